From an optimization exercise on the open Yosys and OpenROAD flow, aimed at small area; shortcuts taken in it are not production practice.
In this exercise RTL edits were held to simulation tests only and were not proved equivalent to the original.
Runs are listed by start time; runs that overlapped did not see each other's results, and the first one shown may already differ from the original design.
The series may have gaps, and a smaller design here may also do less where the tests do not look.

===== flow/config.mk =====
export PLATFORM = sky130hd
export DESIGN_NAME = Modu_BPU
export DESIGN_NICKNAME = Modu_BPU
export VERILOG_FILES = /design/flow/design.v
export SDC_FILE = /design/flow/constraint.sdc
export NUM_CORES = 4
export LEC_CHECK = 0
export CAP_MARGIN = 20
export CORE_MARGIN = 2
export CORE_UTILIZATION = 40
export PLACE_DENSITY = 0.6
export SLEW_MARGIN = 20

===== flow/constraint.sdc =====
create_clock -name core_clock -period 10.0 [get_ports {clk}]
set_input_delay 2.0000 -clock core_clock [delete_from_list [all_inputs] [get_ports {clk}]]
set_output_delay 2.0000 -clock core_clock [all_outputs]
set_load 0.01 [all_outputs]

===== flow/design.v =====
`timescale 1ns / 1ps
module Modu_BPU(
	clk,Iter,blockIndex,Parallel_degree,Init_Flag_BPU_M,Init_Flag_BPU_L,initBeta,Alpha_In_BPU,
	data_In_BPU,
	q_up,
	betaValueOut_next,Le_sys,Le_par,D
	);
	input clk;
	input [3:0] Iter;
	input [2:0] blockIndex;
	input [3:0] Parallel_degree;
	input Init_Flag_BPU_M;
	input Init_Flag_BPU_L;
	input [79:0] initBeta;
	input [79:0] Alpha_In_BPU;
	input [21:0] data_In_BPU;
	input [3:0] q_up;
	output [79:0] betaValueOut_next;
	output [7:0] Le_sys;
	output [7:0] Le_par;
	output D;
	function [11:0] qmax;
		input [11:0] a;
		input [11:0] b;
		reg [11:0] d;
		begin
			d = a - b;
			qmax = d[11] ? b : a;
		end
	endfunction
	function [10:0] emax;
		input [10:0] a;
		input [10:0] b;
		reg [11:0] d;
		begin
			d = {a[10], a} - {b[10], b};
			emax = d[11] ? b : a;
		end
	endfunction
	function [9:0] sat10;
		input [11:0] v;
		begin
			if (v[11:9] == 3'b000 || v[11:9] == 3'b111)
				sat10 = v[9:0];
			else
				sat10 = v[11] ? 10'h200 : 10'h1ff;
		end
	endfunction
	function [7:0] scale_sat;
		input [12:0] x;
		reg [13:0] ex, mag, s;
		reg [12:0] o;
		begin
			ex = {x[12], x};
			mag = ex[13] ? (~ex + 14'd1) : ex;
			s = {2'b00, mag[13:2]} + {3'b000, mag[13:3]} - {6'b000000, mag[13:6]};
			o = x[12] ? (~s[12:0] + 13'd1) : s[12:0];
			if (o[12:7] == 6'b000000 || o[12:7] == 6'b111111)
				scale_sat = o[7:0];
			else
				scale_sat = o[12] ? 8'h80 : 8'h7f;
		end
	endfunction
	reg [8:0] sa_r;    
	reg [6:0] par_r;   
	always @(posedge clk) begin
		sa_r  <= {{2{data_In_BPU[6]}}, data_In_BPU[6:0]} + {data_In_BPU[21], data_In_BPU[21:14]};
		par_r <= data_In_BPU[13:7];
	end
	wire [9:0] g0 = {sa_r[8], sa_r} + {{3{par_r[6]}}, par_r};    
	wire [9:0] g1 = {sa_r[8], sa_r} - {{3{par_r[6]}}, par_r};    
	reg [79:0] Breg;
	wire [9:0] B0 = Breg[9:0],   B1 = Breg[19:10], B2 = Breg[29:20], B3 = Breg[39:30];
	wire [9:0] B4 = Breg[49:40], B5 = Breg[59:50], B6 = Breg[69:60], B7 = Breg[79:70];
	function [10:0] cn;
		input [9:0] b;
		input [9:0] n;
		begin
			cn = {b[9], b} - {n[9], n};
		end
	endfunction
	wire [10:0] C0 = cn(B0, B1), C2 = cn(B2, B1), C3 = cn(B3, B1), C4 = cn(B4, B1);
	wire [10:0] C5 = cn(B5, B1), C6 = cn(B6, B1), C7 = cn(B7, B1);
	wire [11:0] g0x = {{2{g0[9]}}, g0};
	wire [11:0] g1x = {{2{g1[9]}}, g1};
	function [9:0] bfly;
		input [10:0] ci;
		input [10:0] cj;
		input [11:0] g;
		reg [11:0] t1, t2;
		reg [12:0] d;
		begin
			t1 = {ci[10], ci} + g;
			t2 = {cj[10], cj} - g;
			d = {t1[11], t1} - {t2[11], t2};
			bfly = sat10(d[12] ? t2 : t1);
		end
	endfunction
	assign betaValueOut_next = {
		bfly(C6, C7,  g0x),    
		bfly(C4, C5,  g1x),    
		bfly(C2, C3, -g1x),    
		bfly(C0, 11'd0, -g0x), 
		bfly(C6, C7, -g0x),    
		bfly(C4, C5, -g1x),    
		bfly(C2, C3,  g1x),    
		bfly(C0, 11'd0, g0x)   
	};
	wire init_any = Init_Flag_BPU_L == 1 || Init_Flag_BPU_M == 1;
	wire init_zero = (Iter==0 && Init_Flag_BPU_L==1'b0 && Init_Flag_BPU_M==1'b1)
		|| (q_up == 1 && blockIndex<Parallel_degree-1 && Iter==0 && Init_Flag_BPU_L==1'b1 && Init_Flag_BPU_M==1'b0);
	always @(posedge clk) begin
		if (init_any)
			Breg <= init_zero ? 80'd0 : initBeta;
		else
			Breg <= betaValueOut_next;
	end
	function [10:0] ab;
		input [9:0] a;
		input [9:0] b;
		begin
			ab = {a[9], a} + {b[9], b};
		end
	endfunction
	wire [9:0] A0 = Alpha_In_BPU[9:0],   A1 = Alpha_In_BPU[19:10], A2 = Alpha_In_BPU[29:20], A3 = Alpha_In_BPU[39:30];
	wire [9:0] A4 = Alpha_In_BPU[49:40], A5 = Alpha_In_BPU[59:50], A6 = Alpha_In_BPU[69:60], A7 = Alpha_In_BPU[79:70];
	wire [10:0] M1 = emax(ab(A0,B0), ab(A4,B1));
	wire [10:0] M2 = emax(ab(A1,B2), ab(A5,B3));
	wire [10:0] M3 = emax(ab(A6,B4), ab(A2,B5));
	wire [10:0] M4 = emax(ab(A7,B6), ab(A3,B7));
	wire [10:0] M5 = emax(ab(A4,B0), ab(A0,B1));
	wire [10:0] M6 = emax(ab(A5,B2), ab(A1,B3));
	wire [10:0] M7 = emax(ab(A2,B4), ab(A6,B5));
	wire [10:0] M8 = emax(ab(A3,B6), ab(A7,B7));
	wire [11:0] px = {{5{par_r[6]}}, par_r};
	wire [11:0] sx = {{3{sa_r[8]}}, sa_r};
	function [11:0] ext;
		input [10:0] m;
		begin
			ext = {m[10], m};
		end
	endfunction
	wire [11:0] Fs1 = qmax(qmax(ext(M1) + px, ext(M2) - px), qmax(ext(M3) - px, ext(M4) + px));
	wire [11:0] Fs2 = qmax(qmax(ext(M5) - px, ext(M6) + px), qmax(ext(M7) + px, ext(M8) - px));
	wire [11:0] Fp1 = qmax(qmax(ext(M1) + sx, ext(M6) - sx), qmax(ext(M7) - sx, ext(M4) + sx));
	wire [11:0] Fp2 = qmax(qmax(ext(M5) - sx, ext(M2) + sx), qmax(ext(M3) + sx, ext(M8) - sx));
	wire [12:0] les_t = {Fs1[11], Fs1} - {Fs2[11], Fs2};
	wire [12:0] lep_t = {Fp1[11], Fp1} - {Fp2[11], Fp2};
	wire [13:0] d_t = {les_t[12], les_t} + {{4{sa_r[8]}}, sa_r, 1'b0};
	reg [12:0] les_r, lep_r;
	reg [3:0] d_pipe;
	always @(posedge clk) begin
		les_r <= les_t;
		lep_r <= lep_t;
		d_pipe <= {d_pipe[2:0], d_t[13]};
	end
	assign D = d_pipe[3];
	reg [47:0] les_pipe, lep_pipe;
	always @(posedge clk) begin
		les_pipe <= {les_pipe[39:0], scale_sat(les_r)};
		lep_pipe <= {lep_pipe[39:0], scale_sat(lep_r)};
	end
	assign Le_sys = les_pipe[47:40];
	assign Le_par = lep_pipe[47:40];
endmodule

===== flow/run.sh =====
#!/bin/bash
# synth_recipe.tcl (not shown) runs the flow's synth.tcl, then flattens the netlist and writes it again
# the make line also repeats each setting of config.mk as NAME=value (left out here)
make -C /OpenROAD-flow-scripts/flow DESIGN_CONFIG=/design/flow/config.mk WORK_HOME=/design/flow/orfs CLKGATE_MAP_FILE= SYNTH_SCRIPT=/design/flow/synth_recipe.tcl finish

==> results of run 1 <==
## layout make-up
class,count,area [um^2],share of cell area (%)
multi-input cells,4495,38700,62.8
diodes,5,12.5,0.0203
inverters,639,2410,3.90
clock inverters,21,219,0.355
clock buffers,32,767,1.24
flip-flops and latches,222,4450,7.21
repair buffers,1615,13300,21.6
well taps,1414,1770,2.87
## layer usage
metal | track usage, % | part of all wire [%]
met4 | 10.7 | 4.9
met5 | 0 | 0.019
met3 | 3.38 | 5.2
met1 | 36.6 | 44
met2 | 50.1 | 46
## cells by family after synthesis
| family | synth area share, % |
|---|---|
| AOI/OAI and AO/OA | 24.5 |
| xor gates and xnor gates | 11.6 |
| adders and majority gates | 30.6 |
| buffers and inverters | 6.42 |
| DFF | 10.2 |
| muxes | 5.58 |
| other | 0.00860 |
| and+or+nand+nor | 11.0 |
## cells in the final DEF, fill, tap and decap left out, drive strengths merged, types with 13 or more instances in the layout
master | Yosys | final
nor2 | 330 | 330
clkdlybuf4s50 | 0 | 269
xnor2 | 385 | 386
or3 | 19 | 19
nand3 | 59 | 59
buf | 39 | 1327
o21ai | 335 | 335
mux2 | 50 | 50
o21a | 75 | 75
a21o | 244 | 244
o21bai | 145 | 145
a211o | 16 | 16
nand2 | 214 | 214
nor4 | 18 | 18
a21oi | 489 | 489
nor2b | 85 | 85
o31ai | 43 | 43
or2 | 16 | 16
a22o | 31 | 31
a211oi | 31 | 31
ha | 943 | 943
nand4 | 23 | 23
fa | 76 | 76
inv | 639 | 648
a31oi | 41 | 41
a2111oi | 13 | 13
xor2 | 180 | 180
nor3 | 72 | 72
nand2b | 107 | 107
mux2i | 187 | 187
dfxtp | 222 | 222
o211ai | 41 | 41
a21boi | 31 | 31
clkbuf | 43 | 33
## cells in the mapped netlist, drive strengths merged, types with 19 or more instances
master / number
o31ai: 43
nand2: 214
xor2: 180
buf: 39
nor3: 72
mux2: 50
a211oi: 31
a21oi: 489
a22o: 31
inv: 639
mux2i: 187
ha: 943
o21ai: 335
nor2b: 85
a21boi: 31
o21bai: 145
dfxtp: 222
fa: 76
nand3: 59
nand4: 23
a31oi: 41
xnor2: 385
nand2b: 107
or3: 19
o21a: 75
a21o: 244
nor2: 330
o211ai: 41
clkbuf: 43
## worst max-delay path: cells and delay by family
family | cells | cell delay (ps)
and+or+nand+nor | 4 | 420
adders and majority gates | 9 | 1940
AOI/OAI and AO/OA | 25 | 4820
muxes | 4 | 1020
xor gates and xnor gates | 5 | 910
buffers and inverters | 18 | 2060
## what timing repair did
action,in CTS,in global routing
cloned,1,0
setup buffers,127,48
pin swaps,168,123
endpoints found under the hold margin,0,0
gates resized for setup,337,180
setup endpoints to repair,45,65
## registers in the layout, indices dropped and copies added, names as in the netlist
name and count:
Breg 80, lep_pipe 48, les_pipe 48, lep_r 13, les_r 13, sa_r 9, par_r 7, d_pipe 4
## path summary, 6_finish.rpt
check	start	cells past startpoint	to	slack [ps]
worst max-delay path	Alpha_In_BPU[70]	65	lep_r[12]	-2580
worst min-delay path	lep_pipe[31]	0	lep_pipe[39]	300
worst max register to register	Breg[60]	63	d_pipe[0]	-1590
worst min register to register	lep_pipe[31]	0	lep_pipe[39]	300
## metrics by stage
stage | util [%] | setup TNS, ps | setup WS, ps | cell area (um^2)
global route | 56.8 | -59720 | -3120 | 61600
global placement | 52.8 | -81430 | -3880 | 57300
floorplan | - | -44070 | -2720 | 44000
detailed placement | 52.8 | -85640 | -4040 | 57300
CTS | 55.7 | -44880 | -2480 | 60400
finish | 56.8 | -47270 | -2580 | 61700
==> results.txt, run 1 <==
status: complete, but fails checks
SO Viols: negative setup slack
antenna violations before repair: 10
die height: 334 um
Slew Limit Fails: 0
max-cap violations: 0
row count: 121
Die ar.: 0.112 mm^2
H-Tree Depth: 1
worst-skew pair later-pin latency: 660 ps
Most Frequent Cell on Critical Path: buf_4
Die W: 334 um
fraction of layout cells with a size suffix above 1: 26.3%
placed insts: 8225
Min-Delay Path Class: reg2reg
CP startpoint kind: input port
Rel. slew slack: 33.7%
Tcrit/Tclk final: 126%
Residual DRC: 0
synth-to-layout area growth: 41.4%
Via density: 5.29
WL/cell: 19.7 um
crit end category: register
Detailed Route WL: 167 mm
post-synthesis sequential area ratio: 10.2%
CP max FO: 4
Nets: 8221
global-route wire length before repair: 249 mm
post-synth cell types: 98
Min Hold Slack: 297 ps
RSZ-0062 raised after global routing: yes
max incr delay on CP: 430 ps
non-filler cells, final: 8443
yosys warns: 1
worst slew pin tran: 985 ps
Final Worst Setup Slack: -2580 ps
top area cells in the synthesized netlist: ha_1, dfxtp_1, xnor2_1
fmax: 0.0795 GHz
Yosys top cell by area: ha_1
drt first-iter violations: 2331
Worst path slowest cell: o32a_1
synthesized area: 0.0436 mm^2
CTS clk-pin slew, worst paths: 90 ps
post-detail-place hpwl: 143 mm
CTS sink cnt: 222
minimum clock period after layout: 12580 ps
vias in the first global route: 43700
Post-synth ARST share: 0%
Root Buffer: clkbuf_16
IO buf count: 296
Initial Util: 40.2%
data required time of the critical path: 10580 ps
# fillers: 10000
Synth top area share: 27.1%
crit path DAT: 13160 ps
Worst Clk Skew: 62.4 ps
routability cong.: 1.01
CTS Hold Buffers Added: 0
endpoints failing hold: 0
largest net degree at the start of global routing: 59
CTS Buf Count: 29
Yosys reg bits: 222
CTS Buffer Depth: 3
Final Setup Violations: 27
Initial DRT Pass Iterations: 6
I/O pin count: 297
syn_area_per_cell: 8.03 um^2
critical path class: in2reg
TritonCTS clock tree: done
cells after synthesis: 5430
vias: 44700
remaining global-route overflow: 0
Total GRT Usage: 28.9%
Final ANT Viol Nets: 0
EDFF count, synth: 0
core area: 0.109 mm^2
top_reg_cell synth: dfxtp_1
Power of run 1 is left out: the tool's default activity adds up to more than one toggle a clock period on the data nets, which glitch-free logic cannot reach.
==> run 2: changes to the inputs <==
--- a/flow/design.v
+++ b/flow/design.v
@@ -20,4 +20,18 @@
 	output [7:0] Le_par;
 	output D;
+	function [13:0] add14;
+		input [13:0] a;
+		input [13:0] b;
+		input ci;
+		integer i;
+		reg c;
+		begin
+			c = ci;
+			for (i = 0; i < 14; i = i + 1) begin
+				add14[i] = a[i] ^ b[i] ^ c;
+				c = (a[i] & b[i]) | (c & (a[i] ^ b[i]));
+			end
+		end
+	endfunction
 	function [11:0] qmax;
 		input [11:0] a;
@@ -25,5 +39,5 @@
 		reg [11:0] d;
 		begin
-			d = a - b;
+			d = add14({2'b00, a}, ~{2'b00, b}, 1'b1);
 			qmax = d[11] ? b : a;
 		end
@@ -34,5 +48,5 @@
 		reg [11:0] d;
 		begin
-			d = {a[10], a} - {b[10], b};
+			d = add14({{3{a[10]}}, a}, ~{{3{b[10]}}, b}, 1'b1);
 			emax = d[11] ? b : a;
 		end
@@ -53,7 +67,7 @@
 		begin
 			ex = {x[12], x};
-			mag = ex[13] ? (~ex + 14'd1) : ex;
-			s = {2'b00, mag[13:2]} + {3'b000, mag[13:3]} - {6'b000000, mag[13:6]};
-			o = x[12] ? (~s[12:0] + 13'd1) : s[12:0];
+			mag = ex[13] ? add14(~ex, 14'd0, 1'b1) : ex;
+			s = add14(add14({2'b00, mag[13:2]}, {3'b000, mag[13:3]}, 1'b0), ~{6'b000000, mag[13:6]}, 1'b1);
+			o = x[12] ? add14({1'b1, ~s[12:0]}, 14'd0, 1'b1) : s[12:0];
 			if (o[12:7] == 6'b000000 || o[12:7] == 6'b111111)
 				scale_sat = o[7:0];
@@ -65,9 +79,11 @@
 	reg [6:0] par_r;   
 	always @(posedge clk) begin
-		sa_r  <= {{2{data_In_BPU[6]}}, data_In_BPU[6:0]} + {data_In_BPU[21], data_In_BPU[21:14]};
+		sa_r  <= add14({{7{data_In_BPU[6]}}, data_In_BPU[6:0]}, {{6{data_In_BPU[21]}}, data_In_BPU[21:14]}, 1'b0);
 		par_r <= data_In_BPU[13:7];
 	end
-	wire [9:0] g0 = {sa_r[8], sa_r} + {{3{par_r[6]}}, par_r};    
-	wire [9:0] g1 = {sa_r[8], sa_r} - {{3{par_r[6]}}, par_r};    
+	wire [13:0] g0f = add14({{5{sa_r[8]}}, sa_r}, {{7{par_r[6]}}, par_r}, 1'b0);
+	wire [13:0] g1f = add14({{5{sa_r[8]}}, sa_r}, ~{{7{par_r[6]}}, par_r}, 1'b1);
+	wire [9:0] g0 = g0f[9:0];    
+	wire [9:0] g1 = g1f[9:0];    
 	reg [79:0] Breg;
 	wire [9:0] B0 = Breg[9:0],   B1 = Breg[19:10], B2 = Breg[29:20], B3 = Breg[39:30];
@@ -77,5 +93,5 @@
 		input [9:0] n;
 		begin
-			cn = {b[9], b} - {n[9], n};
+			cn = add14({{4{b[9]}}, b}, ~{{4{n[9]}}, n}, 1'b1);
 		end
 	endfunction
@@ -84,26 +100,31 @@
 	wire [11:0] g0x = {{2{g0[9]}}, g0};
 	wire [11:0] g1x = {{2{g1[9]}}, g1};
+	wire [13:0] n0f = add14(~{{4{g0[9]}}, g0}, 14'd0, 1'b1);
+	wire [13:0] n1f = add14(~{{4{g1[9]}}, g1}, 14'd0, 1'b1);
+	wire [11:0] n0x = n0f[11:0];
+	wire [11:0] n1x = n1f[11:0];
 	function [9:0] bfly;
 		input [10:0] ci;
 		input [10:0] cj;
 		input [11:0] g;
+		input [11:0] ng;
 		reg [11:0] t1, t2;
-		reg [12:0] d;
-		begin
-			t1 = {ci[10], ci} + g;
-			t2 = {cj[10], cj} - g;
-			d = {t1[11], t1} - {t2[11], t2};
+		reg [13:0] d;
+		begin
+			t1 = add14({{3{ci[10]}}, ci}, {{2{g[11]}}, g}, 1'b0);
+			t2 = add14({{3{cj[10]}}, cj}, {{2{ng[11]}}, ng}, 1'b0);
+			d = add14({{2{t1[11]}}, t1}, ~{{2{t2[11]}}, t2}, 1'b1);
 			bfly = sat10(d[12] ? t2 : t1);
 		end
 	endfunction
 	assign betaValueOut_next = {
-		bfly(C6, C7,  g0x),    
-		bfly(C4, C5,  g1x),    
-		bfly(C2, C3, -g1x),    
-		bfly(C0, 11'd0, -g0x), 
-		bfly(C6, C7, -g0x),    
-		bfly(C4, C5, -g1x),    
-		bfly(C2, C3,  g1x),    
-		bfly(C0, 11'd0, g0x)   
+		bfly(C6, C7, g0x, n0x),    
+		bfly(C4, C5, g1x, n1x),    
+		bfly(C2, C3, n1x, g1x),    
+		bfly(C0, 11'd0, n0x, g0x), 
+		bfly(C6, C7, n0x, g0x),    
+		bfly(C4, C5, n1x, g1x),    
+		bfly(C2, C3, g1x, n1x),    
+		bfly(C0, 11'd0, g0x, n0x)   
 	};
 	wire init_any = Init_Flag_BPU_L == 1 || Init_Flag_BPU_M == 1;
@@ -120,5 +141,5 @@
 		input [9:0] b;
 		begin
-			ab = {a[9], a} + {b[9], b};
+			ab = add14({{4{a[9]}}, a}, {{4{b[9]}}, b}, 1'b0);
 		end
 	endfunction
@@ -135,30 +156,48 @@
 	wire [11:0] px = {{5{par_r[6]}}, par_r};
 	wire [11:0] sx = {{3{sa_r[8]}}, sa_r};
-	function [11:0] ext;
+	function [11:0] addo;
 		input [10:0] m;
-		begin
-			ext = {m[10], m};
-		end
-	endfunction
-	wire [11:0] Fs1 = qmax(qmax(ext(M1) + px, ext(M2) - px), qmax(ext(M3) - px, ext(M4) + px));
-	wire [11:0] Fs2 = qmax(qmax(ext(M5) - px, ext(M6) + px), qmax(ext(M7) + px, ext(M8) - px));
-	wire [11:0] Fp1 = qmax(qmax(ext(M1) + sx, ext(M6) - sx), qmax(ext(M7) - sx, ext(M4) + sx));
-	wire [11:0] Fp2 = qmax(qmax(ext(M5) - sx, ext(M2) + sx), qmax(ext(M3) + sx, ext(M8) - sx));
-	wire [12:0] les_t = {Fs1[11], Fs1} - {Fs2[11], Fs2};
-	wire [12:0] lep_t = {Fp1[11], Fp1} - {Fp2[11], Fp2};
-	wire [13:0] d_t = {les_t[12], les_t} + {{4{sa_r[8]}}, sa_r, 1'b0};
-	reg [12:0] les_r, lep_r;
-	reg [3:0] d_pipe;
-	always @(posedge clk) begin
-		les_r <= les_t;
-		lep_r <= lep_t;
-		d_pipe <= {d_pipe[2:0], d_t[13]};
-	end
-	assign D = d_pipe[3];
+		input [11:0] o;
+		begin
+			addo = add14({{3{m[10]}}, m}, {{2{o[11]}}, o}, 1'b0);
+		end
+	endfunction
+	function [11:0] subo;
+		input [10:0] m;
+		input [11:0] o;
+		begin
+			subo = add14({{3{m[10]}}, m}, ~{{2{o[11]}}, o}, 1'b1);
+		end
+	endfunction
+	reg [11:0] Xs1, Ys1, Xs2, Ys2, Xp1, Yp1, Xp2, Yp2;
+	reg [8:0] sa_d;
+	always @(posedge clk) begin
+		Xs1 <= qmax(addo(M1, px), subo(M2, px));
+		Ys1 <= qmax(subo(M3, px), addo(M4, px));
+		Xs2 <= qmax(subo(M5, px), addo(M6, px));
+		Ys2 <= qmax(addo(M7, px), subo(M8, px));
+		Xp1 <= qmax(addo(M1, sx), subo(M6, sx));
+		Yp1 <= qmax(subo(M7, sx), addo(M4, sx));
+		Xp2 <= qmax(subo(M5, sx), addo(M2, sx));
+		Yp2 <= qmax(addo(M3, sx), subo(M8, sx));
+		sa_d <= sa_r;
+	end
+	wire [11:0] Fs1 = qmax(Xs1, Ys1);
+	wire [11:0] Fs2 = qmax(Xs2, Ys2);
+	wire [11:0] Fp1 = qmax(Xp1, Yp1);
+	wire [11:0] Fp2 = qmax(Xp2, Yp2);
+	wire [13:0] les_f = add14({{2{Fs1[11]}}, Fs1}, ~{{2{Fs2[11]}}, Fs2}, 1'b1);
+	wire [13:0] lep_f = add14({{2{Fp1[11]}}, Fp1}, ~{{2{Fp2[11]}}, Fp2}, 1'b1);
+	wire [12:0] les_t = les_f[12:0];
+	wire [12:0] lep_t = lep_f[12:0];
+	wire [13:0] d_t = add14({les_t[12], les_t}, {{4{sa_d[8]}}, sa_d, 1'b0}, 1'b0);
+	reg [2:0] d_pipe;
 	reg [47:0] les_pipe, lep_pipe;
 	always @(posedge clk) begin
-		les_pipe <= {les_pipe[39:0], scale_sat(les_r)};
-		lep_pipe <= {lep_pipe[39:0], scale_sat(lep_r)};
-	end
+		d_pipe <= {d_pipe[1:0], d_t[13]};
+		les_pipe <= {les_pipe[39:0], scale_sat(les_t)};
+		lep_pipe <= {lep_pipe[39:0], scale_sat(lep_t)};
+	end
+	assign D = d_pipe[2];
 	assign Le_sys = les_pipe[47:40];
 	assign Le_par = lep_pipe[47:40];
==> run 2 against run 1 <==
Effect of this change:
- the layout still fails its checks (negative setup slack)
- core utilization increased by 1.8 points
- fmax increased by 11%
- hold slack improved by 24 ps
- cell count decreased by 30%
- register-to-register slack improved by 500 ps
- global-route usage increased by 0.51 points
- critical path depth decreased by 26
- clock-buffer cell count increased by 17
- sequential share of layout area increased by 4.1 points
- die area decreased by 16%
- routed wire length decreased by 16%
- synthesized area decreased by 16%
- critical path type unchanged
- largest cell class unchanged
- highest routed layer is now met4
==> results.txt, run 2 <==
DRT met1 WL: 55.9 mm (-23%)
vias in the first global route: 32900 (-25%)
metal2 WL: 63.7 mm (-18%)
CTS Buf Count: 40 (+38%)
max incr delay on CP: 510 ps (+80 ps)
largest net degree at the start of global routing: 81 (+37%)
CP max FO: 4 (unchanged)
synth-to-layout area growth: 45.9%
Nets: 5956 (-28%)
top post-synthesis cells by count: inv_1, fa_1, ha_1, dfxtp_1, a21oi_1
Via density: 5.31 (+0.21%)
Final ANT Viol Nets: 0 (unchanged)
Post-synth ARST share: 0% (unchanged)
crit end category: register
Synth top area share: 32.6% (+5.5 points)
minimum clock period after layout: 11370 ps (-1210 ps)
post-synth cell types: 82 (-16%)
IO buf count: 296 (unchanged)
core area: 0.0912 mm^2 (-16%)
WL/cell: 23.5 um (+19%)
CTS sink cnt: 300 (+35%)
drt first-iter violations: 2114 (-9.3%)
remaining global-route overflow: 0 (unchanged)
endpoints failing hold: 0 (unchanged)
Yosys reg bits: 300 (+35%)
top area cells in the synthesized netlist: fa_1, dfxtp_1, ha_1
antenna violations before repair: 7 (-3)
yosys warns: 1 (unchanged)
Slew Limit Fails: 0 (unchanged)
Rel. slew slack: 32.9% (-0.80 points)
Min-Delay Path Class: reg2reg
non-filler cells, final: 5926 (-30%)
fmax: 0.0880 GHz (+11%)
row count: 111 (-8.3%)
placed insts: 5681 (-31%)
Placed Area: 0.0468 mm^2 (-18%)
crit path DAT: 11840 ps (-1320 ps)
die height: 307 um (-8.2%)
Initial DRT Pass Iterations: 7 (+1)
CTS clk-pin slew, worst paths: 60 ps (-30 ps)
Place WS: -2690 ps (+1350 ps)
Yosys top cell by area: fa_1
Regs by FF count: Breg x80, lep_pipe x48, les_pipe x48
worst-skew pair later-pin latency: 610 ps (-50 ps)
status: complete, but fails checks
Finished Cell Area: 0.0534 mm^2 (-13%)
global-route wire length before repair: 203 mm (-18%)
Initial Util: 40.2% (about the same)
Die ar.: 0.0940 mm^2 (-16%)
TritonCTS clock tree: done
EDFF count, synth: 0 (unchanged)
max-cap violations: 0 (unchanged)
Detailed Route WL: 139 mm (-16%)
top_reg_cell synth: dfxtp_1
RSZ-0062 raised after global routing: yes
highest routed layer: met4
cells after synthesis: 3659 (-33%)
Tcrit/Tclk final: 114% (-12 points)
SO Viols: negative setup slack
Worst path slowest cell: fa_1
Top reg by flops: Breg
synthesized area: 0.0366 mm^2 (-16%)
Worst Clk Skew: 33.5 ps (-29.0 ps)
I/O pin count: 297 (unchanged)
fraction of layout cells with a size suffix above 1: 42.0% (+16 points)
Root Buffer: clkbuf_16
met3 routed WL: 10.7 mm (+24%)
commonest non-fill, non-tap cell in the layout: buf_4
CP startpoint kind: input port
Most Frequent Cell on Critical Path: fa_2
critical path class: in2reg
H-Tree Depth: 2 (+1)
vias: 31400 (-30%)
count leader, synth: inv_1
post-synthesis sequential area ratio: 16.4% (+6.2 points)
Total GRT Usage: 29.4% (+0.51 points)
syn_area_per_cell: 10.0 um^2 (+25%)
Largest register FFs: 80 (unchanged)
Final Setup Violations: 139 (+410%)
data required time of the critical path: 10470 ps (-110 ps)
post-detail-place hpwl: 116 mm (-19%)
commonest non-fill, non-tap cells in the layout: buf_4, inv_1, fa_2, ha_1, dfxtp_1
CTS Buffer Depth: 3 (unchanged)
Die W: 307 um (-8.2%)
Final Worst Setup Slack: -1370 ps (+1210 ps)
Residual DRC: 0 (unchanged)
worst slew pin tran: 1000 ps (+20.5 ps)
Min Hold Slack: 321 ps (+24.3 ps)
routability cong.: 1.00 (-0.56%)
[run 2: path summary, 6_finish.rpt]
check,start,to,slack [ps],depth (start not counted)
max,Alpha_In_BPU[30],Ys1[1],-1370,39
min,lep_pipe[20],lep_pipe[28],320,0
max reg2reg,Ys1[1],les_pipe[6],-1090,46
min reg2reg,lep_pipe[20],lep_pipe[28],320,0
[run 2: through the flow]
step	util (%)	TNS (ps)
6_report	58.6	-129030
5_1_grt	58.6	-164280
4_1_cts	56.7	-132670
3_5_place_dp	51.3	-264880
3_3_place_gp	51.3	-247760
2_1_floorplan	-	-137230
[run 2: final cells by class]
cell class	instances	area [um^2]
Inverter	735	2780
Timing Repair Buffer	1123	9930
Tap cell	1186	1480
Multi-Input combinational cell	2508	31800
Antenna cell	2	5.00
Fill cell	7615	37800
Sequential cell	300	6030
Clock buffer	49	1090
Clock inverter	23	288
[run 2: kinds of logic after synthesis]
logic type,synth area share [%]
compound gates,13.1
xor+xnor,0.693
fa+ha+maj,48.0
buf+inv,9.07
flops,16.4
mux,5.99
other cells,0.0205
simple gates,6.76
[run 2: timing repair]
| action | 4_1_cts | 5_1_grt |
|---|---|---|
| setup buffers | 128 | 74 |
| gates cloned | 15 | 3 |
| hold buffers | 0 | 0 |
| pin swaps | 293 | 235 |
| resized for setup | 944 | 396 |
| endpoints found under the setup margin | 184 | 185 |
[run 2: critical path, delay by kind of cell]
family | cells | cell delay (ps)
AOI/OAI and AO/OA | 4 | 760
xor gates and xnor gates | 1 | 240
adders and majority gates | 23 | 7520
buffers and inverters | 9 | 680
muxes | 2 | 640
[run 2: per-layer routing]
metal  GRT usage [%]  up-vias
met4            14.8        0
met2            47.6     1222
met5               0        -
li1                -    14300
met1            37.6    15600
met3            5.51      286
Power of run 2 is left out for the same reason.
==> run 3: changes to the inputs <==
==> flow/design.v (replaced) <==
`timescale 1ns / 1ps
module Modu_BPU(
	clk,Iter,blockIndex,Parallel_degree,Init_Flag_BPU_M,Init_Flag_BPU_L,initBeta,Alpha_In_BPU,
	data_In_BPU,
	q_up,
	betaValueOut_next,Le_sys,Le_par,D
	);
	input clk;
	input [3:0] Iter;
	input [2:0] blockIndex;
	input [3:0] Parallel_degree;
	input Init_Flag_BPU_M;
	input Init_Flag_BPU_L;
	input [79:0] initBeta;
	input [79:0] Alpha_In_BPU;
	input [21:0] data_In_BPU;
	input [3:0] q_up;
	output [79:0] betaValueOut_next;
	output [7:0] Le_sys;
	output [7:0] Le_par;
	output D;
	function [11:0] qmax;
		input [11:0] a;
		input [11:0] b;
		reg [11:0] d;
		begin
			d = a - b;
			qmax = d[11] ? b : a;
		end
	endfunction
	function [10:0] emax;
		input [10:0] a;
		input [10:0] b;
		reg [11:0] d;
		begin
			d = {a[10], a} - {b[10], b};
			emax = d[11] ? b : a;
		end
	endfunction
	function [9:0] sat10;
		input [11:0] v;
		begin
			if (v[11:9] == 3'b000 || v[11:9] == 3'b111)
				sat10 = v[9:0];
			else
				sat10 = v[11] ? 10'h200 : 10'h1ff;
		end
	endfunction
	function [7:0] scale_sat;
		input [12:0] x;
		reg [13:0] ex, mag, s;
		reg [12:0] o;
		begin
			ex = {x[12], x};
			mag = ex[13] ? (~ex + 14'd1) : ex;
			s = {2'b00, mag[13:2]} + {3'b000, mag[13:3]} - {6'b000000, mag[13:6]};
			o = x[12] ? (~s[12:0] + 13'd1) : s[12:0];
			if (o[12:7] == 6'b000000 || o[12:7] == 6'b111111)
				scale_sat = o[7:0];
			else
				scale_sat = o[12] ? 8'h80 : 8'h7f;
		end
	endfunction
	reg [8:0] sa_r;    
	reg [6:0] par_r;   
	always @(posedge clk) begin
		sa_r  <= {{2{data_In_BPU[6]}}, data_In_BPU[6:0]} + {data_In_BPU[21], data_In_BPU[21:14]};
		par_r <= data_In_BPU[13:7];
	end
	wire [9:0] g0 = {sa_r[8], sa_r} + {{3{par_r[6]}}, par_r};    
	wire [9:0] g1 = {sa_r[8], sa_r} - {{3{par_r[6]}}, par_r};    
	reg [79:0] Breg;
	wire [9:0] B0 = Breg[9:0],   B1 = Breg[19:10], B2 = Breg[29:20], B3 = Breg[39:30];
	wire [9:0] B4 = Breg[49:40], B5 = Breg[59:50], B6 = Breg[69:60], B7 = Breg[79:70];
	function [10:0] cn;
		input [9:0] b;
		input [9:0] n;
		begin
			cn = {b[9], b} - {n[9], n};
		end
	endfunction
	wire [10:0] C0 = cn(B0, B1), C2 = cn(B2, B1), C3 = cn(B3, B1), C4 = cn(B4, B1);
	wire [10:0] C5 = cn(B5, B1), C6 = cn(B6, B1), C7 = cn(B7, B1);
	wire [11:0] g0x = {{2{g0[9]}}, g0};
	wire [11:0] g1x = {{2{g1[9]}}, g1};
	function [9:0] bfly;
		input [10:0] ci;
		input [10:0] cj;
		input [11:0] g;
		reg [11:0] t1, t2;
		reg [12:0] d;
		begin
			t1 = {ci[10], ci} + g;
			t2 = {cj[10], cj} - g;
			d = {t1[11], t1} - {t2[11], t2};
			bfly = sat10(d[12] ? t2 : t1);
		end
	endfunction
	assign betaValueOut_next = {
		bfly(C6, C7,  g0x),    
		bfly(C4, C5,  g1x),    
		bfly(C2, C3, -g1x),    
		bfly(C0, 11'd0, -g0x), 
		bfly(C6, C7, -g0x),    
		bfly(C4, C5, -g1x),    
		bfly(C2, C3,  g1x),    
		bfly(C0, 11'd0, g0x)   
	};
	wire init_any = Init_Flag_BPU_L == 1 || Init_Flag_BPU_M == 1;
	wire init_zero = (Iter==0 && Init_Flag_BPU_L==1'b0 && Init_Flag_BPU_M==1'b1)
		|| (q_up == 1 && blockIndex<Parallel_degree-1 && Iter==0 && Init_Flag_BPU_L==1'b1 && Init_Flag_BPU_M==1'b0);
	always @(posedge clk) begin
		if (init_any)
			Breg <= init_zero ? 80'd0 : initBeta;
		else
			Breg <= betaValueOut_next;
	end
	function [10:0] ab;
		input [9:0] a;
		input [9:0] b;
		begin
			ab = {a[9], a} + {b[9], b};
		end
	endfunction
	wire [9:0] A0 = Alpha_In_BPU[9:0],   A1 = Alpha_In_BPU[19:10], A2 = Alpha_In_BPU[29:20], A3 = Alpha_In_BPU[39:30];
	wire [9:0] A4 = Alpha_In_BPU[49:40], A5 = Alpha_In_BPU[59:50], A6 = Alpha_In_BPU[69:60], A7 = Alpha_In_BPU[79:70];
	wire [10:0] M1 = emax(ab(A0,B0), ab(A4,B1));
	wire [10:0] M2 = emax(ab(A1,B2), ab(A5,B3));
	wire [10:0] M3 = emax(ab(A6,B4), ab(A2,B5));
	wire [10:0] M4 = emax(ab(A7,B6), ab(A3,B7));
	wire [10:0] M5 = emax(ab(A4,B0), ab(A0,B1));
	wire [10:0] M6 = emax(ab(A5,B2), ab(A1,B3));
	wire [10:0] M7 = emax(ab(A2,B4), ab(A6,B5));
	wire [10:0] M8 = emax(ab(A3,B6), ab(A7,B7));
	wire [11:0] px = {{5{par_r[6]}}, par_r};
	wire [11:0] sx = {{3{sa_r[8]}}, sa_r};
	function [11:0] ext;
		input [10:0] m;
		begin
			ext = {m[10], m};
		end
	endfunction
	reg [11:0] Xs1, Ys1, Xs2, Ys2, Xp1, Yp1, Xp2, Yp2;
	reg [8:0] sa_d;
	always @(posedge clk) begin
		Xs1 <= qmax(ext(M1) + px, ext(M2) - px);
		Ys1 <= qmax(ext(M3) - px, ext(M4) + px);
		Xs2 <= qmax(ext(M5) - px, ext(M6) + px);
		Ys2 <= qmax(ext(M7) + px, ext(M8) - px);
		Xp1 <= qmax(ext(M1) + sx, ext(M6) - sx);
		Yp1 <= qmax(ext(M7) - sx, ext(M4) + sx);
		Xp2 <= qmax(ext(M5) - sx, ext(M2) + sx);
		Yp2 <= qmax(ext(M3) + sx, ext(M8) - sx);
		sa_d <= sa_r;
	end
	wire [11:0] Fs1 = qmax(Xs1, Ys1);
	wire [11:0] Fs2 = qmax(Xs2, Ys2);
	wire [11:0] Fp1 = qmax(Xp1, Yp1);
	wire [11:0] Fp2 = qmax(Xp2, Yp2);
	wire [12:0] les_t = {Fs1[11], Fs1} - {Fs2[11], Fs2};
	wire [12:0] lep_t = {Fp1[11], Fp1} - {Fp2[11], Fp2};
	wire [13:0] d_t = {les_t[12], les_t} + {{4{sa_d[8]}}, sa_d, 1'b0};
	reg [2:0] d_pipe;
	reg [47:0] les_pipe, lep_pipe;
	always @(posedge clk) begin
		d_pipe <= {d_pipe[1:0], d_t[13]};
		les_pipe <= {les_pipe[39:0], scale_sat(les_t)};
		lep_pipe <= {lep_pipe[39:0], scale_sat(lep_t)};
	end
	assign D = d_pipe[2];
	assign Le_sys = les_pipe[47:40];
	assign Le_par = lep_pipe[47:40];
endmodule
==> run 3 against run 2 <==
Effect of this change:
- routed wire length grew 22%
- highest routed layer is now met5
- now clean on timing, DRC and antenna
- sequential share of layout area shrank 0.21 points
- cell area grew 1.6%
- clock skew shrank 7.3 ps
- register-to-register slack gained 1800 ps
==> results.txt, run 3 <==
status: finished clean
IO buf count: 296 (unchanged)
fraction of the mapped netlist area in adder cells: 28.4% (-20 points)
CP Buf/Inv Count: 6 (-3)
Initial Util: 40.2% (about the same)
EDFF count, synth: 0 (unchanged)
Yosys top cell by area: ha_1
Final ANT Viol Nets: 0 (unchanged)
top_reg_cell synth: dfxtp_1
Largest register FFs: 80 (unchanged)
Tcrit/Tclk final: 98.2% (-15 points)
yosys warns: 1 (unchanged)
row count: 125 (+13%)
largest net degree at the start of global routing: 82 (+1.2%)
post-detail-place hpwl: 146 mm (+26%)
crit path DAT: 7820 ps (-4020 ps)
Synth Area in Simple Gates: 12.7% (+5.9 points)
count leader, synth: ha_1
TritonCTS clock tree: done
commonest non-fill, non-tap cell in the layout: ha_1
CTS clk-pin slew, worst paths: 60 ps (about the same)
Total GRT Usage: 27.4% (-2.0 points)
Min-Delay Path Class: reg2reg
synthesized area: 0.0466 mm^2 (+27%)
Slew Limit Fails: 0 (unchanged)
worst slew pin tran: 1010 ps (+5.14 ps)
Top reg by flops: Breg
endpoints failing hold: 0 (unchanged)
Yosys reg bits: 300 (unchanged)
Place WS: 77.9 ps (+2770 ps)
top area cells in the synthesized netlist: ha_1, dfxtp_1, xnor2_1
CP startpoint kind: register
max incr delay on CP: 620 ps (+110 ps)
vias in the first global route: 41400 (+26%)
vias: 43300 (+38%)
Die W: 345 um (+13%)
CP max FO: 8 (+4)
drt first-iter violations: 3046 (+44%)
critical path class: reg2out
routability cong.: 1.00 (+0.36%)
Worst path slowest cell: clkdlybuf4s50_1
Worst Clk Skew: 26.1 ps (-7.32 ps)
CTS Buffer Depth: 3 (unchanged)
Residual DRC: 0 (unchanged)
crit end category: primary output
WL/cell: 21.8 um (-7.3%)
commonest non-fill, non-tap cells in the layout: ha_1, inv_1, a21oi_1, nor2_1, xnor2_1
worst-skew pair later-pin latency: 630 ps (+20 ps)
Most Frequent Cell on Critical Path: buf_4
synth-to-layout area growth: 16.7%
I/O pin count: 297 (unchanged)
Initial DRT Pass Iterations: 6 (-1)
post-synth cell types: 94 (+15%)
Root Buffer: clkbuf_16
compound-gate portion of the synthesized area: 23.4% (+10 points)
Post-synth ARST share: 0% (unchanged)
post-synthesis mux area share: 6.37% (+0.39 points)
Finished Cell Area: 0.0543 mm^2 (+1.6%)
core area: 0.116 mm^2 (+27%)
cells after synthesis: 5765 (+58%)
top post-synthesis cells by count: ha_1, inv_1, a21oi_1, nor2_1, xnor2_1
Nets: 7436 (+25%)
top cell family by delay on the critical path: compound AO/OA/AOI/OAI gates
Final Worst Setup Slack: 183 ps (+1550 ps)
CTS Buf Count: 41 (+2.5%)
remaining global-route overflow: 0 (unchanged)
die height: 345 um (+13%)
fmax: 0.102 GHz (+16%)
post-synthesis sequential area ratio: 12.9% (-3.5 points)
Via density: 5.57 (+5.0%)
Placed Area: 0.0526 mm^2 (+12%)
syn_area_per_cell: 8.08 um^2 (-19%)
antenna violations before repair: 7 (unchanged)
Synth top area share: 25.3% (-7.3 points)
XOR/XNOR Fraction of Synth Area: 10.2% (+9.5 points)
fraction of layout cells with a size suffix above 1: 7.12% (-35 points)
minimum clock period after layout: 9820 ps (-1550 ps)
global-route wire length before repair: 250 mm (+23%)
Final Setup Violations: 0 (-100%)
largest family of logic cells by synthesized area: adder cells
H-Tree Depth: 2 (unchanged)
data required time of the critical path: 8000 ps (-2470 ps)
Detailed Route WL: 169 mm (+22%)
Rel. slew slack: 32.7% (-0.21 points)
Regs by FF count: Breg x80, lep_pipe x48, les_pipe x48
Die ar.: 0.119 mm^2 (+27%)
max-cap violations: 0 (unchanged)
CTS sink cnt: 300 (unchanged)
[run 3: changes by cell type after synthesis, sizes merged, moves of 81 or more]
cell,change
nor2,+260
xor2,+166
a21o,+157
o21ai,+192
nor2b,+94
o21bai,+110
fa,-524
nand2,+117
inv,-81
mux2i,+84
a21oi,+268
ha,+489
xnor2,+339
[run 3: logic make-up after synthesis]
kind of cell / after synthesis
AO/OA/AOI/OAI: 1656
AND/OR/NAND/NOR: 1233
adder cells (fa/ha/maj): 1013
buffers and inverters: 740
XOR/XNOR: 535
flip-flops: 300
multiplexers: 286
other: 2
[run 3: layer usage]
metal,global-route usage (%),share of wire [%],vias up
li1,-,-,21500
met1,34.4,43,20200
met2,46.0,45,1313
met3,4.08,6.2,337
met4,12.9,5.4,8
met5,0,0.029,-
[run 3: layout make-up]
cell class	count	area, um^2
fill	11300	61600
multi-input combinational	4731	37900
sequential	300	6020
timing repair buffer	494	4520
inverter	655	2470
tap	1524	1910
clock buffer	51	1090
clock inverter	23	383
antenna	1	2.50
[run 3: final timing paths]
path | start | endpoint | slack [ps] | cells after the start
min | les_pipe[11] | les_pipe[19] | 320 | 0
min reg2reg | les_pipe[11] | les_pipe[19] | 320 | 0
max | par_r[2] | betaValueOut_next[47] | 180 | 25
max reg2reg | Xs2[1] | les_pipe[1] | 690 | 38
[run 3: per-stage QoR]
step | setup TNS [ps] | util (%) | hold WS [ps] | std cells
2_1_floorplan | 0 | - | 310 | 5771
3_3_place_gp | 0 | 45.4 | 310 | 7697
3_5_place_dp | 0 | 45.4 | 312 | 7697
4_1_cts | 0 | 46.7 | 324 | 7773
5_1_grt | -300 | 46.9 | 325 | 7778
6_report | 0 | 46.9 | 324 | 7779
[run 3: what timing repair did]
item                       4_1_cts  5_1_grt
hold buffers                     0        0
setup endpoints to repair       14      112
setup buffers                    2        5
pin swaps                        0        1
gates resized for setup          7       41
hold endpoints to repair         0        0
Power of run 3 is left out for the same reason.
==> run 4: changes to the inputs <==
--- a/flow/config.mk
+++ b/flow/config.mk
@@ -6,4 +6,5 @@
 export NUM_CORES = 4
 export LEC_CHECK = 0
+export ABC_AREA = 1
 export CAP_MARGIN = 20
 export CORE_MARGIN = 2
==> run 4 against run 3 <==
Effect of this change:
- global-route usage is 0.24 points higher
- still clean
- cell count is 12% higher
- routed wire length is 0.74% higher
- via count is 5.8% higher
- fmax is 2.9% higher
- critical path depth is 10 higher
- hold slack hardly changed
- die area hardly changed
- first-iteration DRC count is 12% higher
==> results.txt, run 4 <==
H-Tree Depth: 2 (unchanged)
TritonCTS clock tree: done
Initial Util: 40.2% (about the same)
crit path DAT: 7540 ps (-280 ps)
Largest register FFs: 80 (unchanged)
EDFF count, synth: 0 (unchanged)
minimum clock period after layout: 9540 ps (-275 ps)
routability cong.: 0.990 (-1.4%)
Min-Delay Path Class: reg2reg
Initial DRT Pass Iterations: 6 (unchanged)
Worst path slowest cell: dfxtp_1
fraction of layout cells with a size suffix above 1: 5.00% (-2.1 points)
Worst Hold Path Cells: 0 (unchanged)
largest net degree at the start of global routing: 53 (-35%)
CTS Buf Count: 40 (-2.4%)
R2R depth: 38 (unchanged)
Via density: 5.25 (-5.9%)
count leader, synth: nand2_1
worst-skew pair later-pin latency: 640 ps (about the same)
core area: 0.116 mm^2 (-0.13%)
fraction of the mapped netlist area in adder cells: 28.4% (about the same)
placed insts: 8666 (+13%)
GR Util met1: 35.7% (+1.3 points)
yosys warns: 1 (unchanged)
post-detail-place hpwl: 148 mm (+1.8%)
Final ANT Viol Nets: 0 (unchanged)
remaining global-route overflow: 0 (unchanged)
Final Setup Violations: 0 (unchanged)
GR Layer Usage met2: 46.7% (+0.69 points)
CTS Buffer Depth: 3 (unchanged)
cells after synthesis: 6829 (+18%)
vias: 45900 (+5.8%)
XOR/XNOR Fraction of Synth Area: 10.6% (+0.39 points)
Yosys top cell by area: ha_1
Die ar.: 0.119 mm^2 (about the same)
Root Buffer: clkbuf_16
CP max FO: 9 (+1)
max incr delay on CP: 610 ps (about the same)
worst slew pin tran: 1110 ps (+98.8 ps)
final core occ: 46.1% (-0.77 points)
largest family of logic cells by synthesized area: adder cells
synthesized area: 0.0465 mm^2 (about the same)
antenna violations before repair: 5 (-2)
Tcrit/Tclk final: 95.4% (-2.8 points)
endpoints failing hold: 0 (unchanged)
Synth Area in Simple Gates: 21.4% (+8.7 points)
top_reg_cell synth: dfxtp_1
Rel. slew slack: 25.3% (-7.4 points)
commonest non-fill, non-tap cells in the layout: nand2_1, inv_1, ha_1, a21oi_1, o21ai_0
reg2reg setup slack: 1790 ps (+1100 ps)
commonest non-fill, non-tap cell in the layout: nand2_1
Residual DRC: 0 (unchanged)
Total GRT Usage: 27.6% (+0.24 points)
Most Frequent Cell on Critical Path: inv_1
synth-to-layout area growth: 14.7%
IO buf count: 296 (unchanged)
syn_area_per_cell: 6.81 um^2 (-16%)
Post-synth ARST share: 0% (unchanged)
post-synthesis sequential area ratio: 12.9% (about the same)
max-cap violations: 0 (unchanged)
met3 global-route usage: 3.06% (-1.0 points)
status: finished clean
crit end category: primary output
I/O pin count: 297 (unchanged)
Worst Clk Skew: 38.4 ps (+12.3 ps)
drt first-iter violations: 3401 (+12%)
fmax: 0.105 GHz (+2.9%)
CTS clk-pin slew, worst paths: 70 ps (about the same)
post-synthesis mux area share: 0.153% (-6.2 points)
Detailed Route WL: 171 mm (+0.74%)
critical path class: reg2out
global-route wire length before repair: 254 mm (+1.7%)
die height: 345 um (about the same)
Yosys reg bits: 300 (unchanged)
non-filler cells, final: 8745 (+12%)
vias in the first global route: 43000 (+3.8%)
CP startpoint kind: register
Regs by FF count: Breg x80, lep_pipe x48, les_pipe x48
Synth top area share: 25.3% (about the same)
Die W: 345 um (about the same)
data required time of the critical path: 8000 ps (about the same)
Slew Limit Fails: 0 (unchanged)
compound-gate portion of the synthesized area: 17.4% (-6.0 points)
CTS Hold Buffers Added: 0 (unchanged)
Nets: 8403 (+13%)
Top reg by flops: Breg
row count: 125 (unchanged)
CTS sink cnt: 300 (unchanged)
top post-synthesis cells by count: nand2_1, inv_1, ha_1, a21oi_1, o21ai_0
GRT busiest layer: met2
post-synth cell types: 65 (-31%)
top area cells in the synthesized netlist: ha_1, dfxtp_1, nand2_1
WL/cell: 19.5 um (-10%)
==> run 4: layout make-up <==
class	instances	area (um^2)
fillers	11800	62400
multi-input cells	5418	36300
flip-flops and latches	300	6010
repair buffers	414	3880
inverters	1014	3820
well taps	1524	1910
clock buffers	46	1060
clock inverters	26	315
repair inverters	2	15.0
diodes	1	2.50
==> run 4: worst paths after layout <==
kind	start	endpoint
setup reg to reg	Xs2[10]	les_pipe[5]
hold / removal	les_pipe[39]	les_pipe[47]
setup / recovery	sa_r[1]	betaValueOut_next[20]
hold reg to reg	les_pipe[39]	les_pipe[47]
==> run 4: timing repair <==
action,CTS,global route
pin swaps,0,1
resized for setup,1,44
endpoints found under the setup margin,1,122
setup buffers,0,4
gates cloned,0,2
hold endpoints to repair,0,0
==> run 4: metrics by stage <==
step                TNS (ps)  instance area, um^2  hold WS [ps]  setup WS [ps]
finish                     0                53400           324            458
floorplan                  0                46600           310           1500
global placement       -5880                51800           311           -328
CTS                        0                53200           325           74.0
detailed placement     -5800                51800           312           -329
global route           -35.6                53400           330          -12.8
==> run 4: metal layers <==
metal  vias up  part of all wire (%)
met1     20900                    44
met5         -                 0.024
met2      1336                    45
met4         6                   4.6
li1      23400                     -
met3       262                   5.7
==> run 4: cells by family (layout without fill, tap and decap cells) <==
group / count (synthesis) / after routing
AO/OA/AOI/OAI: 1452 / 1452
XOR/XNOR: 556 / 556
adder cells (fa/ha/maj): 1013 / 1013
buffers and inverters: 1117 / 1502
flip-flops: 300 / 300
multiplexers: 7 / 7
other: 2 / 9
AND/OR/NAND/NOR: 2382 / 2382
==> run 4: critical path: cells and delay by family, from the launching register on <==
family / cells / cell delay, ps
AOI/OAI and AO/OA: 8 / 1450
buffers and inverters: 9 / 1640
adders and majority gates: 3 / 890
xor gates and xnor gates: 2 / 770
and+or+nand+nor: 13 / 1550
DFF: 1 / 610
Power of run 4 is left out for the same reason.
==> run 5: changes to the inputs <==
==> flow/design.v (replaced) <==
`timescale 1ns / 1ps
module Modu_BPU(
	clk,Iter,blockIndex,Parallel_degree,Init_Flag_BPU_M,Init_Flag_BPU_L,initBeta,Alpha_In_BPU,
	data_In_BPU,
	q_up,
	betaValueOut_next,Le_sys,Le_par,D
	);
	input clk;
	input [3:0] Iter;
	input [2:0] blockIndex;
	input [3:0] Parallel_degree;
	input Init_Flag_BPU_M;
	input Init_Flag_BPU_L;
	input [79:0] initBeta;
	input [79:0] Alpha_In_BPU;
	input [21:0] data_In_BPU;
	input [3:0] q_up;
	output [79:0] betaValueOut_next;
	output [7:0] Le_sys;
	output [7:0] Le_par;
	output D;
	function [13:0] add14;
		input [13:0] a;
		input [13:0] b;
		input ci;
		integer i;
		reg c;
		begin
			c = ci;
			for (i = 0; i < 14; i = i + 1) begin
				add14[i] = a[i] ^ b[i] ^ c;
				c = (a[i] & b[i]) | (c & (a[i] ^ b[i]));
			end
		end
	endfunction
	function [13:0] sx10;
		input [9:0] v;
		begin
			sx10 = {{4{v[9]}}, v};
		end
	endfunction
	function [13:0] sx11;
		input [10:0] v;
		begin
			sx11 = {{3{v[10]}}, v};
		end
	endfunction
	function [13:0] sx12;
		input [11:0] v;
		begin
			sx12 = {{2{v[11]}}, v};
		end
	endfunction
	function [10:0] emax;
		input [10:0] a;
		input [10:0] b;
		reg [13:0] d;
		begin
			d = add14(sx11(a), ~sx11(b), 1'b1);
			emax = d[11] ? b : a;
		end
	endfunction
	function [11:0] qmax;
		input [11:0] a;
		input [11:0] b;
		reg [13:0] d;
		begin
			d = add14({2'b00, a}, ~{2'b00, b}, 1'b1);
			qmax = d[11] ? b : a;
		end
	endfunction
	function [11:0] qmaxf;
		input [11:0] a;
		input [11:0] b;
		reg [11:0] d;
		begin
			d = a - b;
			qmaxf = d[11] ? b : a;
		end
	endfunction
	function [9:0] sat10;
		input [11:0] v;
		begin
			if (v[11:9] == 3'b000 || v[11:9] == 3'b111)
				sat10 = v[9:0];
			else
				sat10 = v[11] ? 10'h200 : 10'h1ff;
		end
	endfunction
	function [7:0] scale_sat;
		input [12:0] x;
		reg [13:0] mag, t1, t2;
		reg [7:0] t;
		reg big, sat_p, sat_n;
		begin
			mag = x[12] ? add14(~{x[12], x}, 14'd0, 1'b1) : {x[12], x};
			big = |mag[13:9];
			t1 = add14({7'd0, mag[8:2]}, {8'd0, mag[8:3]}, 1'b0);
			t2 = add14(t1, ~{11'd0, mag[8:6]}, 1'b1);
			t = t2[7:0];
			sat_p = big | t[7];
			sat_n = big | (t[7] & (|t[6:0]));
			if (x[12])
				scale_sat = sat_n ? 8'h80 : (~t + 8'd1);
			else
				scale_sat = sat_p ? 8'h7f : t;
		end
	endfunction
	reg [8:0] sa_r;    
	reg [6:0] par_r;   
	wire [13:0] sa_in = add14({{7{data_In_BPU[6]}}, data_In_BPU[6:0]}, {{6{data_In_BPU[21]}}, data_In_BPU[21:14]}, 1'b0);
	always @(posedge clk) begin
		sa_r  <= sa_in[8:0];
		par_r <= data_In_BPU[13:7];
	end
	wire [13:0] g0f = add14({{5{sa_r[8]}}, sa_r}, {{7{par_r[6]}}, par_r}, 1'b0);    
	wire [13:0] g1f = add14({{5{sa_r[8]}}, sa_r}, ~{{7{par_r[6]}}, par_r}, 1'b1);   
	reg [79:0] Breg;
	wire [9:0] B0 = Breg[9:0],   B1 = Breg[19:10], B2 = Breg[29:20], B3 = Breg[39:30];
	wire [9:0] B4 = Breg[49:40], B5 = Breg[59:50], B6 = Breg[69:60], B7 = Breg[79:70];
	function [10:0] cn;
		input [9:0] b;
		input [9:0] n;
		reg [13:0] d;
		begin
			d = add14(sx10(b), ~sx10(n), 1'b1);
			cn = d[10:0];
		end
	endfunction
	wire [10:0] C0 = cn(B0, B1), C2 = cn(B2, B1), C3 = cn(B3, B1), C4 = cn(B4, B1);
	wire [10:0] C5 = cn(B5, B1), C6 = cn(B6, B1), C7 = cn(B7, B1);
	function [9:0] bfly;
		input [10:0] ci;
		input [10:0] cj;
		input [9:0] g;
		input neg;
		reg [13:0] gp, gn, t1, t2, d;
		begin
			gp = neg ? ~sx10(g) : sx10(g);
			gn = neg ? sx10(g) : ~sx10(g);
			t1 = add14(sx11(ci), gp, neg);
			t2 = add14(sx11(cj), gn, ~neg);
			d = add14(sx12(t1[11:0]), ~sx12(t2[11:0]), 1'b1);
			bfly = sat10(d[12] ? t2[11:0] : t1[11:0]);
		end
	endfunction
	assign betaValueOut_next = {
		bfly(C6, C7,    g0f[9:0], 1'b0),   
		bfly(C4, C5,    g1f[9:0], 1'b0),   
		bfly(C2, C3,    g1f[9:0], 1'b1),   
		bfly(C0, 11'd0, g0f[9:0], 1'b1),   
		bfly(C6, C7,    g0f[9:0], 1'b1),   
		bfly(C4, C5,    g1f[9:0], 1'b1),   
		bfly(C2, C3,    g1f[9:0], 1'b0),   
		bfly(C0, 11'd0, g0f[9:0], 1'b0)    
	};
	wire init_any = Init_Flag_BPU_L == 1 || Init_Flag_BPU_M == 1;
	wire init_zero = (Iter==0 && Init_Flag_BPU_L==1'b0 && Init_Flag_BPU_M==1'b1)
		|| (q_up == 1 && blockIndex<Parallel_degree-1 && Iter==0 && Init_Flag_BPU_L==1'b1 && Init_Flag_BPU_M==1'b0);
	always @(posedge clk) begin
		if (init_any)
			Breg <= init_zero ? 80'd0 : initBeta;
		else
			Breg <= betaValueOut_next;
	end
	function [10:0] ab;
		input [9:0] a;
		input [9:0] b;
		reg [13:0] s;
		begin
			s = add14(sx10(a), sx10(b), 1'b0);
			ab = s[10:0];
		end
	endfunction
	wire [9:0] A0 = Alpha_In_BPU[9:0],   A1 = Alpha_In_BPU[19:10], A2 = Alpha_In_BPU[29:20], A3 = Alpha_In_BPU[39:30];
	wire [9:0] A4 = Alpha_In_BPU[49:40], A5 = Alpha_In_BPU[59:50], A6 = Alpha_In_BPU[69:60], A7 = Alpha_In_BPU[79:70];
	reg [10:0] M1, M2, M3, M4, M5, M6, M7, M8;
	reg [8:0] sa_1;
	reg [6:0] par_1;
	always @(posedge clk) begin
		M1 <= emax(ab(A0,B0), ab(A4,B1));
		M2 <= emax(ab(A1,B2), ab(A5,B3));
		M3 <= emax(ab(A6,B4), ab(A2,B5));
		M4 <= emax(ab(A7,B6), ab(A3,B7));
		M5 <= emax(ab(A4,B0), ab(A0,B1));
		M6 <= emax(ab(A5,B2), ab(A1,B3));
		M7 <= emax(ab(A2,B4), ab(A6,B5));
		M8 <= emax(ab(A3,B6), ab(A7,B7));
		sa_1 <= sa_r;
		par_1 <= par_r;
	end
	function [11:0] addo;
		input [10:0] m;
		input [11:0] o;
		reg [13:0] s;
		begin
			s = add14(sx11(m), sx12(o), 1'b0);
			addo = s[11:0];
		end
	endfunction
	function [11:0] subo;
		input [10:0] m;
		input [11:0] o;
		reg [13:0] s;
		begin
			s = add14(sx11(m), ~sx12(o), 1'b1);
			subo = s[11:0];
		end
	endfunction
	wire [11:0] px = {{5{par_1[6]}}, par_1};
	wire [11:0] sx = {{3{sa_1[8]}}, sa_1};
	reg [11:0] Fs1, Fs2, Fp1, Fp2;
	reg [8:0] sa_2;
	always @(posedge clk) begin
		Fs1 <= qmaxf(qmax(addo(M1, px), subo(M2, px)), qmax(subo(M3, px), addo(M4, px)));
		Fs2 <= qmaxf(qmax(subo(M5, px), addo(M6, px)), qmax(addo(M7, px), subo(M8, px)));
		Fp1 <= qmaxf(qmax(addo(M1, sx), subo(M6, sx)), qmax(subo(M7, sx), addo(M4, sx)));
		Fp2 <= qmaxf(qmax(subo(M5, sx), addo(M2, sx)), qmax(addo(M3, sx), subo(M8, sx)));
		sa_2 <= sa_1;
	end
	wire [13:0] les_f = add14(sx12(Fs1), ~sx12(Fs2), 1'b1);
	wire [13:0] lep_f = add14(sx12(Fp1), ~sx12(Fp2), 1'b1);
	wire [13:0] d_t = add14(les_f, {{4{sa_2[8]}}, sa_2, 1'b0}, 1'b0);
	reg [12:0] les_r, lep_r;
	reg [1:0] d_pipe;
	always @(posedge clk) begin
		les_r <= les_f[12:0];
		lep_r <= lep_f[12:0];
		d_pipe <= {d_pipe[0], d_t[13]};
	end
	assign D = d_pipe[1];
	reg [31:0] les_pipe, lep_pipe;
	always @(posedge clk) begin
		les_pipe <= {les_pipe[23:0], scale_sat(les_r)};
		lep_pipe <= {lep_pipe[23:0], scale_sat(lep_r)};
	end
	assign Le_sys = les_pipe[31:24];
	assign Le_par = lep_pipe[31:24];
endmodule
--- a/flow/config.mk
+++ b/flow/config.mk
@@ -6,5 +6,4 @@
 export NUM_CORES = 4
 export LEC_CHECK = 0
-export ABC_AREA = 1
 export CAP_MARGIN = 20
 export CORE_MARGIN = 2
==> run 5 against run 4 <==
Effect of this change:
- sequential share of layout area is 4.4 points higher
- cell area fell by 16%
- sequential cell count rose by 49
- still clean on timing, DRC and antenna
- critical path type unchanged
- routed wire length fell by 29%
- setup slack lost 340 ps
- cell count shrank 37%
- via count decreased by 38%
- clock-buffer cell count up 8
- largest cell class unchanged
==> results.txt, run 5 <==
Hold Crit Start: les_pipe[15]
routability cong.: 0.954 (-3.6%)
Yosys top cell by area: fa_1
crit end category: primary output
post-detail-place hpwl: 105 mm (-29%)
Worst Hold Path Cells: 0 (unchanged)
fraction of layout cells with a size suffix above 1: 12.6% (+7.6 points)
Root Buffer: clkbuf_16
Total GRT Usage: 25.8% (-1.8 points)
CTS clk-pin slew, worst paths: 60 ps (about the same)
status: finished clean
minimum clock period after layout: 9880 ps (+340 ps)
yosys warns: 1 (unchanged)
worst r2r src: par_1[0]
commonest non-fill, non-tap cells in the layout: inv_1, fa_1, ha_1, dfxtp_1, clkdlybuf4s50_1
Slew Limit Fails: 0 (unchanged)
global-route wire length before repair: 182 mm (-29%)
fmax: 0.101 GHz (-3.4%)
syn_area_per_cell: 9.72 um^2 (+43%)
remaining global-route overflow: 0 (unchanged)
reg2reg setup slack: 600 ps (-1190 ps)
CTS Buffer Depth: 3 (unchanged)
Largest register FFs: 80 (unchanged)
top_reg_cell synth: dfxtp_1
vias in the first global route: 29100 (-32%)
Residual DRC: 0 (unchanged)
synthesized area: 0.0371 mm^2 (-20%)
H-Tree Depth: 2 (unchanged)
Yosys reg bits: 349 (+16%)
Reg-to-Reg End: Fs2[6]
Synth top area share: 31.1% (+5.7 points)
post-synth cell types: 83 (+28%)
Tcrit/Tclk final: 98.8% (+3.4 points)
max-cap violations: 0 (unchanged)
worst slew pin tran: 1050 ps (-54.6 ps)
met3 global-route usage: 4.24% (+1.2 points)
Fin Setup TNS: 0 ps (unchanged)
CP max FO: 6 (-3)
Via density: 5.14 (-2.0%)
largest net degree at the start of global routing: 54 (+1.9%)
top post-synthesis cells by count: inv_1, fa_1, ha_1, dfxtp_1, nand2_1
Post-synth ARST share: 0% (unchanged)
Initial DRT Pass Iterations: 9 (+3)
post-synthesis sequential area ratio: 18.8% (+5.9 points)
CTS sink cnt: 349 (+16%)
worst-skew pair later-pin latency: 590 ps (-50 ps)
Final Setup Violations: 0 (unchanged)
row count: 111 (-11%)
top area cells in the synthesized netlist: fa_1, dfxtp_1, ha_1
Worst Clk Skew: 17.5 ps (-20.9 ps)
Regs by FF count: Breg x80, lep_pipe x32, les_pipe x32
CP startpoint kind: register
GR Util met1: 33.6% (-2.1 points)
Initial Util: 40.5% (+0.24 points)
CTS Buf Count: 44 (+10%)
endpoints failing hold: 0 (unchanged)
R2R depth: 39 (+2.6%)
Top reg by flops: Breg
Rel. slew slack: 29.6% (+4.3 points)
Hold EP: les_pipe[23]
count leader, synth: inv_1
drt first-iter violations: 1913 (-44%)
I/O pin count: 297 (unchanged)
antenna violations before repair: 6 (+1)
cells after synthesis: 3819 (-44%)
Detailed Route WL: 122 mm (-29%)
TritonCTS clock tree: done
EDFF count, synth: 0 (unchanged)
Final ANT Viol Nets: 0 (unchanged)
Min-Delay Path Class: reg2reg
GRT busiest layer: met2
core area: 0.0918 mm^2 (-21%)
IO buf count: 296 (unchanged)
crit path DAT: 7880 ps (+340 ps)
critical path class: reg2out
WL/cell: 22.1 um (+13%)
RSZ-0062 raised after global routing: yes
commonest non-fill, non-tap cell in the layout: inv_1
Die ar.: 0.0953 mm^2 (-20%)
Nets: 5417 (-36%)
die height: 309 um (-11%)
GR Layer Usage met2: 41.6% (-5.1 points)
data required time of the critical path: 8000 ps (about the same)
synth-to-layout area growth: 20.2%
vias: 28400 (-38%)
Die W: 309 um (-11%)
==> run 5: cell count changes after synthesis, sizes merged, moves of 135 or more <==
| cell | delta |
|---|---|
| nand2 | -1372 |
| ha | -547 |
| fa | +504 |
| a21oi | -470 |
| xor2 | -393 |
| o21ai | -347 |
| nand3 | -286 |
| mux2i | +180 |
| inv | -172 |
| nor2 | -157 |
| xnor2 | -135 |
==> run 5: through the flow <==
stage | hold slack, ps | util, % | setup WS [ps] | cells | cell area (um^2)
6_report | 324 | 48.6 | 118 | 5524 | 44700
5_1_grt | 329 | 48.6 | -62.4 | 5524 | 44700
4_1_cts | 325 | 48.0 | -13.4 | 5482 | 44100
3_5_place_dp | 312 | 45.9 | -199 | 5374 | 42200
3_3_place_gp | 310 | 45.9 | -152 | 5374 | 42200
2_1_floorplan | 310 | - | 204 | 3819 | 37100
==> run 5: routing by layer <==
| metal | wire length (um) | part of all wire [%] |
|---|---|---|
| met1 | 51300 | 42 |
| met2 | 56000 | 46 |
| met5 | 0 | 0 |
| met3 | 7400 | 6.1 |
| met4 | 7260 | 6.0 |
==> run 5: final cells by class <==
type                    count  area (um^2)
clock inverters            23          244
fillers                  8650        47100
inverters                 841         3160
clock buffers              54         1190
flip-flops and latches    349         7000
well taps                1243         1560
diodes                      3         7.51
multi-input cells        2524        27100
repair buffers            487         4370
==> run 5: cell families after synthesis <==
logic type | Yosys count | share of synthesized area [%]
fa+ha+maj | 976 | 44.5
buf+inv | 947 | 9.80
compound gates | 699 | 12.6
simple gates | 597 | 7.41
flops | 349 | 18.8
mux | 223 | 6.14
xor+xnor | 28 | 0.782
==> run 5: worst max path at each step <==
stage	startpoint	endpoint	slack, ps	depth (start not counted)
final	sa_r[0]	betaValueOut_next[33]	120	27
after global routing	sa_r[0]	betaValueOut_next[23]	-60	27
after CTS	sa_r[0]	betaValueOut_next[30]	-10	26
after detailed placement	sa_r[1]	betaValueOut_next[30]	-200	28
after global placement	sa_r[1]	betaValueOut_next[30]	-150	28
after floorplan	sa_r[0]	betaValueOut_next[30]	200	24
==> run 5: timing repair <==
action	4_1_cts	5_1_grt
setup endpoints to repair	72	71
hold buffers	0	0
pin swaps	38	45
resized for setup	217	178
cloned	3	2
setup buffers	28	37
==> run 5: critical path, cell delays in order, from the launching register on <==
cell	delay [ps]
dfxtp_2	340
ha_1	140
inv_1	50
fa_1	380
fa_2	350
fa_2	350
fa_2	350
fa_2	350
fa_1	530
buf_4	160
buf_4	170
fa_2	370
fa_2	350
fa_2	340
inv_2	70
fa_2	460
inv_1	80
ha_1	250
a21o_1	200
a211o_1	300
or3_1	320
o21ai_2	130
buf_6	140
buf_4	120
buf_4	110
mux2_2	360
a221oi_4	330
buf_2	200
Power of run 5 is left out for the same reason.
==> run 6: changes to the inputs <==
--- a/flow/config.mk
+++ b/flow/config.mk
@@ -6,4 +6,5 @@
 export NUM_CORES = 4
 export LEC_CHECK = 0
+export ABC_AREA = 1
 export CAP_MARGIN = 20
 export CORE_MARGIN = 2
==> run 6 against run 5 <==
Effect of this change:
- clock-buffer cell count did not move
- global-route usage shrank 2.1 points
- register-to-register slack better by 1200 ps
- critical endpoint is now betaValueOut_next[75]
- setup slack improved by 95 ps
- largest cell class unchanged
- still clean
- synthesized area down 1.8%
- die area is 1.8% lower
- critical path type unchanged
- sequential share of layout area is 0.77 points higher
- cell area is 4.8% lower
- cell count up 4.3%
- highest routed layer is now met5
- synthesized cell count up 12%
- core utilization is 1.5 points lower
==> results.txt, run 6 <==
status: finished clean
Initial Util: 40.4% (about the same)
commonest non-fill, non-tap cells in the layout: inv_1, nand2_1, fa_1, ha_1, dfxtp_1
CTS clk-pin slew, worst paths: 70 ps (about the same)
worst slew pin tran: 964 ps (-90.2 ps)
max incr delay on CP: 560 ps (+30 ps)
drt first-iter violations: 1675 (-12%)
cells after synthesis: 4280 (+12%)
Die W: 306 um (-0.91%)
post-synth cell types: 44 (-47%)
synthesized area: 0.0365 mm^2 (-1.8%)
Top reg by flops: Breg
minimum clock period after layout: 9790 ps (-94.7 ps)
Min Hold Slack: 325 ps (+0.0460 ps)
CTS Hold Buffers Added: 0 (unchanged)
EDFF count, synth: 0 (unchanged)
Synth Area in Simple Gates: 15.7% (+8.3 points)
H-Tree Depth: 2 (unchanged)
Yosys top cell by area: fa_1
Total GRT Usage: 23.8% (-2.1 points)
critical path class: reg2out
CP max FO: 14 (+8)
Regs by FF count: Breg x80, lep_pipe x32, les_pipe x32
max-cap violations: 0 (unchanged)
I/O pin count: 297 (unchanged)
vias: 27400 (-3.5%)
worst-skew pair later-pin latency: 620 ps (+30 ps)
RSZ-0062 raised after global routing: yes
Slew Limit Fails: 0 (unchanged)
remaining global-route overflow: 0 (unchanged)
Worst path slowest cell: fa_1
synth-to-layout area growth: 16.6%
global-route wire length before repair: 166 mm (-8.4%)
commonest non-fill, non-tap cell in the layout: inv_1
fmax: 0.102 GHz (+0.97%)
routability cong.: 0.963 (+0.87%)
fraction of layout cells with a size suffix above 1: 6.24% (-6.4 points)
Rel. slew slack: 35.7% (+6.0 points)
Detailed Route WL: 109 mm (-10%)
yosys warns: 1 (unchanged)
post-detail-place hpwl: 96.7 mm (-7.8%)
Most Frequent Cell on Critical Path: fa_1
top_reg_cell synth: dfxtp_1
endpoints failing hold: 0 (unchanged)
Via density: 4.76 (-7.4%)
placed insts: 5668 (+5.5%)
Tcrit/Tclk final: 97.9% (-0.95 points)
post-synthesis sequential area ratio: 19.2% (+0.35 points)
CTS sink cnt: 349 (unchanged)
Final ANT Viol Nets: 0 (unchanged)
top cell family by delay on the critical path: adder cells
core area: 0.0901 mm^2 (-1.8%)
Fin Setup TNS: 0 ps (unchanged)
Root Buffer: clkbuf_16
data required time of the critical path: 8000 ps (about the same)
XOR/XNOR Fraction of Synth Area: 0.553% (-0.23 points)
Worst Clk Skew: 38.3 ps (+20.8 ps)
syn_area_per_cell: 8.52 um^2 (-12%)
Largest register FFs: 80 (unchanged)
Initial DRT Pass Iterations: 5 (-4)
Nets: 5717 (+5.5%)
fraction of the mapped netlist area in adder cells: 45.2% (+0.67 points)
Yosys reg bits: 349 (unchanged)
largest family of logic cells by synthesized area: adder cells
vias in the first global route: 28100 (-3.4%)
CTS Buffer Depth: 3 (unchanged)
largest net degree at the start of global routing: 82 (+52%)
Post-synth ARST share: 0% (unchanged)
cell chain of the critical path: clkinvlp_4 > buf_12 > fa_1 > fa_1 > fa_1 > fa_1 > fa_1 > fa_1 > fa_1 > inv_1 > fa_1 > fa_1 > fa_1 > fa_1 > ha_1 > nor3_2 > nand2_2 > nand2_4 > buf_8 > nor2_1 > a21oi_1 > nand2_1 > nand2_2 > clkdlybuf4s50_1
crit path DAT: 7790 ps (-90 ps)
WL/cell: 19.0 um (-14%)
top post-synthesis cells by count: inv_1, nand2_1, fa_1, ha_1, dfxtp_1
Final Setup Violations: 0 (unchanged)
IO buf count: 296 (unchanged)
Min-Delay Path Class: reg2reg
TritonCTS clock tree: done
non-filler cells, final: 5759 (+4.3%)
top area cells in the synthesized netlist: fa_1, dfxtp_1, ha_1
die height: 306 um (-0.91%)
crit end category: primary output
CTS Buf Count: 43 (-2.3%)
post-synthesis mux area share: 0.110% (-6.0 points)
Residual DRC: 0 (unchanged)
row count: 110 (-0.90%)
Die ar.: 0.0936 mm^2 (-1.8%)
antenna violations before repair: 3 (-3)
compound-gate portion of the synthesized area: 7.07% (-5.5 points)
CP Buf/Inv Count: 5 (-4)
Synth top area share: 31.6% (+0.58 points)
count leader, synth: inv_1
CP startpoint kind: register
run 6: changes by cell type in the layout (fill, tap and decap cells not counted), moves of 37 or more:
cell	change
mux2i_1	-166
fa_2	-74
fa_1	+74
nand2_1	+629
clkdlybuf4s50_1	+40
nand3_1	+171
mux2_2	-37
buf_4	-147
nand2_2	+81
inv_1	+191
a21o_1	-73
run 6: logic make-up after synthesis:
family / Yosys count
flip-flops: 349
AO/OA/AOI/OAI: 451
XOR/XNOR: 23
adder cells (fa/ha/maj): 970
AND/OR/NAND/NOR: 1340
buffers and inverters: 1143
multiplexers: 4
run 6: area by class of cell:
cell class | instances | area [um^2]
Fill cell | 8739 | 47600
Multi-Input combinational cell | 2788 | 25200
Sequential cell | 349 | 6990
Inverter | 1035 | 3900
Timing Repair Buffer | 330 | 3370
Tap cell | 1176 | 1470
Clock buffer | 54 | 1200
Clock inverter | 26 | 383
Antenna cell | 1 | 2.50
run 6: through the flow:
stage	utilization, %	area, um^2	setup WS (ps)
global route	47.1	42500	-43.9
global placement	44.9	40500	400
floorplan	-	36500	1490
CTS	46.8	42200	-3.20
finish	47.2	42500	213
detailed placement	44.9	40500	393
run 6: metal layers:
layer	GRT usage, %	share of wire, %
met5	0	0.019
met4	9.27	4.2
met3	3.23	5.3
met2	41.1	49
met1	30.1	42
run 6: worst paths after layout:
kind                                               to   startpoint  cells past startpoint  slack (ps)
worst max-delay path            betaValueOut_next[75]     Breg[11]                     24         210
worst min-delay path                     lep_pipe[17]  lep_pipe[9]                      0         320
worst max register to register                 Fs2[0]     par_1[0]                     27        1840
worst min register to register           lep_pipe[17]  lep_pipe[9]                      0         320
run 6: worst register-to-register path, delay by kind of cell, from the launching register on:
family / cells / cell delay (ps)
AOI/OAI and AO/OA: 5 / 1400
adders and majority gates: 12 / 4510
buffers and inverters: 2 / 180
DFF: 1 / 530
and+or+nand+nor: 8 / 1380
run 6: timing repair:
item                                    CTS  global route
cloned                                    0             0
resized for setup                        16            83
buffers inserted                          8             2
endpoints found under the setup margin   63            72
endpoints found under the hold margin     0             0
pin swaps                                 0             2
Power of run 6 is left out for the same reason.
==> run 7: changes to the inputs <==
==> flow/flow/run.sh (new file) <==
#!/bin/bash
# The standard layout, with the port buffers taken from the smallest
# buffer cell instead of the one buffer_ports picks by default.
set -e
export BUFFER_PORTS_ARGS="-buffer_cell sky130_fd_sc_hd__buf_1"
bash standard.sh > standard.log 2>&1
==> flow/standard.sh (new file) <==
#!/bin/bash
# synth_recipe.tcl (not shown) runs the flow's synth.tcl, then flattens the netlist and writes it again
# the make line also repeats each setting of config.mk as NAME=value (left out here)
make -C /OpenROAD-flow-scripts/flow DESIGN_CONFIG=/design/flow/config.mk WORK_HOME=/design/flow/orfs CLKGATE_MAP_FILE= SYNTH_SCRIPT=/design/flow/synth_recipe.tcl "${@:-finish}"
--- a/flow/config.mk
+++ b/flow/config.mk
@@ -11,3 +11,4 @@
 export CORE_UTILIZATION = 40
 export PLACE_DENSITY = 0.6
+export SETUP_SLACK_MARGIN = 0.15
 export SLEW_MARGIN = 20
removed: flow/run.sh
==> run 7 against run 6 <==
Effect of this change:
- sequential cell count stayed put
- register-to-register slack improved by 100 ps
- via count is 1.1% higher
- die area unchanged
- highest routed layer unchanged
- global-route usage fell by 0.49 points
- non-clock buffer count grew 7
- core utilization down 2.1 points
- clock-buffer cell count is 1 higher
- clock skew shrank 4.7 ps
- setup slack improved by 99 ps
==> results.txt, run 7 <==
Die ar.: 0.0936 mm^2 (unchanged)
Nets: 5728 (+0.19%)
post-synthesis sequential area ratio: 19.2% (unchanged)
CP startpoint kind: register
Synth top area share: 31.6% (unchanged)
Fin Setup TNS: 0 ps (unchanged)
Post-synth ARST share: 0% (unchanged)
RSZ-0062 raised after global routing: yes
Tcrit/Tclk final: 96.9% (-0.99 points)
routability cong.: 1.01 (+4.7%)
yosys warns: 1 (unchanged)
Rel. slew slack: 32.9% (-2.7 points)
Worst Clk Skew: 33.6 ps (-4.67 ps)
CP max FO: 10 (-4)
max incr delay on CP: 560 ps (about the same)
syn_area_per_cell: 8.52 um^2 (unchanged)
CTS Buffer Depth: 3 (unchanged)
commonest non-fill, non-tap cells in the layout: inv_1, nand2_1, fa_1, ha_1, dfxtp_1
I/O pin count: 297 (unchanged)
Initial Util: 40.4% (unchanged)
critical path class: reg2out
Detailed Route WL: 109 mm (-0.58%)
CTS sink cnt: 349 (unchanged)
crit end category: primary output
endpoints failing hold: 0 (unchanged)
core area: 0.0901 mm^2 (unchanged)
CTS Buf Count: 42 (-2.3%)
post-synth cell types: 44 (unchanged)
antenna violations before repair: 6 (+3)
Final ANT Viol Nets: 0 (unchanged)
die height: 306 um (unchanged)
Root Buffer: clkbuf_16
fmax: 0.103 GHz (+1.0%)
crit path DAT: 7690 ps (-100 ps)
post-detail-place hpwl: 94.9 mm (-1.9%)
commonest non-fill, non-tap cell in the layout: inv_1
synth-to-layout area growth: 11.5%
global-route wire length before repair: 163 mm (-2.1%)
Largest register FFs: 80 (unchanged)
drt first-iter violations: 1643 (-1.9%)
top_reg_cell synth: dfxtp_1
Residual DRC: 0 (unchanged)
worst slew pin tran: 1010 ps (+42.1 ps)
vias: 27700 (+1.1%)
minimum clock period after layout: 9690 ps (-98.5 ps)
synthesized area: 0.0365 mm^2 (unchanged)
Via density: 4.80 (+0.90%)
IO buf count: 296 (unchanged)
row count: 110 (unchanged)
Total GRT Usage: 23.3% (-0.49 points)
reg2reg setup slack: 1940 ps (+100 ps)
count leader, synth: inv_1
largest net degree at the start of global routing: 81 (-1.2%)
CTS clk-pin slew, worst paths: 90 ps (+20 ps)
WL/cell: 18.8 um (-0.73%)
remaining global-route overflow: 0 (unchanged)
H-Tree Depth: 2 (unchanged)
CTS Hold Buffers Added: 0 (unchanged)
fraction of layout cells with a size suffix above 1: 6.21% (-0.034 points)
Yosys reg bits: 349 (unchanged)
Min-Delay Path Class: reg2reg
TritonCTS clock tree: done
cell chain of the critical path: inv_1 > ha_2 > inv_1 > fa_2 > buf_4 > fa_1 > fa_1 > fa_1 > fa_1 > fa_1 > fa_1 > fa_1 > fa_1 > fa_1 > fa_1 > inv_1 > ha_1 > nand2_1 > nand2_2 > nand2_4 > o21ai_0 > nand2_1 > nand2_2 > buf_1
Slew Limit Fails: 0 (unchanged)
Most Frequent Cell on Critical Path: fa_1
top post-synthesis cells by count: inv_1, nand2_1, fa_1, ha_1, dfxtp_1
EDFF count, synth: 0 (unchanged)
top area cells in the synthesized netlist: fa_1, dfxtp_1, ha_1
final core occ: 45.1% (-2.1 points)
Top reg by flops: Breg
Final Setup Violations: 0 (unchanged)
status: finished clean
data required time of the critical path: 8000 ps (about the same)
worst-skew pair later-pin latency: 600 ps (-20 ps)
cells after synthesis: 4280 (unchanged)
Die W: 306 um (unchanged)
Regs by FF count: Breg x80, lep_pipe x32, les_pipe x32
Yosys top cell by area: fa_1
vias in the first global route: 28000 (-0.36%)
max-cap violations: 0 (unchanged)
Worst path slowest cell: fa_1
Initial DRT Pass Iterations: 8 (+3)
## run 7: changes by cell type in the layout (fill, tap and decap cells not counted), moves of 5 or more
cell / change
buf_6: -5
clkbuf_2: +6
dlymetal6s2s_1: -31
fa_2: -9
clkdlybuf4s50_1: -264
buf_4: +13
nand2_8: +6
fa_1: +9
buf_1: +290
clkbuf_1: +5
## run 7: worst max-delay path: cells and delay by family (launching register included)
family	cells	cell delay, ps
AO/OA/AOI/OAI	1	420
adder cells (fa/ha/maj)	13	5130
buffers and inverters	5	540
flip-flops	1	380
AND/OR/NAND/NOR	5	610
## run 7: layout make-up
type | count | area [um^2]
sequential | 349 | 6990
antenna | 1 | 2.50
tap | 1176 | 1470
inverter | 1035 | 3900
timing repair buffer | 337 | 1470
clock buffer | 55 | 1160
multi-input combinational | 2793 | 25300
clock inverter | 22 | 359
fill | 8946 | 49500
## run 7: per-stage QoR
step	std cells	hold slack [ps]	setup WS, ps	cell area, um^2
after floorplan	4280	310	1490	36500
after global placement	5660	311	672	38600
after detailed placement	5660	312	496	38600
after CTS	5746	324	157	40200
after global routing	5767	329	101	40600
final	5768	317	311	40600
## run 7: cell families after synthesis
| logic type | share of synthesized area (%) |
|---|---|
| xor+xnor | 0.553 |
| compound gates | 7.07 |
| fa+ha+maj | 45.2 |
| buf+inv | 12.2 |
| simple gates | 15.7 |
| flops | 19.2 |
| mux | 0.110 |
## run 7: path summary, 6_finish.rpt
path                start               endpoint  cells after the start
max               sa_r[0]  betaValueOut_next[50]                     24
min          lep_pipe[14]           lep_pipe[22]                      0
max reg2reg       sa_1[1]                 Fp2[0]                     31
min reg2reg  lep_pipe[14]           lep_pipe[22]                      0
## run 7: timing repair
| action | CTS | global route |
|---|---|---|
| endpoints found under the setup margin | 54 | 71 |
| pin swaps | 0 | 12 |
| resized for setup | 11 | 56 |
| cloned | 0 | 5 |
| setup buffers | 9 | 16 |
## run 7: layer usage
metal	global-route usage (%)	share of wire, %
met5	0	0.010
met4	9.96	4.7
met3	3.02	5.9
met2	40.0	48
met1	29.4	41
Power of run 7 is left out for the same reason.
==> run 8: changes to the inputs <==
--- a/flow/config.mk
+++ b/flow/config.mk
@@ -9,6 +9,6 @@
 export CAP_MARGIN = 20
 export CORE_MARGIN = 2
-export CORE_UTILIZATION = 40
-export PLACE_DENSITY = 0.6
+export CORE_UTILIZATION = 60
+export PLACE_DENSITY = 0.75
 export SETUP_SLACK_MARGIN = 0.15
 export SLEW_MARGIN = 20
==> run 8 against run 7 <==
Effect of this change:
- sequential share of layout area increased by 0.32 points
- global-route usage increased by 9.9 points
- hold slack improved by 4.2 ps
- critical endpoint is now betaValueOut_next[10]
==> results.txt, run 8 <==
status: finished clean
Nets: 5712 (-0.28%)
worst-skew pair later-pin latency: 590 ps (about the same)
data required time of the critical path: 8000 ps (about the same)
top area cells in the synthesized netlist: fa_1, dfxtp_1, ha_1
Fin Setup TNS: 0 ps (unchanged)
remaining global-route overflow: 0 (unchanged)
fraction of the mapped netlist area in adder cells: 45.2% (unchanged)
Hold EP: les_pipe[17]
vias in the first global route: 28300 (+0.89%)
Min-Delay Path Class: reg2reg
minimum clock period after layout: 9640 ps (-52.0 ps)
yosys warns: 1 (unchanged)
R2R depth: 32 (+3.2%)
Via density: 5.27 (+9.6%)
RSZ-0062 raised after global routing: yes
CTS Buf Count: 40 (-4.8%)
H-Tree Depth: 2 (unchanged)
GRT busiest layer: met2
Total GRT Usage: 33.2% (+9.9 points)
Worst Hold Path Cells: 0 (unchanged)
CTS Buffer Depth: 3 (unchanged)
top_reg_cell synth: dfxtp_1
CP max FO: 20 (+10)
I/O pin count: 297 (unchanged)
CTS clk-pin slew, worst paths: 70 ps (-20 ps)
syn_area_per_cell: 8.52 um^2 (unchanged)
core area: 0.0602 mm^2 (-33%)
Yosys top cell by area: fa_1
Detailed Route WL: 102 mm (-6.1%)
CTS sink cnt: 349 (unchanged)
Final Setup Violations: 0 (unchanged)
row count: 90 (-18%)
Synth top area share: 31.6% (unchanged)
Reg-to-Reg End: Fp1[9]
Final ANT Viol Nets: 0 (unchanged)
GR Util met1: 41.9% (+12 points)
WL/cell: 19.0 um (+1.0%)
drt first-iter violations: 2078 (+26%)
Synth Area in Simple Gates: 15.7% (unchanged)
met3 global-route usage: 5.75% (+2.7 points)
worst slew pin tran: 970 ps (-36.2 ps)
endpoints failing hold: 0 (unchanged)
crit path DAT: 7640 ps (-50 ps)
Hold Crit Start: les_pipe[9]
top post-synthesis cells by count: inv_1, nand2_1, fa_1, ha_1, dfxtp_1
post-synthesis mux area share: 0.110% (unchanged)
post-synthesis sequential area ratio: 19.2% (unchanged)
max-cap violations: 0 (unchanged)
Tcrit/Tclk final: 96.4% (-0.52 points)
global-route wire length before repair: 156 mm (-4.0%)
synth-to-layout area growth: 9.46%
Residual DRC: 0 (unchanged)
Regs by FF count: Breg x80, lep_pipe x32, les_pipe x32
Root Buffer: clkbuf_16
count leader, synth: inv_1
reg2reg setup slack: 1730 ps (-210 ps)
TritonCTS clock tree: done
EDFF count, synth: 0 (unchanged)
die height: 250 um (-18%)
XOR/XNOR Fraction of Synth Area: 0.553% (unchanged)
antenna violations before repair: 1 (-5)
commonest non-fill, non-tap cell in the layout: inv_1
GR Layer Usage met2: 55.0% (+15 points)
Slew Limit Fails: 0 (unchanged)
synthesized area: 0.0365 mm^2 (unchanged)
Yosys reg bits: 349 (unchanged)
Die W: 250 um (-18%)
Largest register FFs: 80 (unchanged)
critical path class: reg2out
Initial DRT Pass Iterations: 6 (-2)
worst r2r src: sa_1[1]
Initial Util: 60.5% (+20 points)
Die ar.: 0.0627 mm^2 (-33%)
fmax: 0.104 GHz (+0.54%)
Setup crit start: sa_r[0]
fraction of layout cells with a size suffix above 1: 5.79% (-0.41 points)
Top reg by flops: Breg
crit end category: primary output
largest family of logic cells by synthesized area: adder cells
CP startpoint kind: register
largest net degree at the start of global routing: 82 (+1.2%)
IO buf count: 296 (unchanged)
cells after synthesis: 4280 (unchanged)
Rel. slew slack: 35.3% (+2.4 points)
routability cong.: 1.03 (+2.3%)
post-detail-place hpwl: 89.3 mm (-5.9%)
Post-synth ARST share: 0% (unchanged)
Worst Clk Skew: 35.0 ps (+1.35 ps)
post-synth cell types: 44 (unchanged)
compound-gate portion of the synthesized area: 7.07% (unchanged)
commonest non-fill, non-tap cells in the layout: inv_1, nand2_1, fa_1, ha_1, dfxtp_1
vias: 28200 (+1.9%)
-- run 8: worst max path at each step --
stage / to / slack (ps) / depth (start not counted)
finish: betaValueOut_next[10] / 360 / 27
global route: betaValueOut_next[10] / 90 / 27
CTS: betaValueOut_next[53] / 150 / 25
detailed placement: betaValueOut_next[30] / 630 / 26
global placement: betaValueOut_next[33] / 720 / 24
floorplan: betaValueOut_next[30] / 1490 / 24
-- run 8: metal layers --
metal / vias to the layer above / share of wire (%)
met5: - / 0
li1: 13400 / -
met3: 253 / 7.1
met1: 13500 / 40
met4: 0 / 6.1
met2: 1066 / 47
-- run 8: cells by family after synthesis --
logic type | after synthesis
buffers and inverters | 1143
AND/OR/NAND/NOR | 1340
AO/OA/AOI/OAI | 451
multiplexers | 4
flip-flops | 349
adder cells (fa/ha/maj) | 970
XOR/XNOR | 23
-- run 8: final cells by class --
class                   instances  area [um^2]
multi-input cells            2791        25200
fillers                      5044        20300
repair buffers                325         1380
clock buffers                  48         1090
flip-flops and latches        349         6990
well taps                     782          978
clock inverters                26          304
diodes                          3         7.51
inverters                    1035         3900
-- run 8: stage by stage --
| stage | cell area, um^2 | cells | util, % | setup WS (ps) | hold WS (ps) |
|---|---|---|---|---|---|
| after floorplan | 36500 | 4280 | - | 1490 | 310 |
| after global placement | 38100 | 5265 | 63.2 | 722 | 310 |
| after detailed placement | 38100 | 5265 | 63.2 | 627 | 312 |
| after CTS | 39600 | 5346 | 65.7 | 146 | 326 |
| after global routing | 39900 | 5356 | 66.2 | 86.4 | 327 |
| final | 39900 | 5359 | 66.2 | 363 | 321 |
-- run 8: critical path, cell delays in order, from the launching register on --
cell	delay, ps
dfxtp_1	360
inv_1	80
ha_4	160
inv_1	70
fa_2	560
buf_4	210
fa_1	430
fa_1	400
fa_1	390
fa_1	400
fa_1	390
fa_1	390
fa_1	380
fa_1	380
fa_1	400
fa_1	370
inv_1	110
ha_1	250
nor3_1	220
nand2_2	150
nand2_8	160
nand2_1	70
nand2_1	120
nand2_1	100
nand2_4	120
nand2_1	90
nand2_2	100
buf_1	160
-- run 8: repair_timing --
action	CTS	global route
resized for setup	5	53
hold buffers	0	0
buffers inserted	7	6
endpoints found under the setup margin	54	72
pin swaps	0	7
cloned	0	4
Power of run 8 is left out for the same reason.
==> run 9: changes to the inputs <==
--- a/flow/config.mk
+++ b/flow/config.mk
@@ -9,6 +9,6 @@
 export CAP_MARGIN = 20
 export CORE_MARGIN = 2
-export CORE_UTILIZATION = 60
-export PLACE_DENSITY = 0.75
-export SETUP_SLACK_MARGIN = 0.15
+export CORE_UTILIZATION = 75
+export PLACE_DENSITY = 0.85
+export SETUP_SLACK_MARGIN = 0.1
 export SLEW_MARGIN = 20
==> run 9 against run 8 <==
Effect of this change:
- via count increased by 7.6%
- global-route usage increased by 11 points
- fmax decreased by 1.9%
- routed wire length increased by 11%
- still clean on timing, DRC and antenna
- synthesized area unchanged
- synthesized cell count unchanged
- core utilization increased by 16 points
- hold slack got worse by 2.4 ps
- cell area decreased by 0.95%
- sequential share of layout area increased by 0.16 points
- first-iteration DRC count increased by 50%
==> results.txt, run 9 <==
crit end category: primary output
Synth top area share: 31.6% (unchanged)
status: finished clean
minimum clock period after layout: 9830 ps (+191 ps)
WL/cell: 21.8 um (+15%)
worst slew pin tran: 964 ps (-5.78 ps)
largest net degree at the start of global routing: 82 (unchanged)
IO buf count: 296 (unchanged)
CTS Buf Count: 38 (-5.0%)
post-synthesis sequential area ratio: 19.2% (unchanged)
cells after synthesis: 4280 (unchanged)
Yosys top cell by area: fa_1
# fillers: 2871 (-43%)
Root Buffer: clkbuf_16
global-route wire length before repair: 166 mm (+6.5%)
syn_area_per_cell: 8.52 um^2 (unchanged)
CP startpoint kind: register
row count: 80 (-11%)
H-Tree Depth: 2 (unchanged)
TritonCTS clock tree: done
fmax: 0.102 GHz (-1.9%)
CTS Buffer Depth: 3 (unchanged)
crit path DAT: 7830 ps (+190 ps)
CP max FO: 10 (-50%)
Worst Clk Skew: 36.8 ps (+1.87 ps)
fraction of layout cells with a size suffix above 1: 5.57% (-0.22 points)
non-filler cells, final: 5193 (-3.1%)
Via density: 5.85 (+11%)
Residual DRC: 0 (unchanged)
Initial Util: 76.2% (+16 points)
commonest non-fill, non-tap cells in the layout: inv_1, nand2_1, fa_1, ha_1, dfxtp_1
data required time of the critical path: 8000 ps (about the same)
Slew Limit Fails: 0 (unchanged)
die height: 224 um (-10%)
Min-Delay Path Class: reg2reg
synth-to-layout area growth: 8.42%
Yosys reg bits: 349 (unchanged)
EDFF count, synth: 0 (unchanged)
Post-synth ARST share: 0% (unchanged)
CTS sink cnt: 349 (unchanged)
Die W: 224 um (-10%)
max-cap violations: 0 (unchanged)
core area: 0.0478 mm^2 (-21%)
Detailed Route WL: 113 mm (+11%)
routability cong.: 1.03 (about the same)
antenna violations before repair: 7 (+6)
CTS clk-pin slew, worst paths: 70 ps (about the same)
synthesized area: 0.0365 mm^2 (unchanged)
Total GRT Usage: 44.6% (+11 points)
Final ANT Viol Nets: 0 (unchanged)
RSZ-0062 raised after global routing: yes
Initial DRT Pass Iterations: 6 (unchanged)
count leader, synth: inv_1
placed insts: 5095 (-3.2%)
Nets: 5714 (+0.035%)
remaining global-route overflow: 0 (unchanged)
post-detail-place hpwl: 91.5 mm (+2.5%)
post-synth cell types: 44 (unchanged)
worst-skew pair later-pin latency: 600 ps (about the same)
commonest non-fill, non-tap cell in the layout: inv_1
Tcrit/Tclk final: 98.3% (+1.9 points)
Largest register FFs: 80 (unchanged)
Regs by FF count: Breg x80, lep_pipe x32, les_pipe x32
vias: 30400 (+7.6%)
Top reg by flops: Breg
Final Setup Violations: 0 (unchanged)
top post-synthesis cells by count: inv_1, nand2_1, fa_1, ha_1, dfxtp_1
endpoints failing hold: 0 (unchanged)
top area cells in the synthesized netlist: fa_1, dfxtp_1, ha_1
I/O pin count: 297 (unchanged)
CTS Hold Buffers Added: 0 (unchanged)
vias in the first global route: 30900 (+9.2%)
yosys warns: 1 (unchanged)
Die ar.: 0.0504 mm^2 (-20%)
Rel. slew slack: 35.6% (+0.31 points)
critical path class: reg2out
Fin Setup TNS: 0 ps (unchanged)
drt first-iter violations: 3114 (+50%)
top_reg_cell synth: dfxtp_1
## run 9: changes by cell type in the layout (fill, tap and decap cells not counted), sizes merged
cell,change
buf,+10
clkbuf,-7
bufinv,-2
clkinvlp,-1
diode,+1
## run 9: worst max-delay path, cell delays in order (launching register included)
cell,delay (ps)
dfxtp_4,470
ha_1,180
inv_1,130
fa_1,490
fa_1,430
fa_1,580
inv_1,110
fa_1,420
fa_1,420
fa_1,400
fa_1,420
fa_1,410
fa_1,400
fa_1,400
fa_1,470
ha_1,240
nor3_4,230
nand2_4,130
nand2_8,140
nand2_1,60
nand2_1,140
nand2_1,120
nand2_4,120
nand2_1,80
nand2_2,80
buf_1,160
## run 9: final timing paths
check | startpoint | to | slack [ps] | cells after the start
min | les_pipe[7] | les_pipe[15] | 320 | 0
min reg2reg | les_pipe[7] | les_pipe[15] | 320 | 0
max reg2reg | sa_1[1] | Fp2[8] | 1800 | 31
max | Breg[10] | betaValueOut_next[73] | 170 | 25
## run 9: cell families (layout without fill, tap and decap cells)
kind of cell,count (synthesis),in the layout,synth area share (%)
AOI/OAI and AO/OA,451,451,7.07
adders and majority gates,970,970,45.2
and+or+nand+nor,1340,1343,15.7
xor gates and xnor gates,23,23,0.553
DFF,349,349,19.2
muxes,4,4,0.110
buffers and inverters,1143,1434,12.2
other,0,4,0
## run 9: through the flow
stage	utilization (%)	worst slack [ps]	instance area, um^2	hold WS [ps]
finish	82.6	172	39500	319
global route	82.6	-62.5	39500	325
CTS	81.8	83.6	39200	322
detailed placement	79.1	568	37900	312
global placement	79.1	779	37900	310
floorplan	-	1490	36500	310
## run 9: metal layers
metal	part of all wire (%)	vias up	wire [um]	track usage, %
met5	0.020	-	23	0
met2	46	1976	51800	73.2
met1	34	14300	37900	50.6
met4	9.9	4	11200	34.1
met3	11	639	12200	10.6
li1	-	13400	-	-
## run 9: timing repair
action / 4_1_cts / 5_1_grt
pin swaps: 0 / 9
gates cloned: 0 / 3
setup buffers: 0 / 21
endpoints found under the setup margin: 55 / 69
gates resized for setup: 9 / 34
## run 9: area by class of cell
class / count / area, um^2 / share of cell area [%]
Clock buffer: 47 / 1030 / 2.60
Sequential cell: 349 / 6990 / 17.7
Inverter: 1035 / 3890 / 9.85
Antenna cell: 4 / 10.0 / 0.0253
Clock inverter: 23 / 244 / 0.617
Timing Repair Buffer: 329 / 1390 / 3.50
Tap cell: 615 / 769 / 1.95
Multi-Input combinational cell: 2791 / 25200 / 63.8
Power of run 9 is left out for the same reason.
==> run 10: changes to the inputs <==
--- a/flow/design.v
+++ b/flow/design.v
@@ -52,11 +52,23 @@
 		end
 	endfunction
+	function carry13;
+		input [12:0] a;
+		input [12:0] b;
+		input integer n;
+		integer i;
+		reg c;
+		begin
+			c = 1'b1;
+			for (i = 0; i < 13; i = i + 1)
+				if (i < n)
+					c = (a[i] & ~b[i]) | (c & (a[i] | ~b[i]));
+			carry13 = c;
+		end
+	endfunction
 	function [10:0] emax;
 		input [10:0] a;
 		input [10:0] b;
-		reg [13:0] d;
-		begin
-			d = add14(sx11(a), ~sx11(b), 1'b1);
-			emax = d[11] ? b : a;
+		begin
+			emax = (a[10] ^ ~b[10] ^ carry13({2'b00, a}, {2'b00, b}, 11)) ? b : a;
 		end
 	endfunction
@@ -64,8 +76,6 @@
 		input [11:0] a;
 		input [11:0] b;
-		reg [13:0] d;
-		begin
-			d = add14({2'b00, a}, ~{2'b00, b}, 1'b1);
-			qmax = d[11] ? b : a;
+		begin
+			qmax = (a[11] ^ ~b[11] ^ carry13({2'b00, a}, {2'b00, b}, 11)) ? b : a;
 		end
 	endfunction
@@ -135,5 +145,5 @@
 		input [9:0] g;
 		input neg;
-		reg [13:0] gp, gn, t1, t2, d;
+		reg [13:0] gp, gn, t1, t2;
 		begin
 			gp = neg ? ~sx10(g) : sx10(g);
@@ -141,6 +151,5 @@
 			t1 = add14(sx11(ci), gp, neg);
 			t2 = add14(sx11(cj), gn, ~neg);
-			d = add14(sx12(t1[11:0]), ~sx12(t2[11:0]), 1'b1);
-			bfly = sat10(d[12] ? t2[11:0] : t1[11:0]);
+			bfly = sat10((t1[11] ^ ~t2[11] ^ carry13({1'b0, t1[11:0]}, {1'b0, t2[11:0]}, 12)) ? t2[11:0] : t1[11:0]);
 		end
 	endfunction
==> run 10 against run 9 <==
Effect of this change:
- still clean on timing, DRC and antenna
- setup slack better by 95 ps
- die area decreased by 2.7%
- global-route usage rose by 0.56 points
- hold slack improved by 1.1 ps
- clock-buffer cell count is 6 higher
- sequential cell count stayed put
- cell area shrank 2.2%
- register-to-register slack lost 760 ps
- critical path depth rose by 2
- synthesized area fell by 2.8%
- clock skew down 8.9 ps
- first-iteration DRC count is 18% higher
==> results.txt, run 10 <==
final core occ: 83.0% (+0.43 points)
yosys warns: 1 (unchanged)
Residual DRC: 0 (unchanged)
Regs by FF count: Breg x80, lep_pipe x32, les_pipe x32
IO buf count: 296 (unchanged)
Worst Clk Skew: 27.9 ps (-8.89 ps)
antenna violations before repair: 1 (-6)
Initial DRT Pass Iterations: 11 (+5)
Die ar.: 0.0490 mm^2 (-2.7%)
CP max FO: 14 (+4)
worst-skew pair later-pin latency: 580 ps (-20 ps)
vias in the first global route: 31100 (+0.79%)
Initial Util: 76.1% (about the same)
CTS clk-pin slew, worst paths: 70 ps (about the same)
global-route wire length before repair: 168 mm (+1.0%)
H-Tree Depth: 2 (unchanged)
syn_area_per_cell: 8.07 um^2 (-5.3%)
Yosys reg bits: 349 (unchanged)
Root Buffer: clkbuf_16
Place WS: 672 ps (+105 ps)
CP startpoint kind: register
Largest register FFs: 80 (unchanged)
Nets: 5671 (-0.75%)
data required time of the critical path: 8000 ps (about the same)
row count: 79 (-1.3%)
die height: 221 um (-1.4%)
register area: 0.00699 mm^2 (unchanged)
Rel. slew slack: 27.9% (-7.8 points)
Total GRT Usage: 45.1% (+0.56 points)
endpoints failing hold: 0 (unchanged)
commonest non-fill, non-tap cell in the layout: nand2_1
Die W: 221 um (-1.4%)
Final ANT Viol Nets: 0 (unchanged)
Yosys top cell by area: fa_1
drt first-iter violations: 3675 (+18%)
top_reg_cell synth: dfxtp_1
status: finished clean
CTS Hold Buffers Added: 0 (unchanged)
fraction of layout cells with a size suffix above 1: 5.09% (-0.49 points)
synth-to-layout area growth: 9.06%
top post-synthesis cells by count: nand2_1, inv_1, fa_1, dfxtp_1, nand3_1
vias: 31100 (+2.3%)
Tcrit/Tclk final: 97.3% (-0.95 points)
Via density: 5.83 (-0.26%)
routability cong.: 1.03 (-0.54%)
Detailed Route WL: 111 mm (-1.9%)
Final Setup Violations: 0 (unchanged)
fmax: 0.103 GHz (+0.98%)
Min Hold Slack: 320 ps (+1.09 ps)
WL/cell: 20.8 um (-4.3%)
cells after synthesis: 4395 (+2.7%)
multi-input logic area: 0.0243 mm^2 (-3.7%)
CTS sink cnt: 349 (unchanged)
worst slew pin tran: 1080 ps (+116 ps)
# fillers: 2862 (-0.31%)
count leader, synth: nand2_1
post-synthesis sequential area ratio: 19.7% (+0.54 points)
commonest non-fill, non-tap cells in the layout: nand2_1, inv_1, fa_1, dfxtp_1, nand3_1
crit end category: primary output
minimum clock period after layout: 9730 ps (-95.3 ps)
CTS Buf Count: 39 (+2.6%)
Final Worst Setup Slack: 267 ps (+95.3 ps)
core area: 0.0466 mm^2 (-2.7%)
EDFF count, synth: 0 (unchanged)
Slew Limit Fails: 0 (unchanged)
post-synth cell types: 51 (+16%)
synthesized area: 0.0354 mm^2 (-2.8%)
Fin Setup TNS: 0 ps (unchanged)
crit path DAT: 7730 ps (-100 ps)
largest net degree at the start of global routing: 78 (-4.9%)
post-detail-place hpwl: 91.1 mm (-0.43%)
Min-Delay Path Class: reg2reg
max-cap violations: 0 (unchanged)
top area cells in the synthesized netlist: fa_1, dfxtp_1, nand2_1
TritonCTS clock tree: done
Top reg by flops: Breg
RSZ-0062 raised after global routing: yes
Synth top area share: 32.5% (+0.90 points)
I/O pin count: 297 (unchanged)
CTS Buffer Depth: 3 (unchanged)
remaining global-route overflow: 0 (unchanged)
Post-synth ARST share: 0% (unchanged)
critical path class: reg2out
run 10: changes by cell type after synthesis, sizes merged, moves of 10 or more:
cell	before	now
o21a	19	7
a21oi	188	70
o21bai	26	16
nand3	212	317
buf	54	41
nor2	140	68
nand2	936	1196
o21ai	173	270
o22ai	7	45
a21boi	11	1
or2	6	21
nor3	28	10
ha	394	207
a22oi	1	23
run 10: cell type report:
type / count / area share (%)
multi-input combinational: 2935 / 62.8
sequential: 349 / 18.1
inverter: 1026 / 9.99
timing repair buffer: 337 / 3.71
clock buffer: 53 / 2.90
tap: 607 / 1.96
clock inverter: 18 / 0.586
antenna: 1 / 0.00647
run 10: stage by stage:
step           cells  instance area, um^2
2_1_floorplan   4395                35400
3_3_place_gp    5219                36900
3_5_place_dp    5219                36900
4_1_cts         5290                38300
5_1_grt         5325                38700
6_report        5326                38700
run 10: kinds of logic (layout without fill, tap and decap cells):
group / after synthesis / after routing / synth area share, %
AND/OR/NAND/NOR: 1635 / 1638 / 19.5
buffers and inverters: 1114 / 1434 / 12.2
adder cells (fa/ha/maj): 783 / 783 / 39.8
AO/OA/AOI/OAI: 488 / 488 / 8.18
flip-flops: 349 / 349 / 19.7
XOR/XNOR: 26 / 26 / 0.642
other: 0 / 1 / 0
run 10: repair_timing:
item                                    in CTS  in global routing
cloned                                       0                  3
setup buffers                                0                 32
gates resized for setup                      3                 33
pin swaps                                    0                  9
endpoints found under the setup margin      12                 72
run 10: worst paths after layout:
path / slack (ps) / cells past startpoint / endpoint / startpoint
setup / recovery: 270 / 27 / betaValueOut_next[11] / sa_r[0]
hold / removal: 320 / 0 / lep_pipe[31] / lep_pipe[23]
setup reg to reg: 1040 / 30 / Fs1[0] / par_1[0]
hold reg to reg: 320 / 0 / lep_pipe[31] / lep_pipe[23]
run 10: layer usage:
layer / vias up / GRT usage (%) / routed length [um]
met5: - / 0 / 11
met4: 2 / 34.3 / 10100
met3: 529 / 8.79 / 11400
met2: 2048 / 72.7 / 51100
met1: 14600 / 53.8 / 38400
li1: 13900 / - / -
run 10: worst max-delay path, stage by stage (launching register included):
cell and delay (ps):
dfxtp_1 370, inv_1 70, ha_1 230, inv_1 100, fa_2 560, fa_1 480
fa_1 420, fa_1 410, fa_1 390, fa_1 400, fa_1 410, fa_1 400
fa_1 400, fa_1 400, fa_1 430, ha_1 210, nor2_1 130, nand2_2 90
nand2_2 90, nand2_1 120, nand2_4 190, nand2_1 70, nand2_1 140, nand2_1 120
nand2_4 140, nand2_1 70, nand2_1 130, buf_1 170
Power of run 10 is left out for the same reason.
==> run 11: changes to the inputs <==
--- a/flow/config.mk
+++ b/flow/config.mk
@@ -9,6 +9,6 @@
 export CAP_MARGIN = 20
 export CORE_MARGIN = 2
-export CORE_UTILIZATION = 75
-export PLACE_DENSITY = 0.85
-export SETUP_SLACK_MARGIN = 0.1
+export CORE_UTILIZATION = 60
+export PLACE_DENSITY = 0.75
+export SETUP_SLACK_MARGIN = 0.15
 export SLEW_MARGIN = 20
==> run 11 against run 10 <==
Effect of this change:
- setup slack better by 120 ps
- largest cell class unchanged
- synthesized area did not move
- cell count increased by 3.1%
- sequential share of layout area down 0.16 points
- clock skew grew 4.7 ps
- routed wire length decreased by 5.8%
- still clean
- via count shrank 6.8%
==> results.txt, run 11 <==
status: finished clean
core area: 0.0587 mm^2 (+26%)
drt first-iter violations: 2074 (-44%)
Top reg by flops: Breg
data required time of the critical path: 8000 ps (about the same)
Final Setup Violations: 0 (unchanged)
Residual DRC: 0 (unchanged)
remaining global-route overflow: 0 (unchanged)
Rel. slew slack: 20.5% (-7.3 points)
Yosys reg bits: 349 (unchanged)
die height: 247 um (+12%)
post-detail-place hpwl: 91.3 mm (+0.19%)
Root Buffer: clkbuf_16
row count: 89 (+13%)
Min Hold Slack: 325 ps (+5.12 ps)
Fin Setup TNS: 0 ps (unchanged)
placed insts: 5396 (+3.4%)
post-synth cell types: 51 (unchanged)
Total GRT Usage: 35.2% (-9.9 points)
CTS clk-pin slew, worst paths: 60 ps (about the same)
CP Buf/Inv Count: 7 (+4)
vias in the first global route: 28200 (-9.2%)
largest net degree at the start of global routing: 78 (unchanged)
global-route wire length before repair: 160 mm (-5.1%)
antenna violations before repair: 4 (+3)
CP startpoint kind: register
max incr delay on CP: 640 ps (+80 ps)
Initial DRT Pass Iterations: 7 (-4)
CTS sink cnt: 349 (unchanged)
top_reg_cell synth: dfxtp_1
Via density: 5.27 (-9.6%)
count leader, synth: nand2_1
Tcrit/Tclk final: 96.1% (-1.2 points)
Slew Limit Fails: 0 (unchanged)
yosys warns: 1 (unchanged)
Min-Delay Path Class: reg2reg
max-cap violations: 0 (unchanged)
Die ar.: 0.0610 mm^2 (+25%)
Post-synth ARST share: 0% (unchanged)
Synth top area share: 32.5% (unchanged)
top area cells in the synthesized netlist: fa_1, dfxtp_1, nand2_1
top cell family by delay on the critical path: adder cells
syn_area_per_cell: 8.07 um^2 (unchanged)
Worst Clk Skew: 32.6 ps (+4.71 ps)
H-Tree Depth: 2 (unchanged)
minimum clock period after layout: 9610 ps (-121 ps)
Worst path slowest cell: fa_2
Regs by FF count: Breg x80, lep_pipe x32, les_pipe x32
TritonCTS clock tree: done
critical path class: reg2out
crit path DAT: 7610 ps (-120 ps)
cells after synthesis: 4395 (unchanged)
worst slew pin tran: 1180 ps (+99.0 ps)
Most Frequent Cell on Critical Path: fa_1
fraction of layout cells with a size suffix above 1: 5.13% (+0.043 points)
synthesized area: 0.0354 mm^2 (unchanged)
Final ANT Viol Nets: 0 (unchanged)
Detailed Route WL: 105 mm (-5.8%)
I/O pin count: 297 (unchanged)
Nets: 5666 (-0.088%)
vias: 28900 (-6.8%)
EDFF count, synth: 0 (unchanged)
CTS Buf Count: 43 (+10%)
# diodes: 0 (-1)
crit end category: primary output
IO buf count: 296 (unchanged)
Yosys top cell by area: fa_1
non-filler cells, final: 5490 (+3.1%)
endpoints failing hold: 0 (unchanged)
post-synthesis sequential area ratio: 19.7% (unchanged)
WL/cell: 19.0 um (-8.6%)
CTS Hold Buffers Added: 0 (unchanged)
Initial Util: 60.4% (-16 points)
CTS Buffer Depth: 3 (unchanged)
fmax: 0.104 GHz (+1.3%)
routability cong.: 1.04 (+1.7%)
top post-synthesis cells by count: nand2_1, inv_1, fa_1, dfxtp_1, nand3_1
Largest register FFs: 80 (unchanged)
worst-skew pair later-pin latency: 600 ps (+20 ps)
Die W: 247 um (+12%)
synth-to-layout area growth: 10.0%
commonest non-fill, non-tap cell in the layout: nand2_1
CP max FO: 15 (+1)
commonest non-fill, non-tap cells in the layout: nand2_1, inv_1, fa_1, dfxtp_1, nand3_1
RSZ-0062 raised after global routing: yes
[run 11: per-stage QoR]
stage | cell area (um^2) | worst slack [ps] | util (%)
finish | 39000 | 388 | 66.4
global route | 39000 | 116 | 66.4
CTS | 38800 | 144 | 66.1
detailed placement | 37200 | 744 | 63.4
global placement | 37200 | 831 | 63.4
floorplan | 35400 | 1610 | -
[run 11: cells by family after synthesis]
| logic type | Yosys count | synth area share (%) |
|---|---|---|
| flops | 349 | 19.7 |
| buf+inv | 1114 | 12.2 |
| compound gates | 488 | 8.18 |
| fa+ha+maj | 783 | 39.8 |
| simple gates | 1635 | 19.5 |
| xor+xnor | 26 | 0.642 |
[run 11: cell type report]
type / count / area (um^2)
Inverter: 1026 / 3850
Clock buffer: 50 / 1150
Multi-Input combinational cell: 2932 / 24200
Fill cell: 4990 / 19700
Tap cell: 773 / 967
Timing Repair Buffer: 331 / 1380
Sequential cell: 349 / 6990
Clock inverter: 29 / 424
[run 11: worst paths after layout]
| kind | slack [ps] | start | cells after the start | end |
|---|---|---|---|---|
| min reg2reg | 330 | lep_pipe[19] | 0 | lep_pipe[27] |
| min | 330 | lep_pipe[19] | 0 | lep_pipe[27] |
| max reg2reg | 1240 | par_1[0] | 28 | Fs1[10] |
| max | 390 | sa_r[0] | 27 | betaValueOut_next[32] |
[run 11: what timing repair did]
item | in CTS | in global routing
gates cloned | 0 | 0
endpoints found under the setup margin | 8 | 72
resized for setup | 2 | 31
pin swaps | 0 | 6
setup buffers | 0 | 15
[run 11: per-layer routing]
metal	track usage [%]	routed length [um]	part of all wire [%]	up-vias
met2	57.8	48700	47	1112
met1	44.3	41200	39	13600
met4	20.4	7060	6.8	6
met5	0	37	0.035	-
met3	5.63	7540	7.2	276
li1	-	-	-	13900
Power of run 11 is left out for the same reason.
==> run 12: changes to the inputs <==
==> flow/design.v (replaced) <==
`timescale 1ns / 1ps
module Modu_fa(a, b, c, s, co);
	input a, b, c;
	output s, co;
	assign s = a ^ b ^ c;
	assign co = (a & b) | (c & (a ^ b));
endmodule
module Modu_ha(a, b, s, co);
	input a, b;
	output s, co;
	assign s = a ^ b;
	assign co = a & b;
endmodule
module Modu_top(a, b, c, s);
	input a, b, c;
	output s;
	assign s = (a & b) | (~c & (a | b));
endmodule
module Modu_add(a, b, s);
	parameter W = 8;
	parameter CI = 0;
	input [W-2:0] a;
	input [W-2:0] b;
	output [W-1:0] s;
	wire [W-1:0] c;
	genvar i;
	generate
		if (CI == 0) begin : g_lo0
			Modu_ha h0(.a(a[0]), .b(b[0]), .s(s[0]), .co(c[1]));
		end else begin : g_lo1
			Modu_fa h0(.a(a[0]), .b(b[0]), .c(1'b1), .s(s[0]), .co(c[1]));
		end
		for (i = 1; i < W-1; i = i + 1) begin : g_bit
			Modu_fa f(.a(a[i]), .b(b[i]), .c(c[i]), .s(s[i]), .co(c[i+1]));
		end
	endgenerate
	Modu_top t(.a(a[W-2]), .b(b[W-2]), .c(c[W-1]), .s(s[W-1]));
endmodule
`timescale 1ns / 1ps
module Modu_BPU(
	clk,Iter,blockIndex,Parallel_degree,Init_Flag_BPU_M,Init_Flag_BPU_L,initBeta,Alpha_In_BPU,
	data_In_BPU,
	q_up,
	betaValueOut_next,Le_sys,Le_par,D
	);
	input clk;
	input [3:0] Iter;
	input [2:0] blockIndex;
	input [3:0] Parallel_degree;
	input Init_Flag_BPU_M;
	input Init_Flag_BPU_L;
	input [79:0] initBeta;
	input [79:0] Alpha_In_BPU;
	input [21:0] data_In_BPU;
	input [3:0] q_up;
	output [79:0] betaValueOut_next;
	output [7:0] Le_sys;
	output [7:0] Le_par;
	output D;
	function [13:0] add14;
		input [13:0] a;
		input [13:0] b;
		input ci;
		integer i;
		reg c;
		begin
			c = ci;
			for (i = 0; i < 14; i = i + 1) begin
				add14[i] = a[i] ^ b[i] ^ c;
				c = (a[i] & b[i]) | (c & (a[i] ^ b[i]));
			end
		end
	endfunction
	function [13:0] sx10;
		input [9:0] v;
		begin
			sx10 = {{4{v[9]}}, v};
		end
	endfunction
	function [13:0] sx11;
		input [10:0] v;
		begin
			sx11 = {{3{v[10]}}, v};
		end
	endfunction
	function [13:0] sx12;
		input [11:0] v;
		begin
			sx12 = {{2{v[11]}}, v};
		end
	endfunction
	function carry13;
		input [12:0] a;
		input [12:0] b;
		input integer n;
		integer i;
		reg c;
		begin
			c = 1'b1;
			for (i = 0; i < 13; i = i + 1)
				if (i < n)
					c = (a[i] & ~b[i]) | (c & (a[i] | ~b[i]));
			carry13 = c;
		end
	endfunction
	function [10:0] emax;
		input [10:0] a;
		input [10:0] b;
		begin
			emax = (a[10] ^ ~b[10] ^ carry13({2'b00, a}, {2'b00, b}, 11)) ? b : a;
		end
	endfunction
	function [11:0] qmax;
		input [11:0] a;
		input [11:0] b;
		begin
			qmax = (a[11] ^ ~b[11] ^ carry13({2'b00, a}, {2'b00, b}, 11)) ? b : a;
		end
	endfunction
	function [11:0] qmaxf;
		input [11:0] a;
		input [11:0] b;
		reg [11:0] d;
		begin
			d = a - b;
			qmaxf = d[11] ? b : a;
		end
	endfunction
	function [9:0] sat10;
		input [11:0] v;
		begin
			if (v[11:9] == 3'b000 || v[11:9] == 3'b111)
				sat10 = v[9:0];
			else
				sat10 = v[11] ? 10'h200 : 10'h1ff;
		end
	endfunction
	function [7:0] scale_sat;
		input [12:0] x;
		reg [13:0] mag, t1, t2;
		reg [7:0] t;
		reg big, sat_p, sat_n;
		begin
			mag = x[12] ? add14(~{x[12], x}, 14'd0, 1'b1) : {x[12], x};
			big = |mag[13:9];
			t1 = add14({7'd0, mag[8:2]}, {8'd0, mag[8:3]}, 1'b0);
			t2 = add14(t1, ~{11'd0, mag[8:6]}, 1'b1);
			t = t2[7:0];
			sat_p = big | t[7];
			sat_n = big | (t[7] & (|t[6:0]));
			if (x[12])
				scale_sat = sat_n ? 8'h80 : (~t + 8'd1);
			else
				scale_sat = sat_p ? 8'h7f : t;
		end
	endfunction
	reg [8:0] sa_r;    
	reg [6:0] par_r;   
	wire [8:0] sa_in;
	Modu_add #(.W(9), .CI(0)) u_sa(.a({data_In_BPU[6], data_In_BPU[6:0]}), .b(data_In_BPU[21:14]), .s(sa_in));
	always @(posedge clk) begin
		sa_r  <= sa_in;
		par_r <= data_In_BPU[13:7];
	end
	wire [9:0] g0, g1;    
	Modu_add #(.W(10), .CI(0)) u_g0(.a(sa_r), .b({{2{par_r[6]}}, par_r}), .s(g0));
	Modu_add #(.W(10), .CI(1)) u_g1(.a(sa_r), .b(~{{2{par_r[6]}}, par_r}), .s(g1));
	wire [13:0] n0f = add14(~sx10(g0), 14'd0, 1'b1);
	wire [9:0] n0 = n0f[9:0];    
	reg [79:0] Breg;
	wire [9:0] B1 = Breg[19:10];
	wire [87:0] Cf;
	assign Cf[21:11] = 11'd0;
	genvar gi;
	generate
		for (gi = 0; gi < 8; gi = gi + 1) begin : g_c
			if (gi != 1) begin : g_sub
				Modu_add #(.W(11), .CI(1)) u_c(.a(Breg[gi*10 +: 10]), .b(~B1), .s(Cf[gi*11 +: 11]));
			end
		end
	endgenerate
	function [9:0] bsel;
		input [11:0] t1;
		input [11:0] t2;
		begin
			bsel = sat10((t1[11] ^ ~t2[11] ^ carry13({1'b0, t1}, {1'b0, t2}, 12)) ? t2 : t1);
		end
	endfunction
	wire [95:0] t1, t2;
	wire [11:0] gx0 = {{2{g0[9]}}, g0};
	wire [11:0] gx1 = {{2{g1[9]}}, g1};
	wire [10:0] gy0 = {g0[9], g0};
	wire [10:0] gy1 = {g1[9], g1};
	Modu_add #(.W(12), .CI(0)) u_t1_0(.a(Cf[10:0]), .b(gy0), .s(t1[11:0]));
	assign t2[11:0] = {{2{n0[9]}}, n0};
	Modu_add #(.W(12), .CI(1)) u_t1_4(.a(Cf[10:0]), .b(~gy0), .s(t1[59:48]));
	assign t2[59:48] = gx0;
	Modu_add #(.W(12), .CI(0)) u_t1_1(.a(Cf[32:22]), .b(gy1), .s(t1[23:12]));
	Modu_add #(.W(12), .CI(1)) u_t2_1(.a(Cf[43:33]), .b(~gy1), .s(t2[23:12]));
	Modu_add #(.W(12), .CI(1)) u_t1_5(.a(Cf[32:22]), .b(~gy1), .s(t1[71:60]));
	Modu_add #(.W(12), .CI(0)) u_t2_5(.a(Cf[43:33]), .b(gy1), .s(t2[71:60]));
	Modu_add #(.W(12), .CI(1)) u_t1_2(.a(Cf[54:44]), .b(~gy1), .s(t1[35:24]));
	Modu_add #(.W(12), .CI(0)) u_t2_2(.a(Cf[65:55]), .b(gy1), .s(t2[35:24]));
	Modu_add #(.W(12), .CI(0)) u_t1_6(.a(Cf[54:44]), .b(gy1), .s(t1[83:72]));
	Modu_add #(.W(12), .CI(1)) u_t2_6(.a(Cf[65:55]), .b(~gy1), .s(t2[83:72]));
	Modu_add #(.W(12), .CI(1)) u_t1_3(.a(Cf[76:66]), .b(~gy0), .s(t1[47:36]));
	Modu_add #(.W(12), .CI(0)) u_t2_3(.a(Cf[87:77]), .b(gy0), .s(t2[47:36]));
	Modu_add #(.W(12), .CI(0)) u_t1_7(.a(Cf[76:66]), .b(gy0), .s(t1[95:84]));
	Modu_add #(.W(12), .CI(1)) u_t2_7(.a(Cf[87:77]), .b(~gy0), .s(t2[95:84]));
	generate
		for (gi = 0; gi < 8; gi = gi + 1) begin : g_bn
			assign betaValueOut_next[gi*10 +: 10] = bsel(t1[gi*12 +: 12], t2[gi*12 +: 12]);
		end
	endgenerate
	wire init_any = Init_Flag_BPU_L == 1 || Init_Flag_BPU_M == 1;
	wire init_zero = (Iter==0 && Init_Flag_BPU_L==1'b0 && Init_Flag_BPU_M==1'b1)
		|| (q_up == 1 && blockIndex<Parallel_degree-1 && Iter==0 && Init_Flag_BPU_L==1'b1 && Init_Flag_BPU_M==1'b0);
	always @(posedge clk) begin
		if (init_any)
			Breg <= init_zero ? 80'd0 : initBeta;
		else
			Breg <= betaValueOut_next;
	end
	wire [175:0] Sf;
	generate
		for (gi = 0; gi < 16; gi = gi + 1) begin : g_s
			localparam [63:0] AI = 64'h7362_1504_3726_5140;
			localparam [63:0] BJ = 64'h7654_3210_7654_3210;
			localparam integer I = (AI >> (gi*4)) & 15;
			localparam integer J = (BJ >> (gi*4)) & 15;
			Modu_add #(.W(11), .CI(0)) u_ab(.a(Alpha_In_BPU[I*10 +: 10]),
				.b(Breg[J*10 +: 10]), .s(Sf[gi*11 +: 11]));
		end
	endgenerate
	reg [10:0] M1, M2, M3, M4, M5, M6, M7, M8;
	reg [8:0] sa_1;
	reg [6:0] par_1;
	always @(posedge clk) begin
		M1 <= emax(Sf[10:0], Sf[21:11]);
		M2 <= emax(Sf[32:22], Sf[43:33]);
		M3 <= emax(Sf[54:44], Sf[65:55]);
		M4 <= emax(Sf[76:66], Sf[87:77]);
		M5 <= emax(Sf[98:88], Sf[109:99]);
		M6 <= emax(Sf[120:110], Sf[131:121]);
		M7 <= emax(Sf[142:132], Sf[153:143]);
		M8 <= emax(Sf[164:154], Sf[175:165]);
		sa_1 <= sa_r;
		par_1 <= par_r;
	end
	wire [10:0] py = {{4{par_1[6]}}, par_1};
	wire [10:0] sy = {{2{sa_1[8]}}, sa_1};
	wire [87:0] Mv = {M8, M7, M6, M5, M4, M3, M2, M1};
	wire [95:0] Mp;   
	wire [95:0] Ms;   
	generate
		for (gi = 1; gi <= 8; gi = gi + 1) begin : g_mo
			localparam PP = (gi == 1 || gi == 4 || gi == 6 || gi == 7);
			localparam SP = (gi <= 4);
			if (PP) begin : g_pp
				Modu_add #(.W(12), .CI(0)) u_p(.a(Mv[(gi-1)*11 +: 11]), .b(py), .s(Mp[(gi-1)*12 +: 12]));
			end else begin : g_pm
				Modu_add #(.W(12), .CI(1)) u_p(.a(Mv[(gi-1)*11 +: 11]), .b(~py), .s(Mp[(gi-1)*12 +: 12]));
			end
			if (SP) begin : g_sp
				Modu_add #(.W(12), .CI(0)) u_s(.a(Mv[(gi-1)*11 +: 11]), .b(sy), .s(Ms[(gi-1)*12 +: 12]));
			end else begin : g_sm
				Modu_add #(.W(12), .CI(1)) u_s(.a(Mv[(gi-1)*11 +: 11]), .b(~sy), .s(Ms[(gi-1)*12 +: 12]));
			end
		end
	endgenerate
	reg [11:0] Fs1, Fs2, Fp1, Fp2;
	reg [8:0] sa_2;
	always @(posedge clk) begin
		Fs1 <= qmaxf(qmax(Mp[11:0], Mp[23:12]), qmax(Mp[35:24], Mp[47:36]));
		Fs2 <= qmaxf(qmax(Mp[59:48], Mp[71:60]), qmax(Mp[83:72], Mp[95:84]));
		Fp1 <= qmaxf(qmax(Ms[11:0], Ms[71:60]), qmax(Ms[83:72], Ms[47:36]));
		Fp2 <= qmaxf(qmax(Ms[59:48], Ms[23:12]), qmax(Ms[35:24], Ms[95:84]));
		sa_2 <= sa_1;
	end
	wire [12:0] les_t, lep_t;
	Modu_add #(.W(13), .CI(1)) u_les(.a(Fs1), .b(~Fs2), .s(les_t));
	Modu_add #(.W(13), .CI(1)) u_lep(.a(Fp1), .b(~Fp2), .s(lep_t));
	wire [13:0] d_t = add14({les_t[12], les_t}, {{4{sa_2[8]}}, sa_2, 1'b0}, 1'b0);
	reg [12:0] les_r, lep_r;
	reg [1:0] d_pipe;
	always @(posedge clk) begin
		les_r <= les_t;
		lep_r <= lep_t;
		d_pipe <= {d_pipe[0], d_t[13]};
	end
	assign D = d_pipe[1];
	reg [31:0] les_pipe, lep_pipe;
	always @(posedge clk) begin
		les_pipe <= {les_pipe[23:0], scale_sat(les_r)};
		lep_pipe <= {lep_pipe[23:0], scale_sat(lep_r)};
	end
	assign Le_sys = les_pipe[31:24];
	assign Le_par = lep_pipe[31:24];
endmodule
--- a/flow/config.mk
+++ b/flow/config.mk
@@ -13,2 +13,4 @@
 export SETUP_SLACK_MARGIN = 0.15
 export SLEW_MARGIN = 20
+export SYNTH_HIERARCHICAL = 1
+export SYNTH_MINIMUM_KEEP_SIZE = 0
==> run 12 against run 11 <==
Effect of this change:
- clock-buffer cell count is 1 lower
- clock skew fell by 6.8 ps
- setup slack worse by 91 ps
- first-iteration DRC count is 14% higher
- cell area is 0.84% higher
- cell count down 2.3%
- still clean
- fmax decreased by 0.94%
- synthesized area shrank 1.2%
- sequential cell count stayed put
- routed wire length up 5.4%
- global-route usage up 1.0 points
- die area shrank 1.1%
==> results.txt, run 12 <==
Worst path slowest cell: fa_2
Fin Setup TNS: 0 ps (unchanged)
CP startpoint kind: register
row count: 88 (-1.1%)
die height: 246 um (-0.57%)
WL/cell: 20.5 um (+7.8%)
Setup crit start: Breg[10]
Root Buffer: clkbuf_16
CTS clk-pin slew, worst paths: 60 ps (about the same)
minimum clock period after layout: 9700 ps (+91.4 ps)
Post-synth ARST share: 0% (unchanged)
yosys warns: 7 (+6)
Slew Limit Fails: 0 (unchanged)
Most Frequent Cell on Critical Path: fa_1
Die W: 246 um (-0.57%)
worst slew pin tran: 971 ps (-208 ps)
global-route wire length before repair: 163 mm (+1.9%)
Initial DRT Pass Iterations: 6 (-1)
remaining global-route overflow: 0 (unchanged)
vias in the first global route: 28300 (+0.067%)
Tcrit/Tclk final: 97.0% (+0.91 points)
RSZ-0062 raised after global routing: yes
crit end category: primary output
critical path class: reg2out
post-synthesis sequential area ratio: 19.9% (+0.23 points)
antenna violations before repair: 9 (+5)
count leader, synth: nand2_1
Final Worst Setup Slack: 297 ps (-91.4 ps)
final core occ: 68.2% (+1.7 points)
CTS Buffer Depth: 3 (unchanged)
Top reg by flops: Breg
fmax: 0.103 GHz (-0.94%)
Synth top area share: 33.8% (+1.2 points)
Largest register FFs: 80 (unchanged)
Regs by FF count: Breg x80, lep_pipe x32, les_pipe x32
drt first-iter violations: 2372 (+14%)
largest net degree at the start of global routing: 82 (+5.1%)
max-cap violations: 0 (unchanged)
post-synth cell types: 50 (-2.0%)
commonest non-fill, non-tap cells in the layout: nand2_1, inv_1, fa_1, nand3_1, dfxtp_1
Yosys reg bits: 349 (unchanged)
worst-skew pair later-pin latency: 570 ps (-30 ps)
fraction of layout cells with a size suffix above 1: 10.2% (+5.1 points)
Final Setup Violations: 0 (unchanged)
CP max FO: 9 (-6)
CP Buf/Inv Count: 5 (-2)
TritonCTS clock tree: done
R2R depth: 25 (-11%)
Initial Util: 60.7% (+0.33 points)
I/O pin count: 297 (unchanged)
cells after synthesis: 4245 (-3.4%)
synthesized area: 0.0350 mm^2 (-1.2%)
post-detail-place hpwl: 93.9 mm (+2.9%)
top post-synthesis cells by count: nand2_1, inv_1, fa_1, nand3_1, dfxtp_1
top_reg_cell synth: dfxtp_1
# fillers: 4922 (-1.4%)
cell count along the critical path: 26 (-3.7%)
Place WS: 204 ps (-539 ps)
commonest non-fill, non-tap cell in the layout: nand2_1
Rel. slew slack: 35.2% (+15 points)
status: finished clean
endpoints failing hold: 0 (unchanged)
Final ANT Viol Nets: 0 (unchanged)
crit path DAT: 7700 ps (+90 ps)
H-Tree Depth: 2 (unchanged)
vias: 29800 (+3.0%)
Yosys top cell by area: fa_1
max incr delay on CP: 500 ps (-140 ps)
top area cells in the synthesized netlist: fa_1, dfxtp_1, nand2_1
Detailed Route WL: 110 mm (+5.4%)
top cell family by delay on the critical path: adder cells
CTS Buf Count: 40 (-7.0%)
Reg-to-Reg End: Fp2[10]
EDFF count, synth: 0 (unchanged)
Die ar.: 0.0603 mm^2 (-1.1%)
core area: 0.0577 mm^2 (-1.7%)
Total GRT Usage: 36.3% (+1.0 points)
reg2reg setup slack: 1280 ps (+40 ps)
synth-to-layout area growth: 12.2%
Worst Clk Skew: 25.8 ps (-6.84 ps)
Residual DRC: 0 (unchanged)
data required time of the critical path: 8000 ps (about the same)
routability cong.: 1.02 (-2.1%)
Nets: 5537 (-2.3%)
worst r2r src: sa_1[0]
CTS sink cnt: 349 (unchanged)
Critical Path Sink: betaValueOut_next[3]
IO buf count: 296 (unchanged)
Via density: 5.56 (+5.4%)
Min-Delay Path Class: reg2reg
Hold Crit Start: d_pipe[0]
syn_area_per_cell: 8.25 um^2 (+2.3%)
[run 12: worst min-delay path by stage]
stage | end | slack [ps] | cells after the start
floorplan | d_pipe[1] | 310 | 0
global placement | lep_pipe[27] | 310 | 0
detailed placement | les_pipe[11] | 310 | 0
CTS | les_pipe[17] | 330 | 0
global route | lep_pipe[23] | 330 | 0
finish | d_pipe[1] | 320 | 0
[run 12: per-module statistics from Yosys, one instance, submodules excluded, a selection]
| module | cells inside | flops+latches |
|---|---|---|
| Modu_ha | 1 | 0 |
| Modu_BPU | 3436 | 349 |
| Modu_top | 3 | 0 |
| Modu_fa | 1 | 0 |
[run 12: what timing repair did]
item | CTS | global route
cloned | 3 | 8
pin swaps | 18 | 53
hold buffers | 0 | 0
buffers inserted | 15 | 35
gates resized for setup | 80 | 176
endpoints found under the setup margin | 72 | 73
[run 12: cell type report]
class	instances	area, um^2	area share, %
diodes	3	7.51	0.0191
multi-input cells	3173	25900	65.9
repair buffers	359	1680	4.26
inverters	644	2430	6.19
clock buffers	49	1110	2.82
well taps	765	957	2.43
flip-flops and latches	349	6990	17.8
clock inverters	24	251	0.640
[run 12: logic make-up after synthesis]
group / share of synthesized area [%]
XOR/XNOR: 0.600
AO/OA/AOI/OAI: 8.07
other: 0.268
AND/OR/NAND/NOR: 22.6
adder cells (fa/ha/maj): 40.2
flip-flops: 19.9
buffers and inverters: 8.33
[run 12: worst register-to-register path: stages (launching register included)]
cell and delay (ps):
dfxtp_1 590, inv_1 260, fa_1 450, fa_1 410, fa_1 400, fa_1 410, fa_1 390, fa_1 410
fa_1 400, fa_1 430, fa_1 430, fa_1 400, fa_1 370, a21oi_1 240, xor2_1 200, nand3b_1 150
nand2_1 340, o21ai_0 410, inv_1 80, ha_1 290, a21oi_1 160, a31oi_1 120, a2111oi_2 430, nand3_1 460
nand3_1 210, nand2_1 120
[run 12: per-stage QoR]
stage,std cells,hold slack (ps),area (um^2)
finish,5366,325,39300
global route,5365,330,39300
CTS,5320,326,38500
detailed placement,5229,312,36700
global placement,5229,310,36700
floorplan,4245,310,35000
[run 12: per-layer routing]
metal,global-route usage [%],part of all wire [%],vias to the layer above
li1,-,-,14000
met1,45.5,39,14100
met2,58.7,46,1395
met3,6.35,7.7,333
met4,22.2,7.4,14
met5,0,0.081,-
Power of run 12 is left out for the same reason.
==> run 13: changes to the inputs <==
==> flow/design.v: back to that of run 10 <==
--- a/flow/config.mk
+++ b/flow/config.mk
@@ -10,7 +10,6 @@
 export CORE_MARGIN = 2
 export CORE_UTILIZATION = 60
+export CTS_BUF_LIST = sky130_fd_sc_hd__clkbuf_8
 export PLACE_DENSITY = 0.75
 export SETUP_SLACK_MARGIN = 0.15
 export SLEW_MARGIN = 20
-export SYNTH_HIERARCHICAL = 1
-export SYNTH_MINIMUM_KEEP_SIZE = 0
==> run 13 against run 12 <==
Effect of this change:
- clock skew is 15 ps higher
- clock-buffer cell count is 26 higher
- global-route usage is 1.1 points lower
- fmax is 1.1% higher
- core utilization is 1.6 points lower
- cell count is 3.1% higher
- still clean
- routed wire length is 4.7% lower
==> results.txt, run 13 <==
fmax: 0.104 GHz (+1.1%)
remaining global-route overflow: 0 (unchanged)
CTS Buf Count: 60 (+50%)
commonest non-fill, non-tap cell in the layout: nand2_1
Die W: 247 um (+0.57%)
minimum clock period after layout: 9600 ps (-105 ps)
post-detail-place hpwl: 91.3 mm (-2.8%)
commonest non-fill, non-tap cells in the layout: nand2_1, inv_1, fa_1, dfxtp_1, nand3_1
synth-to-layout area growth: 10.2%
die height: 247 um (+0.57%)
CTS clk-pin slew, worst paths: 70 ps (about the same)
cells after synthesis: 4395 (+3.5%)
# fillers: 5006 (+1.7%)
top post-synthesis cells by count: nand2_1, inv_1, fa_1, dfxtp_1, nand3_1
Detailed Route WL: 105 mm (-4.7%)
Post-synth ARST share: 0% (unchanged)
Die ar.: 0.0610 mm^2 (+1.1%)
routability cong.: 1.04 (+2.1%)
top_reg_cell synth: dfxtp_1
Final Setup Violations: 0 (unchanged)
Top reg by flops: Breg
Min-Delay Path Class: reg2reg
Synth top area share: 32.5% (-1.2 points)
CP Buf/Inv Count: 4 (-1)
global-route wire length before repair: 160 mm (-1.9%)
Largest register FFs: 80 (unchanged)
I/O pin count: 297 (unchanged)
Final Worst Setup Slack: 401 ps (+105 ps)
Worst path slowest cell: fa_1
core area: 0.0587 mm^2 (+1.7%)
max incr delay on CP: 550 ps (+50 ps)
Fin Setup TNS: 0 ps (unchanged)
IO buf count: 296 (unchanged)
syn_area_per_cell: 8.07 um^2 (-2.3%)
crit path DAT: 7600 ps (-100 ps)
Yosys top cell by area: fa_1
data required time of the critical path: 8000 ps (about the same)
Via density: 5.24 (-5.6%)
RSZ-0062 raised after global routing: yes
Worst Hold Path Cells: 0 (unchanged)
row count: 89 (+1.1%)
post-synth cell types: 51 (+2.0%)
CTS Hold Buffers Added: 0 (unchanged)
CP max FO: 9 (unchanged)
worst slew pin tran: 1190 ps (+217 ps)
Rel. slew slack: 20.0% (-15 points)
fraction of layout cells with a size suffix above 1: 6.18% (-4.0 points)
yosys warns: 1 (-6)
Tcrit/Tclk final: 96.0% (-1.0 points)
synthesized area: 0.0354 mm^2 (+1.2%)
count leader, synth: nand2_1
Final ANT Viol Nets: 0 (unchanged)
vias in the first global route: 28300 (+0.028%)
multi-input logic area: 0.0243 mm^2 (-6.1%)
Nets: 5691 (+2.8%)
Initial Util: 60.4% (-0.33 points)
WL/cell: 19.0 um (-7.6%)
endpoints failing hold: 0 (unchanged)
Slew Limit Fails: 0 (unchanged)
crit end category: primary output
cell count along the critical path: 26 (unchanged)
status: finished clean
TritonCTS clock tree: done
worst-skew pair later-pin latency: 700 ps (+130 ps)
Initial DRT Pass Iterations: 6 (unchanged)
Yosys reg bits: 349 (unchanged)
largest net degree at the start of global routing: 78 (-4.9%)
top cell family by delay on the critical path: adder cells
CTS Buffer Depth: 3 (unchanged)
Residual DRC: 0 (unchanged)
Total GRT Usage: 35.2% (-1.1 points)
Place WS: 744 ps (+539 ps)
H-Tree Depth: 2 (unchanged)
Root Buffer: clkbuf_8
max-cap violations: 0 (unchanged)
placed insts: 5396 (+3.2%)
EDFF count, synth: 0 (unchanged)
CP startpoint kind: register
R2R depth: 28 (+12%)
vias: 29000 (-2.7%)
drt first-iter violations: 1831 (-23%)
Most Frequent Cell on Critical Path: fa_1
non-filler cells, final: 5534 (+3.1%)
top area cells in the synthesized netlist: fa_1, dfxtp_1, nand2_1
register area: 0.00699 mm^2 (unchanged)
Worst Clk Skew: 40.5 ps (+14.7 ps)
CTS sink cnt: 349 (unchanged)
Regs by FF count: Breg x80, lep_pipe x32, les_pipe x32
post-synthesis sequential area ratio: 19.7% (-0.23 points)
antenna violations before repair: 5 (-4)
critical path class: reg2out
-- run 13: stage by stage --
step                hold slack (ps)  cell area, um^2  utilization [%]
floorplan                       310            35400                -
detailed placement              312            37200             63.4
global route                    327            39100             66.5
global placement                310            37200             63.4
CTS                             322            38700             66.0
finish                          320            39100             66.6
-- run 13: per-layer routing --
metal	vias to the layer above	routed length (um)	part of all wire, %	GRT usage (%)
li1	14000	-	-	-
met1	13600	41200	39	44.2
met2	1165	49100	47	58.2
met3	268	8150	7.8	6.24
met4	6	6480	6.2	18.6
met5	-	32	0.030	0
-- run 13: path summary, 6_finish.rpt --
| kind | from | to | slack (ps) |
|---|---|---|---|
| setup / recovery | Breg[11] | betaValueOut_next[24] | 400 |
| hold / removal | les_pipe[10] | les_pipe[18] | 320 |
| hold reg to reg | les_pipe[10] | les_pipe[18] | 320 |
| setup reg to reg | par_1[0] | Fs1[4] | 1320 |
-- run 13: final cells by class --
type / instances / share of cell area [%]
multi-input combinational: 2934 / 62.3
timing repair buffer: 337 / 3.70
sequential: 349 / 17.9
inverter: 1026 / 9.87
tap: 773 / 2.48
clock buffer: 75 / 2.64
antenna: 3 / 0.0192
clock inverter: 37 / 1.13
-- run 13: cell families after synthesis --
kind of cell / after synthesis / share of synthesized area (%)
simple gates: 1635 / 19.5
buf+inv: 1114 / 12.2
fa+ha+maj: 783 / 39.8
compound gates: 488 / 8.18
flops: 349 / 19.7
xor+xnor: 26 / 0.642
-- run 13: repair_timing --
action	CTS	global route
hold endpoints to repair	0	0
cloned	0	2
setup endpoints to repair	25	72
gates resized for setup	9	62
buffers inserted	0	21
pin swaps	0	11
-- run 13: worst reg2reg max path: cells and delay by family (launching register included) --
| kind | cells | cell delay, ps |
|---|---|---|
| adders and majority gates | 12 | 4360 |
| AOI/OAI and AO/OA | 4 | 1630 |
| and+or+nand+nor | 8 | 1570 |
| DFF | 1 | 680 |
| buffers and inverters | 4 | 320 |
Power of run 13 is left out for the same reason.
==> run 14: changes to the inputs <==
--- a/flow/design.v
+++ b/flow/design.v
@@ -66,4 +66,17 @@
 		end
 	endfunction
+	function carry4;
+		input [3:0] a;
+		input [3:0] b;
+		input ci;
+		integer i;
+		reg c;
+		begin
+			c = ci;
+			for (i = 0; i < 4; i = i + 1)
+				c = (a[i] & ~b[i]) | (c & (a[i] | ~b[i]));
+			carry4 = c;
+		end
+	endfunction
 	function [10:0] emax;
 		input [10:0] a;
@@ -83,8 +96,14 @@
 		input [11:0] a;
 		input [11:0] b;
-		reg [11:0] d;
-		begin
-			d = a - b;
-			qmaxf = d[11] ? b : a;
+		reg c4, c8_0, c8_1, c8, c11_0, c11_1, c11;
+		begin
+			c4 = carry13({9'd0, a[3:0]}, {9'd0, b[3:0]}, 4);
+			c8_0 = carry4(a[7:4], b[7:4], 1'b0);
+			c8_1 = carry4(a[7:4], b[7:4], 1'b1);
+			c8 = c4 ? c8_1 : c8_0;
+			c11_0 = carry4({a[10:8], 1'b1}, {b[10:8], 1'b1}, 1'b0);
+			c11_1 = carry4({a[10:8], 1'b1}, {b[10:8], 1'b1}, 1'b1);
+			c11 = c8 ? c11_1 : c11_0;
+			qmaxf = (a[11] ^ ~b[11] ^ c11) ? b : a;
 		end
 	endfunction
@@ -230,5 +249,17 @@
 	wire [13:0] les_f = add14(sx12(Fs1), ~sx12(Fs2), 1'b1);
 	wire [13:0] lep_f = add14(sx12(Fp1), ~sx12(Fp2), 1'b1);
-	wire [13:0] d_t = add14(les_f, {{4{sa_2[8]}}, sa_2, 1'b0}, 1'b0);
+	function sgn_add;
+		input [13:0] a;
+		input [13:0] b;
+		integer i;
+		reg c;
+		begin
+			c = 1'b0;
+			for (i = 0; i < 13; i = i + 1)
+				c = (a[i] & b[i]) | (c & (a[i] | b[i]));
+			sgn_add = a[13] ^ b[13] ^ c;
+		end
+	endfunction
+	wire d_sign = sgn_add(les_f, {{4{sa_2[8]}}, sa_2, 1'b0});
 	reg [12:0] les_r, lep_r;
 	reg [1:0] d_pipe;
@@ -236,5 +267,5 @@
 		les_r <= les_f[12:0];
 		lep_r <= lep_f[12:0];
-		d_pipe <= {d_pipe[0], d_t[13]};
+		d_pipe <= {d_pipe[0], d_sign};
 	end
 	assign D = d_pipe[1];
--- a/flow/config.mk
+++ b/flow/config.mk
@@ -9,7 +9,6 @@
 export CAP_MARGIN = 20
 export CORE_MARGIN = 2
-export CORE_UTILIZATION = 60
-export CTS_BUF_LIST = sky130_fd_sc_hd__clkbuf_8
-export PLACE_DENSITY = 0.75
-export SETUP_SLACK_MARGIN = 0.15
+export CORE_UTILIZATION = 75
+export PLACE_DENSITY = 0.85
+export SETUP_SLACK_MARGIN = 0.1
 export SLEW_MARGIN = 20
==> run 14 against run 13 <==
Effect of this change:
- still clean on timing, DRC and antenna
- cell count fell by 7.1%
- synthesized cell count fell by 3.5%
- global-route usage rose by 11 points
- via count rose by 3.2%
- core utilization rose by 17 points
- register-to-register slack improved by 1000 ps
- first-iteration DRC count rose by 83%
- critical path depth rose by 3
- clock skew rose by 25 ps
- highest routed layer unchanged
==> results.txt, run 14 <==
Tcrit/Tclk final: 96.3% (+0.35 points)
top_reg_cell synth: dfxtp_1
cells after synthesis: 4240 (-3.5%)
Synth top area share: 33.7% (+1.2 points)
Residual DRC: 0 (unchanged)
Worst path slowest cell: fa_2
Most Frequent Cell on Critical Path: fa_1
Root Buffer: clkbuf_16
Total GRT Usage: 46.2% (+11 points)
I/O pin count: 297 (unchanged)
vias: 29900 (+3.2%)
CTS Hold Buffers Added: 0 (unchanged)
H-Tree Depth: 2 (unchanged)
crit path DAT: 7630 ps (+30 ps)
fmax: 0.104 GHz (-0.36%)
Post-synth ARST share: 0% (unchanged)
Rel. slew slack: 21.3% (+1.3 points)
post-synth cell types: 57 (+12%)
Top reg by flops: Breg
max incr delay on CP: 610 ps (+60 ps)
Slew Limit Fails: 0 (unchanged)
Fin Setup TNS: 0 ps (unchanged)
critical path class: reg2out
worst slew pin tran: 1170 ps (-19.8 ps)
CP startpoint kind: register
core area: 0.0455 mm^2 (-23%)
minimum clock period after layout: 9630 ps (+34.7 ps)
Die W: 219 um (-11%)
synthesized area: 0.0347 mm^2 (-2.1%)
WL/cell: 21.0 um (+11%)
CTS sink cnt: 349 (unchanged)
commonest non-fill, non-tap cells in the layout: nand2_1, inv_1, fa_1, dfxtp_1, buf_1
syn_area_per_cell: 8.19 um^2 (+1.5%)
Place WS: 607 ps (-137 ps)
Via density: 5.83 (+11%)
Worst Clk Skew: 65.1 ps (+24.6 ps)
count leader, synth: nand2_1
drt first-iter violations: 3343 (+83%)
synth-to-layout area growth: 8.91%
CTS Buf Count: 38 (-37%)
CTS clk-pin slew, worst paths: 60 ps (about the same)
fraction of layout cells with a size suffix above 1: 4.74% (-1.4 points)
crit end category: primary output
Detailed Route WL: 108 mm (+2.7%)
global-route wire length before repair: 164 mm (+2.8%)
worst-skew pair later-pin latency: 640 ps (-60 ps)
top area cells in the synthesized netlist: fa_1, dfxtp_1, nand2_1
remaining global-route overflow: 0 (unchanged)
TritonCTS clock tree: done
Initial Util: 76.3% (+16 points)
Regs by FF count: Breg x80, lep_pipe x32, les_pipe x32
Final Setup Violations: 0 (unchanged)
routability cong.: 1.04 (-0.67%)
EDFF count, synth: 0 (unchanged)
largest net degree at the start of global routing: 82 (+5.1%)
RSZ-0062 raised after global routing: no
CP max FO: 18 (+9)
endpoints failing hold: 0 (unchanged)
IO buf count: 296 (unchanged)
commonest non-fill, non-tap cell in the layout: nand2_1
post-detail-place hpwl: 87.3 mm (-4.4%)
Yosys reg bits: 349 (unchanged)
top post-synthesis cells by count: nand2_1, inv_1, fa_1, dfxtp_1, o21ai_0
Largest register FFs: 80 (unchanged)
Initial DRT Pass Iterations: 9 (+3)
Final Worst Setup Slack: 367 ps (-34.7 ps)
Nets: 5453 (-4.2%)
# fillers: 2891 (-42%)
data required time of the critical path: 8000 ps (about the same)
post-synthesis sequential area ratio: 20.1% (+0.42 points)
vias in the first global route: 30200 (+6.7%)
Yosys top cell by area: fa_1
Die ar.: 0.0480 mm^2 (-21%)
row count: 78 (-12%)
Final ANT Viol Nets: 0 (unchanged)
max-cap violations: 0 (unchanged)
CTS Buffer Depth: 3 (unchanged)
status: finished clean
die height: 219 um (-11%)
antenna violations before repair: 5 (unchanged)
yosys warns: 1 (unchanged)
Min-Delay Path Class: reg2reg
-- run 14: routing by layer --
| metal | share of wire (%) | vias to the layer above | GRT usage (%) |
|---|---|---|---|
| met1 | 34 | 14000 | 54.6 |
| met4 | 9.4 | 4 | 35.1 |
| li1 | - | 13300 | - |
| met2 | 45 | 2053 | 73.5 |
| met5 | 0.025 | - | 0 |
| met3 | 11 | 578 | 11.0 |
-- run 14: critical path, delay by kind of cell (launching register included) --
kind            cells  cell delay, ps
compound gates      2             420
fa+ha+maj          12            4500
buf+inv             7             900
flops               1             330
simple gates        8             870
-- run 14: what timing repair did --
action,4_1_cts,5_1_grt
buffers inserted,2,5
gates resized for setup,3,32
endpoints found under the setup margin,27,72
-- run 14: area by class of cell --
type / instances / area (um^2) / area share [%]
well taps: 600 / 751 / 1.99
multi-input cells: 2805 / 23600 / 62.3
repair buffers: 319 / 1300 / 3.43
clock inverters: 25 / 447 / 1.18
inverters: 994 / 3750 / 9.91
flip-flops and latches: 349 / 6990 / 18.5
clock buffers: 45 / 1010 / 2.66
diodes: 3 / 7.51 / 0.0199
-- run 14: per-stage QoR --
stage | util [%] | cells | instance area (um^2) | hold WS (ps)
after global placement | 79.5 | 5060 | 36100 | 309
after global routing | 83.1 | 5139 | 37800 | 330
after floorplan | - | 4240 | 34700 | 310
final | 83.1 | 5140 | 37800 | 326
after detailed placement | 79.5 | 5060 | 36100 | 313
after CTS | 82.8 | 5132 | 37600 | 327
-- run 14: cells by family (layout without fill, tap and decap cells) --
| family | after synthesis | count (layout) | share of synthesized area [%] |
|---|---|---|---|
| muxes | 8 | 8 | 0.245 |
| adders and majority gates | 747 | 747 | 39.6 |
| DFF | 349 | 349 | 20.1 |
| AOI/OAI and AO/OA | 515 | 515 | 8.80 |
| buffers and inverters | 1086 | 1383 | 12.3 |
| xor gates and xnor gates | 32 | 32 | 0.808 |
| other | 0 | 3 | 0 |
| and+or+nand+nor | 1503 | 1503 | 18.1 |
-- run 14: worst paths after layout --
check	endpoint	cells past startpoint	from	slack (ps)
min reg2reg	les_pipe[10]	0	les_pipe[2]	330
min	les_pipe[10]	0	les_pipe[2]	330
max	betaValueOut_next[10]	29	sa_r[0]	370
max reg2reg	Fp1[10]	27	sa_1[0]	2320
Power of run 14 is left out for the same reason.
==> run 15: changes to the inputs <==
--- a/flow/design.v
+++ b/flow/design.v
@@ -34,4 +34,12 @@
 		end
 	endfunction
+	function [13:0] add14d;
+		input [13:0] a;
+		input [13:0] b;
+		input ci;
+		begin
+			add14d = ~add14(~a, ~b, ~ci);
+		end
+	endfunction
 	function [13:0] sx10;
 		input [9:0] v;
@@ -138,5 +146,5 @@
 	reg [8:0] sa_r;    
 	reg [6:0] par_r;   
-	wire [13:0] sa_in = add14({{7{data_In_BPU[6]}}, data_In_BPU[6:0]}, {{6{data_In_BPU[21]}}, data_In_BPU[21:14]}, 1'b0);
+	wire [13:0] sa_in = add14d({{7{data_In_BPU[6]}}, data_In_BPU[6:0]}, {{6{data_In_BPU[21]}}, data_In_BPU[21:14]}, 1'b0);
 	always @(posedge clk) begin
 		sa_r  <= sa_in[8:0];
@@ -197,5 +205,5 @@
 		reg [13:0] s;
 		begin
-			s = add14(sx10(a), sx10(b), 1'b0);
+			s = add14d(sx10(a), sx10(b), 1'b0);
 			ab = s[10:0];
 		end
@@ -223,5 +231,5 @@
 		reg [13:0] s;
 		begin
-			s = add14(sx11(m), sx12(o), 1'b0);
+			s = add14d(sx11(m), sx12(o), 1'b0);
 			addo = s[11:0];
 		end
@@ -232,5 +240,5 @@
 		reg [13:0] s;
 		begin
-			s = add14(sx11(m), ~sx12(o), 1'b1);
+			s = add14d(sx11(m), ~sx12(o), 1'b1);
 			subo = s[11:0];
 		end
==> run 15 against run 14 <==
Effect of this change:
- cell count shrank 3.3%
- critical path depth shrank 2
- synthesized cell count shrank 3.7%
- critical path type unchanged
==> results.txt, run 15 <==
top post-synthesis cells by count: nand2_1, inv_1, fa_1, dfxtp_1, o21ai_0
endpoints failing hold: 0 (unchanged)
Die W: 216 um (-1.4%)
CTS Hold Buffers Added: 0 (unchanged)
Detailed Route WL: 104 mm (-3.5%)
RSZ-0062 raised after global routing: no
Slew Limit Fails: 0 (unchanged)
global-route wire length before repair: 158 mm (-3.8%)
Via density: 5.84 (+0.33%)
fmax: 0.104 GHz (-0.27%)
data required time of the critical path: 8000 ps (about the same)
yosys warns: 1 (unchanged)
vias: 29000 (-3.0%)
critical path class: reg2out
top_reg_cell synth: dfxtp_1
placed insts: 4893 (-3.3%)
worst-skew pair later-pin latency: 590 ps (-50 ps)
commonest non-fill, non-tap cell in the layout: nand2_1
Post-synth ARST share: 0% (unchanged)
Residual DRC: 0 (unchanged)
final core occ: 82.7% (-0.37 points)
non-filler cells, final: 4969 (-3.3%)
remaining global-route overflow: 0 (unchanged)
Worst path slowest cell: fa_1
synth-to-layout area growth: 8.63%
syn_area_per_cell: 8.27 um^2 (+1.0%)
Initial Util: 76.2% (-0.14 points)
antenna violations before repair: 4 (-1)
core area: 0.0443 mm^2 (-2.6%)
CTS clk-pin slew, worst paths: 70 ps (about the same)
Worst Clk Skew: 31.2 ps (-33.9 ps)
vias in the first global route: 29200 (-3.2%)
row count: 77 (-1.3%)
CTS Buf Count: 37 (-2.6%)
Yosys reg bits: 349 (unchanged)
Final Setup Violations: 0 (unchanged)
Rel. slew slack: 26.3% (+5.0 points)
synthesized area: 0.0338 mm^2 (-2.7%)
# fillers: 2790 (-3.5%)
CP Buf/Inv Count: 8 (+1)
Final ANT Viol Nets: 0 (unchanged)
Largest register FFs: 80 (unchanged)
minimum clock period after layout: 9660 ps (+26.1 ps)
I/O pin count: 297 (unchanged)
post-synthesis sequential area ratio: 20.7% (+0.57 points)
crit path DAT: 7660 ps (+30 ps)
Nets: 5282 (-3.1%)
die height: 216 um (-1.4%)
routability cong.: 1.06 (+2.4%)
max incr delay on CP: 530 ps (-80 ps)
CP max FO: 14 (-4)
worst slew pin tran: 1090 ps (-74.4 ps)
TritonCTS clock tree: done
Top reg by flops: Breg
crit end category: primary output
post-detail-place hpwl: 85.4 mm (-2.2%)
cells after synthesis: 4082 (-3.7%)
H-Tree Depth: 2 (unchanged)
Root Buffer: clkbuf_16
Min Hold Slack: 325 ps (-1.07 ps)
top area cells in the synthesized netlist: fa_1, dfxtp_1, nand2_1
top cell family by delay on the critical path: adder cells
CTS Buffer Depth: 3 (unchanged)
post-synth cell types: 52 (-8.8%)
count leader, synth: nand2_1
fraction of layout cells with a size suffix above 1: 3.91% (-0.83 points)
largest net degree at the start of global routing: 68 (-17%)
Most Frequent Cell on Critical Path: fa_1
Total GRT Usage: 45.1% (-1.1 points)
CTS sink cnt: 349 (unchanged)
Die ar.: 0.0467 mm^2 (-2.7%)
Regs by FF count: Breg x80, lep_pipe x32, les_pipe x32
Yosys top cell by area: fa_1
Tcrit/Tclk final: 96.6% (+0.26 points)
Fin Setup TNS: 0 ps (unchanged)
WL/cell: 20.9 um (-0.15%)
IO buf count: 296 (unchanged)
EDFF count, synth: 0 (unchanged)
CP startpoint kind: register
drt first-iter violations: 3266 (-2.3%)
commonest non-fill, non-tap cells in the layout: nand2_1, inv_1, fa_1, dfxtp_1, buf_1
Initial DRT Pass Iterations: 9 (unchanged)
status: finished clean
Min-Delay Path Class: reg2reg
max-cap violations: 0 (unchanged)
Synth top area share: 34.1% (+0.41 points)
## run 15: worst register-to-register path, delay by kind of cell, from the launching register on
family          cells  cell delay, ps
compound gates      3            1250
fa+ha+maj          11            3680
buf+inv             5             440
flops               1             710
simple gates       10            1840
## run 15: stage by stage
| stage | worst slack (ps) | area, um^2 |
|---|---|---|
| floorplan | 1530 | 33800 |
| detailed placement | 726 | 35200 |
| global route | 72.3 | 36700 |
| global placement | 923 | 35200 |
| CTS | 114 | 36500 |
| finish | 340 | 36700 |
## run 15: layout make-up
cell class / count / area, um^2 / area share (%)
antenna: 3 / 7.51 / 0.0205
clock buffer: 49 / 1040 / 2.85
clock inverter: 19 / 246 / 0.672
inverter: 853 / 3210 / 8.76
multi-input combinational: 2786 / 23100 / 63.1
sequential: 349 / 6990 / 19.1
tap: 592 / 741 / 2.02
timing repair buffer: 318 / 1290 / 3.51
## run 15: what timing repair did
item	CTS	global route
hold endpoints to repair	0	0
setup buffers	0	5
resized for setup	5	23
cloned	0	0
setup endpoints to repair	6	72
## run 15: final timing paths
path                 from                     to  slack [ps]  cells past startpoint
max              Breg[11]  betaValueOut_next[42]         340                     27
max reg2reg       sa_1[0]                Fp1[10]        1930                     29
min reg2reg  les_pipe[14]           les_pipe[22]         330                      0
min          les_pipe[14]           les_pipe[22]         330                      0
## run 15: kinds of logic (layout without fill, tap and decap cells)
family / Yosys count / in the layout / synth area share, %
other cells: 0 / 3 / 0
simple gates: 1491 / 1491 / 18.0
flops: 349 / 349 / 20.7
xor+xnor: 30 / 30 / 0.778
fa+ha+maj: 746 / 746 / 40.4
buf+inv: 947 / 1239 / 11.0
compound gates: 512 / 512 / 8.89
mux: 7 / 7 / 0.219
## run 15: per-layer routing
layer  wire (um)  track usage (%)  vias to the layer above
li1            -                -                    13000
met1       36000             52.9                    13600
met2       47800             73.5                     1937
met3       10600             9.87                      544
met4        9690             33.1                        6
met5          40                0                        -
Power of run 15 is left out for the same reason.
==> run 16: changes to the inputs <==
--- a/flow/config.mk
+++ b/flow/config.mk
@@ -7,8 +7,8 @@
 export LEC_CHECK = 0
 export ABC_AREA = 1
-export CAP_MARGIN = 20
+export CAP_MARGIN = 10
 export CORE_MARGIN = 2
 export CORE_UTILIZATION = 75
 export PLACE_DENSITY = 0.85
-export SETUP_SLACK_MARGIN = 0.1
-export SLEW_MARGIN = 20
+export SETUP_SLACK_MARGIN = 0.05
+export SLEW_MARGIN = 10
==> run 16 against run 15 <==
Effect of this change:
- critical endpoint is now betaValueOut_next[3]
- cell count about the same
- still clean on timing, DRC and antenna
- sequential share of layout area about the same
- fmax fell by 0.48%
- routed wire length is essentially flat
- hold slack lost 1.2 ps
==> results.txt, run 16 <==
core area: 0.0443 mm^2 (unchanged)
max-cap violations: 0 (unchanged)
non-filler cells, final: 4967 (-0.040%)
Final ANT Viol Nets: 0 (unchanged)
Detailed Route WL: 104 mm (about the same)
IO buf count: 296 (unchanged)
Yosys reg bits: 349 (unchanged)
Initial DRT Pass Iterations: 6 (-3)
post-detail-place hpwl: 85.4 mm (unchanged)
reg2reg setup slack: 2020 ps (+90 ps)
Setup crit start: Breg[11]
fraction of layout cells with a size suffix above 1: 3.70% (-0.20 points)
worst slew pin tran: 1140 ps (+49.0 ps)
R2R depth: 29 (unchanged)
top area cells in the synthesized netlist: fa_1, dfxtp_1, nand2_1
largest net degree at the start of global routing: 68 (unchanged)
crit end category: primary output
routability cong.: 1.06 (unchanged)
H-Tree Depth: 2 (unchanged)
CTS Buf Count: 37 (unchanged)
Die W: 216 um (unchanged)
EDFF count, synth: 0 (unchanged)
Reg-to-Reg End: Fp1[10]
CTS Buffer Depth: 3 (unchanged)
cells after synthesis: 4082 (unchanged)
Via density: 5.82 (-0.37%)
placed insts: 4893 (unchanged)
data required time of the critical path: 8000 ps (about the same)
Nets: 5281 (-0.019%)
final core occ: 82.6% (-0.10 points)
post-synthesis sequential area ratio: 20.7% (unchanged)
Post-synth ARST share: 0% (unchanged)
Slew Limit Fails: 0 (unchanged)
Yosys top cell by area: fa_1
Die ar.: 0.0467 mm^2 (unchanged)
commonest non-fill, non-tap cells in the layout: nand2_1, inv_1, fa_1, dfxtp_1, buf_1
synthesized area: 0.0338 mm^2 (unchanged)
Worst Clk Skew: 31.0 ps (-0.163 ps)
count leader, synth: nand2_1
# fillers: 2803 (+0.47%)
Final Setup Violations: 0 (unchanged)
crit path DAT: 7710 ps (+50 ps)
TritonCTS clock tree: done
CP max FO: 20 (+6)
endpoints failing hold: 0 (unchanged)
RSZ-0062 raised after global routing: yes
CTS clk-pin slew, worst paths: 60 ps (about the same)
CTS sink cnt: 349 (unchanged)
Largest register FFs: 80 (unchanged)
status: finished clean
vias: 28900 (-0.41%)
yosys warns: 1 (unchanged)
synth-to-layout area growth: 8.49%
commonest non-fill, non-tap cell in the layout: nand2_1
CTS Hold Buffers Added: 0 (unchanged)
register area: 0.00699 mm^2 (about the same)
WL/cell: 21.0 um (about the same)
Tcrit/Tclk final: 97.1% (+0.47 points)
Regs by FF count: Breg x80, lep_pipe x32, les_pipe x32
Residual DRC: 0 (unchanged)
top post-synthesis cells by count: nand2_1, inv_1, fa_1, dfxtp_1, o21ai_0
post-synth cell types: 52 (unchanged)
remaining global-route overflow: 0 (unchanged)
critical path class: reg2out
vias in the first global route: 29200 (-0.062%)
worst r2r src: sa_1[0]
Root Buffer: clkbuf_16
Rel. slew slack: 23.0% (-3.3 points)
minimum clock period after layout: 9710 ps (+47.0 ps)
Synth top area share: 34.1% (unchanged)
row count: 77 (unchanged)
drt first-iter violations: 3275 (+0.28%)
Placed Area: 0.0352 mm^2 (unchanged)
worst-skew pair later-pin latency: 580 ps (about the same)
fmax: 0.103 GHz (-0.48%)
Initial Util: 76.2% (unchanged)
Min-Delay Path Class: reg2reg
Min Hold Slack: 324 ps (-1.16 ps)
syn_area_per_cell: 8.27 um^2 (unchanged)
multi-input logic area: 0.0231 mm^2 (-0.13%)
antenna violations before repair: 4 (unchanged)
die height: 216 um (unchanged)
Critical Path Sink: betaValueOut_next[3]
Top reg by flops: Breg
CP startpoint kind: register
Finished Cell Area: 0.0366 mm^2 (-0.13%)
I/O pin count: 297 (unchanged)
global-route wire length before repair: 158 mm (about the same)
top_reg_cell synth: dfxtp_1
Total GRT Usage: 45.1% (about the same)
-- run 16: repair_timing --
action	CTS	global route
buffers inserted	0	3
pin swaps	0	0
endpoints found under the setup margin	1	70
resized for setup	1	19
-- run 16: critical path, cell delays in order, from the launching register on --
cell,delay (ps)
dfxtp_2,400
clkinvlp_4,100
buf_4,190
buf_12,140
fa_1,430
fa_1,400
fa_1,410
fa_1,410
fa_1,560
inv_1,80
fa_1,420
fa_1,390
fa_1,390
fa_1,370
inv_1,70
fa_1,180
fa_1,450
nand2_1,90
nand3_1,70
nand2_1,100
nand2_1,110
nand2_1,80
nand2_1,330
nand2_1,160
nand2_1,100
o21bai_2,350
nand2_1,190
buf_1,160
-- run 16: worst min-delay path by stage --
stage | from | endpoint | slack (ps) | cells after the start
final | les_pipe[14] | les_pipe[22] | 320 | 0
after global routing | lep_pipe[0] | lep_pipe[8] | 330 | 0
after CTS | les_pipe[14] | les_pipe[22] | 320 | 0
after detailed placement | lep_pipe[18] | lep_pipe[26] | 310 | 0
after global placement | lep_pipe[9] | lep_pipe[17] | 310 | 0
after floorplan | d_pipe[0] | d_pipe[1] | 310 | 0
-- run 16: cell families (layout without fill, tap and decap cells) --
kind of cell    count (synthesis)  after routing  synth area share (%)
flops                         349            349                  20.7
other cells                     0              2                     0
buf+inv                       947           1238                  11.0
simple gates                 1491           1491                  18.0
compound gates                512            512                  8.89
mux                             7              7                 0.219
fa+ha+maj                     746            746                  40.4
xor+xnor                       30             30                 0.778
-- run 16: metal layers --
metal | global-route usage (%) | up-vias | part of all wire [%]
li1 | - | 13000 | -
met1 | 52.9 | 13500 | 34
met2 | 73.6 | 1909 | 46
met3 | 9.96 | 498 | 10
met4 | 32.9 | 6 | 8.9
met5 | 0 | - | 0.037
-- run 16: metrics by stage --
stage	TNS [ps]	worst slack (ps)
after global routing	-22.1	-17.5
after CTS	0	57.8
after detailed placement	0	726
after floorplan	0	1530
after global placement	0	923
final	0	293
-- run 16: layout make-up --
cell class	count	share of cell area, %
Clock buffer	49	2.85
Multi-Input combinational cell	2786	63.1
Clock inverter	19	0.673
Inverter	853	8.76
Timing Repair Buffer	317	3.50
Sequential cell	349	19.1
Antenna cell	2	0.0137
Tap cell	592	2.02
Power of run 16 is left out for the same reason.
==> run 17: changes to the inputs <==
--- a/flow/design.v
+++ b/flow/design.v
@@ -127,19 +127,19 @@
 	function [7:0] scale_sat;
 		input [12:0] x;
+		reg sign, big, sat;
 		reg [13:0] mag, t1, t2;
-		reg [7:0] t;
-		reg big, sat_p, sat_n;
-		begin
-			mag = x[12] ? add14(~{x[12], x}, 14'd0, 1'b1) : {x[12], x};
-			big = |mag[13:9];
+		begin
+			sign = x[12];
+			big = sign ? ((x[11:9] != 3'b111) | (x[8:0] == 9'd0)) : (x[11:9] != 3'b000);
+			mag = sign ? add14({5'd0, ~x[8:0]}, 14'd0, 1'b1) : {5'd0, x[8:0]};
 			t1 = add14({7'd0, mag[8:2]}, {8'd0, mag[8:3]}, 1'b0);
-			t2 = add14(t1, ~{11'd0, mag[8:6]}, 1'b1);
-			t = t2[7:0];
-			sat_p = big | t[7];
-			sat_n = big | (t[7] & (|t[6:0]));
-			if (x[12])
-				scale_sat = sat_n ? 8'h80 : (~t + 8'd1);
-			else
-				scale_sat = sat_p ? 8'h7f : t;
+			t2 = add14(t1, {5'h1f, ~{3'd0, mag[8:6]}}, ~sign);
+			if (sign) begin
+				sat = big | (~t2[8] & t2[7]);
+				scale_sat = sat ? 8'h80 : ~t2[7:0];
+			end else begin
+				sat = big | t2[7];
+				scale_sat = sat ? 8'h7f : t2[7:0];
+			end
 		end
 	endfunction
--- a/flow/config.mk
+++ b/flow/config.mk
@@ -7,8 +7,8 @@
 export LEC_CHECK = 0
 export ABC_AREA = 1
-export CAP_MARGIN = 10
+export CAP_MARGIN = 20
 export CORE_MARGIN = 2
 export CORE_UTILIZATION = 75
 export PLACE_DENSITY = 0.85
-export SETUP_SLACK_MARGIN = 0.05
-export SLEW_MARGIN = 10
+export SETUP_SLACK_MARGIN = 0.1
+export SLEW_MARGIN = 20
==> run 17 against run 16 <==
Effect of this change:
- still clean on timing, DRC and antenna
- core utilization grew 0.082 points
- cell area is essentially flat
- global-route usage shrank 1.2 points
- routed wire length shrank 1.9%
- cell count grew 0.64%
- sequential share of layout area is essentially flat
- clock-buffer cell count grew 4
- synthesized cell count grew 0.73%
- critical path type unchanged
- highest routed layer unchanged
==> results.txt, run 17 <==
status: finished clean
RSZ-0062 raised after global routing: yes
largest family of logic cells by synthesized area: adder cells
Rel. slew slack: 29.6% (+6.6 points)
Final ANT Viol Nets: 0 (unchanged)
max-cap violations: 0 (unchanged)
routability cong.: 1.07 (+0.65%)
register area: 0.00699 mm^2 (unchanged)
fraction of layout cells with a size suffix above 1: 3.75% (+0.043 points)
H-Tree Depth: 2 (unchanged)
XOR/XNOR Fraction of Synth Area: 0.441% (-0.34 points)
die height: 216 um (unchanged)
max incr delay on CP: 550 ps (about the same)
Worst path slowest cell: fa_1
Fin Setup TNS: 0 ps (unchanged)
Initial DRT Pass Iterations: 8 (+2)
Die ar.: 0.0467 mm^2 (unchanged)
Detailed Route WL: 102 mm (-1.9%)
top_reg_cell synth: dfxtp_1
data required time of the critical path: 8000 ps (about the same)
drt first-iter violations: 3361 (+2.6%)
CP startpoint kind: register
Slew Limit Fails: 0 (unchanged)
Post-synth ARST share: 0% (unchanged)
vias in the first global route: 28700 (-1.8%)
syn_area_per_cell: 8.21 um^2 (-0.73%)
EDFF count, synth: 0 (unchanged)
antenna violations before repair: 4 (unchanged)
CTS sink cnt: 349 (unchanged)
Nets: 5301 (+0.38%)
worst slew pin tran: 1040 ps (-98.0 ps)
cells after synthesis: 4112 (+0.73%)
minimum clock period after layout: 9680 ps (-29.9 ps)
Most Frequent Cell on Critical Path: fa_1
Tcrit/Tclk final: 96.8% (-0.30 points)
worst-skew pair later-pin latency: 600 ps (+20 ps)
post-synthesis sequential area ratio: 20.7% (about the same)
vias: 29200 (+0.92%)
synth-to-layout area growth: 8.60%
CP max FO: 20 (unchanged)
Worst Clk Skew: 41.2 ps (+10.1 ps)
synthesized area: 0.0338 mm^2 (about the same)
commonest non-fill, non-tap cell in the layout: nand2_1
Largest register FFs: 80 (unchanged)
Residual DRC: 0 (unchanged)
count leader, synth: nand2_1
Yosys top cell by area: fa_1
Final Setup Violations: 0 (unchanged)
row count: 77 (unchanged)
crit path DAT: 7680 ps (-30 ps)
# fillers: 2843 (+1.4%)
TritonCTS clock tree: done
CTS Hold Buffers Added: 0 (unchanged)
global-route wire length before repair: 154 mm (-2.3%)
Total GRT Usage: 43.9% (-1.2 points)
top area cells in the synthesized netlist: fa_1, dfxtp_1, nand2_1
Min-Delay Path Class: reg2reg
compound-gate portion of the synthesized area: 9.57% (+0.68 points)
fraction of the mapped netlist area in adder cells: 40.0% (-0.37 points)
largest net degree at the start of global routing: 74 (+8.8%)
core area: 0.0443 mm^2 (unchanged)
WL/cell: 20.4 um (-2.6%)
Top reg by flops: Breg
Placed Area: 0.0352 mm^2 (-0.18%)
remaining global-route overflow: 0 (unchanged)
yosys warns: 1 (unchanged)
Synth top area share: 34.2% (+0.12 points)
CTS clk-pin slew, worst paths: 70 ps (about the same)
Initial Util: 76.2% (about the same)
Via density: 5.84 (+0.27%)
post-synth cell types: 53 (+1.9%)
Finished Cell Area: 0.0367 mm^2 (about the same)
fmax: 0.103 GHz (+0.31%)
endpoints failing hold: 0 (unchanged)
Die W: 216 um (unchanged)
Root Buffer: clkbuf_16
Yosys reg bits: 349 (unchanged)
IO buf count: 296 (unchanged)
crit end category: primary output
commonest non-fill, non-tap cells in the layout: nand2_1, inv_1, fa_1, dfxtp_1, buf_1
top post-synthesis cells by count: nand2_1, inv_1, fa_1, dfxtp_1, o21ai_0
post-synthesis mux area share: 0.159% (-0.059 points)
post-detail-place hpwl: 83.7 mm (-2.1%)
CTS Buffer Depth: 3 (unchanged)
I/O pin count: 297 (unchanged)
CTS Buf Count: 40 (+8.1%)
Synth Area in Simple Gates: 17.7% (-0.31 points)
Regs by FF count: Breg x80, lep_pipe x32, les_pipe x32
multi-input logic area: 0.0230 mm^2 (-0.42%)
critical path class: reg2out
## run 17: cells by family after synthesis
logic type	Yosys count
mux	5
simple gates	1474
fa+ha+maj	734
compound gates	558
buf+inv	975
flops	349
xor+xnor	17
## run 17: layout make-up
cell class	count	area share, %
multi-input combinational	2788	62.8
sequential	349	19.1
clock buffer	53	3.14
inverter	879	9.03
tap	592	2.02
timing repair buffer	314	3.43
clock inverter	20	0.509
antenna	4	0.0273
## run 17: worst max-delay path, delay by kind of cell (launching register included)
| kind | cells | cell delay (ps) |
|---|---|---|
| AO/OA/AOI/OAI | 2 | 300 |
| adder cells (fa/ha/maj) | 11 | 4450 |
| buffers and inverters | 5 | 760 |
| flip-flops | 1 | 400 |
| AND/OR/NAND/NOR | 9 | 1130 |
## run 17: stage by stage
stage	utilization [%]	setup slack [ps]	std cells	hold slack (ps)
after detailed placement	79.3	679	4917	312
after CTS	82.4	111	4990	326
final	82.7	323	4999	325
after floorplan	-	1390	4112	310
after global placement	79.3	886	4917	310
after global routing	82.7	12.7	4996	328
## run 17: final timing paths
path                start  slack [ps]  depth (start not counted)                     to
max              Breg[11]         320                         27  betaValueOut_next[15]
min          lep_pipe[23]         320                          0           lep_pipe[31]
max reg2reg      par_1[0]        2210                         34                Fs1[10]
min reg2reg  lep_pipe[23]         320                          0           lep_pipe[31]
## run 17: repair_timing
action,in CTS,in global routing
endpoints found under the setup margin,11,72
resized for setup,2,30
gates cloned,0,0
buffers inserted,0,5
## run 17: per-layer routing
metal,track usage [%],wire length (um),vias up
li1,-,-,13100
met1,54.2,36300,13700
met2,69.5,45900,1949
met3,8.58,10800,507
met4,32.0,9050,2
met5,0,11,-
Power of run 17 is left out for the same reason.
==> run 18: changes to the inputs <==
--- a/flow/design.v
+++ b/flow/design.v
@@ -125,12 +125,18 @@
 		end
 	endfunction
-	function [7:0] scale_sat;
+	function big512;
 		input [12:0] x;
+		begin
+			big512 = x[12] ? ((x[11:9] != 3'b111) | (x[8:0] == 9'd0)) : (x[11:9] != 3'b000);
+		end
+	endfunction
+	function [7:0] scale_sat;
+		input [10:0] y;    
 		reg sign, big, sat;
 		reg [13:0] mag, t1, t2;
 		begin
-			sign = x[12];
-			big = sign ? ((x[11:9] != 3'b111) | (x[8:0] == 9'd0)) : (x[11:9] != 3'b000);
-			mag = sign ? add14({5'd0, ~x[8:0]}, 14'd0, 1'b1) : {5'd0, x[8:0]};
+			sign = y[10];
+			big = y[9];
+			mag = sign ? add14({5'd0, ~y[8:0]}, 14'd0, 1'b1) : {5'd0, y[8:0]};
 			t1 = add14({7'd0, mag[8:2]}, {8'd0, mag[8:3]}, 1'b0);
 			t2 = add14(t1, {5'h1f, ~{3'd0, mag[8:6]}}, ~sign);
@@ -156,38 +162,60 @@
 	wire [9:0] B0 = Breg[9:0],   B1 = Breg[19:10], B2 = Breg[29:20], B3 = Breg[39:30];
 	wire [9:0] B4 = Breg[49:40], B5 = Breg[59:50], B6 = Breg[69:60], B7 = Breg[79:70];
-	function [10:0] cn;
-		input [9:0] b;
+	function [10:0] gsub;
+		input [9:0] g;
 		input [9:0] n;
 		reg [13:0] d;
 		begin
-			d = add14(sx10(b), ~sx10(n), 1'b1);
-			cn = d[10:0];
+			d = add14(sx10(g), ~sx10(n), 1'b1);
+			gsub = d[10:0];
 		end
 	endfunction
-	wire [10:0] C0 = cn(B0, B1), C2 = cn(B2, B1), C3 = cn(B3, B1), C4 = cn(B4, B1);
-	wire [10:0] C5 = cn(B5, B1), C6 = cn(B6, B1), C7 = cn(B7, B1);
-	function [9:0] bfly;
-		input [10:0] ci;
-		input [10:0] cj;
+	function [10:0] gadd;
 		input [9:0] g;
-		input neg;
-		reg [13:0] gp, gn, t1, t2;
+		input [9:0] n;
+		reg [13:0] d;
+		begin
+			d = add14(sx10(g), sx10(n), 1'b0);
+			gadd = d[10:0];
+		end
+	endfunction
+	wire [9:0] g0 = g0f[9:0], g1 = g1f[9:0];
+	wire [10:0] G0p = gsub(g0, B1), G1p = gsub(g1, B1);
+	wire [10:0] H0 = gadd(g0, B1), H1 = gadd(g1, B1);
+	function [11:0] tp;
+		input [9:0] b;
+		input [10:0] gp;
+		reg [13:0] d;
+		begin
+			d = add14(sx10(b), sx11(gp), 1'b0);
+			tp = d[11:0];
+		end
+	endfunction
+	function [11:0] tm;
+		input [9:0] b;
+		input [10:0] h;
+		reg [13:0] d;
+		begin
+			d = add14(sx10(b), ~sx11(h), 1'b1);
+			tm = d[11:0];
+		end
+	endfunction
+	function [9:0] bmax;
+		input [11:0] t1;
+		input [11:0] t2;
 		begin
-			gp = neg ? ~sx10(g) : sx10(g);
-			gn = neg ? sx10(g) : ~sx10(g);
-			t1 = add14(sx11(ci), gp, neg);
-			t2 = add14(sx11(cj), gn, ~neg);
-			bfly = sat10((t1[11] ^ ~t2[11] ^ carry13({1'b0, t1[11:0]}, {1'b0, t2[11:0]}, 12)) ? t2[11:0] : t1[11:0]);
+			bmax = sat10((t1[11] ^ ~t2[11] ^ carry13({1'b0, t1}, {1'b0, t2}, 12)) ? t2 : t1);
 		end
 	endfunction
+	wire [13:0] n0f = add14(~sx10(g0), 14'd0, 1'b1);    
 	assign betaValueOut_next = {
-		bfly(C6, C7,    g0f[9:0], 1'b0),   
-		bfly(C4, C5,    g1f[9:0], 1'b0),   
-		bfly(C2, C3,    g1f[9:0], 1'b1),   
-		bfly(C0, 11'd0, g0f[9:0], 1'b1),   
-		bfly(C6, C7,    g0f[9:0], 1'b1),   
-		bfly(C4, C5,    g1f[9:0], 1'b1),   
-		bfly(C2, C3,    g1f[9:0], 1'b0),   
-		bfly(C0, 11'd0, g0f[9:0], 1'b0)    
+		bmax(tp(B6, G0p), tm(B7, H0)),    
+		bmax(tp(B4, G1p), tm(B5, H1)),    
+		bmax(tm(B2, H1), tp(B3, G1p)),    
+		bmax(tm(B0, H0), {{2{g0[9]}}, g0}),   
+		bmax(tm(B6, H0), tp(B7, G0p)),    
+		bmax(tm(B4, H1), tp(B5, G1p)),    
+		bmax(tp(B2, G1p), tm(B3, H1)),    
+		bmax(tp(B0, G0p), n0f[11:0])      
 	};
 	wire init_any = Init_Flag_BPU_L == 1 || Init_Flag_BPU_M == 1;
@@ -270,9 +298,9 @@
 	endfunction
 	wire d_sign = sgn_add(les_f, {{4{sa_2[8]}}, sa_2, 1'b0});
-	reg [12:0] les_r, lep_r;
+	reg [10:0] les_r, lep_r;    
 	reg [1:0] d_pipe;
 	always @(posedge clk) begin
-		les_r <= les_f[12:0];
-		lep_r <= lep_f[12:0];
+		les_r <= {les_f[12], big512(les_f[12:0]), les_f[8:0]};
+		lep_r <= {lep_f[12], big512(lep_f[12:0]), lep_f[8:0]};
 		d_pipe <= {d_pipe[0], d_sign};
 	end
==> run 18 against run 17 <==
Effect of this change:
- the layout now fails its checks (negative setup slack)
- core utilization up 1.5 points
- synthesized cell count shrank 0.29%
- clock-buffer cell count shrank 3
- routed wire length is 4.8% higher
- via count increased by 2.5%
- setup slack worse by 330 ps
- cell area decreased by 0.62%
- sequential cell count down 4
- clock skew decreased by 6.7 ps
==> results.txt, run 18 <==
Initial Util: 76.3% (+0.14 points)
Initial DRT Pass Iterations: 9 (+1)
metal2 WL: 49.1 mm (+6.8%)
WL/cell: 21.4 um (+5.0%)
Place WS: 170 ps (-509 ps)
yosys warns: 1 (unchanged)
data required time of the critical path: 8000 ps (about the same)
vias in the first global route: 28900 (+0.94%)
antenna violations before repair: 7 (+3)
Residual DRC: 0 (unchanged)
Top reg by flops: Breg
fmax: 0.100 GHz (-3.3%)
status: complete, but fails checks
commonest non-fill, non-tap cells in the layout: nand2_1, inv_1, fa_1, dfxtp_1, o21ai_0
CTS Buf Count: 37 (-7.5%)
met3 routed WL: 12.3 mm (+14%)
Final ANT Viol Nets: 0 (unchanged)
Largest register FFs: 80 (unchanged)
Final Worst Setup Slack: -3.84 ps (-327 ps)
Final Setup Violations: 1 (+1)
crit path DAT: 8000 ps (+320 ps)
H-Tree Depth: 2 (unchanged)
max incr delay on CP: 660 ps (+110 ps)
endpoints failing hold: 0 (unchanged)
multi-input logic area: 0.0229 mm^2 (-0.45%)
commonest non-fill, non-tap cell in the layout: nand2_1
top area cells in the synthesized netlist: fa_1, dfxtp_1, nand2_1
Fin Setup TNS: -3.84 ps (-3.84 ps)
Nets: 5268 (-0.62%)
Die W: 214 um (-1.1%)
top post-synthesis cells by count: nand2_1, inv_1, fa_1, dfxtp_1, o21ai_0
CTS clk-pin slew, worst paths: 60 ps (about the same)
Post-synth ARST share: 0% (unchanged)
critical path class: reg2out
CTS Hold Buffers Added: 0 (unchanged)
Slew Limit Fails: 0 (unchanged)
top_reg_cell synth: dfxtp_1
global-route wire length before repair: 153 mm (-1.0%)
EDFF count, synth: 0 (unchanged)
core area: 0.0433 mm^2 (-2.4%)
SO Viols: negative setup slack
routability cong.: 1.08 (+1.2%)
Rel. slew slack: 42.2% (+13 points)
register area: 0.00691 mm^2 (-1.2%)
count leader, synth: nand2_1
cells after synthesis: 4100 (-0.29%)
# fillers: 2577 (-9.4%)
minimum clock period after layout: 10000 ps (+327 ps)
RSZ-0062 raised after global routing: yes
remaining global-route overflow: 0 (unchanged)
IO buf count: 296 (unchanged)
I/O pin count: 297 (unchanged)
CTS sink cnt: 345 (-1.1%)
Tcrit/Tclk final: 100% (+3.3 points)
syn_area_per_cell: 8.05 um^2 (-1.9%)
Worst Clk Skew: 34.5 ps (-6.68 ps)
worst-skew pair later-pin latency: 610 ps (about the same)
Yosys reg bits: 345 (-1.1%)
Synth top area share: 32.9% (-1.3 points)
Total GRT Usage: 45.4% (+1.5 points)
Regs by FF count: Breg x80, lep_pipe x32, les_pipe x32
max-cap violations: 0 (unchanged)
synth-to-layout area growth: 10.4%
Detailed Route WL: 107 mm (+4.8%)
post-synthesis sequential area ratio: 20.9% (+0.22 points)
Die ar.: 0.0457 mm^2 (-2.2%)
DRT met1 WL: 35.1 mm (-3.2%)
drt first-iter violations: 3657 (+8.8%)
fraction of layout cells with a size suffix above 1: 7.40% (+3.7 points)
post-detail-place hpwl: 82.2 mm (-1.8%)
Yosys top cell by area: fa_1
vias: 29900 (+2.5%)
post-synth cell types: 48 (-9.4%)
Via density: 5.99 (+2.6%)
die height: 214 um (-1.1%)
TritonCTS clock tree: done
Worst path slowest cell: fa_2
CP startpoint kind: register
highest routed layer: met5
row count: 76 (-1.3%)
Min-Delay Path Class: reg2reg
Root Buffer: clkbuf_16
CTS Buffer Depth: 3 (unchanged)
crit end category: primary output
largest net degree at the start of global routing: 67 (-9.5%)
synthesized area: 0.0330 mm^2 (-2.2%)
CP max FO: 9 (-55%)
worst slew pin tran: 865 ps (-179 ps)
==> run 18: cell families after synthesis <==
| kind of cell | Yosys count | share of synthesized area [%] |
|---|---|---|
| xor+xnor | 18 | 0.478 |
| flops | 345 | 20.9 |
| compound gates | 505 | 8.86 |
| simple gates | 1572 | 19.4 |
| buf+inv | 956 | 11.4 |
| fa+ha+maj | 697 | 38.7 |
| mux | 7 | 0.224 |
==> run 18: layout make-up <==
type,count,area share [%]
Clock buffer,50,2.90
Timing Repair Buffer,321,3.88
Sequential cell,345,19.0
Tap cell,585,2.01
Antenna cell,4,0.0275
Clock inverter,15,0.491
Multi-Input combinational cell,2812,62.9
Inverter,860,8.86
==> run 18: layer usage <==
layer	vias to the layer above	GRT usage [%]
li1	13100	-
met1	14000	51.3
met2	2163	74.4
met3	688	11.1
met4	6	35.2
met5	-	0
==> run 18: path summary, 6_finish.rpt <==
check                   start               endpoint  slack, ps  cells after the start
hold reg to reg   lep_pipe[2]           lep_pipe[10]        320                      0
setup reg to reg      sa_1[1]                 Fp1[9]       2400                     36
hold / removal    lep_pipe[2]           lep_pipe[10]        320                      0
setup / recovery      sa_r[0]  betaValueOut_next[56]         -4                     31
==> run 18: repair_timing <==
| item | in CTS | in global routing |
|---|---|---|
| pin swaps | 1 | 34 |
| gates cloned | 0 | 14 |
| setup buffers | 0 | 10 |
| setup endpoints to repair | 72 | 72 |
| gates resized for setup | 28 | 195 |
==> run 18: critical path, delay by kind of cell, from the launching register on <==
family | cells | cell delay (ps)
buffers and inverters | 7 | 610
DFF | 1 | 320
AOI/OAI and AO/OA | 1 | 240
adders and majority gates | 13 | 5090
and+or+nand+nor | 10 | 1140
==> run 18: per-stage QoR <==
stage	hold WS [ps]	util [%]	cell area [um^2]	std cells
4_1_cts	323	82.6	35800	4964
2_1_floorplan	310	-	33000	4100
3_5_place_dp	312	79.6	34400	4899
6_report	319	84.2	36400	4992
3_3_place_gp	310	79.6	34400	4899
5_1_grt	325	84.2	36400	4988
Power of run 18 is left out for the same reason.
==> run 19: changes to the inputs <==
--- a/flow/design.v
+++ b/flow/design.v
@@ -152,11 +152,14 @@
 	reg [8:0] sa_r;    
 	reg [6:0] par_r;   
+	reg [9:0] g0r, g1r;
 	wire [13:0] sa_in = add14d({{7{data_In_BPU[6]}}, data_In_BPU[6:0]}, {{6{data_In_BPU[21]}}, data_In_BPU[21:14]}, 1'b0);
+	wire [13:0] g0f = add14(sa_in, {{7{data_In_BPU[13]}}, data_In_BPU[13:7]}, 1'b0);
+	wire [13:0] g1f = add14(sa_in, ~{{7{data_In_BPU[13]}}, data_In_BPU[13:7]}, 1'b1);
 	always @(posedge clk) begin
 		sa_r  <= sa_in[8:0];
 		par_r <= data_In_BPU[13:7];
+		g0r   <= g0f[9:0];
+		g1r   <= g1f[9:0];
 	end
-	wire [13:0] g0f = add14({{5{sa_r[8]}}, sa_r}, {{7{par_r[6]}}, par_r}, 1'b0);    
-	wire [13:0] g1f = add14({{5{sa_r[8]}}, sa_r}, ~{{7{par_r[6]}}, par_r}, 1'b1);   
 	reg [79:0] Breg;
 	wire [9:0] B0 = Breg[9:0],   B1 = Breg[19:10], B2 = Breg[29:20], B3 = Breg[39:30];
@@ -180,5 +183,5 @@
 		end
 	endfunction
-	wire [9:0] g0 = g0f[9:0], g1 = g1f[9:0];
+	wire [9:0] g0 = g0r, g1 = g1r;
 	wire [10:0] G0p = gsub(g0, B1), G1p = gsub(g1, B1);
 	wire [10:0] H0 = gadd(g0, B1), H1 = gadd(g1, B1);
==> run 19 against run 18 <==
Effect of this change:
- now clean on timing, DRC and antenna
- setup slack improved by 360 ps
- die area up 0.97%
- synthesized area rose by 0.99%
- critical path type unchanged
- critical endpoint is now betaValueOut_next[43]
- highest routed layer unchanged
==> results.txt, run 19 <==
global-route wire length before repair: 156 mm (+1.9%)
Top reg by flops: Breg
worst-skew pair later-pin latency: 590 ps (-20 ps)
Placed Area: 0.0348 mm^2 (+0.98%)
Largest register FFs: 80 (unchanged)
fraction of layout cells with a size suffix above 1: 3.61% (-3.8 points)
drt first-iter violations: 3164 (-13%)
critical path class: reg2out
Rel. slew slack: 47.9% (+5.7 points)
core area: 0.0440 mm^2 (+1.8%)
Total GRT Usage: 44.8% (-0.51 points)
worst slew pin tran: 782 ps (-83.7 ps)
syn_area_per_cell: 8.19 um^2 (+1.7%)
Worst Clk Skew: 27.6 ps (-6.83 ps)
Detailed Route WL: 102 mm (-4.3%)
crit path DAT: 7640 ps (-360 ps)
crit end category: primary output
EDFF count, synth: 0 (unchanged)
commonest non-fill, non-tap cell in the layout: nand2_1
row count: 77 (+1.3%)
data required time of the critical path: 8000 ps (about the same)
Via density: 5.79 (-3.3%)
Worst path slowest cell: fa_1
Fin Setup TNS: 0 ps (+3.84 ps)
count leader, synth: nand2_1
Worst Hold Path Cells: 0 (unchanged)
Final Setup Violations: 0 (-1)
Die W: 215 um (+0.48%)
CP max FO: 19 (+10)
reg2reg setup slack: 2640 ps (+240 ps)
top cell family by delay on the critical path: adder cells
RSZ-0062 raised after global routing: no
H-Tree Depth: 2 (unchanged)
max-cap violations: 0 (unchanged)
Die ar.: 0.0462 mm^2 (+0.97%)
Post-synth ARST share: 0% (unchanged)
Min-Delay Path Class: reg2reg
remaining global-route overflow: 0 (unchanged)
Residual DRC: 0 (unchanged)
worst r2r src: par_1[1]
CP Buf/Inv Count: 4 (-3)
antenna violations before repair: 10 (+3)
Nets: 5219 (-0.93%)
CTS Buf Count: 39 (+5.4%)
vias: 28700 (-4.1%)
Most Frequent Cell on Critical Path: fa_1
vias in the first global route: 28600 (-1.0%)
synth-to-layout area growth: 8.50%
post-synth cell types: 50 (+4.2%)
Regs by FF count: Breg x80, lep_pipe x32, les_pipe x32
IO buf count: 296 (unchanged)
die height: 215 um (+0.48%)
Initial Util: 75.7% (-0.58 points)
CTS clk-pin slew, worst paths: 60 ps (about the same)
Initial DRT Pass Iterations: 7 (-2)
Hold EP: lep_pipe[11]
top_reg_cell synth: dfxtp_1
cells after synthesis: 4073 (-0.66%)
I/O pin count: 297 (unchanged)
post-synthesis sequential area ratio: 21.9% (+0.94 points)
largest net degree at the start of global routing: 81 (+21%)
R2R depth: 35 (-2.8%)
synthesized area: 0.0333 mm^2 (+0.99%)
max incr delay on CP: 450 ps (-210 ps)
status: finished clean
fmax: 0.104 GHz (+3.8%)
Final ANT Viol Nets: 0 (unchanged)
Yosys top cell by area: fa_1
minimum clock period after layout: 9640 ps (-363 ps)
endpoints failing hold: 0 (unchanged)
Finished Cell Area: 0.0362 mm^2 (-0.70%)
Slew Limit Fails: 0 (unchanged)
CP startpoint kind: register
Root Buffer: clkbuf_16
Tcrit/Tclk final: 96.4% (-3.6 points)
TritonCTS clock tree: done
CTS sink cnt: 364 (+5.5%)
yosys warns: 1 (unchanged)
Yosys reg bits: 364 (+5.5%)
routability cong.: 1.05 (-3.2%)
Synth top area share: 32.7% (-0.20 points)
Hold Crit Start: lep_pipe[3]
CTS Hold Buffers Added: 0 (unchanged)
commonest non-fill, non-tap cells in the layout: nand2_1, inv_1, fa_1, dfxtp_1, buf_1
CTS Buffer Depth: 3 (unchanged)
Reg-to-Reg End: Fs1[8]
top area cells in the synthesized netlist: fa_1, dfxtp_1, nand2_1
WL/cell: 20.7 um (-3.5%)
post-detail-place hpwl: 83.8 mm (+1.9%)
top post-synthesis cells by count: nand2_1, inv_1, fa_1, dfxtp_1, o21ai_0
run 19: cell count changes in the layout (fill, tap and decap cells not counted), moves of 13 or more:
cell	previous run	this run
fa_2	40	0
buf_1	250	296
nand3_1	231	216
inv_2	22	5
clkbuf_2	44	0
fa_1	503	545
dfxtp_1	345	364
inv_1	838	853
nand2_2	70	30
o21ai_1	40	27
run 19: layout make-up:
type                    instances  area (um^2)
clock buffers                  53         1080
fillers                      2861         7860
well taps                     592          741
multi-input cells            2757        22400
flip-flops and latches        364         7290
inverters                     858         3220
repair buffers                308         1200
clock inverters                14          190
diodes                          5         12.5
run 19: how the worst max path moves through the flow:
stage	end	cells past startpoint	start
6_report	betaValueOut_next[43]	25	g0r[0]
5_1_grt	betaValueOut_next[56]	28	g0r[0]
4_1_cts	betaValueOut_next[25]	29	g0r[0]
3_5_place_dp	betaValueOut_next[25]	27	g0r[0]
3_3_place_gp	betaValueOut_next[20]	29	g0r[0]
2_1_floorplan	betaValueOut_next[60]	27	Breg[11]
run 19: cell families (layout without fill, tap and decap cells):
logic type,Yosys count,count (layout),synth area share [%]
AOI/OAI and AO/OA,516,516,9.12
xor gates and xnor gates,23,23,0.604
adders and majority gates,694,694,38.3
buffers and inverters,953,1233,11.2
DFF,364,364,21.9
muxes,6,6,0.191
other,0,5,0
and+or+nand+nor,1517,1518,18.7
run 19: per-layer routing:
layer / track usage, % / vias to the layer above / routed length, um
met3: 9.94 / 529 / 10400
met5: 0 / - / 34
met4: 34.6 / 6 / 9490
li1: - / 12900 / -
met2: 72.5 / 1794 / 47300
met1: 52.3 / 13400 / 35100
run 19: metrics by stage:
step	hold slack [ps]	setup slack, ps	std cells	utilization, %
after floorplan	310	1540	4073	-
after global placement	309	940	4877	79.0
after detailed placement	312	754	4877	79.0
after CTS	325	120	4944	81.9
after global routing	330	106	4948	82.1
final	323	359	4951	82.2
run 19: worst register-to-register path: cells and delay by family (launching register included):
family          cells  cell delay [ps]
compound gates      2              350
fa+ha+maj          10             3590
simple gates       19             2290
buf+inv             4              210
flops               1              800
run 19: what timing repair did:
| action | in CTS | in global routing |
|---|---|---|
| gates resized for setup | 0 | 23 |
| setup endpoints to repair | 0 | 72 |
| setup buffers | 0 | 1 |
Power of run 19 is left out for the same reason.
==> run 20: changes to the inputs <==
--- a/flow/config.mk
+++ b/flow/config.mk
@@ -9,6 +9,6 @@
 export CAP_MARGIN = 20
 export CORE_MARGIN = 2
-export CORE_UTILIZATION = 75
-export PLACE_DENSITY = 0.85
-export SETUP_SLACK_MARGIN = 0.1
+export CORE_UTILIZATION = 60
+export PLACE_DENSITY = 0.75
+export SETUP_SLACK_MARGIN = 0.15
 export SLEW_MARGIN = 20
==> run 20 against run 19 <==
Effect of this change:
- still clean
- fmax is 1.2% higher
- first-iteration DRC count decreased by 35%
- via count fell by 5.1%
- clock-buffer cell count is 3 lower
- cell area up 1.1%
- cell count up 3.3%
- register-to-register slack gained 200 ps
- critical path depth stayed put
- hold slack gained 1.2 ps
- setup slack gained 120 ps
- die area is 25% higher
- critical path type unchanged
- highest routed layer unchanged
==> results.txt, run 20 <==
Detailed Route WL: 98.1 mm (-4.3%)
# diodes: 0 (-5)
Initial Util: 60.6% (-15 points)
top post-synthesis cells by count: nand2_1, inv_1, fa_1, dfxtp_1, o21ai_0
Final ANT Viol Nets: 0 (unchanged)
EDFF count, synth: 0 (unchanged)
post-synthesis sequential area ratio: 21.9% (unchanged)
row count: 86 (+12%)
multi-input logic area: 0.0225 mm^2 (about the same)
vias: 27200 (-5.1%)
register area: 0.00729 mm^2 (unchanged)
minimum clock period after layout: 9530 ps (-116 ps)
Synth top area share: 32.7% (unchanged)
Top reg by flops: Breg
reg2reg setup slack: 2840 ps (+200 ps)
Worst Clk Skew: 33.3 ps (+5.65 ps)
Largest register FFs: 80 (unchanged)
fmax: 0.105 GHz (+1.2%)
WL/cell: 19.2 um (-7.3%)
Via density: 5.32 (-8.1%)
synth-to-layout area growth: 9.68%
core area: 0.0550 mm^2 (+25%)
R2R depth: 26 (-26%)
drt first-iter violations: 2065 (-35%)
die height: 240 um (+12%)
worst slew pin tran: 909 ps (+127 ps)
IO buf count: 296 (unchanged)
TritonCTS clock tree: done
post-detail-place hpwl: 84.3 mm (+0.64%)
antenna violations before repair: 5 (-5)
Slew Limit Fails: 0 (unchanged)
Hold Crit Start: les_pipe[11]
Die W: 240 um (+12%)
top_reg_cell synth: dfxtp_1
CP max FO: 19 (unchanged)
Root Buffer: clkbuf_16
largest net degree at the start of global routing: 76 (-6.2%)
cells after synthesis: 4073 (unchanged)
Reg-to-Reg End: Breg[43]
vias in the first global route: 26600 (-7.0%)
post-synth cell types: 50 (unchanged)
RSZ-0062 raised after global routing: no
Tcrit/Tclk final: 95.3% (-1.2 points)
worst r2r src: g0r[0]
critical path class: reg2out
I/O pin count: 297 (unchanged)
routability cong.: 1.06 (+1.7%)
commonest non-fill, non-tap cells in the layout: nand2_1, inv_1, fa_1, dfxtp_1, buf_1
Fin Setup TNS: 0 ps (unchanged)
global-route wire length before repair: 148 mm (-4.9%)
Post-synth ARST share: 0% (unchanged)
top area cells in the synthesized netlist: fa_1, dfxtp_1, nand2_1
yosys warns: 1 (unchanged)
CP startpoint kind: register
worst-skew pair later-pin latency: 600 ps (about the same)
commonest non-fill, non-tap cell in the layout: nand2_1
H-Tree Depth: 2 (unchanged)
Residual DRC: 0 (unchanged)
CTS Buffer Depth: 3 (unchanged)
syn_area_per_cell: 8.19 um^2 (unchanged)
Yosys reg bits: 364 (unchanged)
Final Setup Violations: 0 (unchanged)
Total GRT Usage: 34.9% (-9.9 points)
Rel. slew slack: 39.3% (-8.6 points)
Min-Delay Path Class: reg2reg
Nets: 5227 (+0.15%)
Regs by FF count: Breg x80, lep_pipe x32, les_pipe x32
Die ar.: 0.0575 mm^2 (+25%)
crit end category: primary output
synthesized area: 0.0333 mm^2 (unchanged)
data required time of the critical path: 8000 ps (about the same)
remaining global-route overflow: 0 (unchanged)
endpoints failing hold: 0 (unchanged)
Setup crit start: g0r[0]
max-cap violations: 0 (unchanged)
Critical Path Sink: betaValueOut_next[48]
count leader, synth: nand2_1
crit path DAT: 7530 ps (-110 ps)
status: finished clean
CTS clk-pin slew, worst paths: 60 ps (about the same)
CTS sink cnt: 364 (unchanged)
fraction of layout cells with a size suffix above 1: 3.99% (+0.38 points)
Initial DRT Pass Iterations: 6 (-1)
Yosys top cell by area: fa_1
CTS Buf Count: 41 (+5.1%)
# fillers: 4756 (+66%)
CTS Hold Buffers Added: 0 (unchanged)
==> run 20: changes by cell type in the layout (fill, tap and decap cells not counted), moves of 4 or more <==
| cell | before | now |
|---|---|---|
| buf_4 | 12 | 17 |
| diode_2 | 5 | 0 |
| nand2_2 | 30 | 35 |
| clkbuf_1 | 9 | 5 |
| nand2_1 | 1121 | 1117 |
==> run 20: kinds of logic (layout without fill, tap and decap cells) <==
kind of cell / Yosys count / in the layout / share of synthesized area (%)
xor gates and xnor gates: 23 / 23 / 0.604
muxes: 6 / 6 / 0.191
and+or+nand+nor: 1517 / 1519 / 18.7
buffers and inverters: 953 / 1244 / 11.2
DFF: 364 / 364 / 21.9
adders and majority gates: 694 / 694 / 38.3
AOI/OAI and AO/OA: 516 / 516 / 9.12
==> run 20: metrics by stage <==
| step | cell area, um^2 | util (%) | worst slack [ps] | hold WS, ps | cells |
|---|---|---|---|---|---|
| 2_1_floorplan | 33300 | - | 1540 | 310 | 4073 |
| 3_3_place_gp | 35000 | 63.6 | 860 | 310 | 5035 |
| 3_5_place_dp | 35000 | 63.6 | 757 | 312 | 5035 |
| 4_1_cts | 36400 | 66.2 | 199 | 325 | 5108 |
| 5_1_grt | 36600 | 66.5 | 122 | 330 | 5114 |
| 6_report | 36600 | 66.5 | 475 | 324 | 5114 |
==> run 20: repair_timing <==
item	in CTS	in global routing
pin swaps	0	3
resized for setup	1	26
setup buffers	0	4
cloned	0	2
endpoints found under the setup margin	9	72
==> run 20: critical path: stages (launching register included) <==
cell      delay (ps)
dfxtp_1          370
inv_1            110
ha_1             290
inv_1            260
ha_1             310
fa_1             390
fa_1             410
fa_1             390
fa_1             380
fa_1             390
fa_1             400
fa_1             390
fa_1             360
inv_1             70
fa_1             170
fa_1             450
o21ai_0          190
o211ai_1         120
nand2_1           90
nand3_1          130
nand2_4          200
nand2_1           80
and2_1           150
o21bai_2         320
nand2_1          310
buf_1            210
==> run 20: how the worst min path moves through the flow <==
| stage | endpoint | slack, ps | cells past startpoint |
|---|---|---|---|
| after floorplan | d_pipe[1] | 310 | 0 |
| after global placement | les_pipe[13] | 310 | 0 |
| after detailed placement | lep_pipe[8] | 310 | 0 |
| after CTS | les_pipe[24] | 330 | 0 |
| after global routing | lep_pipe[29] | 330 | 0 |
| final | les_pipe[19] | 320 | 0 |
==> run 20: final cells by class <==
class                      count  area share, %
clock inverter                23          0.893
inverter                     858           8.81
tap                          748           2.56
clock buffer                  50           3.01
sequential                   364           19.9
multi-input combinational   2758           61.4
timing repair buffer         313           3.39
==> run 20: routing by layer <==
layer | part of all wire [%] | routed length (um) | global-route usage (%) | vias up
met5 | 0.056 | 55 | 0 | -
met4 | 7.9 | 7770 | 24.0 | 8
met3 | 7.4 | 7290 | 6.64 | 347
met2 | 47 | 46000 | 57.6 | 1139
met1 | 38 | 37000 | 41.4 | 12800
li1 | - | - | - | 13000
Power of run 20 is left out for the same reason.

[static timing again, ports no longer ideal]
How much do the figures lean on ideal ports? The routed layouts below were timed once more, with nothing changed but the port constraints. Step 1 (the two cells are an assumption about what drives the block):
set clk [get_ports {clk}]
set_driving_cell -lib_cell sky130_fd_sc_hd__clkbuf_16 $clk
set_driving_cell -lib_cell sky130_fd_sc_hd__buf_2 [delete_from_list [all_inputs] $clk]
Step 2 adds t to the input delays and takes it off the output delays; t is the mean of the earliest and latest rising clock arrival at the registers after step 1. Input paths then give back, and output paths get back, about the clock's delay inside the block. a / b / c = ideal / step 1 / step 2; a / b = the first two.
| run | t (ns) | slack for setup (ns) | worst slew at a driven data input, ns |
|---|---|---|---|
| run 1 | 0.701 | -2.578 / -2.558 / -3.259 | 0.23 |
| run 2 | 0.663 | -1.366 / -1.359 / -2.022 | 0.15 |
| run 3 | 0.688 | 0.183 / 0.114 / 0.010 | 0.18 |
| run 4 | 0.692 | 0.458 / 0.389 / 0.043 | 0.21 |
| run 5 | 0.641 | 0.118 / 0.055 / 0.603 | 0.12 |
| run 6 | 0.665 | 0.213 / 0.147 / 0.811 | 0.09 |
| run 7 | 0.653 | 0.311 / 0.243 / 0.897 | 0.10 |
| run 8 | 0.631 | 0.363 / 0.304 / 0.935 | 0.07 |
| run 9 | 0.643 | 0.172 / 0.109 / 0.753 | 0.14 |
| run 10 | 0.635 | 0.267 / 0.200 / 0.835 | 0.10 |
| run 11 | 0.653 | 0.388 / 0.320 / 0.973 | 0.13 |
| run 12 | 0.629 | 0.297 / 0.229 / 0.858 | 0.13 |
| run 13 | 0.742 | 0.401 / 0.340 / 1.082 | 0.14 |
| run 14 | 0.667 | 0.367 / 0.303 / 0.970 | 0.10 |
| run 15 | 0.633 | 0.340 / 0.279 / 0.912 | 0.11 |
| run 16 | 0.630 | 0.293 / 0.232 / 0.862 | 0.11 |
| run 17 | 0.640 | 0.323 / 0.260 / 0.900 | 0.11 |
| run 18 | 0.655 | -0.004 / -0.070 / 0.585 | 0.08 |
| run 19 | 0.637 | 0.359 / 0.295 / 0.932 | 0.11 |
| run 20 | 0.653 | 0.475 / 0.407 / 1.061 | 0.10 |
The setup slack of run 1, which loses most, moves by +0.020 ns with the drivers and by -0.681 ns with both steps.
